What follows belongs to an exercise in optimizing a design on an open flow for small area, a short achievable clock period and few clock cycles per item; a production flow would make more cautious choices.
Where RTL was checked, it was by simulation tests only, not by an equivalence proof against the original.
The runs stand in the order in which they began. Some may have run side by side, so a run need not build on the results above it, and the first need not be the original design.
Some runs may be left out. An edit can pass the tests and still lose a function that they never use.
No functional check of the RTL was part of runs 4 to 6, 14 and 15.
Power is estimated from default activity; no workload was simulated.

[flow/design.v]
`timescale 1ns/1ps
module action_config
#(parameter
    C_S_AXI_ADDR_WIDTH = 16,
    C_S_AXI_DATA_WIDTH = 32
)(
    (* X_INTERFACE_INFO = "xilinx.com:signal:clock:1.0 clk CLK" *)
    (* X_INTERFACE_PARAMETER = "ASSOCIATED_BUSIF s_axi, ASSOCIATED_RESET resetn" *)
    input                                   clk                   ,
    (* X_INTERFACE_INFO = "xilinx.com:signal:reset:1.0 resetn RST" *)
    (* X_INTERFACE_PARAMETER = "POLARITY ACTIVE_LOW" *)
    input                                   resetn                 ,
    input  wire [C_S_AXI_ADDR_WIDTH-1:0]   s_axi_AWADDR,
    input  wire                            s_axi_AWVALID,
    output wire                            s_axi_AWREADY,
    input  wire [C_S_AXI_DATA_WIDTH-1:0]   s_axi_WDATA,
    input  wire [C_S_AXI_DATA_WIDTH/8-1:0] s_axi_WSTRB,
    input  wire                            s_axi_WVALID,
    output wire                            s_axi_WREADY,
    output wire [1:0]                      s_axi_BRESP,
    output wire                            s_axi_BVALID,
    input  wire                            s_axi_BREADY,
    input  wire [C_S_AXI_ADDR_WIDTH-1:0]   s_axi_ARADDR,
    input  wire                            s_axi_ARVALID,
    output wire                            s_axi_ARREADY,
    output wire [C_S_AXI_DATA_WIDTH-1:0]   s_axi_RDATA,
    output wire [1:0]                      s_axi_RRESP,
    output wire                            s_axi_RVALID,
    input  wire                            s_axi_RREADY,
    output reg [31:0]                      data_collection_mode     ,
    output reg [47:0]                      fpga_mac_addr            ,
    output reg [31:0]                      fpga_ipv4_addr           ,
    output reg [31:0]                      one_over_energy          ,
    output reg [31:0]                      frames_per_trigger       ,
    output reg [7:0]                       nmodules                 ,
    output reg [3:0]                       nstorage_cells           ,
    output reg                             data_collection_start    ,
    output reg                             data_collection_cancel   ,
    input                                  data_collection_idle     ,
    input                                  qsfpdd_modprs            ,
    input [6:0]                            hbm_temperature          ,
    input                                  hbm_temp_trip            ,
    input                                  apb_complete_0           ,
    input                                  pede2gain_data_fifo_empty  ,
    input                                  pede2gain_data_fifo_full   ,
    input                                  pede2gain_addr_fifo_empty  ,
    input                                  pede2gain_addr_fifo_full   ,
    input                                  udp_fifo_empty             ,
    input                                  udp_fifo_full              ,
    input                                  host_mem_data_fifo_empty   ,
    input                                  host_mem_data_fifo_full    ,
    input                                  host_mem_cmd_fifo_empty    ,
    input                                  host_mem_cmd_fifo_full     ,
    input                                  work_req_fifo_empty        ,
    input                                  work_req_fifo_full         ,
    input                                  work_compl_fifo_empty      ,
    input                                  work_compl_fifo_full       ,
    input                                  last_data_fifo_empty       ,
    input                                  last_data_fifo_full        ,
    input                                  last_addr_fifo_empty       ,
    input                                  last_addr_fifo_full        ,
    input                                  mailbox_interrupt_0        ,
    input                                  mailbox_interrupt_1        ,
    input [63:0]                           stalls_hbm                 ,
    input [63:0]                           stalls_host                ,
    input                                  stalls_hbm_valid           ,
    input                                  stalls_host_valid          ,
    input [63:0]                           packets_processed          ,
    input                                  packets_processed_valid    ,
    input [63:0]                           packets_eth                ,
    input                                  packets_eth_valid          ,
    input [63:0]                           packets_icmp               ,
    input                                  packets_icmp_valid         ,
    input [63:0]                           packets_udp                ,
    input                                  packets_udp_valid          ,
    input [3:0]                            host_writer_err       ,
    input                                  host_writer_err_valid ,
    input                                  eth_stat_rx_status         ,
    input                                  eth_stat_rx_aligned        ,
    input                                  eth_busy                   ,
    input                                  eth_stat_rx_packet_bad_fcs ,
    input                                  mm2s_error                 ,
    input                                  s2mm_error                 ,
    output                                 qsfp_led_busy                ,
    output                                 qsfp_led_conn
);
localparam
    WRIDLE                 = 2'd0,
    WRDATA                 = 2'd1,
    WRRESP                 = 2'd2,
    WRRESET                = 2'd3,
    RDIDLE                 = 2'd0,
    RDDATA                 = 2'd1,
    RDRESET                = 2'd2,
    ADDR_BITS              = C_S_AXI_ADDR_WIDTH;
    reg  [1:0]                    wstate;
    reg  [1:0]                    wnext;
    reg  [ADDR_BITS-1:0]          waddr;
    wire [31:0]                   wmask;
    wire                          aw_hs;
    wire                          w_hs;
    reg  [1:0]                    rstate;
    reg  [1:0]                    rnext;
    reg  [31:0]                   rdata;
    wire                          ar_hs;
    wire [ADDR_BITS-1:0]          raddr;
    (* ASYNC_REG = "TRUE" *) reg reg_eth_busy_1;
    (* ASYNC_REG = "TRUE" *) reg reg_eth_busy_2;
    (* ASYNC_REG = "TRUE" *) reg reg_eth_stat_rx_status_1;
    (* ASYNC_REG = "TRUE" *) reg reg_eth_stat_rx_aligned_1;
    (* ASYNC_REG = "TRUE" *) reg reg_eth_stat_rx_status_2;
    (* ASYNC_REG = "TRUE" *) reg reg_eth_stat_rx_aligned_2;
    (* ASYNC_REG = "TRUE" *) reg reg_eth_stat_rx_packet_bad_fcs_1;
    (* ASYNC_REG = "TRUE" *) reg reg_eth_stat_rx_packet_bad_fcs_2;
    reg reg_eth_stat_rx_packet_bad_fcs_ever;
    reg [6:0]  reg_hbm_temperature;
    reg [6:0]  reg_hbm_max_temperature;
    reg        reg_hbm_temp_trip;
    reg        reg_hbm_temp_trip_ever;
    reg [63:0] reg_stalls_hbm;
    reg [63:0] reg_stalls_host;
    reg [63:0] reg_packets_processed;
    reg [63:0] reg_packets_eth;
    reg [63:0] reg_packets_icmp;
    reg [63:0] reg_packets_udp;
    reg [31:0] reg_fifo_status;
    reg [3:0]  reg_host_writer_err;
    reg        reg_qsfpdd_modprs;
    reg        reg_data_collection_idle;
assign s_axi_AWREADY = (wstate == WRIDLE);
assign s_axi_WREADY  = (wstate == WRDATA);
assign s_axi_BRESP   = 2'b00;   
assign s_axi_BVALID  = (wstate == WRRESP);
assign wmask   = { {8{s_axi_WSTRB[3]}}, {8{s_axi_WSTRB[2]}}, {8{s_axi_WSTRB[1]}}, {8{s_axi_WSTRB[0]}} };
assign aw_hs   = s_axi_AWVALID & s_axi_AWREADY;
assign w_hs    = s_axi_WVALID & s_axi_WREADY;
always @(posedge clk) begin
    if (!resetn)
        wstate <= WRRESET;
    else
        wstate <= wnext;
end
always @(*) begin
    case (wstate)
        WRIDLE:
            if (s_axi_AWVALID)
                wnext = WRDATA;
            else
                wnext = WRIDLE;
        WRDATA:
            if (s_axi_WVALID)
                wnext = WRRESP;
            else
                wnext = WRDATA;
        WRRESP:
            if (s_axi_BREADY)
                wnext = WRIDLE;
            else
                wnext = WRRESP;
        default:
            wnext = WRIDLE;
    endcase
end
always @(posedge clk) begin
    if (aw_hs)
        waddr <= s_axi_AWADDR[ADDR_BITS-1:0];
end
assign s_axi_ARREADY = (rstate == RDIDLE);
assign s_axi_RDATA   = rdata;
assign s_axi_RRESP   = 2'b00;   
assign s_axi_RVALID  = (rstate == RDDATA);
assign ar_hs   = s_axi_ARVALID & s_axi_ARREADY;
assign raddr   = s_axi_ARADDR[ADDR_BITS-1:0];
always @(posedge clk) begin
    if (!resetn)
        rstate <= RDRESET;
    else
        rstate <= rnext;
end
always @(*) begin
    case (rstate)
        RDIDLE:
            if (s_axi_ARVALID)
                rnext = RDDATA;
            else
                rnext = RDIDLE;
        RDDATA:
            if (s_axi_RREADY & s_axi_RVALID)
                rnext = RDIDLE;
            else
                rnext = RDDATA;
        default:
            rnext = RDIDLE;
    endcase
end
always @(posedge clk) begin
    if (ar_hs) begin
        rdata <= 1'b0;
        case (raddr)
            16'h0000: begin
                rdata[0] <= data_collection_start;
                rdata[1] <= reg_data_collection_idle;
                rdata[2] <= data_collection_cancel;
                rdata[8] <= reg_eth_stat_rx_status_2;
                rdata[9] <= reg_eth_stat_rx_aligned_2;
                if (mm2s_error)
                    rdata[10] <= 1;
                if (s2mm_error)
                    rdata[11] <= 1;
                rdata[12] <= reg_hbm_temp_trip;
                rdata[13] <= reg_hbm_temp_trip_ever;
                rdata[14] <= apb_complete_0;
                rdata[15] <= reg_eth_stat_rx_packet_bad_fcs_ever;
                rdata[16] <= mailbox_interrupt_0;
                rdata[17] <= mailbox_interrupt_1;
                rdata[18] <= !reg_qsfpdd_modprs;
                rdata[31:24] <= reg_host_writer_err;
            end
            16'h0064: begin
                rdata <= fpga_mac_addr[47:32];
            end
            16'h0060: begin
                rdata <= fpga_mac_addr[31:0];
            end
            16'h0068: begin
                rdata <= fpga_ipv4_addr;
            end
            16'h0070: begin
                rdata <= data_collection_mode;
            end
            16'h0074: begin
                rdata <= one_over_energy;
            end
            16'h0078: begin
                rdata <= frames_per_trigger;
            end
            16'h006C: begin
                rdata <= nmodules;
            end
            16'h007C: begin
                rdata <= nstorage_cells;
            end
            32'h0010: begin
                rdata <= 32'h52324158;
            end
            32'h0014: begin
                rdata <= 32'h00000000;
            end
            16'h000C: begin
                rdata <= 32'h00000000;
            end
            16'h0020: begin
                rdata <= 32'd8;
            end
            16'h0024: begin
                rdata <= 32'd1;
            end
            16'h0018: begin
                rdata <= reg_hbm_temperature;
            end
            16'h001C: begin
                rdata <= reg_hbm_max_temperature;
            end
            16'h0034: begin
                rdata <= reg_stalls_hbm[63:32];
            end
            16'h0030: begin
                rdata <= reg_stalls_hbm[31:0];
            end
            16'h002C: begin
                rdata <= reg_stalls_host[63:32];
            end
            16'h0028: begin
                rdata <= reg_stalls_host[31:0];
            end
            16'h004C: begin
                rdata <= reg_packets_eth[63:32];
            end
            16'h0048: begin
                rdata <= reg_packets_eth[31:0];
            end
            16'h005C: begin
                rdata <= reg_packets_udp[63:32];
            end
            16'h0058: begin
                rdata <= reg_packets_udp[31:0];
            end
            16'h0054: begin
                rdata <= reg_packets_icmp[63:32];
            end
            16'h0050: begin
                rdata <= reg_packets_icmp[31:0];
            end
            16'h0044: begin
                rdata <= reg_packets_processed[63:32];
            end
            16'h0040: begin
                rdata <= reg_packets_processed[31:0];
            end
            16'h0038: begin
                rdata <= reg_fifo_status;
            end
        endcase
    end
end
always @(posedge clk) begin
    if (!resetn)
        data_collection_start <= 1'b0;
    else if (!reg_data_collection_idle)
        data_collection_start <= 1'b0;
    else if (w_hs && waddr == 16'h0000 && s_axi_WSTRB[0] && s_axi_WDATA[0])
        data_collection_start <= 1'b1;
end
always @(posedge clk) begin
    if (!resetn)
        data_collection_cancel <= 1'b0;
    else if (w_hs && waddr == 16'h0000 && s_axi_WSTRB[0])
        data_collection_cancel <= s_axi_WDATA[2];
end
always @(posedge clk) begin
    if (!resetn)
        reg_data_collection_idle <= 1'b1;
    else begin
        reg_data_collection_idle <= data_collection_idle;
    end
end
always @(posedge clk) begin
    if (!resetn)
        data_collection_mode <= 0;
    else if (reg_data_collection_idle) begin
        if (w_hs && waddr == 16'h0070)
            data_collection_mode <= (s_axi_WDATA[31:0] & wmask) | (data_collection_mode & ~wmask);
    end
end
always @(posedge clk) begin
    if (!resetn)
        fpga_mac_addr[47:32] <= 0;
    else if (reg_data_collection_idle) begin
        if (w_hs && waddr == 16'h0064 )
            fpga_mac_addr[47:32] <= (s_axi_WDATA[31:0] & wmask) | (fpga_mac_addr[47:32] & ~wmask);
    end
end
always @(posedge clk) begin
    if (!resetn)
        fpga_mac_addr[31:0] <= 0;
    else if (reg_data_collection_idle) begin
        if (w_hs && waddr == 16'h0060 )
            fpga_mac_addr[31:0] <= (s_axi_WDATA[31:0] & wmask) | (fpga_mac_addr[31:0] & ~wmask);
    end
end
always @(posedge clk) begin
    if (!resetn)
        fpga_ipv4_addr <= 0;
    else if (reg_data_collection_idle) begin
        if (w_hs && waddr == 16'h0068 )
            fpga_ipv4_addr <= (s_axi_WDATA[31:0] & wmask) | (fpga_ipv4_addr & ~wmask);
    end
end
always @(posedge clk) begin
    if (!resetn)
        one_over_energy <= 0;
    else if (reg_data_collection_idle) begin
        if (w_hs && waddr == 16'h0074 )
            one_over_energy <= (s_axi_WDATA[31:0] & wmask) | (one_over_energy & ~wmask);
    end
end
always @(posedge clk) begin
    if (!resetn)
        frames_per_trigger <= 0;
    else if (reg_data_collection_idle) begin
        if (w_hs && waddr == 16'h0078 )
            frames_per_trigger <= (s_axi_WDATA[31:0] & wmask) | (frames_per_trigger & ~wmask);
    end
end
always @(posedge clk) begin
    if (!resetn)
        nmodules <= 0;
    else if (reg_data_collection_idle) begin
        if (w_hs && waddr == 16'h006C )
            nmodules <= (s_axi_WDATA[7:0] & wmask[7:0]) | (nmodules & ~wmask[7:0]);
    end
end
always @(posedge clk) begin
    if (!resetn)
        nstorage_cells <= 0;
    else if (reg_data_collection_idle) begin
        if (w_hs && waddr == 16'h007C)
            nstorage_cells <= (s_axi_WDATA[3:0] & wmask[3:0]) | (nstorage_cells & ~wmask[3:0]);
    end
end
always @ (posedge clk) begin
    reg_eth_stat_rx_status_1  <= eth_stat_rx_status;
    reg_eth_stat_rx_status_2  <= reg_eth_stat_rx_status_1;
    reg_eth_stat_rx_aligned_1 <= eth_stat_rx_aligned;
    reg_eth_stat_rx_aligned_2 <= reg_eth_stat_rx_aligned_1;
    reg_eth_stat_rx_packet_bad_fcs_1 <= eth_stat_rx_packet_bad_fcs;
    reg_eth_stat_rx_packet_bad_fcs_2 <= reg_eth_stat_rx_packet_bad_fcs_1;
    reg_eth_busy_1            <= eth_busy;
    reg_eth_busy_2            <= reg_eth_busy_1;
    reg_hbm_temperature       <= hbm_temperature;
    reg_hbm_temp_trip         <= hbm_temp_trip;
end
always @ (posedge clk) begin
    if (!resetn)
        begin
            reg_stalls_hbm        <= 0;
            reg_stalls_host       <= 0;
            reg_packets_processed <= 0;
            reg_packets_eth       <= 0;
            reg_packets_udp       <= 0;
            reg_packets_icmp      <= 0;
            reg_host_writer_err   <= 0;
        end
    else
        begin
            if (stalls_hbm_valid)
                reg_stalls_hbm <= stalls_hbm;
            if (stalls_host_valid)
                reg_stalls_host <= stalls_host;
            if (packets_processed_valid)
                reg_packets_processed <= packets_processed;
            if (packets_eth_valid)
                reg_packets_eth <= packets_eth;
            if (packets_udp_valid)
                reg_packets_udp <= packets_udp;
            if (packets_icmp_valid)
                reg_packets_icmp <= packets_icmp;
            if (host_writer_err_valid)
                reg_host_writer_err <= host_writer_err;
        end
end
always @ (posedge clk) begin
    if (!resetn)
        reg_hbm_temp_trip_ever <= 0;
    else if (hbm_temp_trip)
        reg_hbm_temp_trip_ever <= 1;
end
always @ (posedge clk) begin
    if (!resetn)
        reg_eth_stat_rx_packet_bad_fcs_ever <= 0;
    else if (reg_eth_stat_rx_packet_bad_fcs_2)
        reg_eth_stat_rx_packet_bad_fcs_ever <= 1;
end
always @ (posedge clk) begin
    if (!resetn)
        reg_qsfpdd_modprs <= 0;
    else
        reg_qsfpdd_modprs <= qsfpdd_modprs;
end
always @ (posedge clk) begin
    if (!resetn)
        reg_hbm_max_temperature <= 0;
    else if (reg_hbm_temperature > reg_hbm_max_temperature)
        reg_hbm_max_temperature <= reg_hbm_temperature;
end
always @(posedge clk) begin
    if (!resetn)
        reg_fifo_status <= 32'h0;
    else
        begin
        reg_fifo_status[0] <= pede2gain_data_fifo_empty;
        reg_fifo_status[1] <= pede2gain_data_fifo_full;
        reg_fifo_status[2] <= pede2gain_addr_fifo_empty;
        reg_fifo_status[3] <= pede2gain_addr_fifo_full;
        reg_fifo_status[6] <= udp_fifo_empty;
        reg_fifo_status[7] <= udp_fifo_full;
        reg_fifo_status[8] <= host_mem_data_fifo_empty;
        reg_fifo_status[9] <= host_mem_data_fifo_full;
        reg_fifo_status[10] <= host_mem_cmd_fifo_empty;
        reg_fifo_status[11] <= host_mem_cmd_fifo_full;
        reg_fifo_status[12] <= work_req_fifo_empty;
        reg_fifo_status[13] <= work_req_fifo_full;
        reg_fifo_status[14] <= work_compl_fifo_empty;
        reg_fifo_status[15] <= work_compl_fifo_full;
        reg_fifo_status[16] <= last_data_fifo_empty;
        reg_fifo_status[17] <= last_data_fifo_full;
        reg_fifo_status[18] <= last_addr_fifo_empty;
        reg_fifo_status[19] <= last_addr_fifo_full;
        end
end
assign qsfp_led_conn = !reg_eth_stat_rx_status_2;
assign qsfp_led_busy = !reg_eth_busy_2;
endmodule
[flow/config.mk]
export PLATFORM = sky130hd
export DESIGN_NAME = action_config
export DESIGN_NICKNAME = action_config
export VERILOG_FILES = /design/flow/design.v
export SDC_FILE = /design/flow/constraint.sdc
export NUM_CORES = 4
export LEC_CHECK = 0
export CAP_MARGIN = 20
export CORE_MARGIN = 2
export CORE_UTILIZATION = 40
export SLEW_MARGIN = 20
[flow/constraint.sdc]
create_clock -name core_clock -period 4.0 [get_ports {clk}]
set_input_delay 0.8000 -clock core_clock [delete_from_list [all_inputs] [get_ports {clk}]]
set_output_delay 0.8000 -clock core_clock [all_outputs]
set_load 0.01 [all_outputs]
[flow/run.sh]
#!/bin/bash
# synth_recipe.tcl (not shown) runs the flow's synth.tcl, then flattens the netlist and writes it again
# the make line also repeats each setting of config.mk as NAME=value (left out here)
make -C /OpenROAD-flow-scripts/flow DESIGN_CONFIG=/design/flow/config.mk WORK_HOME=/design/flow/orfs CLKGATE_MAP_FILE= SYNTH_SCRIPT=/design/flow/synth_recipe.tcl finish
==> impl_metrics.json, run 1 <==
{
  "max_freq_ghz": 0.3127,
  "gp_congestion": 0.9813,
  "min-delay-start": "reg_eth_busy_1",
  "grt_usage": 0.3822,
  "synthCells": 2832,
  "fin_crit_ns": 3.198,
  "numCtsBuffers": 75,
  "r2r_setup_slack_ns": 1.13,
  "dpl_worst_slack_ns": 0.2602,
  "setup_violations": 0,
  "dieArea_sq_um": 71370,
  "die_x_um": 267.2,
  "antenna_found_initial": 17,
  "synth_top_area_frac": 0.4531,
  "clock_skew_ns": 0.02236,
  "grt-ovfl-total": 0,
  "instances_no_fill": 4568,
  "synth_async_sr_flop_share": 0,
  "startpoint_type": "input pin",
  "ys_types": 63,
  "dp_cells": 4423,
  "clock-sinks": 675,
  "tightestPinTransition_ns": 1.118,
  "hold_viol_final": 0,
  "htree_levels": 3,
  "layout-drive-gt1-share": 0.08464,
  "path_class": "input pin to flip-flop",
  "ys_seq_elements": 675,
  "viasPerCell": 5.928,
  "worst_path_largest_cell_delay_ns": 0.68,
  "grt_setup_unrepaired": "no",
  "setup_slack_ns": 0.8017,
  "ys.warnings.count": 1,
  "status": "timing/DRC/antenna clean",
  "min_path_type": "flip-flop to flip-flop",
  "synth_area_per_cell_sq_um": 9.782,
  "first_pass_iters": 8,
  "power_density_nw_per_um2": 399.5,
  "antenna_left": 0,
  "leakagePower_nw": 15.54,
  "critPathBufInv": 4,
  "maxSlewHeadroom": 0.2488,
  "dr_total_vias": 27080,
  "ys_seq_area_frac": 0.5051,
  "tns_ns": 0,
  "yosys.area.top_type": "dfxtp_1",
  "clk_latency_ns": 0.62,
  "syn2layout_area_growth_pct": 41.42,
  "cts_resized": 0,
  "root_buffer": "clkbuf_16",
  "core_area_sq_um": 68590,
  "startpoint": "s_axi_ARADDR[5]",
  "arrival_ns": 3.67,
  "hold_buffers": 0,
  "crit_top_cell": "buf_4",
  "fin_crit_sh": 0.7996,
  "gr-usage-met2": 0.6244,
  "path_cells": "clkdlybuf4s50_1, buf_4, buf_4, nor4_1, nor4b_4, buf_4, a22o_1, a221oi_1, and3_1, nand4_1",
  "nNetsFinal": 4084,
  "drc": 0,
  "reg2reg_depth": 7,
  "max-vdd-ir-drop_mv": 0.2771,
  "postCtsSetupRepairBufs": 0,
  "rows": 96,
  "path_delay_family": "simple AND/OR/NAND/NOR gates",
  "whs_path_depth": 0,
  "busiest_layer": "met2",
  "grt_start_max_net_pins": 107,
  "die_y_um": 267.2,
  "endpoint_kind": "flip-flop",
  "synth_area_sq_um": 27700,
  "grt_pass1_wl_um": 193300,
  "worst_hold_path.endpoint": "reg_eth_busy_2",
  "clk_pin_slew_ns": 0.06,
  "grt_util_met3": 0.08165,
  "critPathSlowestCell": "nor4_1",
  "clockBufferDepth": 3,
  "ys.flop_type": "dfxtp_1",
  "worstPathMaxFanout": 10,
  "cts_tree": "yes",
  "drv_slew": 0,
  "wire_per_inst_um": 31.01,
  "maxCapViolCount": 0,
  "num-fill-cells": 5935,
  "dpl.hpwl_um": 107700,
  "grt_pass1_vias": 26060,
  "met1_usage": 0.4698,
  "synthTopCellsByArea": "dfxtp_1, mux2i_1, nor2_1",
  "initial_core_util": 0.4039,
  "r2r-start": "waddr[1]",
  "port_buffers": 735,
  "ios": 740,
  "synth_edf_count": 48,
  "drt-initial-drc-count": 3516,
  "worstPathRequired_ns": 4.47,
  "wl_um": 141700
}
==> layout by cell type, fill, tap and decap left out, types with 4 or more instances in the layout <==
master           synthesis  layout
clkinv_1                 0       6
nor3_1                   5       5
diode_2                  0      10
clkdlybuf4s50_1          0     728
nor2_1                 436     436
nand2_1                313     313
nor2b_1                  6       6
nor4_2                  21       9
clkbuf_16                0      78
and4_1                   5       5
a222oi_1                47      47
a21oi_1                171     171
clkbuf_1               127      20
conb_1                   1       4
nor4_4                  15      31
mux2i_1                428     428
a221oi_1                77      77
nand3_1                 75      75
clkbuf_8                 0      10
nor4b_4                  1       4
a22o_1                  70      70
inv_1                   21      21
nand4_1                 33      33
a31oi_1                  4       4
or4b_1                   4       4
clkinv_2                 0      11
o21ai_0                  5       5
buf_4                   16     123
buf_12                   0      23
nor4_1                  14      10
a22oi_1                 79      79
ha_1                     7       7
dfxtp_1                627     627
and3_1                  17      17
and2_1                  34      33
nand2b_1                 4       4
edfxtp_1                48      48
==> kinds of logic (layout without fill, tap and decap cells) <==
kind of cell | Yosys count | after routing | synth area share
buffers and inverters | 239 | 1031 | 0.03880
muxes | 428 | 428 | 0.1547
DFF | 675 | 675 | 0.5051
adders and majority gates | 7 | 7 | 0.003162
and+or+nand+nor | 1008 | 1008 | 0.1742
AOI/OAI and AO/OA | 473 | 473 | 0.1236
xor gates and xnor gates | 1 | 1 | 0.0003162
other | 1 | 14 | 0.0001354
==> worst register-to-register path, cell delays in order, from the launching register on <==
cell      delay, ns
edfxtp_1       0.38
nor4b_1        0.52
nand4_1        0.40
nor4_4         0.53
buf_4          0.31
nand2_1        0.30
nand2_1        0.21
a21oi_1        0.08
==> synth_stat cells (5+ instances only) <==
library cell	number
nor3_1	5
a22oi_1	79
clkbuf_1	127
nor2_1	436
nand2_1	313
and4_1	5
mux2i_1	428
and3_1	17
nor4_2	21
inv_1	21
buf_6	10
a222oi_1	47
nor4_4	15
o21ai_0	5
buf_4	16
nor2b_1	6
nor4_1	14
nand4_1	33
a21oi_1	171
a22o_1	70
edfxtp_1	48
buf_2	34
a221oi_1	77
nand3_1	75
dfxtp_1	627
and2_1	34
ha_1	7
buf_1	30
==> power breakdown <==
part           internal (mW)  total [mW]  switching (mW)
Sequential              7.08        7.32           0.245
Combinational          0.782        1.50           0.723
Clock                   3.96        6.82            2.86
==> per-layer routing <==
| layer | share of wire | vias up |
|---|---|---|
| met5 | 0.00092 | - |
| met4 | 0.061 | 18 |
| met3 | 0.090 | 410 |
| met2 | 0.46 | 1776 |
| met1 | 0.38 | 13180 |
| li1 | - | 11700 |
==> per-stage QoR <==
step	util	power (mW)	hold WS [ns]	instance area, sq um
after floorplan	-	7.971	0.3096	27710
after global placement	0.5360	8.928	0.3119	36760
after detailed placement	0.5360	8.936	0.3128	36760
after CTS	0.5707	15.66	0.3262	39140
after global routing	0.5711	16.05	0.3301	39170
final	0.5712	15.65	0.3254	39180
==> layout make-up <==
cell class	instances	area (sq um)	area share
diodes	10	25.02	0.0006388
clock inverters	25	209.0	0.005334
repair buffers	875	8676	0.2215
clock buffers	109	2172	0.05544
flip-flops and latches	675	13990	0.3572
well taps	931	1165	0.02973
inverters	22	90.09	0.002300
multi-input cells	1921	12850	0.3279
==> worst max-delay path by stage <==
stage,end,slack (ns),cells past startpoint
after floorplan,rdata[25],1.23,9
after global placement,rdata[12],0.32,9
after detailed placement,rdata[11],0.26,9
after CTS,rdata[7],0.91,9
after global routing,rdata[12],0.77,10
final,rdata[12],0.80,10
Testbench counts, summed over its fixed seeds: cycles 5,971, transactions 4,800.
==> run 2: changes to the inputs <==
==> flow/design.v (replaced) <==
`timescale 1ns/1ps
module action_config
#(parameter
    C_S_AXI_ADDR_WIDTH = 16,
    C_S_AXI_DATA_WIDTH = 32
)(
    input                                   clk                   ,
    input                                   resetn                 ,
    input  wire [C_S_AXI_ADDR_WIDTH-1:0]   s_axi_AWADDR,
    input  wire                            s_axi_AWVALID,
    output wire                            s_axi_AWREADY,
    input  wire [C_S_AXI_DATA_WIDTH-1:0]   s_axi_WDATA,
    input  wire [C_S_AXI_DATA_WIDTH/8-1:0] s_axi_WSTRB,
    input  wire                            s_axi_WVALID,
    output wire                            s_axi_WREADY,
    output wire [1:0]                      s_axi_BRESP,
    output wire                            s_axi_BVALID,
    input  wire                            s_axi_BREADY,
    input  wire [C_S_AXI_ADDR_WIDTH-1:0]   s_axi_ARADDR,
    input  wire                            s_axi_ARVALID,
    output wire                            s_axi_ARREADY,
    output wire [C_S_AXI_DATA_WIDTH-1:0]   s_axi_RDATA,
    output wire [1:0]                      s_axi_RRESP,
    output wire                            s_axi_RVALID,
    input  wire                            s_axi_RREADY,
    output reg [31:0]                      data_collection_mode     ,
    output reg [47:0]                      fpga_mac_addr            ,
    output reg [31:0]                      fpga_ipv4_addr           ,
    output reg [31:0]                      one_over_energy          ,
    output reg [31:0]                      frames_per_trigger       ,
    output reg [7:0]                       nmodules                 ,
    output reg [3:0]                       nstorage_cells           ,
    output reg                             data_collection_start    ,
    output reg                             data_collection_cancel   ,
    input                                  data_collection_idle     ,
    input                                  qsfpdd_modprs            ,
    input [6:0]                            hbm_temperature          ,
    input                                  hbm_temp_trip            ,
    input                                  apb_complete_0           ,
    input                                  pede2gain_data_fifo_empty  ,
    input                                  pede2gain_data_fifo_full   ,
    input                                  pede2gain_addr_fifo_empty  ,
    input                                  pede2gain_addr_fifo_full   ,
    input                                  udp_fifo_empty             ,
    input                                  udp_fifo_full              ,
    input                                  host_mem_data_fifo_empty   ,
    input                                  host_mem_data_fifo_full    ,
    input                                  host_mem_cmd_fifo_empty    ,
    input                                  host_mem_cmd_fifo_full     ,
    input                                  work_req_fifo_empty        ,
    input                                  work_req_fifo_full         ,
    input                                  work_compl_fifo_empty      ,
    input                                  work_compl_fifo_full       ,
    input                                  last_data_fifo_empty       ,
    input                                  last_data_fifo_full        ,
    input                                  last_addr_fifo_empty       ,
    input                                  last_addr_fifo_full        ,
    input                                  mailbox_interrupt_0        ,
    input                                  mailbox_interrupt_1        ,
    input [63:0]                           stalls_hbm                 ,
    input [63:0]                           stalls_host                ,
    input                                  stalls_hbm_valid           ,
    input                                  stalls_host_valid          ,
    input [63:0]                           packets_processed          ,
    input                                  packets_processed_valid    ,
    input [63:0]                           packets_eth                ,
    input                                  packets_eth_valid          ,
    input [63:0]                           packets_icmp               ,
    input                                  packets_icmp_valid         ,
    input [63:0]                           packets_udp                ,
    input                                  packets_udp_valid          ,
    input [3:0]                            host_writer_err       ,
    input                                  host_writer_err_valid ,
    input                                  eth_stat_rx_status         ,
    input                                  eth_stat_rx_aligned        ,
    input                                  eth_busy                   ,
    input                                  eth_stat_rx_packet_bad_fcs ,
    input                                  mm2s_error                 ,
    input                                  s2mm_error                 ,
    output                                 qsfp_led_busy                ,
    output                                 qsfp_led_conn
);
    reg        rvalid;
    reg [31:0] rdata;
    reg [1:0]  bcnt;           
    reg        idle_r;
    reg        rst_d;          
    reg        st1, st2, al1, al2, fcs1, fcs2, fcs_ever, busy1, busy2n;
    reg [6:0]  temp_r, maxtemp;
    reg        trip_r, trip_ever, modprs_r;
    reg [17:0] fifo_r;
    reg [3:0]  hwerr;
    reg [63:0] c_shost, c_shbm, c_pproc, c_peth, c_picmp, c_pudp;
    reg        v_shost, v_shbm, v_pproc, v_peth, v_picmp, v_pudp;
    wire wr_ok = (bcnt != 2'd3);
    assign s_axi_AWREADY = wr_ok & s_axi_WVALID;
    assign s_axi_WREADY  = wr_ok & s_axi_AWVALID;
    assign s_axi_BVALID  = (bcnt != 2'd0);
    assign s_axi_BRESP   = 2'b00;
    wire wr = s_axi_AWVALID & s_axi_WVALID & wr_ok;
    wire b_hs = s_axi_BVALID & s_axi_BREADY;
    always @(posedge clk) begin
        if (!resetn)
            bcnt <= 2'd0;
        else
            bcnt <= bcnt + {1'b0, wr} - {1'b0, b_hs};
    end
    wire aw_hi0 = (s_axi_AWADDR[15:7] == 9'd0) && (s_axi_AWADDR[1:0] == 2'd0);
    wire w_ap   = wr && aw_hi0 && (s_axi_AWADDR[6:2] == 5'd0);
    wire w_cfg  = wr && aw_hi0 && (s_axi_AWADDR[6:5] == 2'b11) && idle_r;
    wire [2:0] w_idx = s_axi_AWADDR[4:2];
    wire [31:0] wd = s_axi_WDATA & {32{resetn}};
    wire [7:0]  w_sel = {8{w_cfg}} & (8'd1 << w_idx);
    wire [3:0] be_maclo  = ({4{w_sel[0]}} & s_axi_WSTRB) | {4{~resetn}};
    wire [3:0] be_machi  = ({4{w_sel[1]}} & s_axi_WSTRB) | {4{~resetn}};
    wire [3:0] be_ipv4   = ({4{w_sel[2]}} & s_axi_WSTRB) | {4{~resetn}};
    wire [3:0] be_nmod   = ({4{w_sel[3]}} & s_axi_WSTRB) | {4{~resetn}};
    wire [3:0] be_mode   = ({4{w_sel[4]}} & s_axi_WSTRB) | {4{~resetn}};
    wire [3:0] be_energy = ({4{w_sel[5]}} & s_axi_WSTRB) | {4{~resetn}};
    wire [3:0] be_frames = ({4{w_sel[6]}} & s_axi_WSTRB) | {4{~resetn}};
    wire [3:0] be_nsc    = ({4{w_sel[7]}} & s_axi_WSTRB) | {4{~resetn}};
    integer i;
    always @(posedge clk) begin
        for (i = 0; i < 4; i = i + 1) begin
            if (be_maclo[i])  fpga_mac_addr[8*i +: 8]    <= wd[8*i +: 8];
            if (be_ipv4[i])   fpga_ipv4_addr[8*i +: 8]   <= wd[8*i +: 8];
            if (be_mode[i])   data_collection_mode[8*i +: 8] <= wd[8*i +: 8];
            if (be_energy[i]) one_over_energy[8*i +: 8]  <= wd[8*i +: 8];
            if (be_frames[i]) frames_per_trigger[8*i +: 8] <= wd[8*i +: 8];
        end
        for (i = 0; i < 2; i = i + 1)
            if (be_machi[i])  fpga_mac_addr[32+8*i +: 8] <= wd[8*i +: 8];
        if (be_nmod[0]) nmodules       <= wd[7:0];
        if (be_nsc[0])  nstorage_cells <= wd[3:0];
    end
    always @(posedge clk) begin
        if (!resetn)
            data_collection_start <= 1'b0;
        else if (!idle_r)
            data_collection_start <= 1'b0;
        else if (w_ap && s_axi_WSTRB[0] && s_axi_WDATA[0])
            data_collection_start <= 1'b1;
    end
    always @(posedge clk) begin
        if (!resetn)
            data_collection_cancel <= 1'b0;
        else if (w_ap && s_axi_WSTRB[0])
            data_collection_cancel <= s_axi_WDATA[2];
    end
    assign s_axi_ARREADY = ~rvalid | s_axi_RREADY;
    assign s_axi_RVALID  = rvalid;
    assign s_axi_RDATA   = rdata;
    assign s_axi_RRESP   = 2'b00;
    always @(posedge clk) begin
        if (!resetn)
            rvalid <= 1'b0;
        else if (s_axi_ARREADY)
            rvalid <= s_axi_ARVALID;
    end
    wire [31:0] ap_ctrl = {4'd0, hwerr, 5'd0,
                           ~(modprs_r & rst_d), mailbox_interrupt_1, mailbox_interrupt_0,
                           fcs_ever, apb_complete_0, trip_ever, trip_r,
                           s2mm_error, mm2s_error, al2, st2,
                           5'd0, data_collection_cancel, idle_r, data_collection_start};
    reg [31:0] rmux;
    always @(*) begin
        rmux = 32'd0;
        case (s_axi_ARADDR[6:2])
            5'd0:  rmux = ap_ctrl;
            5'd4:  rmux = 32'h52324158;
            5'd6:  rmux = {25'd0, temp_r};
            5'd7:  rmux = {25'd0, maxtemp};
            5'd8:  rmux = 32'd8;
            5'd9:  rmux = 32'd1;
            5'd10: rmux = c_shost[31:0]  & {32{v_shost}};
            5'd11: rmux = c_shost[63:32] & {32{v_shost}};
            5'd12: rmux = c_shbm[31:0]   & {32{v_shbm}};
            5'd13: rmux = c_shbm[63:32]  & {32{v_shbm}};
            5'd14: rmux = {12'd0, fifo_r[17:4], 2'd0, fifo_r[3:0]} & {32{rst_d}};
            5'd16: rmux = c_pproc[31:0]  & {32{v_pproc}};
            5'd17: rmux = c_pproc[63:32] & {32{v_pproc}};
            5'd18: rmux = c_peth[31:0]   & {32{v_peth}};
            5'd19: rmux = c_peth[63:32]  & {32{v_peth}};
            5'd20: rmux = c_picmp[31:0]  & {32{v_picmp}};
            5'd21: rmux = c_picmp[63:32] & {32{v_picmp}};
            5'd22: rmux = c_pudp[31:0]   & {32{v_pudp}};
            5'd23: rmux = c_pudp[63:32]  & {32{v_pudp}};
            5'd24: rmux = fpga_mac_addr[31:0];
            5'd25: rmux = {16'd0, fpga_mac_addr[47:32]};
            5'd26: rmux = fpga_ipv4_addr;
            5'd27: rmux = {24'd0, nmodules};
            5'd28: rmux = data_collection_mode;
            5'd29: rmux = one_over_energy;
            5'd30: rmux = frames_per_trigger;
            5'd31: rmux = {28'd0, nstorage_cells};
            default: rmux = 32'd0;
        endcase
        if (s_axi_ARADDR[15:7] != 9'd0 || s_axi_ARADDR[1:0] != 2'd0)
            rmux = 32'd0;
    end
    always @(posedge clk) begin
        if (s_axi_ARREADY)
            rdata <= rmux;
    end
    always @(posedge clk) begin
        st1    <= eth_stat_rx_status;
        st2    <= st1;
        al1    <= eth_stat_rx_aligned;
        al2    <= al1;
        fcs1   <= eth_stat_rx_packet_bad_fcs;
        fcs2   <= fcs1;
        busy1  <= eth_busy;
        busy2n <= ~busy1;
        temp_r <= hbm_temperature;
        trip_r <= hbm_temp_trip;
        rst_d  <= resetn;
        modprs_r <= qsfpdd_modprs;
        fifo_r <= {last_addr_fifo_full, last_addr_fifo_empty,
                   last_data_fifo_full, last_data_fifo_empty,
                   work_compl_fifo_full, work_compl_fifo_empty,
                   work_req_fifo_full, work_req_fifo_empty,
                   host_mem_cmd_fifo_full, host_mem_cmd_fifo_empty,
                   host_mem_data_fifo_full, host_mem_data_fifo_empty,
                   udp_fifo_full, udp_fifo_empty,
                   pede2gain_addr_fifo_full, pede2gain_addr_fifo_empty,
                   pede2gain_data_fifo_full, pede2gain_data_fifo_empty};
    end
    assign qsfp_led_conn = ~st2;
    assign qsfp_led_busy = busy2n;
    always @(posedge clk) begin
        if (!resetn) begin
            idle_r    <= 1'b1;
            trip_ever <= 1'b0;
            fcs_ever  <= 1'b0;
            maxtemp   <= 7'd0;
            hwerr     <= 4'd0;
        end else begin
            idle_r <= data_collection_idle;
            if (hbm_temp_trip) trip_ever <= 1'b1;
            if (fcs2) fcs_ever <= 1'b1;
            if (temp_r > maxtemp) maxtemp <= temp_r;
            if (host_writer_err_valid) hwerr <= host_writer_err;
        end
    end
    always @(posedge clk) begin
        if (stalls_host_valid)       c_shost <= stalls_host;
        if (stalls_hbm_valid)        c_shbm  <= stalls_hbm;
        if (packets_processed_valid) c_pproc <= packets_processed;
        if (packets_eth_valid)       c_peth  <= packets_eth;
        if (packets_icmp_valid)      c_picmp <= packets_icmp;
        if (packets_udp_valid)       c_pudp  <= packets_udp;
    end
    always @(posedge clk) begin
        if (!resetn) begin
            v_shost <= 1'b0; v_shbm <= 1'b0; v_pproc <= 1'b0;
            v_peth  <= 1'b0; v_picmp <= 1'b0; v_pudp <= 1'b0;
        end else begin
            if (stalls_host_valid)       v_shost <= 1'b1;
            if (stalls_hbm_valid)        v_shbm  <= 1'b1;
            if (packets_processed_valid) v_pproc <= 1'b1;
            if (packets_eth_valid)       v_peth  <= 1'b1;
            if (packets_icmp_valid)      v_picmp <= 1'b1;
            if (packets_udp_valid)       v_pudp  <= 1'b1;
        end
    end
endmodule
==> run 2 against run 1 <==
Effect of this change: still clean; wire length fell by 19%; first-iteration DRC count shrank 24%; critical path depth shrank 1; combinational power up 23%; critical path type unchanged; critical endpoint is now rdata[22]; largest power group unchanged; highest routed layer unchanged.
==> impl_metrics.json, run 2 <==
{
  "yosys.area.top_type": "edfxtp_1",
  "drc": 0,
  "place_area_sq_um": 34010,
  "ys_types": 68,
  "root_buffer": "clkbuf_16",
  "wl_um": 114700,
  "tns_ns": 0,
  "layout_commonest_cell": "clkdlybuf4s50_1",
  "clock_skew_ns": 0.02261,
  "crit_top_cell": "buf_4",
  "worstPathRequired_ns": 4.36,
  "port_buffers": 735,
  "hold_buffers": 0,
  "initial_core_util": 0.4031,
  "whs_path_depth": 0,
  "tightestPinTransition_ns": 1.166,
  "antenna_left": 0,
  "endpoint_kind": "flip-flop",
  "grt_pass1_vias": 19190,
  "rows": 92,
  "final_cell_mix": "clkdlybuf4s50_1, edfxtp_1, o221ai_1",
  "path_class": "input pin to flip-flop",
  "synthTopCellsByArea": "edfxtp_1, dfxtp_1, o221ai_1",
  "drt-initial-drc-count": 2681,
  "clk_pin_slew_ns": 0.06,
  "dr_total_vias": 19270,
  "ys_seq_elements": 665,
  "ys.warnings.count": 1,
  "r2r-start": "maxtemp[5]",
  "maxSlewHeadroom": 0.2224,
  "fin_area_sq_um": 36440,
  "postCtsSetupRepairBufs": 0,
  "min_path_type": "flip-flop to flip-flop",
  "fin_hold_ws_ns": 0.3320,
  "reg2reg_depth": 7,
  "die_y_um": 255.7,
  "synth_async_sr_flop_share": 0,
  "max-vdd-ir-drop_mv": 0.2758,
  "grt_pass1_wl_um": 155600,
  "grt_start_max_net_pins": 66,
  "synth_top_area_frac": 0.7159,
  "nNetsFinal": 2838,
  "path_delay_family": "buffers and inverters",
  "num-fill-cells": 5030,
  "dpl_worst_slack_ns": 0.04105,
  "dieArea_sq_um": 65360,
  "antenna_found_initial": 25,
  "ys_top_cells_by_count": "edfxtp_1, o221ai_1, dfxtp_1, clkbuf_1, a22oi_1",
  "synth_area_sq_um": 25330,
  "maxCapViolCount": 0,
  "viasPerCell": 5.949,
  "cts_resized": 0,
  "synth_most_common_cell": "edfxtp_1",
  "htree_levels": 3,
  "worstPathMaxFanout": 18,
  "cts_tree": "yes",
  "die_x_um": 255.7,
  "synth_edf_count": 604,
  "clk_latency_ns": 0.61,
  "fin_crit_sh": 0.8722,
  "core_area_sq_um": 62850,
  "syn2layout_area_growth_pct": 43.83,
  "first_pass_iters": 8,
  "dpl.hpwl_um": 88280,
  "total_power_mw": 17.22,
  "grt_usage": 0.3433,
  "layout-drive-gt1-share": 0.09891,
  "ys.flop_type": "edfxtp_1",
  "ys_seq_area_frac": 0.7641,
  "status": "timing/DRC/antenna clean",
  "min-delay-start": "al1",
  "leakagePower_nw": 12.87,
  "critPathSlowestCell": "a222oi_1",
  "final_core_util": 0.5798,
  "clock-sinks": 665,
  "path_cells": "clkdlybuf4s50_1, buf_4, and3b_1, and2_1, buf_4, buf_4, a222oi_1, nand3_1, o31a_1",
  "cp.depth": 9,
  "gp_congestion": 0.9670,
  "arrival_ns": 3.85,
  "setup_slack_ns": 0.5113,
  "wire_per_inst_um": 35.40,
  "hold_viol_final": 0,
  "setup_violations": 0,
  "dp_cells": 3093,
  "power_density_nw_per_um2": 472.6,
  "worst_path_largest_cell_delay_ns": 0.57,
  "grt_setup_unrepaired": "no",
  "startpoint_type": "input pin",
  "grt-ovfl-total": 0,
  "critPathBufInv": 4,
  "numCtsBuffers": 73,
  "synth_area_per_cell_sq_um": 16.59,
  "clockBufferDepth": 3,
  "drv_slew": 0,
  "ios": 740,
  "fin_crit_ns": 3.489,
  "instances_no_fill": 3239,
  "synthCells": 1527,
  "max_freq_ghz": 0.2866,
  "startpoint": "s_axi_ARADDR[3]"
}
[run 2: metal layers]
layer  GRT usage  vias up  share of wire
li1            -     7962              -
met1      0.4494     9771           0.38
met2      0.5617     1315           0.48
met3     0.08705      204           0.10
met4      0.1106       18          0.033
met5           0        -        0.00091
[run 2: final timing paths]
kind,slack (ns),to
worst max-delay path,0.51,rdata[22]
worst min-delay path,0.33,al2
worst max register to register,1.44,maxtemp[6]
worst min register to register,0.33,al2
[run 2: layout make-up]
| type | instances | area (sq um) | share of cell area |
|---|---|---|---|
| Multi-Input combinational cell | 739 | 5461 | 0.1499 |
| Sequential cell | 665 | 19360 | 0.5313 |
| Timing Repair Buffer | 825 | 8068 | 0.2214 |
| Clock inverter | 38 | 394.1 | 0.01082 |
| Inverter | 18 | 67.56 | 0.001854 |
| Clock buffer | 91 | 1988 | 0.05456 |
| Tap cell | 846 | 1059 | 0.02905 |
| Antenna cell | 17 | 42.54 | 0.001167 |
[run 2: report_power, final]
part           internal, mW  switching (mW)
Combinational         0.963           0.886
Clock                  3.99            2.80
Sequential             8.19           0.394
[run 2: cell families after synthesis]
logic type                 Yosys count  synth area share
and+or+nand+nor                    287           0.06519
AOI/OAI and AO/OA                  379            0.1202
adders and majority gates            9          0.004445
xor gates and xnor gates             3          0.001037
other                                1         0.0001480
muxes                               57           0.02297
buffers and inverters              126           0.02193
DFF                                665            0.7641
Testbench counts for the RTL of run 2, summed over its fixed seeds: cycles 2,995, transactions 4,800.
==> run 3: changes to the inputs <==
==> flow/flow/run.sh (new file) <==
#!/bin/bash
# Standard ORFS flow, with small port buffers and no CTS dummy loads.
set -e
cp standard.sh standard.sh.txt 2>/dev/null || true
export BUFFER_PORTS_ARGS="-buffer_cell sky130_fd_sc_hd__buf_1"
export CTS_ARGS="-sink_clustering_enable -repair_clock_nets -dont_use_dummy_load"
bash standard.sh > standard.log 2>&1
==> flow/standard.sh (new file) <==
#!/bin/bash
# synth_recipe.tcl (not shown) runs the flow's synth.tcl, then flattens the netlist and writes it again
# the make line also repeats each setting of config.mk as NAME=value (left out here)
make -C /OpenROAD-flow-scripts/flow DESIGN_CONFIG=/design/flow/config.mk WORK_HOME=/design/flow/orfs CLKGATE_MAP_FILE= SYNTH_SCRIPT=/design/flow/synth_recipe.tcl "${@:-finish}"
--- a/flow/config.mk
+++ b/flow/config.mk
@@ -8,4 +8,5 @@
 export CAP_MARGIN = 20
 export CORE_MARGIN = 2
 export CORE_UTILIZATION = 40
+export SETUP_SLACK_MARGIN = 1.5
 export SLEW_MARGIN = 20
removed: flow/run.sh
==> run 3 against run 2 <==
Effect of this change: core utilization shrank 7.0 points; clock power shrank 16%; first-iteration DRC count grew 11%; power shrank 9.1%; highest routed layer unchanged.
==> impl_metrics.json, run 3 <==
{
  "status": "timing/DRC/antenna clean",
  "whs_path_depth": 1,
  "synthTopCellsByArea": "edfxtp_1, dfxtp_1, o221ai_1",
  "clk_pin_slew_ns": 0.06,
  "rows": 92,
  "final_core_util": 0.5099,
  "dpl.hpwl_um": 85710,
  "met1_usage": 0.4562,
  "startpoint_type": "input pin",
  "synthCells": 1527,
  "clockBufferDepth": 3,
  "root_buffer": "clkbuf_16",
  "tightestPinTransition_ns": 1.264,
  "reg2reg_depth": 7,
  "cts_tree": "yes",
  "ios": 740,
  "ys_top_cells_by_count": "edfxtp_1, o221ai_1, dfxtp_1, clkbuf_1, a22oi_1",
  "grt_usage": 0.3369,
  "p_switching_mw": 3.830,
  "total_power_mw": 15.66,
  "min-delay-start": "last_addr_fifo_full",
  "min_path_type": "input pin to flip-flop",
  "layout-drive-gt1-share": 0.1121,
  "die_x_um": 255.7,
  "fin_crit_ns": 2.599,
  "place_area_sq_um": 29370,
  "worstPathRequired_ns": 4.30,
  "maxSlewHeadroom": 0.1574,
  "synth_area_sq_um": 25330,
  "seq_power_share": 0.547,
  "leakagePower_nw": 10.92,
  "fin_crit_sh": 0.6497,
  "die_y_um": 255.7,
  "wire_per_inst_um": 35.81,
  "setup_violations": 0,
  "dieArea_sq_um": 65360,
  "synth_top_area_frac": 0.7159,
  "power_density_nw_per_um2": 488.7,
  "synth_area_per_cell_sq_um": 16.59,
  "ys_seq_elements": 665,
  "viasPerCell": 6.159,
  "critPathSlowestCell": "a222oi_1",
  "antenna_left": 0,
  "pwr-share-clk": 0.362,
  "gr-usage-met2": 0.5429,
  "synth_async_sr_flop_share": 0,
  "gp_congestion": 0.9914,
  "initial_core_util": 0.4031,
  "drv_slew": 0,
  "numCtsBuffers": 72,
  "core_area_sq_um": 62850,
  "startpoint": "s_axi_ARADDR[5]",
  "dpl_worst_slack_ns": 0.2018,
  "hold_viol_final": 0,
  "tns_ns": 0,
  "ys_types": 68,
  "grt_setup_unrepaired": "yes",
  "swShare": 0.2446,
  "clk_latency_ns": 0.64,
  "first_pass_iters": 6,
  "r2r-start": "maxtemp[5]",
  "grt-ovfl-total": 0,
  "path_cells": "buf_12, buf_12, nor3b_4, buf_6, and2_4, buf_12, a222oi_1, a41oi_1",
  "busiest_layer": "met2",
  "worst_path_largest_cell_delay_ns": 1.06,
  "max_freq_ghz": 0.3848,
  "r2r_setup_slack_ns": 1.60,
  "wl_um": 114500,
  "maxCapViolCount": 0,
  "dr_total_vias": 19700,
  "power.internal_mw": 11.83,
  "instances_no_fill": 3198,
  "max-vdd-ir-drop_mv": 0.3323,
  "worstPathMaxFanout": 7,
  "ys.warnings.count": 1,
  "power_frac_comb": 0.090,
  "dp_cells": 3066,
  "ys.flop_type": "edfxtp_1",
  "synth_most_common_cell": "edfxtp_1",
  "crit_top_cell": "buf_12",
  "clock_skew_ns": 0.07367,
  "setup_slack_ns": 1.401,
  "drt-initial-drc-count": 2964,
  "antenna_found_initial": 22,
  "drc": 0,
  "layout_commonest_cell": "buf_1",
  "synth_edf_count": 604,
  "yosys.area.top_type": "edfxtp_1",
  "grt_pass1_vias": 19130,
  "path_class": "input pin to flip-flop",
  "syn2layout_area_growth_pct": 26.49,
  "nNetsFinal": 2855,
  "fin_hold_ws_ns": 0.2551,
  "endpoint_kind": "flip-flop",
  "grt_start_max_net_pins": 66,
  "grt_pass1_wl_um": 153300,
  "grt_util_met3": 0.08606,
  "fin_area_sq_um": 32040,
  "final_cell_mix": "buf_1, edfxtp_1, o221ai_1",
  "port_buffers": 735,
  "ys_seq_area_frac": 0.7641,
  "clock-sinks": 665,
  "htree_levels": 3,
  "arrival_ns": 2.90
}
[run 3: cell counts after synthesis]
No cell type changed its count.
[run 3: worst paths after layout]
check,end
max,rdata[19]
min,fifo_r[17]
max reg2reg,maxtemp[5]
min reg2reg,st2
[run 3: critical path, delay by kind of cell]
kind	cells	cell delay [ns]
AOI/OAI and AO/OA	2	1.28
and+or+nand+nor	2	0.30
buffers and inverters	4	0.50
[run 3: routing by layer]
metal	part of all wire	vias to the layer above	wire length, um
met1	0.39	10020	44380
li1	-	7946	-
met3	0.11	195	12450
met5	0.0012	-	133
met2	0.48	1514	54570
met4	0.026	20	3000
[run 3: power groups by stage]
stage / logic, mW / clock network (mW) / registers (mW)
3_5_place_dp: 1.32 / 0 / 8.68
6_report: 1.42 / 5.68 / 8.57
4_1_cts: 1.37 / 5.70 / 8.55
5_1_grt: 1.49 / 5.95 / 8.59
2_1_floorplan: 0.502 / 0 / 8.58
3_3_place_gp: 1.30 / 0 / 8.70
[run 3: cells by family (layout without fill, tap and decap cells)]
| kind of cell | after synthesis | after routing | synth area share |
|---|---|---|---|
| AOI/OAI and AO/OA | 379 | 379 | 0.1202 |
| xor gates and xnor gates | 3 | 3 | 0.001037 |
| adders and majority gates | 9 | 9 | 0.004445 |
| buffers and inverters | 126 | 932 | 0.02193 |
| DFF | 665 | 665 | 0.7641 |
| muxes | 57 | 57 | 0.02297 |
| other | 1 | 19 | 0.0001480 |
| and+or+nand+nor | 287 | 288 | 0.06519 |
[run 3: cell type report]
| cell class | instances | area, sq um |
|---|---|---|
| diodes | 15 | 37.54 |
| clock buffers | 72 | 1802 |
| fillers | 5430 | 30810 |
| inverters | 18 | 67.56 |
| multi-input cells | 740 | 5717 |
| flip-flops and latches | 665 | 19360 |
| well taps | 846 | 1059 |
| repair buffers | 842 | 4004 |
[run 3: timing repair]
item                       in CTS  in global routing
hold buffers                    0                  0
pin swaps                      15                 16
setup endpoints to repair      56                130
gates resized for setup        50                 32
setup buffers                  18                 15
cloned                          7                  5
==> run 4: changes to the inputs <==
--- a/flow/design.v
+++ b/flow/design.v
@@ -85,30 +85,54 @@
     reg [1:0]  bcnt;           
     reg        idle_r;
     reg        rst_d;          
-    reg        st1, st2, al1, al2, fcs1, fcs2, fcs_ever, busy1, busy2n;
+    reg        st1, st2n, al1, al2, fcs1, fcs2, fcs_ever, busy1, busy2n;
     reg [6:0]  temp_r, maxtemp;
     reg        trip_r, trip_ever, modprs_r;
     reg [17:0] fifo_r;
     reg [3:0]  hwerr;
     reg [63:0] c_shost, c_shbm, c_pproc, c_peth, c_picmp, c_pudp;
     reg        v_shost, v_shbm, v_pproc, v_peth, v_picmp, v_pudp;
-    wire wr_ok = (bcnt != 2'd3);
-    assign s_axi_AWREADY = wr_ok & s_axi_WVALID;
-    assign s_axi_WREADY  = wr_ok & s_axi_AWVALID;
+    reg        awready_r, wready_r;
+    reg        q0v, q1v;
+    reg [4:0]  q0c, q1c;
+    assign s_axi_AWREADY = awready_r;
+    assign s_axi_WREADY  = wready_r;
     assign s_axi_BVALID  = (bcnt != 2'd0);
     assign s_axi_BRESP   = 2'b00;
-    wire wr = s_axi_AWVALID & s_axi_WVALID & wr_ok;
-    wire b_hs = s_axi_BVALID & s_axi_BREADY;
-    always @(posedge clk) begin
-        if (!resetn)
+    wire aw_hs = s_axi_AWVALID & awready_r;
+    wire wr    = s_axi_WVALID & wready_r;
+    wire b_hs  = s_axi_BVALID & s_axi_BREADY;
+    wire aw_hi0 = (s_axi_AWADDR[15:7] == 9'd0) && (s_axi_AWADDR[1:0] == 2'd0);
+    wire [4:0] aw_code = {aw_hi0 && (s_axi_AWADDR[6:2] == 5'd0),
+                          aw_hi0 && (s_axi_AWADDR[6:5] == 2'b11),
+                          s_axi_AWADDR[4:2]};
+    wire       n_q0v = q1v | (q0v & ~wr) | (aw_hs & ~(q0v & ~wr));
+    wire       n_q1v = (q1v & ~wr) | (aw_hs & q0v & ~wr);
+    wire [1:0] n_bcnt = bcnt + {1'b0, wr} - {1'b0, b_hs};
+    always @(posedge clk) begin
+        if (!resetn) begin
+            q0v <= 1'b0;
+            q1v <= 1'b0;
             bcnt <= 2'd0;
-        else
-            bcnt <= bcnt + {1'b0, wr} - {1'b0, b_hs};
-    end
-    wire aw_hi0 = (s_axi_AWADDR[15:7] == 9'd0) && (s_axi_AWADDR[1:0] == 2'd0);
-    wire w_ap   = wr && aw_hi0 && (s_axi_AWADDR[6:2] == 5'd0);
-    wire w_cfg  = wr && aw_hi0 && (s_axi_AWADDR[6:5] == 2'b11) && idle_r;
-    wire [2:0] w_idx = s_axi_AWADDR[4:2];
+            awready_r <= 1'b1;
+            wready_r <= 1'b0;
+        end else begin
+            q0v <= n_q0v;
+            q1v <= n_q1v;
+            bcnt <= n_bcnt;
+            awready_r <= ~n_q1v;
+            wready_r <= n_q0v & (n_bcnt != 2'd3);
+        end
+    end
+    always @(posedge clk) begin
+        if (q1v ? wr : (~q0v | wr))
+            q0c <= q1v ? q1c : aw_code;
+        if (~q1v)
+            q1c <= aw_code;
+    end
+    wire w_ap  = wr && q0c[4];
+    wire w_cfg = wr && q0c[3] && idle_r;
+    wire [2:0] w_idx = q0c[2:0];
     wire [31:0] wd = s_axi_WDATA & {32{resetn}};
     wire [7:0]  w_sel = {8{w_cfg}} & (8'd1 << w_idx);
     wire [3:0] be_maclo  = ({4{w_sel[0]}} & s_axi_WSTRB) | {4{~resetn}};
@@ -147,20 +171,38 @@
         else if (w_ap && s_axi_WSTRB[0])
             data_collection_cancel <= s_axi_WDATA[2];
     end
-    assign s_axi_ARREADY = ~rvalid | s_axi_RREADY;
+    reg        arready_r, svalid;
+    reg [31:0] sdata;
+    assign s_axi_ARREADY = arready_r;
     assign s_axi_RVALID  = rvalid;
     assign s_axi_RDATA   = rdata;
     assign s_axi_RRESP   = 2'b00;
-    always @(posedge clk) begin
-        if (!resetn)
+    wire ar_hs     = s_axi_ARVALID & arready_r;
+    wire main_free = ~rvalid | s_axi_RREADY;
+    always @(posedge clk) begin
+        if (!resetn) begin
             rvalid <= 1'b0;
-        else if (s_axi_ARREADY)
-            rvalid <= s_axi_ARVALID;
+            svalid <= 1'b0;
+            arready_r <= 1'b1;
+        end else begin
+            if (main_free)
+                rvalid <= svalid | ar_hs;
+            if (svalid) begin
+                if (main_free) begin
+                    svalid <= 1'b0;
+                    arready_r <= 1'b1;
+                end
+            end else if (ar_hs && !main_free) begin
+                svalid <= 1'b1;
+                arready_r <= 1'b0;
+            end else
+                arready_r <= 1'b1;
+        end
     end
     wire [31:0] ap_ctrl = {4'd0, hwerr, 5'd0,
                            ~(modprs_r & rst_d), mailbox_interrupt_1, mailbox_interrupt_0,
                            fcs_ever, apb_complete_0, trip_ever, trip_r,
-                           s2mm_error, mm2s_error, al2, st2,
+                           s2mm_error, mm2s_error, al2, ~st2n,
                            5'd0, data_collection_cancel, idle_r, data_collection_start};
     reg [31:0] rmux;
     always @(*) begin
@@ -199,12 +241,14 @@
             rmux = 32'd0;
     end
     always @(posedge clk) begin
-        if (s_axi_ARREADY)
-            rdata <= rmux;
+        if (main_free)
+            rdata <= svalid ? sdata : rmux;
+        if (!svalid)
+            sdata <= rmux;
     end
     always @(posedge clk) begin
         st1    <= eth_stat_rx_status;
-        st2    <= st1;
+        st2n   <= ~st1;
         al1    <= eth_stat_rx_aligned;
         al2    <= al1;
         fcs1   <= eth_stat_rx_packet_bad_fcs;
@@ -225,7 +269,7 @@
                    pede2gain_addr_fifo_full, pede2gain_addr_fifo_empty,
                    pede2gain_data_fifo_full, pede2gain_data_fifo_empty};
     end
-    assign qsfp_led_conn = ~st2;
+    assign qsfp_led_conn = st2n;
     assign qsfp_led_busy = busy2n;
     always @(posedge clk) begin
         if (!resetn) begin
==> run 4 against run 3 <==
Effect of this change: critical path type unchanged; non-clock buffer count up 21; maximum frequency decreased by 3.4%; cell count is 7.2% higher; critical endpoint is now rdata[4]; first-iteration DRC count shrank 8.2%; still clean.
==> impl_metrics.json, run 4 <==
{
  "status": "timing/DRC/antenna clean",
  "fin_crit_ns": 2.689,
  "port_buffers": 735,
  "core_area_sq_um": 65860,
  "r2r-start": "svalid",
  "p_switching_mw": 3.794,
  "die_y_um": 262,
  "dpl_worst_slack_ns": -0.2810,
  "ios": 740,
  "tightestPinTransition_ns": 1.059,
  "path_cells": "buf_6, buf_8, and3_4, and3_4, a222oi_1, nand4_1, o21ai_4, nand3_1",
  "critPathSlowestCell": "nand4_1",
  "grt_usage": 0.3416,
  "startpoint": "s_axi_ARADDR[4]",
  "critPathBufInv": 2,
  "initial_core_util": 0.4043,
  "viasPerCell": 5.898,
  "antenna_left": 0,
  "endpoint_kind": "flip-flop",
  "cp.depth": 8,
  "dr_total_vias": 20220,
  "wl_um": 121000,
  "hold_viol_final": 0,
  "power.internal_mw": 12.37,
  "layout_commonest_cell": "buf_1",
  "setup_slack_ns": 1.311,
  "ys_top_cells_by_count": "edfxtp_1, nand2_1, dfxtp_1, mux2i_1, o221ai_1",
  "nNetsFinal": 3064,
  "max_freq_ghz": 0.3718,
  "reg2reg_depth": 6,
  "rows": 94,
  "min_path_type": "input pin to flip-flop",
  "drt-initial-drc-count": 2720,
  "startpoint_type": "input pin",
  "drc": 0,
  "swShare": 0.2348,
  "crit_top_cell": "and3_4",
  "root_buffer": "clkbuf_16",
  "hold_buffers": 0,
  "synthCells": 1706,
  "gp_congestion": 0.9944,
  "dieArea_sq_um": 68640,
  "leakagePower_nw": 11.39,
  "r2r-end": "rdata[3]",
  "ys.flop_type": "edfxtp_1",
  "maxCapViolCount": 0,
  "dp_cells": 3292,
  "clk_pin_slew_ns": 0.06,
  "clockBufferDepth": 3,
  "final_cell_mix": "buf_1, edfxtp_1, nand2_1",
  "path_class": "input pin to flip-flop",
  "max-vdd-ir-drop_mv": 0.2894,
  "synth_area_sq_um": 26630,
  "r2r_setup_slack_ns": 1.68,
  "dpl.hpwl_um": 92180,
  "power_density_nw_per_um2": 482.4,
  "power_frac_comb": 0.075,
  "clk_latency_ns": 0.62,
  "grt-ovfl-total": 0,
  "setup_violations": 0,
  "pwr-share-clk": 0.372,
  "first_pass_iters": 6,
  "numCtsBuffers": 76,
  "grt_pass1_wl_um": 158900,
  "instances_no_fill": 3428,
  "setup.worst_path.end": "rdata[4]",
  "ys_types": 72,
  "synthTopCellsByArea": "edfxtp_1, dfxtp_1, mux2i_1",
  "worstPathRequired_ns": 4.36,
  "cts_tree": "yes",
  "synth_edf_count": 609,
  "seq_power_share": 0.552,
  "clock_skew_ns": 0.04133,
  "maxSlewHeadroom": 0.2943,
  "htree_levels": 3,
  "fin_crit_sh": 0.6724,
  "ys.warnings.count": 1,
  "grt_start_max_net_pins": 66,
  "clock-sinks": 713,
  "ys_seq_area_frac": 0.7650,
  "total_power_mw": 16.16,
  "worst_path_largest_cell_delay_ns": 0.55,
  "yosys.area.top_type": "edfxtp_1",
  "synth_most_common_cell": "edfxtp_1",
  "synth_top_area_frac": 0.6868,
  "synth_area_per_cell_sq_um": 15.61,
  "die_x_um": 262,
  "drv_slew": 0,
  "wire_per_inst_um": 35.29,
  "path_delay_family": "simple AND/OR/NAND/NOR gates",
  "worstPathMaxFanout": 6,
  "antenna_found_initial": 21,
  "syn2layout_area_growth_pct": 25.83,
  "grt_pass1_vias": 19650,
  "ys_seq_elements": 713,
  "layout-drive-gt1-share": 0.1182,
  "synth_async_sr_flop_share": 0,
  "tns_ns": 0,
  "arrival_ns": 3.05,
  "grt_setup_unrepaired": "no"
}
run 4: cell types whose count changed in the layout (fill, tap and decap cells not counted), sizes merged, moves of 11 or more:
cell	delta
a21oi	+50
and3	-30
buf	+31
dfxtp	+43
mux2i	+25
nand2	+134
nand4	-11
nor2	-11
nor3	+14
nor4	+16
o21ai	+39
o221ai	-44
o22ai	-15
o31a	-20
run 4: what timing repair did:
action | in CTS | in global routing
setup endpoints to repair | 65 | 28
gates resized for setup | 79 | 35
setup buffers | 28 | 9
hold endpoints to repair | 0 | 0
cloned | 2 | 3
pin swaps | 26 | 25
run 4: worst register-to-register path, cell delays in order (launching register included):
cell,delay (ns)
dfxtp_4,0.47
buf_4,0.34
nand2_1,0.21
o21ai_0,0.12
a21oi_1,0.13
o311ai_0,0.30
o41a_1,0.48
run 4: routing by layer:
layer  vias up  share of wire  global-route usage
met5         -        0.00028                   0
met4         6          0.041              0.1224
met3       230           0.10             0.08777
met2      1324           0.48              0.5638
met1     10260           0.38              0.4370
li1       8405              -                   -
run 4: cell families (layout without fill, tap and decap cells):
logic type,Yosys count,after routing,synth area share
AOI/OAI and AO/OA,379,379,0.1025
xor gates and xnor gates,2,2,0.0006580
DFF,713,713,0.7650
muxes,87,87,0.03365
buffers and inverters,124,959,0.02105
other,1,22,0.0001408
and+or+nand+nor,391,393,0.07270
adders and majority gates,9,9,0.004229
run 4: worst min-delay path by stage:
stage | from | end | slack (ns) | depth (start not counted)
CTS | work_req_fifo_empty | fifo_r[10] | 0.25 | 1
floorplan | al1 | al2 | 0.31 | 0
finish | work_req_fifo_full | fifo_r[11] | 0.28 | 1
global route | work_req_fifo_empty | fifo_r[10] | 0.26 | 1
global placement | al1 | al2 | 0.32 | 0
detailed placement | al1 | al2 | 0.32 | 0
run 4: cell type report:
cell class | instances | area, sq um
multi-input cells | 874 | 6053
clock buffers | 76 | 1902
diodes | 18 | 45.04
repair buffers | 863 | 3974
well taps | 864 | 1081
fillers | 5758 | 32360
flip-flops and latches | 713 | 20370
inverters | 20 | 75.07
run 4: stage by stage:
stage                     utilization  instance area [sq um]  hold WS (ns)
after global routing           0.5085                  33490        0.2576
after global placement         0.4671                  30760        0.3209
after floorplan                     -                  26680        0.3096
final                          0.5087                  33500        0.2759
after detailed placement       0.4671                  30760        0.3179
after CTS                      0.5040                  33190        0.2481
run 4: power by group through the flow:
stage	sequential, mW	combinational, mW	clock (mW)
2_1_floorplan	8.98	0.384	0
3_3_place_gp	9.07	1.12	0
3_5_place_dp	9.07	1.14	0
4_1_cts	8.92	1.19	6.08
5_1_grt	8.96	1.29	6.33
6_report	8.93	1.22	6.02
==> run 5: changes to the inputs <==
--- a/flow/design.v
+++ b/flow/design.v
@@ -92,47 +92,23 @@
     reg [3:0]  hwerr;
     reg [63:0] c_shost, c_shbm, c_pproc, c_peth, c_picmp, c_pudp;
     reg        v_shost, v_shbm, v_pproc, v_peth, v_picmp, v_pudp;
-    reg        awready_r, wready_r;
-    reg        q0v, q1v;
-    reg [4:0]  q0c, q1c;
-    assign s_axi_AWREADY = awready_r;
-    assign s_axi_WREADY  = wready_r;
+    wire wr_ok = (bcnt != 2'd3);
+    assign s_axi_AWREADY = wr_ok & s_axi_WVALID;
+    assign s_axi_WREADY  = wr_ok & s_axi_AWVALID;
     assign s_axi_BVALID  = (bcnt != 2'd0);
     assign s_axi_BRESP   = 2'b00;
-    wire aw_hs = s_axi_AWVALID & awready_r;
-    wire wr    = s_axi_WVALID & wready_r;
-    wire b_hs  = s_axi_BVALID & s_axi_BREADY;
+    wire wr = s_axi_AWVALID & s_axi_WVALID & wr_ok;
+    wire b_hs = s_axi_BVALID & s_axi_BREADY;
+    always @(posedge clk) begin
+        if (!resetn)
+            bcnt <= 2'd0;
+        else
+            bcnt <= bcnt + {1'b0, wr} - {1'b0, b_hs};
+    end
     wire aw_hi0 = (s_axi_AWADDR[15:7] == 9'd0) && (s_axi_AWADDR[1:0] == 2'd0);
-    wire [4:0] aw_code = {aw_hi0 && (s_axi_AWADDR[6:2] == 5'd0),
-                          aw_hi0 && (s_axi_AWADDR[6:5] == 2'b11),
-                          s_axi_AWADDR[4:2]};
-    wire       n_q0v = q1v | (q0v & ~wr) | (aw_hs & ~(q0v & ~wr));
-    wire       n_q1v = (q1v & ~wr) | (aw_hs & q0v & ~wr);
-    wire [1:0] n_bcnt = bcnt + {1'b0, wr} - {1'b0, b_hs};
-    always @(posedge clk) begin
-        if (!resetn) begin
-            q0v <= 1'b0;
-            q1v <= 1'b0;
-            bcnt <= 2'd0;
-            awready_r <= 1'b1;
-            wready_r <= 1'b0;
-        end else begin
-            q0v <= n_q0v;
-            q1v <= n_q1v;
-            bcnt <= n_bcnt;
-            awready_r <= ~n_q1v;
-            wready_r <= n_q0v & (n_bcnt != 2'd3);
-        end
-    end
-    always @(posedge clk) begin
-        if (q1v ? wr : (~q0v | wr))
-            q0c <= q1v ? q1c : aw_code;
-        if (~q1v)
-            q1c <= aw_code;
-    end
-    wire w_ap  = wr && q0c[4];
-    wire w_cfg = wr && q0c[3] && idle_r;
-    wire [2:0] w_idx = q0c[2:0];
+    wire w_ap   = wr && aw_hi0 && (s_axi_AWADDR[6:2] == 5'd0);
+    wire w_cfg  = wr && aw_hi0 && (s_axi_AWADDR[6:5] == 2'b11) && idle_r;
+    wire [2:0] w_idx = s_axi_AWADDR[4:2];
     wire [31:0] wd = s_axi_WDATA & {32{resetn}};
     wire [7:0]  w_sel = {8{w_cfg}} & (8'd1 << w_idx);
     wire [3:0] be_maclo  = ({4{w_sel[0]}} & s_axi_WSTRB) | {4{~resetn}};
@@ -171,80 +147,54 @@
         else if (w_ap && s_axi_WSTRB[0])
             data_collection_cancel <= s_axi_WDATA[2];
     end
-    reg        arready_r, svalid;
-    reg [31:0] sdata;
-    assign s_axi_ARREADY = arready_r;
+    assign s_axi_ARREADY = ~rvalid | s_axi_RREADY;
     assign s_axi_RVALID  = rvalid;
     assign s_axi_RDATA   = rdata;
     assign s_axi_RRESP   = 2'b00;
-    wire ar_hs     = s_axi_ARVALID & arready_r;
-    wire main_free = ~rvalid | s_axi_RREADY;
-    always @(posedge clk) begin
-        if (!resetn) begin
+    always @(posedge clk) begin
+        if (!resetn)
             rvalid <= 1'b0;
-            svalid <= 1'b0;
-            arready_r <= 1'b1;
-        end else begin
-            if (main_free)
-                rvalid <= svalid | ar_hs;
-            if (svalid) begin
-                if (main_free) begin
-                    svalid <= 1'b0;
-                    arready_r <= 1'b1;
-                end
-            end else if (ar_hs && !main_free) begin
-                svalid <= 1'b1;
-                arready_r <= 1'b0;
-            end else
-                arready_r <= 1'b1;
-        end
+        else if (s_axi_ARREADY)
+            rvalid <= s_axi_ARVALID;
     end
     wire [31:0] ap_ctrl = {4'd0, hwerr, 5'd0,
                            ~(modprs_r & rst_d), mailbox_interrupt_1, mailbox_interrupt_0,
                            fcs_ever, apb_complete_0, trip_ever, trip_r,
                            s2mm_error, mm2s_error, al2, ~st2n,
                            5'd0, data_collection_cancel, idle_r, data_collection_start};
-    reg [31:0] rmux;
-    always @(*) begin
-        rmux = 32'd0;
-        case (s_axi_ARADDR[6:2])
-            5'd0:  rmux = ap_ctrl;
-            5'd4:  rmux = 32'h52324158;
-            5'd6:  rmux = {25'd0, temp_r};
-            5'd7:  rmux = {25'd0, maxtemp};
-            5'd8:  rmux = 32'd8;
-            5'd9:  rmux = 32'd1;
-            5'd10: rmux = c_shost[31:0]  & {32{v_shost}};
-            5'd11: rmux = c_shost[63:32] & {32{v_shost}};
-            5'd12: rmux = c_shbm[31:0]   & {32{v_shbm}};
-            5'd13: rmux = c_shbm[63:32]  & {32{v_shbm}};
-            5'd14: rmux = {12'd0, fifo_r[17:4], 2'd0, fifo_r[3:0]} & {32{rst_d}};
-            5'd16: rmux = c_pproc[31:0]  & {32{v_pproc}};
-            5'd17: rmux = c_pproc[63:32] & {32{v_pproc}};
-            5'd18: rmux = c_peth[31:0]   & {32{v_peth}};
-            5'd19: rmux = c_peth[63:32]  & {32{v_peth}};
-            5'd20: rmux = c_picmp[31:0]  & {32{v_picmp}};
-            5'd21: rmux = c_picmp[63:32] & {32{v_picmp}};
-            5'd22: rmux = c_pudp[31:0]   & {32{v_pudp}};
-            5'd23: rmux = c_pudp[63:32]  & {32{v_pudp}};
-            5'd24: rmux = fpga_mac_addr[31:0];
-            5'd25: rmux = {16'd0, fpga_mac_addr[47:32]};
-            5'd26: rmux = fpga_ipv4_addr;
-            5'd27: rmux = {24'd0, nmodules};
-            5'd28: rmux = data_collection_mode;
-            5'd29: rmux = one_over_energy;
-            5'd30: rmux = frames_per_trigger;
-            5'd31: rmux = {28'd0, nstorage_cells};
-            default: rmux = 32'd0;
-        endcase
-        if (s_axi_ARADDR[15:7] != 9'd0 || s_axi_ARADDR[1:0] != 2'd0)
-            rmux = 32'd0;
-    end
-    always @(posedge clk) begin
-        if (main_free)
-            rdata <= svalid ? sdata : rmux;
-        if (!svalid)
-            sdata <= rmux;
+    wire ar_in = (s_axi_ARADDR[15:7] == 9'd0) && (s_axi_ARADDR[1:0] == 2'd0);
+    wire [31:0] rsel = {31'd0, ar_in} << s_axi_ARADDR[6:2];
+    wire [31:0] rmux =
+          ({32{rsel[0]}}  & ap_ctrl)
+        | ({32{rsel[4]}}  & 32'h52324158)
+        | ({32{rsel[6]}}  & {25'd0, temp_r})
+        | ({32{rsel[7]}}  & {25'd0, maxtemp})
+        | ({32{rsel[8]}}  & 32'd8)
+        | ({32{rsel[9]}}  & 32'd1)
+        | ({32{rsel[10] & v_shost}} & c_shost[31:0])
+        | ({32{rsel[11] & v_shost}} & c_shost[63:32])
+        | ({32{rsel[12] & v_shbm}}  & c_shbm[31:0])
+        | ({32{rsel[13] & v_shbm}}  & c_shbm[63:32])
+        | ({32{rsel[14] & rst_d}}   & {12'd0, fifo_r[17:4], 2'd0, fifo_r[3:0]})
+        | ({32{rsel[16] & v_pproc}} & c_pproc[31:0])
+        | ({32{rsel[17] & v_pproc}} & c_pproc[63:32])
+        | ({32{rsel[18] & v_peth}}  & c_peth[31:0])
+        | ({32{rsel[19] & v_peth}}  & c_peth[63:32])
+        | ({32{rsel[20] & v_picmp}} & c_picmp[31:0])
+        | ({32{rsel[21] & v_picmp}} & c_picmp[63:32])
+        | ({32{rsel[22] & v_pudp}}  & c_pudp[31:0])
+        | ({32{rsel[23] & v_pudp}}  & c_pudp[63:32])
+        | ({32{rsel[24]}} & fpga_mac_addr[31:0])
+        | ({32{rsel[25]}} & {16'd0, fpga_mac_addr[47:32]})
+        | ({32{rsel[26]}} & fpga_ipv4_addr)
+        | ({32{rsel[27]}} & {24'd0, nmodules})
+        | ({32{rsel[28]}} & data_collection_mode)
+        | ({32{rsel[29]}} & one_over_energy)
+        | ({32{rsel[30]}} & frames_per_trigger)
+        | ({32{rsel[31]}} & {28'd0, nstorage_cells});
+    always @(posedge clk) begin
+        if (s_axi_ARREADY)
+            rdata <= rmux;
     end
     always @(posedge clk) begin
         st1    <= eth_stat_rx_status;
==> flow/flow/run.sh (replaced) <==
#!/bin/bash
# Standard ORFS flow, with small port buffers and no CTS dummy loads.
set -e
export BUFFER_PORTS_ARGS="-buffer_cell sky130_fd_sc_hd__buf_1"
export CTS_ARGS="-sink_clustering_enable -repair_clock_nets -dont_use_dummy_load"
bash standard.sh > standard.log 2>&1
--- a/flow/config.mk
+++ b/flow/config.mk
@@ -7,6 +7,6 @@
 export LEC_CHECK = 0
 export CAP_MARGIN = 20
 export CORE_MARGIN = 2
-export CORE_UTILIZATION = 40
-export SETUP_SLACK_MARGIN = 1.5
+export CORE_UTILIZATION = 55
+export SETUP_SLACK_MARGIN = 1.8
 export SLEW_MARGIN = 20
==> run 5 against run 4 <==
Effect of this change: sequential power decreased by 4.9%; core utilization increased by 22 points; still clean; maximum frequency shrank 10%; first-iteration DRC count up 25%; register-to-register slack got worse by 0.32 ns; critical path type unchanged; worst setup slack worse by 0.31 ns; non-clock buffer count up 34; count of clock-buffer cells in the layout fell by 8; clock power fell by 9.8%; clock skew down 0.018 ns.
==> impl_metrics.json, run 5 <==
{
  "grt_usage": 0.4363,
  "ys_seq_area_frac": 0.7865,
  "synthCells": 1398,
  "wl_um": 103600,
  "leakagePower_nw": 11.34,
  "highest_layer": "met5",
  "numCtsBuffers": 68,
  "root_buffer": "clkbuf_16",
  "max-vdd-ir-drop_mv": 0.3722,
  "nNetsFinal": 2802,
  "final_core_util": 0.7282,
  "grt_pass1_vias": 17930,
  "synth_top_area_frac": 0.7369,
  "dr_total_vias": 19060,
  "drt-met1-wl_um": 34630,
  "core_area_sq_um": 44220,
  "dpl.hpwl_um": 72860,
  "synth_async_sr_flop_share": 0,
  "p_switching_mw": 3.406,
  "status": "timing/DRC/antenna clean",
  "worst_path_largest_cell_delay_ns": 0.99,
  "grt-ovfl-total": 0,
  "clk_latency_ns": 0.60,
  "fin_hold_ws_ns": 0.2884,
  "ys.flop_type": "edfxtp_1",
  "dieArea_sq_um": 46460,
  "ys_seq_elements": 665,
  "path_delay_family": "simple AND/OR/NAND/NOR gates",
  "fin_area_sq_um": 32200,
  "startpoint_type": "input pin",
  "layout_commonest_cell": "buf_1",
  "dp_cells": 2686,
  "path_class": "input pin to flip-flop",
  "setup_violations": 0,
  "power.internal_mw": 11.50,
  "tightestPinTransition_ns": 1.180,
  "ys_types": 59,
  "endpoint_kind": "flip-flop",
  "antenna_found_initial": 36,
  "total_power_mw": 14.91,
  "dr_wl_met2_um": 48230,
  "rows": 77,
  "fin_crit_ns": 3.000,
  "synth_area_per_cell_sq_um": 17.61,
  "hold_viol_final": 0,
  "hold_buffers": 0,
  "path_cells": "buf_6, or4b_4, nor4_4, and2_4, buf_12, a222oi_1, inv_1, or4_1",
  "setup_slack_ns": 1.000,
  "fin_crit_sh": 0.7499,
  "final_cell_mix": "buf_1, edfxtp_1, a22oi_1",
  "critPathSlowestCell": "a222oi_1",
  "clock-sinks": 665,
  "die_y_um": 215.5,
  "clk_pin_slew_ns": 0.06,
  "antenna_left": 0,
  "ys.warnings.count": 1,
  "port_buffers": 735,
  "viasPerCell": 6.557,
  "worstPathRequired_ns": 4.32,
  "htree_levels": 3,
  "clock_skew_ns": 0.02294,
  "drt-initial-drc-count": 3393,
  "seq_power_share": 0.570,
  "arrival_ns": 3.32,
  "gp_congestion": 0.9756,
  "first_pass_iters": 6,
  "synthTopCellsByArea": "edfxtp_1, dfxtp_1, a22oi_1",
  "drv_slew": 0,
  "ios": 740,
  "tns_ns": 0,
  "wire_per_inst_um": 35.64,
  "die_x_um": 215.5,
  "clockBufferDepth": 3,
  "min_path_type": "input pin to flip-flop",
  "cts_tree": "yes",
  "dpl_worst_slack_ns": 0.1970,
  "syn2layout_area_growth_pct": 30.83,
  "place_area_sq_um": 28330,
  "pwr-share-clk": 0.364,
  "grt_setup_unrepaired": "yes",
  "critPathBufInv": 3,
  "power_frac_comb": 0.066,
  "maxSlewHeadroom": 0.2135,
  "synth_most_common_cell": "edfxtp_1",
  "yosys.area.top_type": "edfxtp_1",
  "max_freq_ghz": 0.3334,
  "synth_edf_count": 604,
  "initial_core_util": 0.5566,
  "maxCapViolCount": 0,
  "drc": 0,
  "ys_top_cells_by_count": "edfxtp_1, a22oi_1, dfxtp_1, and2_1, and3_1",
  "synth_area_sq_um": 24610,
  "worstPathMaxFanout": 7,
  "layout-drive-gt1-share": 0.1738,
  "power_density_nw_per_um2": 463.1,
  "instances_no_fill": 2907,
  "swShare": 0.2284,
  "wl_met3_um": 15250,
  "grt_start_max_net_pins": 66,
  "grt_pass1_wl_um": 138600
}
==> run 5: cell count changes in the layout (fill, tap and decap cells not counted), sizes merged, moves of 31 or more <==
cell	delta
o221ai	-73
a221oi	+31
nand2	-137
o21ai	-43
a22oi	+86
a21oi	-55
dfxtp	-43
and3	+48
mux2i	-57
==> run 5: final cells by class <==
cell class	instances	area (sq um)
Multi-Input combinational cell	635	5473
Inverter	19	71.32
Antenna cell	31	77.57
Fill cell	2943	12020
Clock buffer	68	1702
Timing Repair Buffer	897	4777
Sequential cell	665	19360
Tap cell	592	740.7
==> run 5: power by group through the flow <==
stage                     combinational [mW]  sequential (mW)  clock (mW)
after floorplan                        0.222             8.55           0
after global placement                 0.884             8.61           0
after detailed placement               0.893             8.60           0
after CTS                              0.941             8.47        5.41
after global routing                    1.03             8.52        5.65
final                                  0.985             8.49        5.43
==> run 5: logic make-up after synthesis <==
logic type               after synthesis  share of synthesized area
AO/OA/AOI/OAI                        314                     0.1028
XOR/XNOR                               2                  0.0007118
adder cells (fa/ha/maj)                9                   0.004575
buffers and inverters                105                    0.02511
flip-flops                           665                     0.7865
multiplexers                          17                   0.006964
other                                  1                  0.0001524
AND/OR/NAND/NOR                      285                    0.07315
==> run 5: worst paths after layout <==
path | from | endpoint | slack [ns] | depth (start not counted)
worst max-delay path | s_axi_ARADDR[4] | rdata[18] | 1.00 | 8
worst min register to register | fcs1 | fcs2 | 0.33 | 0
worst min-delay path | eth_busy | busy1 | 0.29 | 1
worst max register to register | one_over_energy[18] | rdata[18] | 1.36 | 3
==> run 5: layer usage <==
metal  up-vias  global-route usage
met5         -                   0
met4        18              0.2048
met3       311              0.1425
met2      1895              0.6777
met1      9289              0.5613
li1       7548                   -
==> run 5: what timing repair did <==
action,CTS,global route
gates resized for setup,132,63
endpoints found under the hold margin,0,0
setup buffers,90,19
setup endpoints to repair,182,201
pin swaps,57,63
cloned,12,1
==> run 5: worst reg2reg max path: stages, from the launching register on <==
cell	delay, ns
edfxtp_1	0.48
a222oi_1	1.05
inv_1	0.29
or4_1	0.55
==> run 6: changes to the inputs <==
==> flow/flow/run.sh (replaced) <==
#!/bin/bash
# Standard ORFS flow, with small port buffers, larger clock sink clusters and no CTS dummy loads.
set -e
export BUFFER_PORTS_ARGS="-buffer_cell sky130_fd_sc_hd__buf_1"
export CTS_ARGS="-sink_clustering_enable -repair_clock_nets -dont_use_dummy_load -sink_clustering_size 24 -sink_clustering_max_diameter 120"
bash standard.sh > standard.log 2>&1
==> run 6 against run 5 <==
Effect of this change: non-clock buffer count fell by 15; core utilization down 2.4 points; synthesized cell count is the same; clock power decreased by 36%; combinational power rose by 0.9%.
==> impl_metrics.json, run 6 <==
{
  "min-delay-start": "hbm_temperature[2]",
  "maxSlewHeadroom": 0.1844,
  "synth_area_per_cell_sq_um": 17.61,
  "setup_violations": 0,
  "tightestPinTransition_ns": 1.223,
  "setup.worst_path.end": "rdata[18]",
  "critPathBufInv": 3,
  "synth_area_sq_um": 24610,
  "ys_types": 59,
  "grt_usage": 0.4220,
  "worstPathRequired_ns": 4.37,
  "grt_pass1_vias": 17270,
  "first_pass_iters": 9,
  "status": "timing/DRC/antenna clean",
  "rows": 77,
  "dieArea_sq_um": 46460,
  "nNetsFinal": 2749,
  "min_path_type": "input pin to flip-flop",
  "hold_buffers": 0,
  "worst_path_largest_cell_delay_ns": 0.97,
  "tns_ns": 0,
  "num-fill-cells": 3098,
  "drc": 0,
  "grt_pass1_wl_um": 134900,
  "clockBufferDepth": 3,
  "synth_async_sr_flop_share": 0,
  "arrival_ns": 3.29,
  "clock_skew_ns": 0.03160,
  "cts_tree": "yes",
  "grt_setup_unrepaired": "yes",
  "final_cell_mix": "buf_1, edfxtp_1, a22oi_1",
  "cp.depth": 8,
  "ys_seq_elements": 665,
  "wl_um": 102400,
  "numCtsBuffers": 31,
  "instances_no_fill": 2851,
  "endpoint_kind": "flip-flop",
  "grt_start_max_net_pins": 66,
  "core_area_sq_um": 44220,
  "synth_edf_count": 604,
  "r2r-start": "one_over_energy[18]",
  "max_freq_ghz": 0.3420,
  "ys_top_cells_by_count": "edfxtp_1, a22oi_1, dfxtp_1, and2_1, and3_1",
  "drv_slew": 0,
  "critPathSlowestCell": "a222oi_1",
  "reg2reg_depth": 3,
  "fin_crit_sh": 0.7310,
  "drt-initial-drc-count": 3334,
  "port_buffers": 735,
  "dr_total_vias": 18640,
  "leakagePower_nw": 10.80,
  "synthTopCellsByArea": "edfxtp_1, dfxtp_1, a22oi_1",
  "antenna_left": 0,
  "clk_pin_slew_ns": 0.09,
  "clk_latency_ns": 0.64,
  "clock-sinks": 665,
  "ys.flop_type": "edfxtp_1",
  "path_cells": "buf_6, or4b_4, nor4_4, and2_4, buf_6, a222oi_1, inv_1, or4_1",
  "max-vdd-ir-drop_mv": 0.4581,
  "r2r-end": "rdata[18]",
  "gp_congestion": 0.9756,
  "antenna_found_initial": 30,
  "r2r_setup_slack_ns": 1.38,
  "syn2layout_area_growth_pct": 26.45,
  "synthCells": 1398,
  "path_class": "input pin to flip-flop",
  "die_y_um": 215.5,
  "startpoint": "s_axi_ARADDR[4]",
  "synth_most_common_cell": "edfxtp_1",
  "fin_crit_ns": 2.924,
  "layout-drive-gt1-share": 0.1569,
  "dp_cells": 2686,
  "htree_levels": 1,
  "ios": 740,
  "maxCapViolCount": 0,
  "crit_top_cell": "buf_6",
  "hold_viol_final": 0,
  "path_delay_family": "simple AND/OR/NAND/NOR gates",
  "power_density_nw_per_um2": 415.3,
  "die_x_um": 215.5,
  "worstPathMaxFanout": 3,
  "root_buffer": "clkbuf_16",
  "yosys.area.top_type": "edfxtp_1",
  "ys.warnings.count": 1,
  "startpoint_type": "input pin",
  "grt-ovfl-total": 0,
  "synth_top_area_frac": 0.7369,
  "initial_core_util": 0.5566,
  "viasPerCell": 6.538,
  "ys_seq_area_frac": 0.7865,
  "layout_commonest_cell": "buf_1",
  "wire_per_inst_um": 35.92,
  "dpl.hpwl_um": 72860
}
==> run 6: cell counts after synthesis <==
No cell type changed its count.
==> run 6: final cells by class <==
cell class / count / area [sq um] / share of cell area
antenna: 28 / 70.07 / 0.002251
clock buffer: 31 / 775.7 / 0.02492
inverter: 19 / 71.32 / 0.002291
multi-input combinational: 634 / 5391 / 0.1732
sequential: 665 / 19360 / 0.6220
tap: 592 / 740.7 / 0.02380
timing repair buffer: 882 / 4715 / 0.1515
==> run 6: power by group <==
group	internal [mW]	switching (mW)	total (mW)
registers	8.16	0.313	8.48
clock network	1.38	2.08	3.46
logic	0.347	0.647	0.994
total	9.89	3.04	12.9
==> run 6: worst min-delay path by stage <==
stage               depth (start not counted)   endpoint  slack (ns)
floorplan                                   0        al2        0.31
global placement                            0       fcs2        0.32
detailed placement                          0       fcs2        0.31
CTS                                         1  temp_r[2]        0.25
global route                                1      busy1        0.25
finish                                      1  temp_r[2]        0.25
==> run 6: stage by stage <==
step	total power, mW	setup slack (ns)	utilization	hold slack (ns)	cell area (sq um)
after floorplan	8.770	1.278	-	0.3096	24990
after detailed placement	9.491	0.1970	0.6406	0.3128	28330
after global routing	13.19	1.208	0.7029	0.2527	31080
final	12.93	1.076	0.7038	0.2524	31120
after global placement	9.494	0.2962	0.6406	0.3157	28330
after CTS	12.84	1.175	0.6815	0.2486	30140
==> run 6: layer usage <==
| layer | global-route usage | wire (um) | up-vias |
|---|---|---|---|
| met3 | 0.1205 | 14300 | 280 |
| met5 | 0 | 113 | - |
| met4 | 0.1618 | 4862 | 20 |
| met1 | 0.5494 | 34940 | 9204 |
| li1 | - | - | 7423 |
| met2 | 0.6786 | 48200 | 1712 |
==> run 6: logic make-up (layout without fill, tap and decap cells) <==
logic type,after synthesis,count (layout),share of synthesized area
other,1,32,0.0001524
muxes,17,17,0.006964
buffers and inverters,105,932,0.02511
xor gates and xnor gates,2,2,0.0007118
DFF,665,665,0.7865
AOI/OAI and AO/OA,314,314,0.1028
adders and majority gates,9,9,0.004575
and+or+nand+nor,285,288,0.07315
==> run 6: worst reg2reg max path, delay by kind of cell, from the launching register on <==
kind	cells	cell delay [ns]
compound gates	1	1.02
buf+inv	1	0.31
flops	1	0.48
simple gates	1	0.54
==> run 6: repair_timing <==
item / CTS / global route
endpoints found under the setup margin: 143 / 169
cloned: 7 / 3
buffers inserted: 54 / 41
pin swaps: 40 / 68
gates resized for setup: 94 / 102
==> run 7: changes to the inputs <==
--- a/flow/design.v
+++ b/flow/design.v
@@ -162,36 +162,42 @@
                            fcs_ever, apb_complete_0, trip_ever, trip_r,
                            s2mm_error, mm2s_error, al2, ~st2n,
                            5'd0, data_collection_cancel, idle_r, data_collection_start};
-    wire ar_in = (s_axi_ARADDR[15:7] == 9'd0) && (s_axi_ARADDR[1:0] == 2'd0);
-    wire [31:0] rsel = {31'd0, ar_in} << s_axi_ARADDR[6:2];
-    wire [31:0] rmux =
-          ({32{rsel[0]}}  & ap_ctrl)
-        | ({32{rsel[4]}}  & 32'h52324158)
-        | ({32{rsel[6]}}  & {25'd0, temp_r})
-        | ({32{rsel[7]}}  & {25'd0, maxtemp})
-        | ({32{rsel[8]}}  & 32'd8)
-        | ({32{rsel[9]}}  & 32'd1)
-        | ({32{rsel[10] & v_shost}} & c_shost[31:0])
-        | ({32{rsel[11] & v_shost}} & c_shost[63:32])
-        | ({32{rsel[12] & v_shbm}}  & c_shbm[31:0])
-        | ({32{rsel[13] & v_shbm}}  & c_shbm[63:32])
-        | ({32{rsel[14] & rst_d}}   & {12'd0, fifo_r[17:4], 2'd0, fifo_r[3:0]})
-        | ({32{rsel[16] & v_pproc}} & c_pproc[31:0])
-        | ({32{rsel[17] & v_pproc}} & c_pproc[63:32])
-        | ({32{rsel[18] & v_peth}}  & c_peth[31:0])
-        | ({32{rsel[19] & v_peth}}  & c_peth[63:32])
-        | ({32{rsel[20] & v_picmp}} & c_picmp[31:0])
-        | ({32{rsel[21] & v_picmp}} & c_picmp[63:32])
-        | ({32{rsel[22] & v_pudp}}  & c_pudp[31:0])
-        | ({32{rsel[23] & v_pudp}}  & c_pudp[63:32])
-        | ({32{rsel[24]}} & fpga_mac_addr[31:0])
-        | ({32{rsel[25]}} & {16'd0, fpga_mac_addr[47:32]})
-        | ({32{rsel[26]}} & fpga_ipv4_addr)
-        | ({32{rsel[27]}} & {24'd0, nmodules})
-        | ({32{rsel[28]}} & data_collection_mode)
-        | ({32{rsel[29]}} & one_over_energy)
-        | ({32{rsel[30]}} & frames_per_trigger)
-        | ({32{rsel[31]}} & {28'd0, nstorage_cells});
+    reg [31:0] rmux;
+    always @(*) begin
+        rmux = 32'd0;
+        case (s_axi_ARADDR[6:2])
+            5'd0:  rmux = ap_ctrl;
+            5'd4:  rmux = 32'h52324158;
+            5'd6:  rmux = {25'd0, temp_r};
+            5'd7:  rmux = {25'd0, maxtemp};
+            5'd8:  rmux = 32'd8;
+            5'd9:  rmux = 32'd1;
+            5'd10: rmux = c_shost[31:0]  & {32{v_shost}};
+            5'd11: rmux = c_shost[63:32] & {32{v_shost}};
+            5'd12: rmux = c_shbm[31:0]   & {32{v_shbm}};
+            5'd13: rmux = c_shbm[63:32]  & {32{v_shbm}};
+            5'd14: rmux = {12'd0, fifo_r[17:4], 2'd0, fifo_r[3:0]} & {32{rst_d}};
+            5'd16: rmux = c_pproc[31:0]  & {32{v_pproc}};
+            5'd17: rmux = c_pproc[63:32] & {32{v_pproc}};
+            5'd18: rmux = c_peth[31:0]   & {32{v_peth}};
+            5'd19: rmux = c_peth[63:32]  & {32{v_peth}};
+            5'd20: rmux = c_picmp[31:0]  & {32{v_picmp}};
+            5'd21: rmux = c_picmp[63:32] & {32{v_picmp}};
+            5'd22: rmux = c_pudp[31:0]   & {32{v_pudp}};
+            5'd23: rmux = c_pudp[63:32]  & {32{v_pudp}};
+            5'd24: rmux = fpga_mac_addr[31:0];
+            5'd25: rmux = {16'd0, fpga_mac_addr[47:32]};
+            5'd26: rmux = fpga_ipv4_addr;
+            5'd27: rmux = {24'd0, nmodules};
+            5'd28: rmux = data_collection_mode;
+            5'd29: rmux = one_over_energy;
+            5'd30: rmux = frames_per_trigger;
+            5'd31: rmux = {28'd0, nstorage_cells};
+            default: rmux = 32'd0;
+        endcase
+        if (s_axi_ARADDR[15:7] != 9'd0 || s_axi_ARADDR[1:0] != 2'd0)
+            rmux = 32'd0;
+    end
     always @(posedge clk) begin
         if (s_axi_ARREADY)
             rdata <= rmux;
==> flow/flow/run.sh (replaced) <==
#!/bin/bash
# Standard ORFS flow, with small port buffers, large clock sink clusters and no CTS dummy loads.
set -e
export BUFFER_PORTS_ARGS="-buffer_cell sky130_fd_sc_hd__buf_1"
export CTS_ARGS="-sink_clustering_enable -repair_clock_nets -dont_use_dummy_load -sink_clustering_size 25 -sink_clustering_max_diameter 80"
bash standard.sh > standard.log 2>&1
--- a/flow/config.mk
+++ b/flow/config.mk
@@ -8,5 +8,5 @@
 export CAP_MARGIN = 20
 export CORE_MARGIN = 2
 export CORE_UTILIZATION = 55
-export SETUP_SLACK_MARGIN = 1.8
-export SLEW_MARGIN = 20
+export SETUP_SLACK_MARGIN = 1.75
+export SLEW_MARGIN = 60
==> run 7 against run 6 <==
Effect of this change: cell area is 1.7% higher; synthesized area grew 4.1%; still clean; largest power group unchanged; power is 5.9% higher; critical endpoint is now rdata[5]; sequential share of layout area decreased by 1.0 points.
==> impl_metrics.json, run 7 <==
{
  "grt-ovfl-total": 0,
  "dr_total_vias": 19820,
  "hold_buffers": 0,
  "dieArea_sq_um": 48330,
  "wl_um": 106000,
  "grt_start_max_net_pins": 66,
  "drt-initial-drc-count": 2904,
  "ys_types": 77,
  "synth_edf_count": 604,
  "die_y_um": 219.8,
  "tightestPinTransition_ns": 0.6890,
  "syn2layout_area_growth_pct": 23.48,
  "grt_pass1_wl_um": 139600,
  "maxSlewHeadroom": 0.5407,
  "endpoint_kind": "flip-flop",
  "synth_async_sr_flop_share": 0,
  "instances_no_fill": 2948,
  "clock_skew_ns": 0.06207,
  "tns_ns": 0,
  "gr-usage-met2": 0.6873,
  "ios": 740,
  "first_pass_iters": 7,
  "synth_top_area_frac": 0.7079,
  "cts_tree": "yes",
  "synth_area_per_cell_sq_um": 16.57,
  "arrival_ns": 2.61,
  "antenna_left": 0,
  "status": "timing/DRC/antenna clean",
  "ys.warnings.count": 1,
  "ys_seq_area_frac": 0.7555,
  "port_buffers": 735,
  "drv_slew": 0,
  "grt_util_met3": 0.1119,
  "worstPathMaxFanout": 6,
  "clock-sinks": 665,
  "synthTopCellsByArea": "edfxtp_1, dfxtp_1, o221ai_1",
  "die_x_um": 219.8,
  "initial_core_util": 0.5539,
  "clk_pin_slew_ns": 0.10,
  "min_path_type": "input pin to flip-flop",
  "total_power_mw": 13.69,
  "numCtsBuffers": 35,
  "startpoint_type": "input pin",
  "fin_crit_ns": 2.312,
  "leakagePower_nw": 10.55,
  "num-fill-cells": 3372,
  "rows": 79,
  "dp_cells": 2824,
  "synth_area_sq_um": 25620,
  "core_area_sq_um": 46260,
  "wire_per_inst_um": 35.95,
  "synthCells": 1546,
  "worstPathRequired_ns": 4.30,
  "grt_setup_unrepaired": "yes",
  "drc": 0,
  "busiest_layer": "met2",
  "viasPerCell": 6.722,
  "nNetsFinal": 2832,
  "grt_pass1_vias": 18520,
  "hold_viol_final": 0,
  "max-vdd-ir-drop_mv": 0.3481,
  "ys_top_cells_by_count": "edfxtp_1, o221ai_1, mux2i_1, dfxtp_1, nand3_1",
  "ys_seq_elements": 665,
  "ys.flop_type": "edfxtp_1",
  "yosys.area.top_type": "edfxtp_1",
  "dpl.hpwl_um": 78560,
  "path_class": "input pin to flip-flop",
  "final_core_util": 0.6840,
  "power_density_nw_per_um2": 432.6,
  "grt_usage": 0.4241,
  "met1_usage": 0.5420,
  "max_freq_ghz": 0.4326,
  "htree_levels": 2,
  "layout_commonest_cell": "buf_1",
  "clockBufferDepth": 3,
  "fin_crit_sh": 0.5779,
  "antenna_found_initial": 22,
  "setup_violations": 0,
  "final_cell_mix": "buf_1, edfxtp_1, o221ai_1",
  "gp_congestion": 1.007,
  "layout-drive-gt1-share": 0.1296,
  "clk_latency_ns": 0.60,
  "root_buffer": "clkbuf_16",
  "maxCapViolCount": 0,
  "synth_most_common_cell": "edfxtp_1"
}
==> run 7: changes by cell type in the layout (fill, tap and decap cells not counted), moves of 20 or more <==
cell      change
o221ai_1    +109
a22oi_1      -86
mux2i_1      +44
nand3_1      +36
a222oi_1     -28
a221oi_1     -27
nor2_1       +25
a22o_1       -24
buf_6        -24
buf_1        +20
==> run 7: cell type report <==
type / count / area, sq um / share of cell area
antenna: 27 / 67.56 / 0.002135
multi-input combinational: 761 / 6440 / 0.2035
timing repair buffer: 834 / 4063 / 0.1284
clock buffer: 35 / 875.8 / 0.02768
inverter: 19 / 73.82 / 0.002333
tap: 607 / 759.5 / 0.02400
sequential: 665 / 19360 / 0.6119
==> run 7: path summary, 6_finish.rpt <==
path / from / to / slack (ns) / cells after the start
min: last_data_fifo_empty / fifo_r[14] / 0.29 / 1
min reg2reg: fcs1 / fcs2 / 0.33 / 0
max: s_axi_ARADDR[5] / rdata[5] / 1.69 / 7
max reg2reg: bcnt[1] / nmodules[5] / 1.87 / 4
==> run 7: per-stage QoR <==
step	cell area, sq um	hold slack (ns)	setup slack (ns)
floorplan	26290	0.3096	1.504
global placement	29320	0.3145	0.3873
detailed placement	29440	0.3121	0.5745
CTS	31010	0.2749	1.711
global route	31600	0.2814	1.671
finish	31640	0.2865	1.688
==> run 7: report_power, final <==
part | switching (mW) | internal [mW] | total, mW
sequential | 0.340 | 8.17 | 8.51
combinational | 0.968 | 0.526 | 1.49
clock | 2.10 | 1.57 | 3.68
==> run 7: critical path, cell delays in order <==
cell      delay [ns]
buf_6           0.12
buf_12          0.14
nor3b_4         0.24
nand2_2         0.13
mux2_4          0.33
a222oi_1        0.63
a41oi_1         0.21
==> run 7: repair_timing <==
item,CTS,global route
pin swaps,26,25
gates cloned,9,3
buffers inserted,26,19
gates resized for setup,64,45
endpoints found under the setup margin,176,116
==> run 7: kinds of logic after synthesis <==
logic type	count (synthesis)	synth area share
AO/OA/AOI/OAI	372	0.1166
XOR/XNOR	2	0.0006838
adder cells (fa/ha/maj)	9	0.004395
buffers and inverters	130	0.02603
flip-flops	665	0.7555
multiplexers	72	0.02876
other	1	0.0001464
AND/OR/NAND/NOR	295	0.06783
==> run 7: metal layers <==
metal,up-vias,share of wire
met1,9927,0.34
li1,7939,-
met3,272,0.13
met2,1669,0.48
met5,-,0.00058
met4,10,0.053
Testbench counts for the RTL of run 7, summed over its fixed seeds: cycles 2,995, transactions 4,800.
==> run 8: changes to the inputs <==
--- a/flow/config.mk
+++ b/flow/config.mk
@@ -7,6 +7,6 @@
 export LEC_CHECK = 0
 export CAP_MARGIN = 20
 export CORE_MARGIN = 2
-export CORE_UTILIZATION = 55
+export CORE_UTILIZATION = 65
 export SETUP_SLACK_MARGIN = 1.75
 export SLEW_MARGIN = 60
==> run 8 against run 7 <==
Effect of this change: the run now fails in I/O pin placement; synthesized cell count unchanged; synthesized area unchanged.
==> impl_metrics.json, run 8 <==
{
  "synth_area_per_cell_sq_um": 16.57,
  "synth_async_sr_flop_share": 0,
  "ys_top_cells_by_count": "edfxtp_1, o221ai_1, mux2i_1, dfxtp_1, nand3_1",
  "status": "stopped before the end",
  "ys_types": 77,
  "die_x_um": 202.5,
  "synth_edf_count": 604,
  "ys.warnings.count": 1,
  "ys_seq_elements": 665,
  "rows": 72,
  "ys.flop_type": "edfxtp_1",
  "synth_most_common_cell": "edfxtp_1",
  "yosys.area.top_type": "edfxtp_1",
  "ys_seq_area_frac": 0.7555,
  "error": "[ERROR PPL-0024] Number of IO pins (740) exceeds maximum number of available positions (726). Increase the die perimeter from 810.16um to 1006.40um.",
  "synthTopCellsByArea": "edfxtp_1, dfxtp_1, o221ai_1",
  "die_y_um": 202.5,
  "synth_top_area_frac": 0.7079,
  "lastStage": "I/O pin placement",
  "synth_area_sq_um": 25620,
  "synthCells": 1546,
  "initial_core_util": 0.6614
}
-- run 8: cells by family after synthesis --
family | after synthesis | synth area share
DFF | 665 | 0.7555
adders and majority gates | 9 | 0.004395
muxes | 72 | 0.02876
buffers and inverters | 130 | 0.02603
and+or+nand+nor | 295 | 0.06783
other | 1 | 0.0001464
xor gates and xnor gates | 2 | 0.0006838
AOI/OAI and AO/OA | 372 | 0.1166
==> run 9: changes to the inputs <==
--- a/flow/config.mk
+++ b/flow/config.mk
@@ -7,6 +7,7 @@
 export LEC_CHECK = 0
 export CAP_MARGIN = 20
 export CORE_MARGIN = 2
-export CORE_UTILIZATION = 65
-export SETUP_SLACK_MARGIN = 1.75
+export CORE_UTILIZATION = 55
+export SETUP_SLACK_MARGIN = 2.2
 export SLEW_MARGIN = 60
+export TNS_END_PERCENT = 0
==> run 9 against run 8 <==
Effect of this change: the run now finishes clean; synthesized area stayed put; synthesized cell count stayed put.
==> impl_metrics.json, run 9 <==
{
  "synth_compound_area_frac": 0.1166,
  "first_pass_iters": 6,
  "r2r-start": "temp_r[1]",
  "multi_input_area_sq_um": 6352,
  "fin_hold_ws_ns": 0.3055,
  "ios": 740,
  "ys_types": 77,
  "clk_latency_ns": 0.59,
  "tns_ns": 0,
  "arrival_ns": 2.65,
  "ys.warnings.count": 1,
  "startpoint_type": "input pin",
  "tightestPinTransition_ns": 0.6365,
  "synth_most_common_cell": "edfxtp_1",
  "syn2layout_area_growth_pct": 23.96,
  "gp_congestion": 0.9758,
  "wire_per_inst_um": 35.41,
  "clock-sinks": 665,
  "yosys.area_share.simple": 0.06783,
  "leakagePower_nw": 10.63,
  "max-vdd-ir-drop_mv": 0.3620,
  "synthAdderAreaFrac": 0.004395,
  "dpl.hpwl_um": 79050,
  "ys.flop_type": "edfxtp_1",
  "dr_total_vias": 19830,
  "synth_area_per_cell_sq_um": 16.57,
  "startpoint": "s_axi_ARADDR[6]",
  "clk_pin_slew_ns": 0.10,
  "fin_crit_sh": 0.5731,
  "synth_async_sr_flop_share": 0,
  "synth_mux_area_frac": 0.02876,
  "worstPathRequired_ns": 4.35,
  "drv_slew": 0,
  "core_area_sq_um": 46260,
  "antenna_left": 0,
  "grt_pass1_vias": 18580,
  "maxCapViolCount": 0,
  "grt_pass1_wl_um": 139700,
  "hold_buffers": 0,
  "critPathSlowestCell": "nand4_1",
  "antenna_found_initial": 28,
  "final_cell_mix": "buf_1, edfxtp_1, o221ai_1",
  "clock_skew_ns": 0.04312,
  "rows": 79,
  "min-delay-start": "eth_stat_rx_status",
  "yosys.area.top_type": "edfxtp_1",
  "grt_usage": 0.4231,
  "htree_levels": 2,
  "endpoint_kind": "flip-flop",
  "clockBufferDepth": 3,
  "grt_setup_unrepaired": "yes",
  "path_cells": "clkbuf_8, nor3b_4, and2_4, buf_12, buf_12, a22oi_1, nand4_1, o31a_1",
  "setup_violations": 0,
  "ys_top_cells_by_count": "edfxtp_1, o221ai_1, mux2i_1, dfxtp_1, nand3_1",
  "drc": 0,
  "seqCellArea_sq_um": 19360,
  "layout-drive-gt1-share": 0.1320,
  "synth_area_sq_um": 25620,
  "cts_tree": "yes",
  "viasPerCell": 6.674,
  "synthXorXnorAreaFrac": 0.0006837,
  "synth_edf_count": 604,
  "grt-ovfl-total": 0,
  "maxSlewHeadroom": 0.5724,
  "synth_top_family_by_area": "compound AO/OA/AOI/OAI gates",
  "die_y_um": 219.8,
  "ys_seq_area_frac": 0.7555,
  "status": "timing/DRC/antenna clean",
  "worstPathMaxFanout": 18,
  "root_buffer": "clkbuf_16",
  "nNetsFinal": 2844,
  "wl_um": 105200,
  "synthCells": 1546,
  "crit_top_cell": "buf_12",
  "num-fill-cells": 3308,
  "path_class": "input pin to flip-flop",
  "initial_core_util": 0.5539,
  "numCtsBuffers": 34,
  "min_path_type": "input pin to flip-flop",
  "hold_viol_final": 0,
  "worst_path_largest_cell_delay_ns": 0.38,
  "grt_start_max_net_pins": 66,
  "layout_commonest_cell": "buf_1",
  "die_x_um": 219.8,
  "ys_seq_elements": 665,
  "synth_top_area_frac": 0.7079,
  "dieArea_sq_um": 48330,
  "power_density_nw_per_um2": 429.9,
  "fin_crit_ns": 2.292,
  "drt-initial-drc-count": 2671,
  "synthTopCellsByArea": "edfxtp_1, dfxtp_1, o221ai_1",
  "port_buffers": 735,
  "max_freq_ghz": 0.4363
}
run 9: critical path: cells and delay by family:
kind | cells | cell delay (ns)
buf+inv | 3 | 0.44
simple gates | 3 | 0.76
compound gates | 2 | 0.62
run 9: kinds of logic (layout without fill, tap and decap cells):
logic type	count (synthesis)	count (layout)
XOR/XNOR	2	2
AND/OR/NAND/NOR	295	297
other	1	43
buffers and inverters	130	905
adder cells (fa/ha/maj)	9	9
AO/OA/AOI/OAI	372	372
multiplexers	72	72
flip-flops	665	665
run 9: worst paths after layout:
path | slack [ns] | cells after the start | endpoint
worst min register to register | 0.34 | 0 | fcs2
worst max-delay path | 1.71 | 8 | rdata[12]
worst min-delay path | 0.31 | 1 | st1
worst max register to register | 1.83 | 6 | maxtemp[4]
run 9: routing by layer:
metal	share of wire	global-route usage	vias up
met5	0.00078	0	-
met4	0.053	0.2013	14
met3	0.12	0.1176	260
met2	0.49	0.6942	1588
met1	0.34	0.5210	9999
li1	-	-	7973
run 9: final cells by class:
type / count / share of cell area
sequential: 665 / 0.6095
multi-input combinational: 756 / 0.2000
timing repair buffer: 852 / 0.1344
clock buffer: 34 / 0.02679
tap: 607 / 0.02391
antenna: 39 / 0.003073
inverter: 19 / 0.002245
run 9: where the power goes:
part / switching, mW / internal, mW / leakage [nW]
clock network: 2.11 / 1.53 / 0.419
registers: 0.320 / 8.18 / 6.45
logic: 0.976 / 0.539 / 3.76
total: 3.41 / 10.2 / 10.6
run 9: what timing repair did:
action,CTS,global route
setup buffers,42,9
pin swaps,38,21
gates resized for setup,149,36
setup endpoints to repair,458,458
cloned,6,4
run 9: stage by stage:
stage	instance area [sq um]	power, mW	setup WS [ns]	utilization	cells
after detailed placement	29260	9.946	0.3328	0.6324	2837
after global placement	29090	9.912	0.1686	0.6287	2831
after global routing	31710	13.97	1.770	0.6854	2950
final	31760	13.65	1.708	0.6866	2972
after CTS	31300	13.55	1.795	0.6766	2919
after floorplan	25730	9.090	1.495	-	1549
==> run 10: changes to the inputs <==
--- a/flow/config.mk
+++ b/flow/config.mk
@@ -8,6 +8,6 @@
 export CAP_MARGIN = 20
 export CORE_MARGIN = 2
 export CORE_UTILIZATION = 55
-export SETUP_SLACK_MARGIN = 2.2
+export SETUP_SLACK_MARGIN = 2.0
 export SLEW_MARGIN = 60
 export TNS_END_PERCENT = 0
==> run 10 against run 9 <==
Effect of this change: first-iteration DRC count did not move; register-to-register slack barely moved; count of clock-buffer cells in the layout did not move; critical path depth did not move; combinational power barely moved; worst setup slack did not move; die area did not move; wire length did not move; power did not move.
==> impl_metrics.json, run 10 <==
{
  "ys_types": 77,
  "r2r-end": "maxtemp[4]",
  "clk_latency_ns": 0.59,
  "arrival_ns": 2.65,
  "grt-ovfl-total": 0,
  "dr_total_vias": 19830,
  "root_buffer": "clkbuf_16",
  "max_freq_ghz": 0.4363,
  "startpoint_type": "input pin",
  "synth_area_per_cell_sq_um": 16.57,
  "fin_area_sq_um": 31760,
  "tns_ns": 0,
  "port_buffers": 735,
  "power_frac_comb": 0.111,
  "layout_commonest_cell": "buf_1",
  "synth_async_sr_flop_share": 0,
  "dieArea_sq_um": 48330,
  "seq_power_share": 0.622,
  "whs_path_depth": 1,
  "dpl.hpwl_um": 79050,
  "cts_tree": "yes",
  "status": "timing/DRC/antenna clean",
  "ys.flop_type": "edfxtp_1",
  "final_core_util": 0.6866,
  "clockBufferDepth": 3,
  "numCtsBuffers": 34,
  "grt_pass1_vias": 18580,
  "worstPathRequired_ns": 4.35,
  "r2r-start": "temp_r[1]",
  "drc": 0,
  "synth_area_sq_um": 25620,
  "reg2reg_depth": 6,
  "layout-drive-gt1-share": 0.1320,
  "synthCells": 1546,
  "num-fill-cells": 3308,
  "worstPathMaxFanout": 18,
  "grt_start_max_net_pins": 66,
  "synth_most_common_cell": "edfxtp_1",
  "path_delay_family": "simple AND/OR/NAND/NOR gates",
  "hold_viol_final": 0,
  "path_cells": "clkbuf_8, nor3b_4, and2_4, buf_12, buf_12, a22oi_1, nand4_1, o31a_1",
  "min-delay-start": "eth_stat_rx_status",
  "swShare": 0.2495,
  "ys_top_cells_by_count": "edfxtp_1, o221ai_1, mux2i_1, dfxtp_1, nand3_1",
  "htree_levels": 2,
  "crit_top_cell": "buf_12",
  "grt_pass1_wl_um": 139700,
  "ys.warnings.count": 1,
  "fin_crit_sh": 0.5731,
  "ys_seq_elements": 665,
  "antenna_left": 0,
  "nNetsFinal": 2844,
  "antenna_found_initial": 28,
  "final_cell_mix": "buf_1, edfxtp_1, o221ai_1",
  "clk_pin_slew_ns": 0.10,
  "drv_slew": 0,
  "rows": 79,
  "syn2layout_area_growth_pct": 23.96,
  "fin_crit_ns": 2.292,
  "critPathBufInv": 3,
  "maxCapViolCount": 0,
  "yosys.area.top_type": "edfxtp_1",
  "grt_usage": 0.4231,
  "maxSlewHeadroom": 0.5724,
  "gp_congestion": 0.9758,
  "ios": 740,
  "worst_hold_path.endpoint": "st1",
  "drt-initial-drc-count": 2671,
  "clock_skew_ns": 0.04312,
  "r2r_setup_slack_ns": 1.83,
  "worst_path_largest_cell_delay_ns": 0.38,
  "endpoint_kind": "flip-flop",
  "power_density_nw_per_um2": 429.9,
  "viasPerCell": 6.674,
  "clock-sinks": 665,
  "ys_seq_area_frac": 0.7555,
  "place_area_sq_um": 29260,
  "pwr-share-clk": 0.267,
  "path_class": "input pin to flip-flop",
  "die_y_um": 219.8,
  "critPathSlowestCell": "nand4_1",
  "first_pass_iters": 6,
  "tightestPinTransition_ns": 0.6365,
  "synth_top_area_frac": 0.7079,
  "hold_buffers": 0,
  "p_switching_mw": 3.407,
  "initial_core_util": 0.5539,
  "die_x_um": 219.8,
  "max-vdd-ir-drop_mv": 0.3620,
  "setup_violations": 0,
  "leakagePower_nw": 10.63,
  "synth_edf_count": 604,
  "synthTopCellsByArea": "edfxtp_1, dfxtp_1, o221ai_1",
  "grt_setup_unrepaired": "yes",
  "wire_per_inst_um": 35.41,
  "min_path_type": "input pin to flip-flop",
  "wl_um": 105200,
  "power.internal_mw": 10.25,
  "core_area_sq_um": 46260
}
run 10: per-stage QoR:
step | hold WS, ns | setup WS [ns] | instances | power [mW]
after global routing | 0.2894 | 1.770 | 2950 | 13.97
final | 0.3055 | 1.708 | 2972 | 13.65
after floorplan | 0.3096 | 1.495 | 1549 | 9.090
after detailed placement | 0.3185 | 0.3328 | 2837 | 9.946
after CTS | 0.2946 | 1.795 | 2919 | 13.55
after global placement | 0.3165 | 0.1686 | 2831 | 9.912
run 10: worst reg2reg max path, stage by stage, from the launching register on:
cell,delay [ns]
dfxtp_1,0.51
ha_1,0.30
nor2b_1,0.13
o21a_1,0.16
o21a_2,0.28
or4_1,0.51
a31oi_1,0.17
run 10: worst max-delay path by stage:
stage,startpoint,endpoint,cells after the start
floorplan,s_axi_AWADDR[8],fpga_ipv4_addr[0],5
global placement,s_axi_ARADDR[4],rdata[5],7
detailed placement,s_axi_ARADDR[4],rdata[5],8
CTS,s_axi_ARADDR[5],rdata[17],8
global route,s_axi_ARADDR[5],rdata[15],6
finish,s_axi_ARADDR[6],rdata[12],8
run 10: logic make-up (layout without fill, tap and decap cells):
family | after synthesis | after routing | synth area share
fa+ha+maj | 9 | 9 | 0.004395
xor+xnor | 2 | 2 | 0.0006838
flops | 665 | 665 | 0.7555
mux | 72 | 72 | 0.02876
compound gates | 372 | 372 | 0.1166
other cells | 1 | 43 | 0.0001464
buf+inv | 130 | 905 | 0.02603
simple gates | 295 | 297 | 0.06783
run 10: cell type report:
class | instances | area (sq um) | area share
sequential | 665 | 19360 | 0.6095
multi-input combinational | 756 | 6352 | 0.2000
timing repair buffer | 852 | 4270 | 0.1344
clock buffer | 34 | 850.8 | 0.02679
tap | 607 | 759.5 | 0.02391
antenna | 39 | 97.59 | 0.003073
inverter | 19 | 71.32 | 0.002245
run 10: repair_timing:
item,CTS,global route
gates cloned,6,4
setup buffers,42,9
resized for setup,149,36
setup endpoints to repair,308,355
pin swaps,38,21
run 10: power groups by stage:
| stage | clock network [mW] | logic, mW | registers [mW] |
|---|---|---|---|
| 2_1_floorplan | 0 | 0.512 | 8.58 |
| 3_3_place_gp | 0 | 1.29 | 8.63 |
| 3_5_place_dp | 0 | 1.32 | 8.63 |
| 4_1_cts | 3.63 | 1.44 | 8.48 |
| 5_1_grt | 3.84 | 1.60 | 8.53 |
| 6_report | 3.64 | 1.52 | 8.50 |
run 10: metal layers:
| metal | global-route usage | routed length (um) |
|---|---|---|
| met5 | 0 | 82 |
| met4 | 0.2013 | 5568 |
| met3 | 0.1176 | 12860 |
| met2 | 0.6942 | 51100 |
| met1 | 0.5210 | 35620 |
==> run 11: changes to the inputs <==
--- a/flow/design.v
+++ b/flow/design.v
@@ -162,42 +162,49 @@
                            fcs_ever, apb_complete_0, trip_ever, trip_r,
                            s2mm_error, mm2s_error, al2, ~st2n,
                            5'd0, data_collection_cancel, idle_r, data_collection_start};
-    reg [31:0] rmux;
-    always @(*) begin
-        rmux = 32'd0;
-        case (s_axi_ARADDR[6:2])
-            5'd0:  rmux = ap_ctrl;
-            5'd4:  rmux = 32'h52324158;
-            5'd6:  rmux = {25'd0, temp_r};
-            5'd7:  rmux = {25'd0, maxtemp};
-            5'd8:  rmux = 32'd8;
-            5'd9:  rmux = 32'd1;
-            5'd10: rmux = c_shost[31:0]  & {32{v_shost}};
-            5'd11: rmux = c_shost[63:32] & {32{v_shost}};
-            5'd12: rmux = c_shbm[31:0]   & {32{v_shbm}};
-            5'd13: rmux = c_shbm[63:32]  & {32{v_shbm}};
-            5'd14: rmux = {12'd0, fifo_r[17:4], 2'd0, fifo_r[3:0]} & {32{rst_d}};
-            5'd16: rmux = c_pproc[31:0]  & {32{v_pproc}};
-            5'd17: rmux = c_pproc[63:32] & {32{v_pproc}};
-            5'd18: rmux = c_peth[31:0]   & {32{v_peth}};
-            5'd19: rmux = c_peth[63:32]  & {32{v_peth}};
-            5'd20: rmux = c_picmp[31:0]  & {32{v_picmp}};
-            5'd21: rmux = c_picmp[63:32] & {32{v_picmp}};
-            5'd22: rmux = c_pudp[31:0]   & {32{v_pudp}};
-            5'd23: rmux = c_pudp[63:32]  & {32{v_pudp}};
-            5'd24: rmux = fpga_mac_addr[31:0];
-            5'd25: rmux = {16'd0, fpga_mac_addr[47:32]};
-            5'd26: rmux = fpga_ipv4_addr;
-            5'd27: rmux = {24'd0, nmodules};
-            5'd28: rmux = data_collection_mode;
-            5'd29: rmux = one_over_energy;
-            5'd30: rmux = frames_per_trigger;
-            5'd31: rmux = {28'd0, nstorage_cells};
-            default: rmux = 32'd0;
-        endcase
-        if (s_axi_ARADDR[15:7] != 9'd0 || s_axi_ARADDR[1:0] != 2'd0)
-            rmux = 32'd0;
-    end
+    wire [31:0] w [0:31];
+    assign w[0]  = ap_ctrl;
+    assign w[1]  = 32'd0;
+    assign w[2]  = 32'd0;
+    assign w[3]  = 32'd0;
+    assign w[4]  = 32'h52324158;
+    assign w[5]  = 32'd0;
+    assign w[6]  = {25'd0, temp_r};
+    assign w[7]  = {25'd0, maxtemp};
+    assign w[8]  = 32'd8;
+    assign w[9]  = 32'd1;
+    assign w[10] = c_shost[31:0]  & {32{v_shost}};
+    assign w[11] = c_shost[63:32] & {32{v_shost}};
+    assign w[12] = c_shbm[31:0]   & {32{v_shbm}};
+    assign w[13] = c_shbm[63:32]  & {32{v_shbm}};
+    assign w[14] = {12'd0, fifo_r[17:4], 2'd0, fifo_r[3:0]} & {32{rst_d}};
+    assign w[15] = 32'd0;
+    assign w[16] = c_pproc[31:0]  & {32{v_pproc}};
+    assign w[17] = c_pproc[63:32] & {32{v_pproc}};
+    assign w[18] = c_peth[31:0]   & {32{v_peth}};
+    assign w[19] = c_peth[63:32]  & {32{v_peth}};
+    assign w[20] = c_picmp[31:0]  & {32{v_picmp}};
+    assign w[21] = c_picmp[63:32] & {32{v_picmp}};
+    assign w[22] = c_pudp[31:0]   & {32{v_pudp}};
+    assign w[23] = c_pudp[63:32]  & {32{v_pudp}};
+    assign w[24] = fpga_mac_addr[31:0];
+    assign w[25] = {16'd0, fpga_mac_addr[47:32]};
+    assign w[26] = fpga_ipv4_addr;
+    assign w[27] = {24'd0, nmodules};
+    assign w[28] = data_collection_mode;
+    assign w[29] = one_over_energy;
+    assign w[30] = frames_per_trigger;
+    assign w[31] = {28'd0, nstorage_cells};
+    wire [1:0] alo = s_axi_ARADDR[3:2];
+    wire [2:0] ahi = s_axi_ARADDR[6:4];
+    wire [31:0] g [0:7];
+    genvar gi;
+    generate
+        for (gi = 0; gi < 8; gi = gi + 1) begin : grp
+            assign g[gi] = w[4*gi + alo];
+        end
+    endgenerate
+    wire [31:0] rmux = ((s_axi_ARADDR[15:7] == 9'd0) && (s_axi_ARADDR[1:0] == 2'd0)) ? g[ahi] : 32'd0;
     always @(posedge clk) begin
         if (s_axi_ARREADY)
             rdata <= rmux;
--- a/flow/config.mk
+++ b/flow/config.mk
@@ -7,7 +7,6 @@
 export LEC_CHECK = 0
 export CAP_MARGIN = 20
 export CORE_MARGIN = 2
-export CORE_UTILIZATION = 55
-export SETUP_SLACK_MARGIN = 2.0
+export CORE_UTILIZATION = 50
+export SETUP_SLACK_MARGIN = 1.75
 export SLEW_MARGIN = 60
-export TNS_END_PERCENT = 0
==> run 11 against run 10 <==
Effect of this change: cell count rose by 3.9%; combinational power rose by 4%; power rose by 0.69%; sequential share of layout area rose by 0.60 points; critical endpoint is now rdata[1]; highest routed layer unchanged; critical path depth did not move; worst setup slack improved by 0.060 ns; clock skew fell by 0.011 ns; largest power group unchanged; synthesized cell count rose by 6.1%; core utilization fell by 7.5 points.
==> impl_metrics.json, run 11 <==
{
  "status": "timing/DRC/antenna clean",
  "setup_slack_ns": 1.767,
  "first_pass_iters": 7,
  "multi_input_area_sq_um": 6504,
  "cts_tree": "yes",
  "dpl_worst_slack_ns": 0.7371,
  "max-vdd-ir-drop_mv": 0.4492,
  "max_freq_ghz": 0.4479,
  "grt_usage": 0.3420,
  "critPathSlowestCell": "a21oi_1",
  "tns_ns": 0,
  "die_y_um": 232.4,
  "grt_start_max_net_pins": 72,
  "htree_levels": 2,
  "hold_buffers": 0,
  "numCtsBuffers": 36,
  "layout_commonest_cell": "buf_1",
  "core_area_sq_um": 51410,
  "path_cells": "clkbuf_8, and2_4, buf_4, mux2i_1, o22ai_1, a21oi_1, a31oi_1, a21o_1",
  "whs_path_depth": 1,
  "synth_async_sr_flop_share": 0,
  "path_class": "input pin to flip-flop",
  "hold_viol_final": 0,
  "fin_crit_sh": 0.5582,
  "wire_per_inst_um": 30.97,
  "pwr-share-clk": 0.273,
  "clk_pin_slew_ns": 0.09,
  "synth_most_common_cell": "edfxtp_1",
  "swShare": 0.2466,
  "tightestPinTransition_ns": 0.6036,
  "viasPerCell": 5.864,
  "fin_crit_ns": 2.233,
  "clockBufferDepth": 3,
  "syn2layout_area_growth_pct": 20.61,
  "grt_pass1_vias": 17620,
  "setup_violations": 0,
  "grt_pass1_wl_um": 127900,
  "grt-ovfl-total": 0,
  "drv_slew": 0,
  "port_buffers": 735,
  "drt-initial-drc-count": 1736,
  "nNetsFinal": 2905,
  "gp_congestion": 0.9508,
  "min_path_type": "input pin to flip-flop",
  "power.internal_mw": 10.36,
  "p_switching_mw": 3.391,
  "clock_skew_ns": 0.03233,
  "yosys.area.top_type": "edfxtp_1",
  "wl_um": 95620,
  "ios": 740,
  "worst_path_largest_cell_delay_ns": 0.36,
  "layout-drive-gt1-share": 0.08630,
  "clk_latency_ns": 0.59,
  "final_core_util": 0.6118,
  "reg2reg_depth": 7,
  "num-fill-cells": 4154,
  "antenna_found_initial": 21,
  "seqCellArea_sq_um": 19360,
  "leakagePower_nw": 10.96,
  "ys_types": 57,
  "root_buffer": "clkbuf_16",
  "startpoint_type": "input pin",
  "arrival_ns": 2.58,
  "synthTopCellsByArea": "edfxtp_1, mux2i_1, dfxtp_1",
  "dpl.hpwl_um": 72950,
  "drc": 0,
  "synthCells": 1640,
  "power_frac_comb": 0.115,
  "initial_core_util": 0.5073,
  "ys_seq_elements": 665,
  "maxCapViolCount": 0,
  "worstPathRequired_ns": 4.35,
  "ys.flop_type": "edfxtp_1",
  "clock-sinks": 665,
  "synth_area_per_cell_sq_um": 15.90,
  "grt_setup_unrepaired": "yes",
  "worstPathMaxFanout": 16,
  "endpoint_kind": "flip-flop",
  "ys.warnings.count": 1,
  "final_cell_mix": "buf_1, edfxtp_1, mux2i_1",
  "dr_total_vias": 18100,
  "synth_edf_count": 604,
  "seq_power_share": 0.612,
  "antenna_left": 0,
  "ys_top_cells_by_count": "edfxtp_1, mux2i_1, nand2_1, o22ai_1, o21ai_0",
  "dieArea_sq_um": 54000,
  "die_x_um": 232.4,
  "maxSlewHeadroom": 0.5976,
  "ys_seq_area_frac": 0.7424,
  "power_density_nw_per_um2": 437.1,
  "synth_top_area_frac": 0.6956,
  "synth_area_sq_um": 26080,
  "rows": 83
}
## run 11: repair_timing
item | in CTS | in global routing
pin swaps | 7 | 12
buffers inserted | 20 | 7
endpoints found under the hold margin | 0 | 0
resized for setup | 28 | 41
cloned | 2 | 1
endpoints found under the setup margin | 85 | 150
## run 11: final timing paths
path | slack, ns | start | to
max | 1.77 | s_axi_ARADDR[2] | rdata[1]
min | 0.30 | host_mem_data_fifo_full | fifo_r[7]
min reg2reg | 0.34 | al1 | al2
max reg2reg | 1.83 | v_shost | rdata[14]
## run 11: power groups by stage
stage	Sequential, mW	Clock (mW)	Combinational [mW]
3_5_place_dp	8.57	0	1.50
3_3_place_gp	8.57	0	1.48
4_1_cts	8.42	3.78	1.55
2_1_floorplan	8.55	0	0.650
6_report	8.42	3.75	1.58
5_1_grt	8.46	3.98	1.68
## run 11: logic make-up after synthesis
family | after synthesis | share of synthesized area
mux | 245 | 0.09937
flops | 665 | 0.7424
compound gates | 325 | 0.07836
xor+xnor | 2 | 0.0006719
other cells | 1 | 0.0001438
buf+inv | 124 | 0.02509
fa+ha+maj | 9 | 0.004318
simple gates | 269 | 0.04966
## run 11: metrics by stage
stage                     area, sq um  instances  hold slack [ns]  total power, mW
final                           31450       3087           0.2970            13.75
after global routing            31430       3080           0.2844            14.12
after CTS                       31060       3058           0.2736            13.74
after detailed placement        29780       3000           0.3164            10.07
after global placement          29700       3000           0.3166            10.04
after floorplan                 26270       1643           0.3096            9.200
## run 11: critical path: cells and delay by family
kind                   cells  cell delay [ns]
AOI/OAI and AO/OA          4             0.83
buffers and inverters      2             0.39
muxes                      1             0.28
and+or+nand+nor            1             0.25
## run 11: final cells by class
cell class / count / area share
antenna: 20 / 0.001591
multi-input combinational: 855 / 0.2068
clock buffer: 36 / 0.02864
timing repair buffer: 809 / 0.1178
tap: 680 / 0.02705
sequential: 665 / 0.6155
inverter: 22 / 0.002626
## run 11: routing by layer
layer | routed length [um] | vias up | track usage
met5 | 75 | - | 0
met4 | 3243 | 12 | 0.1182
met3 | 9206 | 150 | 0.08615
met2 | 48420 | 978 | 0.5799
met1 | 34670 | 9127 | 0.4276
li1 | - | 7835 | -
Testbench counts for the RTL of run 11, summed over its fixed seeds: cycles 2,995, transactions 4,800.
==> run 12: changes to the inputs <==
--- a/flow/config.mk
+++ b/flow/config.mk
@@ -8,5 +8,6 @@
 export CAP_MARGIN = 20
 export CORE_MARGIN = 2
 export CORE_UTILIZATION = 50
-export SETUP_SLACK_MARGIN = 1.75
+export SETUP_SLACK_MARGIN = 2.0
 export SLEW_MARGIN = 60
+export TNS_END_PERCENT = 0
==> run 12 against run 11 <==
Effect of this change: core utilization increased by 0.63 points; sequential power barely moved; hold slack better by 0.0097 ns; register-to-register slack about the same; flip-flop and latch count is the same; largest power group unchanged.
==> impl_metrics.json, run 12 <==
{
  "ys_types": 57,
  "numCtsBuffers": 37,
  "root_buffer": "clkbuf_16",
  "dpl.hpwl_um": 72780,
  "syn2layout_area_growth_pct": 21.85,
  "synth_top_area_frac": 0.6956,
  "status": "timing/DRC/antenna clean",
  "grt-ovfl-total": 0,
  "drc": 0,
  "path_class": "input pin to flip-flop",
  "seqCellArea_sq_um": 19360,
  "drt-initial-drc-count": 1960,
  "synth_area_per_cell_sq_um": 15.90,
  "dieArea_sq_um": 54000,
  "gp_congestion": 0.9367,
  "ys_seq_area_frac": 0.7424,
  "synth_area_sq_um": 26080,
  "worst_path_largest_cell_delay_ns": 0.38,
  "yosys.area.top_type": "edfxtp_1",
  "worstPathMaxFanout": 32,
  "die_x_um": 232.4,
  "synthTopCellsByArea": "edfxtp_1, mux2i_1, dfxtp_1",
  "ios": 740,
  "hold_viol_final": 0,
  "endpoint_kind": "flip-flop",
  "worstPathRequired_ns": 4.29,
  "layout_commonest_cell": "buf_1",
  "max_freq_ghz": 0.4565,
  "multi_input_area_sq_um": 6575,
  "synth_async_sr_flop_share": 0,
  "cts_tree": "yes",
  "ys_seq_elements": 665,
  "synth_edf_count": 604,
  "clock_skew_ns": 0.04366,
  "clk_pin_slew_ns": 0.09,
  "ys.warnings.count": 1,
  "grt_setup_unrepaired": "yes",
  "setup_violations": 0,
  "grt_usage": 0.3472,
  "core_area_sq_um": 51410,
  "grt_start_max_net_pins": 90,
  "antenna_found_initial": 30,
  "clk_latency_ns": 0.58,
  "startpoint_type": "input pin",
  "fin_crit_sh": 0.5476,
  "first_pass_iters": 5,
  "tightestPinTransition_ns": 0.6059,
  "final_cell_mix": "buf_1, edfxtp_1, mux2i_1",
  "power_density_nw_per_um2": 435.0,
  "tns_ns": 0,
  "num-fill-cells": 4094,
  "htree_levels": 2,
  "place_area_sq_um": 29730,
  "viasPerCell": 5.893,
  "layout-drive-gt1-share": 0.09383,
  "antenna_left": 0,
  "grt_pass1_vias": 18140,
  "maxCapViolCount": 0,
  "wire_per_inst_um": 31.18,
  "leakagePower_nw": 11.10,
  "rows": 83,
  "path_delay_family": "buffers and inverters",
  "synthCells": 1640,
  "grt_pass1_wl_um": 130300,
  "die_y_um": 232.4,
  "critPathBufInv": 2,
  "synth_most_common_cell": "edfxtp_1",
  "hold_buffers": 0,
  "drv_slew": 0,
  "fin_crit_ns": 2.190,
  "max-vdd-ir-drop_mv": 0.4958,
  "arrival_ns": 2.48,
  "dr_total_vias": 18270,
  "nNetsFinal": 2916,
  "wl_um": 96650,
  "clock-sinks": 665,
  "initial_core_util": 0.5073,
  "min_path_type": "input pin to flip-flop",
  "critPathSlowestCell": "mux2i_1",
  "clockBufferDepth": 3,
  "ys_top_cells_by_count": "edfxtp_1, mux2i_1, nand2_1, o22ai_1, o21ai_0",
  "fin_area_sq_um": 31770,
  "port_buffers": 735,
  "path_cells": "clkbuf_16, and2_4, buf_4, mux2i_1, o22ai_2, nor3_1, nor2_1",
  "ys.flop_type": "edfxtp_1",
  "maxSlewHeadroom": 0.5918
}
==> run 12: power breakdown <==
part	switching, mW	total, mW	internal, mW	leakage [nW]
combinational	1.02	1.64	0.620	4.19
clock	2.12	3.78	1.66	0.456
sequential	0.241	8.40	8.16	6.45
total	3.39	13.8	10.4	11.1
==> run 12: what timing repair did <==
action	CTS	global route
pin swaps	12	18
setup buffers	21	7
resized for setup	85	24
gates cloned	5	3
setup endpoints to repair	238	277
==> run 12: worst paths after layout <==
check	start	slack (ns)	cells after the start	endpoint
hold reg to reg	al1	0.34	0	al2
setup reg to reg	idle_r	1.83	6	fpga_ipv4_addr[15]
setup / recovery	s_axi_ARADDR[2]	1.81	7	rdata[31]
hold / removal	eth_stat_rx_status	0.31	1	st1
==> run 12: cell type report <==
| type | instances | area share |
|---|---|---|
| flip-flops and latches | 665 | 0.6093 |
| clock buffers | 37 | 0.02914 |
| multi-input cells | 857 | 0.2069 |
| inverters | 22 | 0.002599 |
| diodes | 22 | 0.001733 |
| repair buffers | 817 | 0.1235 |
| well taps | 680 | 0.02678 |
==> run 12: worst reg2reg max path, stage by stage, from the launching register on <==
cell	delay, ns
dfxtp_1	0.50
nand3_1	0.25
nor4_4	0.45
nand3b_1	0.18
buf_6	0.18
o21ai_4	0.15
buf_12	0.15
==> run 12: metrics by stage <==
stage	worst slack (ns)	hold WS, ns	instances	power, mW	util
finish	1.810	0.3067	3100	13.82	0.6181
global route	1.744	0.2991	3094	14.23	0.6178
CTS	1.857	0.2831	3066	13.81	0.6101
detailed placement	0.6702	0.3168	3003	10.06	0.5784
global placement	0.5505	0.3140	3003	10.02	0.5763
floorplan	1.566	0.3096	1643	9.190	-
==> run 12: cells by family after synthesis <==
family,count (synthesis),synth area share
flops,665,0.7424
compound gates,325,0.07836
simple gates,269,0.04966
mux,245,0.09937
buf+inv,124,0.02509
fa+ha+maj,9,0.004318
xor+xnor,2,0.0006719
other cells,1,0.0001438
==> run 12: metal layers <==
| metal | up-vias | share of wire | track usage |
|---|---|---|---|
| met5 | - | 0.0013 | 0 |
| met4 | 20 | 0.035 | 0.1310 |
| met3 | 155 | 0.091 | 0.08591 |
| met2 | 946 | 0.51 | 0.5906 |
| met1 | 9290 | 0.37 | 0.4288 |
| li1 | 7857 | - | - |
==> run 13: changes to the inputs <==
--- a/flow/config.mk
+++ b/flow/config.mk
@@ -8,6 +8,7 @@
 export CAP_MARGIN = 20
 export CORE_MARGIN = 2
 export CORE_UTILIZATION = 50
+export PLACE_DENSITY = 0.75
 export SETUP_SLACK_MARGIN = 2.0
 export SLEW_MARGIN = 60
 export TNS_END_PERCENT = 0
==> run 13 against run 12 <==
Effect of this change: sequential share of layout area shrank 0.72 points; clock power rose by 2%; wire length is 1.3% lower; synthesized cell count stayed put; clock skew is 0.016 ns higher; synthesized area unchanged; critical path type is now flip-flop to flip-flop; largest power group unchanged.
==> impl_metrics.json, run 13 <==
{
  "power_density_nw_per_um2": 433.6,
  "dr_total_vias": 18780,
  "hold_viol_final": 0,
  "clk_pin_slew_ns": 0.09,
  "nNetsFinal": 2941,
  "fin_crit_sh": 0.5372,
  "reg2reg_depth": 8,
  "final_cell_mix": "buf_1, edfxtp_1, mux2i_1",
  "num-fill-cells": 3860,
  "r2r-start": "bcnt[1]",
  "synthCells": 1640,
  "grt_setup_unrepaired": "yes",
  "drv_slew": 0,
  "maxCapViolCount": 0,
  "synth_area_per_cell_sq_um": 15.90,
  "synth_area_sq_um": 26080,
  "synthTopCellsByArea": "edfxtp_1, mux2i_1, dfxtp_1",
  "die_y_um": 232.4,
  "die_x_um": 232.4,
  "ys_seq_elements": 665,
  "tightestPinTransition_ns": 0.6328,
  "total_power_mw": 13.94,
  "dieArea_sq_um": 54000,
  "htree_levels": 2,
  "ys.flop_type": "edfxtp_1",
  "ys_types": 57,
  "max-vdd-ir-drop_mv": 0.4581,
  "ios": 740,
  "grt-ovfl-total": 0,
  "yosys.area.top_type": "edfxtp_1",
  "leakagePower_nw": 11.29,
  "worstPathRequired_ns": 4.28,
  "initial_core_util": 0.5073,
  "arrival_ns": 2.43,
  "synth_most_common_cell": "edfxtp_1",
  "ys_top_cells_by_count": "edfxtp_1, mux2i_1, nand2_1, o22ai_1, o21ai_0",
  "worst_path_largest_cell_delay_ns": 0.40,
  "wire_per_inst_um": 30.55,
  "root_buffer": "clkbuf_16",
  "synth_edf_count": 604,
  "grt_start_max_net_pins": 68,
  "grt_usage": 0.3376,
  "ys.warnings.count": 1,
  "dpl.hpwl_um": 69500,
  "worstPathMaxFanout": 8,
  "drt-initial-drc-count": 2036,
  "syn2layout_area_growth_pct": 23.33,
  "startpoint_type": "flip-flop",
  "path_class": "flip-flop to flip-flop",
  "grt_pass1_vias": 18060,
  "core_area_sq_um": 51410,
  "setup.worst_path.end": "fpga_mac_addr[0]",
  "viasPerCell": 6.011,
  "synth_async_sr_flop_share": 0,
  "antenna_left": 0,
  "wl_um": 95430,
  "status": "timing/DRC/antenna clean",
  "endpoint_kind": "flip-flop",
  "r2r_setup_slack_ns": 1.85,
  "clock_skew_ns": 0.05940,
  "max_freq_ghz": 0.4654,
  "maxSlewHeadroom": 0.5737,
  "grt_pass1_wl_um": 127500,
  "port_buffers": 735,
  "critPathSlowestCell": "nor4_4",
  "numCtsBuffers": 38,
  "first_pass_iters": 6,
  "tns_ns": 0,
  "clockBufferDepth": 3,
  "layout-drive-gt1-share": 0.1106,
  "antenna_found_initial": 19,
  "clk_latency_ns": 0.59,
  "gp_congestion": 0.9711,
  "hold_buffers": 0,
  "path_cells": "nand2_1, and3_4, inv_1, nor4_4, buf_4, nand2_4, o21ai_4, buf_12",
  "ys_seq_area_frac": 0.7424,
  "cts_tree": "yes",
  "rows": 83,
  "min_path_type": "input pin to flip-flop",
  "clock-sinks": 665,
  "startpoint": "bcnt[1]",
  "drc": 0,
  "synth_top_area_frac": 0.6956,
  "setup_violations": 0,
  "fin_crit_ns": 2.149,
  "r2r-end": "fpga_mac_addr[0]",
  "layout_commonest_cell": "buf_1"
}
[run 13: logic make-up after synthesis]
logic type | after synthesis | share of synthesized area
adder cells (fa/ha/maj) | 9 | 0.004318
other | 1 | 0.0001438
AO/OA/AOI/OAI | 325 | 0.07836
multiplexers | 245 | 0.09937
buffers and inverters | 124 | 0.02509
flip-flops | 665 | 0.7424
XOR/XNOR | 2 | 0.0006719
AND/OR/NAND/NOR | 269 | 0.04966
[run 13: worst min path at each step]
stage	slack (ns)	endpoint	cells after the start	from
3_5_place_dp	0.32	al2	0	al1
2_1_floorplan	0.31	al2	0	al1
4_1_cts	0.26	st1	1	eth_stat_rx_status
6_report	0.29	st1	1	eth_stat_rx_status
5_1_grt	0.27	st1	1	eth_stat_rx_status
3_3_place_gp	0.31	al2	0	al1
[run 13: final cells by class]
class / count / area (sq um) / area share
sequential: 665 / 19360 / 0.6020
multi-input combinational: 855 / 6624 / 0.2060
timing repair buffer: 843 / 4238 / 0.1318
clock buffer: 38 / 950.9 / 0.02957
tap: 680 / 850.8 / 0.02646
inverter: 22 / 82.58 / 0.002568
antenna: 21 / 52.55 / 0.001634
[run 13: stage by stage]
step           hold WS [ns]  std cells  setup WS [ns]    util  cell area (sq um)
3_3_place_gp         0.3142       3003         0.4672  0.5764              29630
2_1_floorplan        0.3096       1643          1.566       -              26130
6_report             0.2919       3124          1.851  0.6256              32160
3_5_place_dp         0.3239       3003         0.6021  0.5779              29710
5_1_grt              0.2709       3117          1.766  0.6253              32140
4_1_cts              0.2638       3064          1.844  0.6116              31440
[run 13: report_power, final]
part	switching, mW	internal, mW
Sequential	0.245	8.16
Combinational	1.04	0.655
Clock	2.14	1.70
[run 13: routing by layer]
layer / wire length (um) / GRT usage / part of all wire / up-vias
met1: 34800 / 0.4344 / 0.36 / 9351
met5: 38 / 0 / 0.00040 / -
met2: 46980 / 0.5620 / 0.49 / 1297
li1: - / - / - / 7898
met3: 8953 / 0.05944 / 0.094 / 226
met4: 4656 / 0.1522 / 0.049 / 6
[run 13: timing repair]
action	in CTS	in global routing
resized for setup	86	48
setup endpoints to repair	253	289
pin swaps	10	17
cloned	6	4
buffers inserted	17	34
[run 13: critical path: cells and delay by family (launching register included)]
family | cells | cell delay, ns
buf+inv | 3 | 0.46
simple gates | 4 | 0.85
compound gates | 1 | 0.21
flops | 1 | 0.34
==> run 14: changes to the inputs <==
--- a/flow/design.v
+++ b/flow/design.v
@@ -92,22 +92,29 @@
     reg [3:0]  hwerr;
     reg [63:0] c_shost, c_shbm, c_pproc, c_peth, c_picmp, c_pudp;
     reg        v_shost, v_shbm, v_pproc, v_peth, v_picmp, v_pudp;
-    wire wr_ok = (bcnt != 2'd3);
+    reg  wok_r, cok_r;
+    wire wr_ok = wok_r;
     assign s_axi_AWREADY = wr_ok & s_axi_WVALID;
     assign s_axi_WREADY  = wr_ok & s_axi_AWVALID;
     assign s_axi_BVALID  = (bcnt != 2'd0);
     assign s_axi_BRESP   = 2'b00;
     wire wr = s_axi_AWVALID & s_axi_WVALID & wr_ok;
     wire b_hs = s_axi_BVALID & s_axi_BREADY;
-    always @(posedge clk) begin
-        if (!resetn)
-            bcnt <= 2'd0;
-        else
-            bcnt <= bcnt + {1'b0, wr} - {1'b0, b_hs};
+    wire [1:0] n_bcnt = bcnt + {1'b0, wr} - {1'b0, b_hs};
+    always @(posedge clk) begin
+        if (!resetn) begin
+            bcnt  <= 2'd0;
+            wok_r <= 1'b1;
+            cok_r <= 1'b1;
+        end else begin
+            bcnt  <= n_bcnt;
+            wok_r <= (n_bcnt != 2'd3);
+            cok_r <= (n_bcnt != 2'd3) & data_collection_idle;
+        end
     end
     wire aw_hi0 = (s_axi_AWADDR[15:7] == 9'd0) && (s_axi_AWADDR[1:0] == 2'd0);
     wire w_ap   = wr && aw_hi0 && (s_axi_AWADDR[6:2] == 5'd0);
-    wire w_cfg  = wr && aw_hi0 && (s_axi_AWADDR[6:5] == 2'b11) && idle_r;
+    wire w_cfg  = s_axi_AWVALID && s_axi_WVALID && cok_r && aw_hi0 && (s_axi_AWADDR[6:5] == 2'b11);
     wire [2:0] w_idx = s_axi_AWADDR[4:2];
     wire [31:0] wd = s_axi_WDATA & {32{resetn}};
     wire [7:0]  w_sel = {8{w_cfg}} & (8'd1 << w_idx);
@@ -162,49 +169,39 @@
                            fcs_ever, apb_complete_0, trip_ever, trip_r,
                            s2mm_error, mm2s_error, al2, ~st2n,
                            5'd0, data_collection_cancel, idle_r, data_collection_start};
-    wire [31:0] w [0:31];
-    assign w[0]  = ap_ctrl;
-    assign w[1]  = 32'd0;
-    assign w[2]  = 32'd0;
-    assign w[3]  = 32'd0;
-    assign w[4]  = 32'h52324158;
-    assign w[5]  = 32'd0;
-    assign w[6]  = {25'd0, temp_r};
-    assign w[7]  = {25'd0, maxtemp};
-    assign w[8]  = 32'd8;
-    assign w[9]  = 32'd1;
-    assign w[10] = c_shost[31:0]  & {32{v_shost}};
-    assign w[11] = c_shost[63:32] & {32{v_shost}};
-    assign w[12] = c_shbm[31:0]   & {32{v_shbm}};
-    assign w[13] = c_shbm[63:32]  & {32{v_shbm}};
-    assign w[14] = {12'd0, fifo_r[17:4], 2'd0, fifo_r[3:0]} & {32{rst_d}};
-    assign w[15] = 32'd0;
-    assign w[16] = c_pproc[31:0]  & {32{v_pproc}};
-    assign w[17] = c_pproc[63:32] & {32{v_pproc}};
-    assign w[18] = c_peth[31:0]   & {32{v_peth}};
-    assign w[19] = c_peth[63:32]  & {32{v_peth}};
-    assign w[20] = c_picmp[31:0]  & {32{v_picmp}};
-    assign w[21] = c_picmp[63:32] & {32{v_picmp}};
-    assign w[22] = c_pudp[31:0]   & {32{v_pudp}};
-    assign w[23] = c_pudp[63:32]  & {32{v_pudp}};
-    assign w[24] = fpga_mac_addr[31:0];
-    assign w[25] = {16'd0, fpga_mac_addr[47:32]};
-    assign w[26] = fpga_ipv4_addr;
-    assign w[27] = {24'd0, nmodules};
-    assign w[28] = data_collection_mode;
-    assign w[29] = one_over_energy;
-    assign w[30] = frames_per_trigger;
-    assign w[31] = {28'd0, nstorage_cells};
-    wire [1:0] alo = s_axi_ARADDR[3:2];
-    wire [2:0] ahi = s_axi_ARADDR[6:4];
-    wire [31:0] g [0:7];
-    genvar gi;
-    generate
-        for (gi = 0; gi < 8; gi = gi + 1) begin : grp
-            assign g[gi] = w[4*gi + alo];
-        end
-    endgenerate
-    wire [31:0] rmux = ((s_axi_ARADDR[15:7] == 9'd0) && (s_axi_ARADDR[1:0] == 2'd0)) ? g[ahi] : 32'd0;
+    wire [3:0] aq = s_axi_ARADDR[6:3];
+    wire cs_shost = (aq == 4'd5)  & v_shost;
+    wire cs_shbm  = (aq == 4'd6)  & v_shbm;
+    wire cs_pproc = (aq == 4'd8)  & v_pproc;
+    wire cs_peth  = (aq == 4'd9)  & v_peth;
+    wire cs_picmp = (aq == 4'd10) & v_picmp;
+    wire cs_pudp  = (aq == 4'd11) & v_pudp;
+    wire [63:0] cnt = ({64{cs_shost}} & c_shost) | ({64{cs_shbm}}  & c_shbm)
+                    | ({64{cs_pproc}} & c_pproc) | ({64{cs_peth}}  & c_peth)
+                    | ({64{cs_picmp}} & c_picmp) | ({64{cs_pudp}}  & c_pudp);
+    wire [31:0] cnt_w = s_axi_ARADDR[2] ? cnt[63:32] : cnt[31:0];
+    reg [31:0] oth;
+    always @(*) begin
+        case (s_axi_ARADDR[6:2])
+            5'd0:  oth = ap_ctrl;
+            5'd4:  oth = 32'h52324158;
+            5'd6:  oth = {25'd0, temp_r};
+            5'd7:  oth = {25'd0, maxtemp};
+            5'd8:  oth = 32'd8;
+            5'd9:  oth = 32'd1;
+            5'd14: oth = {12'd0, fifo_r[17:4], 2'd0, fifo_r[3:0]} & {32{rst_d}};
+            5'd24: oth = fpga_mac_addr[31:0];
+            5'd25: oth = {16'd0, fpga_mac_addr[47:32]};
+            5'd26: oth = fpga_ipv4_addr;
+            5'd27: oth = {24'd0, nmodules};
+            5'd28: oth = data_collection_mode;
+            5'd29: oth = one_over_energy;
+            5'd30: oth = frames_per_trigger;
+            5'd31: oth = {28'd0, nstorage_cells};
+            default: oth = 32'd0;
+        endcase
+    end
+    wire [31:0] rmux = ((s_axi_ARADDR[15:7] == 9'd0) && (s_axi_ARADDR[1:0] == 2'd0)) ? (cnt_w | oth) : 32'd0;
     always @(posedge clk) begin
         if (s_axi_ARREADY)
             rdata <= rmux;
--- a/flow/config.mk
+++ b/flow/config.mk
@@ -8,7 +8,6 @@
 export CAP_MARGIN = 20
 export CORE_MARGIN = 2
 export CORE_UTILIZATION = 50
-export PLACE_DENSITY = 0.75
 export SETUP_SLACK_MARGIN = 2.0
 export SLEW_MARGIN = 60
 export TNS_END_PERCENT = 0
==> run 14 against run 13 <==
Effect of this change: synthesized cell count fell by 6.5%; global-route usage up 4.1 points; flip-flop and latch count up 2; maximum frequency shrank 6.3%; sequential power is 0.6% higher; power fell by 3.3%; synthesized area fell by 5.6%; cell area decreased by 3.7%; register-to-register slack improved by 0.04 ns; highest routed layer unchanged; clock power is 2% lower; largest power group unchanged; first-iteration DRC count grew 6.7%.
==> impl_metrics.json, run 14 <==
{
  "ys_top_cells_by_count": "edfxtp_1, nand2_1, a22oi_1, dfxtp_1, nand3_1",
  "root_buffer": "clkbuf_16",
  "grt_usage": 0.3785,
  "numCtsBuffers": 36,
  "port_buffers": 735,
  "yosys.area_share.simple": 0.06888,
  "grt-ovfl-total": 0,
  "ys_seq_elements": 667,
  "maxSlewHeadroom": 0.5973,
  "first_pass_iters": 8,
  "synth_async_sr_flop_share": 0,
  "wl_um": 98730,
  "fin_crit_sh": 0.5730,
  "grt_start_max_net_pins": 66,
  "initial_core_util": 0.5049,
  "ios": 740,
  "min-delay-start": "work_req_fifo_full",
  "synth_most_common_cell": "edfxtp_1",
  "synth_compound_area_frac": 0.1127,
  "rows": 81,
  "r2r_setup_slack_ns": 1.89,
  "antenna_found_initial": 38,
  "synth_area_sq_um": 24610,
  "hold_buffers": 0,
  "final_core_util": 0.6355,
  "status": "timing/DRC/antenna clean",
  "total_power_mw": 13.49,
  "final_cell_mix": "buf_1, edfxtp_1, nand2_1",
  "worstPathRequired_ns": 4.31,
  "yosys.area.top_type": "edfxtp_1",
  "drt-initial-drc-count": 2172,
  "worst_hold_path.endpoint": "fifo_r[11]",
  "grt_pass1_wl_um": 133200,
  "synthCells": 1533,
  "synth_edf_count": 604,
  "clk_pin_slew_ns": 0.10,
  "worstPathMaxFanout": 9,
  "startpoint_type": "input pin",
  "drv_slew": 0,
  "dr_total_vias": 18560,
  "instances_no_fill": 3047,
  "tns_ns": 0,
  "drc": 0,
  "leakagePower_nw": 10.47,
  "clock-sinks": 667,
  "ys.flop_type": "edfxtp_1",
  "whs_path_depth": 1,
  "synthXorXnorAreaFrac": 0.0007117,
  "nNetsFinal": 2862,
  "max_freq_ghz": 0.4363,
  "synth_top_area_frac": 0.7369,
  "synthTopCellsByArea": "edfxtp_1, dfxtp_1, a22oi_1",
  "ys_types": 50,
  "arrival_ns": 2.60,
  "path_class": "input pin to flip-flop",
  "dpl.hpwl_um": 71110,
  "dp_cells": 2904,
  "grt_pass1_vias": 17720,
  "ys.warnings.count": 1,
  "synth_top_family_by_area": "compound AO/OA/AOI/OAI gates",
  "synthAdderAreaFrac": 0.004575,
  "r2r-start": "v_pproc",
  "cts_tree": "yes",
  "tightestPinTransition_ns": 0.6041,
  "core_area_sq_um": 48750,
  "layout_commonest_cell": "buf_1",
  "setup_violations": 0,
  "power_density_nw_per_um2": 435.4,
  "fin_crit_ns": 2.292,
  "clockBufferDepth": 3,
  "viasPerCell": 6.091,
  "grt_setup_unrepaired": "yes",
  "wire_per_inst_um": 32.40,
  "clock_skew_ns": 0.04886,
  "reg2reg_depth": 8,
  "r2r-end": "rdata[15]",
  "synth_mux_area_frac": 0.003253,
  "syn2layout_area_growth_pct": 25.86,
  "hold_viol_final": 0,
  "layout-drive-gt1-share": 0.1143,
  "num-fill-cells": 3690,
  "gp_congestion": 0.9644,
  "ys_seq_area_frac": 0.7881,
  "min_path_type": "input pin to flip-flop",
  "antenna_left": 0,
  "max-vdd-ir-drop_mv": 0.3856,
  "die_x_um": 225.9,
  "htree_levels": 2,
  "synth_area_per_cell_sq_um": 16.06,
  "clk_latency_ns": 0.59,
  "endpoint_kind": "flip-flop",
  "die_y_um": 225.9,
  "maxCapViolCount": 0,
  "dieArea_sq_um": 51020
}
-- run 14: cell types whose count changed in the layout (fill, tap and decap cells not counted), sizes merged, moves of 32 or more --
| cell | previous run | this run |
|---|---|---|
| o22ai | 83 | 14 |
| a221oi | 4 | 54 |
| nand2 | 101 | 171 |
| nand3 | 18 | 61 |
| mux2i | 233 | 8 |
| o21ai | 79 | 47 |
| a22oi | 35 | 122 |
-- run 14: area by class of cell --
type / count / area, sq um / area share
flip-flops and latches: 667 / 19400 / 0.6262
multi-input cells: 760 / 5436 / 0.1755
repair buffers: 862 / 4243 / 0.1370
clock buffers: 36 / 900.9 / 0.02908
well taps: 664 / 830.8 / 0.02682
diodes: 39 / 97.59 / 0.003150
inverters: 19 / 71.32 / 0.002302
-- run 14: timing repair --
item,CTS,global route
gates cloned,4,0
setup endpoints to repair,296,344
resized for setup,75,26
setup buffers,57,5
pin swaps,44,13
-- run 14: how the worst max path moves through the flow --
stage	from	slack, ns	endpoint
finish	s_axi_ARADDR[3]	1.71	rdata[3]
global route	s_axi_ARADDR[3]	1.69	rdata[16]
CTS	s_axi_ARADDR[3]	1.77	rdata[23]
detailed placement	s_axi_ARADDR[3]	0.68	rdata[23]
global placement	s_axi_ARADDR[3]	0.30	rdata[28]
floorplan	s_axi_AWADDR[13]	1.51	data_collection_mode[0]
-- run 14: cells by family after synthesis --
group / count (synthesis)
AO/OA/AOI/OAI: 382
AND/OR/NAND/NOR: 353
XOR/XNOR: 2
flip-flops: 667
multiplexers: 8
buffers and inverters: 111
adder cells (fa/ha/maj): 9
other: 1
-- run 14: power breakdown --
| group | internal [mW] | switching [mW] | leakage (nW) |
|---|---|---|---|
| Clock | 1.62 | 2.15 | 0.444 |
| Sequential | 8.19 | 0.268 | 6.47 |
| Combinational | 0.448 | 0.814 | 3.55 |
| Total | 10.3 | 3.24 | 10.5 |
-- run 14: layer usage --
| layer | vias to the layer above | part of all wire | wire length [um] | global-route usage |
|---|---|---|---|---|
| li1 | 7723 | - | - | - |
| met1 | 9380 | 0.36 | 35890 | 0.4911 |
| met2 | 1254 | 0.47 | 46800 | 0.6043 |
| met3 | 181 | 0.13 | 13050 | 0.1313 |
| met4 | 20 | 0.029 | 2850 | 0.1130 |
| met5 | - | 0.0014 | 135 | 0 |
-- run 14: critical path, stage by stage --
cell and delay [ns]:
buf_8 0.10, buf_6 0.12, and3b_2 0.21, and3b_2 0.29, buf_6 0.18, a222oi_1 0.41
nand3_1 0.18, o21ai_2 0.15, a41oi_1 0.14
-- run 14: stage by stage --
| stage | setup WS [ns] | instance area [sq um] | hold WS [ns] |
|---|---|---|---|
| 2_1_floorplan | 1.507 | 24900 | 0.3096 |
| 3_3_place_gp | 0.2965 | 28540 | 0.3176 |
| 3_5_place_dp | 0.6834 | 28740 | 0.3172 |
| 4_1_cts | 1.769 | 30690 | 0.2783 |
| 5_1_grt | 1.686 | 30920 | 0.2908 |
| 6_report | 1.708 | 30980 | 0.2989 |
==> run 15: changes to the inputs <==
--- a/flow/config.mk
+++ b/flow/config.mk
@@ -8,6 +8,7 @@
 export CAP_MARGIN = 20
 export CORE_MARGIN = 2
 export CORE_UTILIZATION = 50
+export PLACE_DENSITY = 0.75
 export SETUP_SLACK_MARGIN = 2.0
 export SLEW_MARGIN = 60
 export TNS_END_PERCENT = 0
==> run 15 against run 14 <==
Effect of this change: still clean on timing, DRC and antenna; maximum frequency up 0.78%; critical path depth unchanged; flip-flop and latch count unchanged; worst setup slack improved by 0.018 ns; first-iteration DRC count grew 27%; wire length shrank 1.7%; via count grew 2.7%.
==> impl_metrics.json, run 15 <==
{
  "tns_ns": 0,
  "layout-drive-gt1-share": 0.1196,
  "antenna_left": 0,
  "synth_edf_count": 604,
  "synth_area_per_cell_sq_um": 16.06,
  "synthAdderAreaFrac": 0.004575,
  "final_cell_mix": "buf_1, edfxtp_1, nand2_1",
  "yosys.area_share.simple": 0.06888,
  "num-fill-cells": 3504,
  "syn2layout_area_growth_pct": 26.41,
  "clk_pin_slew_ns": 0.09,
  "fin_area_sq_um": 31110,
  "viasPerCell": 6.272,
  "worstPathRequired_ns": 4.26,
  "endpoint_kind": "flip-flop",
  "status": "timing/DRC/antenna clean",
  "synthCells": 1533,
  "drv_slew": 0,
  "ys_seq_elements": 667,
  "grt_setup_unrepaired": "yes",
  "startpoint_type": "input pin",
  "crit_top_cell": "buf_6",
  "grt_pass1_vias": 18430,
  "clk_latency_ns": 0.59,
  "synthXorXnorAreaFrac": 0.0007117,
  "seqCellArea_sq_um": 19400,
  "multi_input_area_sq_um": 5524,
  "tightestPinTransition_ns": 0.5778,
  "grt_start_max_net_pins": 66,
  "synth_area_sq_um": 24610,
  "dieArea_sq_um": 51020,
  "synth_mux_area_frac": 0.003253,
  "synth_async_sr_flop_share": 0,
  "antenna_found_initial": 30,
  "hold_viol_final": 0,
  "final_core_util": 0.6383,
  "ys.warnings.count": 1,
  "min_path_type": "input pin to flip-flop",
  "port_buffers": 735,
  "grt_pass1_wl_um": 131200,
  "dr_total_vias": 19060,
  "wire_per_inst_um": 31.94,
  "power_density_nw_per_um2": 434.9,
  "layout_commonest_cell": "buf_1",
  "drt-initial-drc-count": 2756,
  "ys_seq_area_frac": 0.7881,
  "place_area_sq_um": 28740,
  "max_freq_ghz": 0.4397,
  "critPathSlowestCell": "a31o_1",
  "die_x_um": 225.9,
  "nNetsFinal": 2860,
  "hold_buffers": 0,
  "r2r-start": "bcnt[1]",
  "startpoint": "s_axi_ARADDR[6]",
  "min-delay-start": "host_mem_data_fifo_full",
  "path_class": "input pin to flip-flop",
  "root_buffer": "clkbuf_16",
  "synthTopCellsByArea": "edfxtp_1, dfxtp_1, a22oi_1",
  "wl_um": 97080,
  "htree_levels": 2,
  "yosys.area.top_type": "edfxtp_1",
  "synth_compound_area_frac": 0.1127,
  "drc": 0,
  "arrival_ns": 2.53,
  "maxCapViolCount": 0,
  "core_area_sq_um": 48750,
  "synth_most_common_cell": "edfxtp_1",
  "worstPathMaxFanout": 6,
  "ios": 740,
  "fin_crit_sh": 0.5686,
  "ys.flop_type": "edfxtp_1",
  "grt_usage": 0.3670,
  "path_cells": "buf_6, buf_6, and3b_2, and3b_4, buf_12, a22o_4, a211oi_2, a31o_1, a31oi_1",
  "grt-ovfl-total": 0,
  "fin_crit_ns": 2.274,
  "setup_violations": 0,
  "clockBufferDepth": 3,
  "initial_core_util": 0.5049,
  "maxSlewHeadroom": 0.6148,
  "gp_congestion": 1.008,
  "ys_types": 50,
  "clock-sinks": 667,
  "ys_top_cells_by_count": "edfxtp_1, nand2_1, a22oi_1, dfxtp_1, nand3_1",
  "rows": 81,
  "max-vdd-ir-drop_mv": 0.4734,
  "numCtsBuffers": 37,
  "die_y_um": 225.9,
  "clock_skew_ns": 0.06724,
  "synth_top_area_frac": 0.7369,
  "dpl.hpwl_um": 68790,
  "cts_tree": "yes",
  "synth_top_family_by_area": "compound AO/OA/AOI/OAI gates",
  "first_pass_iters": 9,
  "leakagePower_nw": 10.46,
  "total_power_mw": 13.53,
  "worst_path_largest_cell_delay_ns": 0.27
}
==> run 15: cell families (layout without fill, tap and decap cells) <==
| kind of cell | after synthesis | after routing |
|---|---|---|
| AO/OA/AOI/OAI | 382 | 382 |
| XOR/XNOR | 2 | 2 |
| adder cells (fa/ha/maj) | 9 | 9 |
| buffers and inverters | 111 | 915 |
| flip-flops | 667 | 667 |
| multiplexers | 8 | 8 |
| other | 1 | 37 |
| AND/OR/NAND/NOR | 353 | 355 |
==> run 15: where the power goes <==
group	total, mW	switching [mW]	internal (mW)
Combinational	1.27	0.822	0.444
Clock	3.79	2.13	1.66
Sequential	8.48	0.287	8.19
==> run 15: cell type report <==
type,count,share of cell area
antenna,33,0.002654
inverter,19,0.002292
tap,664,0.02670
multi-input combinational,760,0.1775
clock buffer,37,0.02976
timing repair buffer,859,0.1376
sequential,667,0.6235
==> run 15: final timing paths <==
check	end	slack [ns]	cells after the start
hold reg to reg	al2	0.34	0
setup / recovery	rdata[16]	1.73	9
hold / removal	fifo_r[7]	0.30	1
setup reg to reg	cok_r	1.91	10
==> run 15: repair_timing <==
item	4_1_cts	5_1_grt
setup endpoints to repair	285	315
resized for setup	93	19
cloned	6	1
setup buffers	48	12
pin swaps	52	15
==> run 15: metal layers <==
layer	GRT usage	vias up	part of all wire
met5	0	-	0.0012
met4	0.1647	18	0.044
met3	0.1184	271	0.15
met2	0.5794	1801	0.47
met1	0.4649	9273	0.34
li1	-	7698	-
==> run 15: through the flow <==
stage / worst slack (ns) / std cells / hold WS [ns]
after global routing: 1.682 / 3023 / 0.2770
after global placement: 0.4500 / 2889 / 0.3136
after CTS: 1.784 / 2991 / 0.2683
after floorplan: 1.507 / 1536 / 0.3096
final: 1.726 / 3039 / 0.2952
after detailed placement: 0.6579 / 2900 / 0.3179
==> run 15: critical path, delay by kind of cell <==
kind / cells / cell delay (ns)
compound gates: 4 / 0.84
buf+inv: 3 / 0.37
simple gates: 2 / 0.51
==> run 16: changes to the inputs <==
--- a/flow/design.v
+++ b/flow/design.v
@@ -169,39 +169,49 @@
                            fcs_ever, apb_complete_0, trip_ever, trip_r,
                            s2mm_error, mm2s_error, al2, ~st2n,
                            5'd0, data_collection_cancel, idle_r, data_collection_start};
-    wire [3:0] aq = s_axi_ARADDR[6:3];
-    wire cs_shost = (aq == 4'd5)  & v_shost;
-    wire cs_shbm  = (aq == 4'd6)  & v_shbm;
-    wire cs_pproc = (aq == 4'd8)  & v_pproc;
-    wire cs_peth  = (aq == 4'd9)  & v_peth;
-    wire cs_picmp = (aq == 4'd10) & v_picmp;
-    wire cs_pudp  = (aq == 4'd11) & v_pudp;
-    wire [63:0] cnt = ({64{cs_shost}} & c_shost) | ({64{cs_shbm}}  & c_shbm)
-                    | ({64{cs_pproc}} & c_pproc) | ({64{cs_peth}}  & c_peth)
-                    | ({64{cs_picmp}} & c_picmp) | ({64{cs_pudp}}  & c_pudp);
-    wire [31:0] cnt_w = s_axi_ARADDR[2] ? cnt[63:32] : cnt[31:0];
-    reg [31:0] oth;
-    always @(*) begin
-        case (s_axi_ARADDR[6:2])
-            5'd0:  oth = ap_ctrl;
-            5'd4:  oth = 32'h52324158;
-            5'd6:  oth = {25'd0, temp_r};
-            5'd7:  oth = {25'd0, maxtemp};
-            5'd8:  oth = 32'd8;
-            5'd9:  oth = 32'd1;
-            5'd14: oth = {12'd0, fifo_r[17:4], 2'd0, fifo_r[3:0]} & {32{rst_d}};
-            5'd24: oth = fpga_mac_addr[31:0];
-            5'd25: oth = {16'd0, fpga_mac_addr[47:32]};
-            5'd26: oth = fpga_ipv4_addr;
-            5'd27: oth = {24'd0, nmodules};
-            5'd28: oth = data_collection_mode;
-            5'd29: oth = one_over_energy;
-            5'd30: oth = frames_per_trigger;
-            5'd31: oth = {28'd0, nstorage_cells};
-            default: oth = 32'd0;
-        endcase
-    end
-    wire [31:0] rmux = ((s_axi_ARADDR[15:7] == 9'd0) && (s_axi_ARADDR[1:0] == 2'd0)) ? (cnt_w | oth) : 32'd0;
+    wire [31:0] w [0:31];
+    assign w[0]  = ap_ctrl;
+    assign w[1]  = 32'd0;
+    assign w[2]  = 32'd0;
+    assign w[3]  = 32'd0;
+    assign w[4]  = 32'h52324158;
+    assign w[5]  = 32'd0;
+    assign w[6]  = {25'd0, temp_r};
+    assign w[7]  = {25'd0, maxtemp};
+    assign w[8]  = 32'd8;
+    assign w[9]  = 32'd1;
+    assign w[10] = c_shost[31:0]  & {32{v_shost}};
+    assign w[11] = c_shost[63:32] & {32{v_shost}};
+    assign w[12] = c_shbm[31:0]   & {32{v_shbm}};
+    assign w[13] = c_shbm[63:32]  & {32{v_shbm}};
+    assign w[14] = {12'd0, fifo_r[17:4], 2'd0, fifo_r[3:0]} & {32{rst_d}};
+    assign w[15] = 32'd0;
+    assign w[16] = c_pproc[31:0]  & {32{v_pproc}};
+    assign w[17] = c_pproc[63:32] & {32{v_pproc}};
+    assign w[18] = c_peth[31:0]   & {32{v_peth}};
+    assign w[19] = c_peth[63:32]  & {32{v_peth}};
+    assign w[20] = c_picmp[31:0]  & {32{v_picmp}};
+    assign w[21] = c_picmp[63:32] & {32{v_picmp}};
+    assign w[22] = c_pudp[31:0]   & {32{v_pudp}};
+    assign w[23] = c_pudp[63:32]  & {32{v_pudp}};
+    assign w[24] = fpga_mac_addr[31:0];
+    assign w[25] = {16'd0, fpga_mac_addr[47:32]};
+    assign w[26] = fpga_ipv4_addr;
+    assign w[27] = {24'd0, nmodules};
+    assign w[28] = data_collection_mode;
+    assign w[29] = one_over_energy;
+    assign w[30] = frames_per_trigger;
+    assign w[31] = {28'd0, nstorage_cells};
+    wire [1:0] alo = s_axi_ARADDR[3:2];
+    wire [2:0] ahi = s_axi_ARADDR[6:4];
+    wire [31:0] g [0:7];
+    genvar gi;
+    generate
+        for (gi = 0; gi < 8; gi = gi + 1) begin : grp
+            assign g[gi] = w[4*gi + alo];
+        end
+    endgenerate
+    wire [31:0] rmux = ((s_axi_ARADDR[15:7] == 9'd0) && (s_axi_ARADDR[1:0] == 2'd0)) ? g[ahi] : 32'd0;
     always @(posedge clk) begin
         if (s_axi_ARREADY)
             rdata <= rmux;
==> run 16 against run 15 <==
Effect of this change: core utilization down 3.3 points; highest routed layer unchanged; critical path type unchanged; flip-flop and latch count unchanged; sequential share of layout area decreased by 1.1 points.
==> impl_metrics.json, run 16 <==
{
  "drv_slew": 0,
  "die_x_um": 233.6,
  "viasPerCell": 6.093,
  "path_cells": "clkbuf_16, bufbuf_16, mux2i_1, o22ai_1, a22oi_2, nand4_1, a22o_1",
  "grt_start_max_net_pins": 48,
  "gp_congestion": 0.9625,
  "initial_core_util": 0.5038,
  "htree_levels": 2,
  "startpoint_type": "input pin",
  "syn2layout_area_growth_pct": 20.08,
  "tns_ns": 0,
  "antenna_found_initial": 16,
  "final_core_util": 0.6050,
  "dpl_worst_slack_ns": 0.7014,
  "hold_viol_final": 0,
  "p_switching_mw": 3.523,
  "worst_path_largest_cell_delay_ns": 0.37,
  "clock_skew_ns": 0.05123,
  "setup_slack_ns": 1.858,
  "num-fill-cells": 4040,
  "grt_pass1_wl_um": 136800,
  "maxSlewHeadroom": 0.5963,
  "fin_hold_ws_ns": 0.3050,
  "path_delay_family": "compound AO/OA/AOI/OAI gates",
  "clk_pin_slew_ns": 0.09,
  "drt-met1-wl_um": 37610,
  "worst_hold_path.endpoint": "busy1",
  "max_freq_ghz": 0.4668,
  "first_pass_iters": 5,
  "r2r_setup_slack_ns": 1.97,
  "critPathBufInv": 2,
  "hold_buffers": 0,
  "clk_latency_ns": 0.59,
  "leakagePower_nw": 10.93,
  "status": "timing/DRC/antenna clean",
  "synth_area_sq_um": 26370,
  "layout-drive-gt1-share": 0.1012,
  "r2r-end": "maxtemp[6]",
  "instances_no_fill": 3063,
  "drt-initial-drc-count": 2284,
  "path_class": "input pin to flip-flop",
  "layout_commonest_cell": "buf_1",
  "pwr-share-clk": 0.271,
  "tightestPinTransition_ns": 0.5992,
  "synth_edf_count": 604,
  "synth_top_area_frac": 0.6878,
  "dr_wl_met2_um": 49980,
  "rows": 84,
  "drc": 0,
  "ios": 740,
  "ys.warnings.count": 1,
  "r2r-start": "maxtemp[1]",
  "worstPathMaxFanout": 19,
  "nNetsFinal": 2880,
  "final_cell_mix": "buf_1, edfxtp_1, mux2i_1",
  "seq_power_share": 0.608,
  "grt_usage": 0.3656,
  "grt-ovfl-total": 0,
  "wire_per_inst_um": 33.29,
  "numCtsBuffers": 36,
  "reg2reg_depth": 7,
  "grt_pass1_vias": 18130,
  "fin_area_sq_um": 31660,
  "dr_total_vias": 18660,
  "wl_um": 102000,
  "root_buffer": "clkbuf_16",
  "core_area_sq_um": 52340,
  "die_y_um": 233.6,
  "highest_layer": "met5",
  "swShare": 0.2529,
  "min_path_type": "input pin to flip-flop",
  "arrival_ns": 2.48,
  "endpoint_kind": "flip-flop",
  "min-delay-start": "eth_busy",
  "max-vdd-ir-drop_mv": 0.4539,
  "fin_crit_ns": 2.142,
  "critPathSlowestCell": "bufbuf_16",
  "ys_seq_elements": 667,
  "clockBufferDepth": 3,
  "power_density_nw_per_um2": 439.9,
  "synthTopCellsByArea": "edfxtp_1, mux2i_1, dfxtp_1",
  "dp_cells": 2985,
  "setup_violations": 0,
  "power.internal_mw": 10.41,
  "clock-sinks": 667,
  "total_power_mw": 13.93,
  "dpl.hpwl_um": 78210,
  "port_buffers": 735,
  "grt_setup_unrepaired": "yes",
  "ys_top_cells_by_count": "edfxtp_1, mux2i_1, nand2_1, o22ai_1, dfxtp_1",
  "ys_seq_area_frac": 0.7357,
  "dieArea_sq_um": 54590,
  "power_frac_comb": 0.121,
  "yosys.area.top_type": "edfxtp_1",
  "synth_async_sr_flop_share": 0,
  "ys.flop_type": "edfxtp_1",
  "worstPathRequired_ns": 4.34,
  "ys_types": 75,
  "place_area_sq_um": 29960,
  "wl_met3_um": 10540,
  "whs_path_depth": 1,
  "antenna_left": 0,
  "cts_tree": "yes",
  "synthCells": 1618,
  "maxCapViolCount": 0,
  "synth_most_common_cell": "edfxtp_1",
  "cp.depth": 7,
  "synth_area_per_cell_sq_um": 16.30,
  "fin_crit_sh": 0.5355
}
run 16: cell types whose count changed after synthesis, moves of 23 or more:
cell | before | now
mux2i_1 | 8 | 230
a221oi_1 | 54 | 4
nand2_1 | 171 | 143
a22oi_1 | 122 | 43
o22ai_1 | 14 | 77
nand3_1 | 61 | 14
o2bb2ai_1 | 0 | 32
o21ai_0 | 47 | 24
run 16: per-layer routing:
layer  vias to the layer above  global-route usage
met5                         -                   0
met3                       180             0.07690
met4                        12              0.1250
li1                       7799                   -
met2                      1298              0.6074
met1                      9373              0.4792
run 16: kinds of logic after synthesis:
logic type,synth area share
compound gates,0.07796
xor+xnor,0.0006644
fa+ha+maj,0.004271
buf+inv,0.02714
flops,0.7357
mux,0.09926
other cells,0.0001422
simple gates,0.05490
run 16: worst max-delay path by stage:
stage | from | endpoint | slack (ns)
finish | s_axi_ARADDR[2] | rdata[16] | 1.86
global route | s_axi_AWADDR[8] | fpga_ipv4_addr[31] | 1.85
CTS | s_axi_ARADDR[3] | rdata[26] | 1.87
detailed placement | s_axi_ARADDR[2] | rdata[18] | 0.70
global placement | s_axi_ARADDR[2] | rdata[30] | 0.57
floorplan | s_axi_AWADDR[8] | frames_per_trigger[24] | 1.75
run 16: power by group through the flow:
stage	clock network, mW	logic (mW)	registers, mW
6_report	3.77	1.69	8.47
5_1_grt	4.00	1.78	8.51
2_1_floorplan	0	0.676	8.58
3_3_place_gp	0	1.54	8.61
3_5_place_dp	0	1.58	8.61
4_1_cts	3.78	1.66	8.46
run 16: final cells by class:
cell class	instances	area, sq um	area share
clock buffers	36	900.9	0.02845
well taps	688	860.8	0.02719
inverters	15	56.30	0.001778
repair buffers	801	3646	0.1151
multi-input cells	843	6765	0.2137
diodes	13	32.53	0.001027
flip-flops and latches	667	19400	0.6128
run 16: repair_timing:
| action | CTS | global route |
|---|---|---|
| gates resized for setup | 52 | 31 |
| setup endpoints to repair | 312 | 340 |
| cloned | 8 | 1 |
| pin swaps | 5 | 3 |
| setup buffers | 17 | 3 |
Testbench counts for the RTL of run 16, summed over its fixed seeds: cycles 2,995, transactions 4,800.
==> run 17: changes to the inputs <==
--- a/flow/config.mk
+++ b/flow/config.mk
@@ -8,7 +8,7 @@
 export CAP_MARGIN = 20
 export CORE_MARGIN = 2
 export CORE_UTILIZATION = 50
-export PLACE_DENSITY = 0.75
+export PLACE_DENSITY = 0.85
 export SETUP_SLACK_MARGIN = 2.0
 export SLEW_MARGIN = 60
 export TNS_END_PERCENT = 0
==> run 17 against run 16 <==
Effect of this change: sequential power barely moved; count of clock-buffer cells in the layout rose by 2; largest cell class unchanged; register-to-register slack improved by 0.03 ns; worst setup slack got worse by 0.043 ns; global-route usage rose by 0.40 points; maximum frequency fell by 2.0%; cell count rose by 0.59%; cell area rose by 1.8%; hold slack improved by 0.0043 ns; first-iteration DRC count fell by 8.1%; synthesized cell count did not move; wire length rose by 1.8%.
==> impl_metrics.json, run 17 <==
{
  "htree_levels": 2,
  "yosys.area.top_type": "edfxtp_1",
  "endpoint_kind": "flip-flop",
  "leakagePower_nw": 11.20,
  "synth_area_per_cell_sq_um": 16.30,
  "rows": 84,
  "wire_per_inst_um": 33.70,
  "initial_core_util": 0.5038,
  "pwr-share-clk": 0.272,
  "gp_congestion": 0.9807,
  "hold_buffers": 0,
  "final_cell_mix": "buf_1, edfxtp_1, mux2i_1",
  "layout-drive-gt1-share": 0.1191,
  "r2r-end": "cok_r",
  "viasPerCell": 6.154,
  "max_freq_ghz": 0.4576,
  "r2r-start": "bcnt[1]",
  "antenna_left": 0,
  "grt-ovfl-total": 0,
  "ys_seq_elements": 667,
  "max-vdd-ir-drop_mv": 0.4518,
  "power.internal_mw": 10.54,
  "tns_ns": 0,
  "clk_latency_ns": 0.59,
  "antenna_found_initial": 10,
  "instances_no_fill": 3081,
  "dieArea_sq_um": 54590,
  "swShare": 0.2513,
  "tightestPinTransition_ns": 0.6190,
  "drt-initial-drc-count": 2100,
  "ys.warnings.count": 1,
  "synth_most_common_cell": "edfxtp_1",
  "power_density_nw_per_um2": 436.5,
  "power_frac_comb": 0.126,
  "dr_total_vias": 18960,
  "r2r_setup_slack_ns": 2.00,
  "startpoint_type": "input pin",
  "synth_async_sr_flop_share": 0,
  "grt_pass1_vias": 18540,
  "synthCells": 1618,
  "numCtsBuffers": 38,
  "ys.flop_type": "edfxtp_1",
  "clk_pin_slew_ns": 0.09,
  "root_buffer": "clkbuf_16",
  "ios": 740,
  "worstPathRequired_ns": 4.31,
  "fin_crit_ns": 2.186,
  "wl_um": 103800,
  "dpl_worst_slack_ns": 0.6075,
  "synth_edf_count": 604,
  "maxCapViolCount": 0,
  "ys_top_cells_by_count": "edfxtp_1, mux2i_1, nand2_1, o22ai_1, dfxtp_1",
  "clock_skew_ns": 0.07563,
  "first_pass_iters": 5,
  "die_y_um": 233.6,
  "ys_seq_area_frac": 0.7357,
  "arrival_ns": 2.50,
  "seq_power_share": 0.602,
  "path_class": "input pin to flip-flop",
  "layout_commonest_cell": "buf_1",
  "reg2reg_depth": 10,
  "grt_setup_unrepaired": "yes",
  "nNetsFinal": 2903,
  "grt_start_max_net_pins": 66,
  "cts_tree": "yes",
  "maxSlewHeadroom": 0.5830,
  "dpl.hpwl_um": 78080,
  "setup_violations": 0,
  "status": "timing/DRC/antenna clean",
  "ys_types": 75,
  "clockBufferDepth": 3,
  "clock-sinks": 667,
  "fin_crit_sh": 0.5464,
  "setup_slack_ns": 1.815,
  "min_path_type": "input pin to flip-flop",
  "worstPathMaxFanout": 12,
  "grt_usage": 0.3696,
  "p_switching_mw": 3.537,
  "drc": 0,
  "die_x_um": 233.6,
  "synth_area_sq_um": 26370,
  "startpoint": "s_axi_ARADDR[3]",
  "drv_slew": 0,
  "synthTopCellsByArea": "edfxtp_1, mux2i_1, dfxtp_1",
  "grt_pass1_wl_um": 138700,
  "core_area_sq_um": 52340,
  "syn2layout_area_growth_pct": 22.28,
  "synth_top_area_frac": 0.6878,
  "setup.worst_path.end": "rdata[1]",
  "dp_cells": 2981,
  "port_buffers": 735,
  "hold_viol_final": 0
}
-- run 17: cell types whose count changed in the layout (fill, tap and decap cells not counted), sizes merged --
| cell | change |
|---|---|
| buf | +17 |
| bufbuf | -1 |
| clkbuf | +7 |
| diode | -5 |
-- run 17: cell type report --
class | instances | area (sq um)
tap | 688 | 860.8
fill | 3932 | 20100
clock buffer | 38 | 950.9
multi-input combinational | 843 | 6943
antenna | 8 | 20.02
inverter | 15 | 56.30
timing repair buffer | 822 | 4009
sequential | 667 | 19400
-- run 17: power groups by stage --
stage / combinational [mW] / clock (mW) / sequential (mW)
3_3_place_gp: 1.52 / 0 / 8.59
6_report: 1.77 / 3.83 / 8.47
2_1_floorplan: 0.676 / 0 / 8.58
4_1_cts: 1.70 / 3.84 / 8.46
5_1_grt: 1.86 / 4.05 / 8.51
3_5_place_dp: 1.59 / 0 / 8.61
-- run 17: what timing repair did --
action,in CTS,in global routing
endpoints found under the setup margin,306,330
gates cloned,10,2
gates resized for setup,62,67
endpoints found under the hold margin,0,0
setup buffers,29,11
pin swaps,17,17
-- run 17: metal layers --
layer | wire (um) | GRT usage | vias up
li1 | - | - | 7847
met2 | 49170 | 0.5992 | 1493
met5 | 16 | 0 | -
met3 | 11040 | 0.08435 | 282
met4 | 6805 | 0.1990 | 2
met1 | 36800 | 0.4626 | 9336
-- run 17: cell families after synthesis --
logic type,count (synthesis),synth area share
fa+ha+maj,9,0.004271
xor+xnor,2,0.0006644
buf+inv,113,0.02714
compound gates,292,0.07796
flops,667,0.7357
other cells,1,0.0001422
simple gates,288,0.05490
mux,246,0.09926
-- run 17: per-stage QoR --
step	power (mW)	hold slack, ns	cell area (sq um)	util
2_1_floorplan	9.253	0.3096	26490	-
3_3_place_gp	10.11	0.3173	29740	0.5682
3_5_place_dp	10.19	0.3135	30020	0.5736
4_1_cts	14.00	0.2868	31750	0.6066
5_1_grt	14.42	0.3086	32240	0.6160
6_report	14.07	0.3093	32240	0.6160
-- run 17: worst min path at each step --
stage	from	endpoint	slack (ns)	cells after the start
floorplan	al1	al2	0.31	0
global placement	fcs1	fcs2	0.32	0
detailed placement	fcs1	fcs2	0.31	0
CTS	eth_busy	busy1	0.29	1
global route	work_compl_fifo_full	fifo_r[13]	0.31	1
finish	eth_busy	busy1	0.31	1
-- run 17: worst max-delay path, cell delays in order --
cell       delay (ns)
clkbuf_16        0.16
and2_4           0.24
buf_4            0.16
mux2i_1          0.53
o221a_1          0.31
nand3_1          0.08
a22o_1           0.20
==> run 18: changes to the inputs <==
--- a/flow/config.mk
+++ b/flow/config.mk
@@ -8,7 +8,8 @@
 export CAP_MARGIN = 20
 export CORE_MARGIN = 2
 export CORE_UTILIZATION = 50
-export PLACE_DENSITY = 0.85
+export GPL_ROUTABILITY_DRIVEN = 0
+export PLACE_DENSITY = 0.75
 export SETUP_SLACK_MARGIN = 2.0
 export SLEW_MARGIN = 60
 export TNS_END_PERCENT = 0
==> run 18 against run 17 <==
Effect of this change: still clean; sequential power barely moved; cell area fell by 1.4%; die area did not move; global-route usage fell by 0.69 points; hold slack got worse by 0.011 ns; count of clock-buffer cells in the layout fell by 1; register-to-register slack barely moved; worst setup slack improved by 0.052 ns; via count fell by 0.38%; sequential share of layout area rose by 0.85 points; critical path depth did not move; maximum frequency rose by 2.5%; largest power group unchanged.
==> impl_metrics.json, run 18 <==
{
  "critPathBufInv": 2,
  "port_buffers": 735,
  "min_path_type": "input pin to flip-flop",
  "yosys.area_share.simple": 0.05490,
  "final_cell_mix": "buf_1, edfxtp_1, mux2i_1",
  "setup_violations": 0,
  "grt_pass1_wl_um": 136400,
  "dpl.hpwl_um": 77600,
  "yosys.area.top_type": "edfxtp_1",
  "synth_edf_count": 604,
  "reg2reg_depth": 7,
  "initial_core_util": 0.5038,
  "clockBufferDepth": 3,
  "endpoint_kind": "flip-flop",
  "synthAdderAreaFrac": 0.004270,
  "synthTopCellsByArea": "edfxtp_1, mux2i_1, dfxtp_1",
  "max-vdd-ir-drop_mv": 0.4705,
  "path_class": "input pin to flip-flop",
  "power_density_nw_per_um2": 440.0,
  "grt_setup_unrepaired": "yes",
  "die_x_um": 233.6,
  "synth_area_per_cell_sq_um": 16.30,
  "grt_start_max_net_pins": 57,
  "maxSlewHeadroom": 0.5871,
  "fin_crit_ns": 2.133,
  "synth_most_common_cell": "edfxtp_1",
  "ios": 740,
  "synthXorXnorAreaFrac": 0.0006643,
  "root_buffer": "clkbuf_16",
  "synth_top_family_by_area": "multiplexers",
  "r2r-end": "maxtemp[0]",
  "wl_um": 101600,
  "ys.warnings.count": 1,
  "cp.depth": 7,
  "first_pass_iters": 5,
  "synth_compound_area_frac": 0.07796,
  "ys_types": 75,
  "antenna_left": 0,
  "startpoint": "s_axi_ARADDR[3]",
  "dr_total_vias": 18890,
  "numCtsBuffers": 37,
  "instances_no_fill": 3073,
  "grt_pass1_vias": 18540,
  "htree_levels": 2,
  "worstPathMaxFanout": 18,
  "worst_path_largest_cell_delay_ns": 0.38,
  "rows": 84,
  "antenna_found_initial": 13,
  "r2r_setup_slack_ns": 2.00,
  "tns_ns": 0,
  "worstPathRequired_ns": 4.27,
  "clock-sinks": 667,
  "leakagePower_nw": 11.03,
  "die_y_um": 233.6,
  "drt-initial-drc-count": 2208,
  "max_freq_ghz": 0.4688,
  "clk_latency_ns": 0.59,
  "grt-ovfl-total": 0,
  "viasPerCell": 6.146,
  "layout_commonest_cell": "buf_1",
  "synth_top_area_frac": 0.6878,
  "worst_hold_path.endpoint": "st1",
  "wire_per_inst_um": 33.05,
  "ys_top_cells_by_count": "edfxtp_1, mux2i_1, nand2_1, o22ai_1, dfxtp_1",
  "r2r-start": "temp_r[0]",
  "path_cells": "clkbuf_16, and2b_4, buf_4, mux2i_2, o22ai_1, nor2_2, a31oi_1",
  "drc": 0,
  "startpoint_type": "input pin",
  "path_delay_family": "simple AND/OR/NAND/NOR gates",
  "synth_area_sq_um": 26370,
  "core_area_sq_um": 52340,
  "synthCells": 1618,
  "ys_seq_area_frac": 0.7357,
  "nNetsFinal": 2887,
  "dp_cells": 2985,
  "dieArea_sq_um": 54590,
  "synth_mux_area_frac": 0.09926,
  "synth_async_sr_flop_share": 0,
  "status": "timing/DRC/antenna clean",
  "ys.flop_type": "edfxtp_1",
  "layout-drive-gt1-share": 0.1034,
  "ys_seq_elements": 667,
  "clock_skew_ns": 0.05441,
  "whs_path_depth": 1,
  "maxCapViolCount": 0,
  "fin_crit_sh": 0.5333,
  "arrival_ns": 2.41,
  "hold_viol_final": 0,
  "grt_usage": 0.3627,
  "tightestPinTransition_ns": 0.6194,
  "min-delay-start": "eth_stat_rx_status",
  "critPathSlowestCell": "and2b_4",
  "cts_tree": "yes",
  "clk_pin_slew_ns": 0.09,
  "syn2layout_area_growth_pct": 20.56,
  "drv_slew": 0
}
run 18: cell types whose count changed in the layout (fill, tap and decap cells not counted), moves of 4 or more:
cell	before	now
o22ai_1	65	72
buf_6	12	7
nand2_4	12	8
buf_4	52	47
buf_8	8	1
diode_2	8	16
nand2_2	12	16
o22ai_2	13	6
run 18: layer usage:
metal  vias to the layer above  routed length, um  track usage
li1                       7833                  -            -
met1                      9442              36050       0.4602
met2                      1385              48720       0.5884
met3                       222              11510      0.08984
met4                         6               5248       0.1687
met5                         -                 42            0
run 18: kinds of logic after synthesis:
| family | after synthesis |
|---|---|
| adders and majority gates | 9 |
| and+or+nand+nor | 288 |
| other | 1 |
| DFF | 667 |
| muxes | 246 |
| AOI/OAI and AO/OA | 292 |
| buffers and inverters | 113 |
| xor gates and xnor gates | 2 |
run 18: worst max-delay path by stage:
stage	endpoint
5_1_grt	fpga_ipv4_addr[20]
3_3_place_gp	rdata[30]
3_5_place_dp	rdata[30]
6_report	rdata[5]
4_1_cts	s_axi_BVALID
2_1_floorplan	frames_per_trigger[24]
run 18: stage by stage:
stage	hold WS, ns	util	cell area (sq um)	power (mW)	worst slack [ns]
4_1_cts	0.2746	0.6032	31570	13.94	1.879
5_1_grt	0.2866	0.6069	31760	14.32	1.851
3_3_place_gp	0.3159	0.5691	29790	10.12	0.5645
3_5_place_dp	0.3308	0.5723	29950	10.17	0.4845
2_1_floorplan	0.3096	-	26490	9.253	1.751
6_report	0.2981	0.6074	31790	13.99	1.867
run 18: worst reg2reg max path: stages (launching register included):
cell and delay (ns):
dfxtp_1 0.44, inv_1 0.08, ha_1 0.19, nand2b_1 0.17, a21oi_4 0.26, o21bai_1 0.13
and3_1 0.28, a221o_1 0.31
run 18: final cells by class:
class / count / area [sq um]
diodes: 16 / 40.04
clock buffers: 37 / 925.9
fillers: 3988 / 20550
inverters: 15 / 56.30
multi-input cells: 842 / 6731
flip-flops and latches: 667 / 19400
well taps: 688 / 860.8
repair buffers: 808 / 3776
run 18: timing repair:
action	in CTS	in global routing
hold buffers	0	0
buffers inserted	24	1
gates cloned	8	0
gates resized for setup	59	35
setup endpoints to repair	300	320
pin swaps	12	7
run 18: where the power goes:
| part | internal [mW] | switching (mW) |
|---|---|---|
| Sequential | 8.19 | 0.287 |
| Clock | 1.66 | 2.16 |
| Combinational | 0.622 | 1.08 |
| Total | 10.5 | 3.52 |
==> run 19: changes to the inputs <==
--- a/flow/config.mk
+++ b/flow/config.mk
@@ -8,8 +8,7 @@
 export CAP_MARGIN = 20
 export CORE_MARGIN = 2
 export CORE_UTILIZATION = 50
-export GPL_ROUTABILITY_DRIVEN = 0
 export PLACE_DENSITY = 0.75
 export SETUP_SLACK_MARGIN = 2.0
-export SLEW_MARGIN = 60
+export SLEW_MARGIN = 40
 export TNS_END_PERCENT = 0
==> run 19 against run 18 <==
Effect of this change: still clean on timing, DRC and antenna; core utilization down 0.28 points; wire length up 0.83%; sequential share of layout area up 0.29 points; via count is 0.26% lower; critical path type unchanged; critical endpoint is now rdata[15]; largest power group unchanged.
==> impl_metrics.json, run 19 <==
{
  "status": "timing/DRC/antenna clean",
  "swShare": 0.2525,
  "r2r-end": "maxtemp[3]",
  "path_class": "input pin to flip-flop",
  "worstPathRequired_ns": 4.31,
  "multi_input_area_sq_um": 6782,
  "leakagePower_nw": 10.91,
  "power.internal_mw": 10.41,
  "clockBufferDepth": 3,
  "worstPathMaxFanout": 24,
  "final_cell_mix": "buf_1, edfxtp_1, mux2i_1",
  "ys_top_cells_by_count": "edfxtp_1, mux2i_1, nand2_1, o22ai_1, dfxtp_1",
  "antenna_found_initial": 16,
  "antenna_left": 0,
  "p_switching_mw": 3.518,
  "maxSlewHeadroom": 0.4219,
  "htree_levels": 2,
  "total_power_mw": 13.93,
  "synth_async_sr_flop_share": 0,
  "dr_total_vias": 18840,
  "ios": 740,
  "yosys.area.top_type": "edfxtp_1",
  "clk_latency_ns": 0.60,
  "reg2reg_depth": 7,
  "synth_area_sq_um": 26370,
  "grt_setup_unrepaired": "yes",
  "power_frac_comb": 0.122,
  "fin_crit_sh": 0.5397,
  "die_y_um": 233.6,
  "endpoint_kind": "flip-flop",
  "fin_area_sq_um": 31650,
  "grt_pass1_vias": 18200,
  "core_area_sq_um": 52340,
  "rows": 84,
  "max_freq_ghz": 0.4632,
  "maxCapViolCount": 0,
  "dieArea_sq_um": 54590,
  "dp_cells": 2983,
  "nNetsFinal": 2876,
  "min_path_type": "input pin to flip-flop",
  "r2r_setup_slack_ns": 2.00,
  "synth_edf_count": 604,
  "ys_types": 75,
  "clk_pin_slew_ns": 0.09,
  "synthCells": 1618,
  "seqCellArea_sq_um": 19400,
  "grt-ovfl-total": 0,
  "min-delay-start": "eth_stat_rx_status",
  "tightestPinTransition_ns": 0.8671,
  "place_area_sq_um": 29820,
  "layout_commonest_cell": "buf_1",
  "grt_start_max_net_pins": 48,
  "syn2layout_area_growth_pct": 20.01,
  "grt_usage": 0.3645,
  "arrival_ns": 2.47,
  "grt_pass1_wl_um": 136700,
  "power_density_nw_per_um2": 440.3,
  "root_buffer": "clkbuf_16",
  "tns_ns": 0,
  "die_x_um": 233.6,
  "clock_skew_ns": 0.06874,
  "hold_viol_final": 0,
  "max-vdd-ir-drop_mv": 0.3603,
  "synthTopCellsByArea": "edfxtp_1, mux2i_1, dfxtp_1",
  "setup_slack_ns": 1.841,
  "dpl.hpwl_um": 78250,
  "num-fill-cells": 4020,
  "ys.flop_type": "edfxtp_1",
  "fin_hold_ws_ns": 0.3104,
  "wire_per_inst_um": 33.48,
  "ys.warnings.count": 1,
  "seq_power_share": 0.608,
  "port_buffers": 735,
  "setup_violations": 0,
  "drv_slew": 0,
  "clock-sinks": 667,
  "numCtsBuffers": 36,
  "gp_congestion": 0.9625,
  "drc": 0,
  "layout-drive-gt1-share": 0.09754,
  "synth_most_common_cell": "edfxtp_1",
  "dpl_worst_slack_ns": 0.5258,
  "ys_seq_area_frac": 0.7357,
  "startpoint_type": "input pin",
  "cts_tree": "yes",
  "ys_seq_elements": 667,
  "initial_core_util": 0.5038,
  "fin_crit_ns": 2.159,
  "worst_hold_path.endpoint": "st1",
  "final_core_util": 0.6046,
  "pwr-share-clk": 0.270,
  "instances_no_fill": 3059,
  "r2r-start": "temp_r[0]",
  "first_pass_iters": 6,
  "wl_um": 102400,
  "whs_path_depth": 1,
  "viasPerCell": 6.159,
  "drt-initial-drc-count": 2286,
  "synth_top_area_frac": 0.6878,
  "synth_area_per_cell_sq_um": 16.30
}
## run 19: logic make-up (layout without fill, tap and decap cells)
logic type | count (synthesis) | after routing | synth area share
flip-flops | 667 | 667 | 0.7357
AO/OA/AOI/OAI | 292 | 292 | 0.07796
AND/OR/NAND/NOR | 288 | 290 | 0.05490
multiplexers | 246 | 246 | 0.09926
buffers and inverters | 113 | 848 | 0.02714
adder cells (fa/ha/maj) | 9 | 9 | 0.004271
XOR/XNOR | 2 | 2 | 0.0006644
other | 1 | 17 | 0.0001422
## run 19: area by class of cell
cell class,instances,share of cell area
diodes,13,0.001028
clock buffers,36,0.02847
inverters,15,0.001779
multi-input cells,843,0.2143
flip-flops and latches,667,0.6131
well taps,688,0.02720
repair buffers,797,0.1141
## run 19: worst max path at each step
stage                               start                endpoint  slack (ns)  cells after the start
after floorplan           s_axi_AWADDR[8]  frames_per_trigger[24]        1.75                      5
after global placement    s_axi_ARADDR[2]               rdata[30]        0.57                      7
after detailed placement  s_axi_ARADDR[2]               rdata[30]        0.53                      7
after CTS                 s_axi_ARADDR[3]               rdata[16]        1.88                      7
after global routing      s_axi_AWADDR[8]     one_over_energy[31]        1.87                      7
final                     s_axi_ARADDR[2]               rdata[15]        1.84                      7
## run 19: routing by layer
layer | track usage | share of wire | vias up
li1 | - | - | 7809
met1 | 0.4785 | 0.36 | 9509
met2 | 0.6072 | 0.49 | 1315
met3 | 0.06836 | 0.11 | 194
met4 | 0.1329 | 0.041 | 12
met5 | 0 | 0.00079 | -
## run 19: timing repair
action,CTS,global route
endpoints found under the setup margin,298,320
hold buffers,0,0
buffers inserted,14,3
pin swaps,5,6
gates resized for setup,67,45
gates cloned,8,2
## run 19: power by group through the flow
stage | Clock (mW) | Combinational (mW) | Sequential (mW)
2_1_floorplan | 0 | 0.676 | 8.58
3_3_place_gp | 0 | 1.54 | 8.61
3_5_place_dp | 0 | 1.56 | 8.61
4_1_cts | 3.76 | 1.64 | 8.46
5_1_grt | 3.98 | 1.78 | 8.52
6_report | 3.76 | 1.70 | 8.48
## run 19: worst max-delay path, stage by stage
cell	delay, ns
clkbuf_16	0.17
bufbuf_16	0.38
mux2i_1	0.52
o2bb2ai_1	0.17
nand2_1	0.10
o2111ai_1	0.10
a22o_1	0.20
==> run 20: changes to the inputs <==
--- a/flow/config.mk
+++ b/flow/config.mk
@@ -7,8 +7,8 @@
 export LEC_CHECK = 0
 export CAP_MARGIN = 20
 export CORE_MARGIN = 2
-export CORE_UTILIZATION = 50
+export CORE_UTILIZATION = 55
 export PLACE_DENSITY = 0.75
 export SETUP_SLACK_MARGIN = 2.0
-export SLEW_MARGIN = 40
+export SLEW_MARGIN = 60
 export TNS_END_PERCENT = 0
==> run 20 against run 19 <==
Effect of this change: largest cell class unchanged; largest power group unchanged; global-route usage rose by 2.6 points; first-iteration DRC count up 3.8%; critical path depth fell by 6; core utilization rose by 5.5 points; synthesized cell count did not move.
==> impl_metrics.json, run 20 <==
{
  "status": "timing/DRC/antenna clean",
  "ys_top_cells_by_count": "edfxtp_1, mux2i_1, nand2_1, o22ai_1, dfxtp_1",
  "place_area_sq_um": 29870,
  "clk_latency_ns": 0.60,
  "synth_edf_count": 604,
  "final_cell_mix": "buf_1, edfxtp_1, mux2i_1",
  "synth_most_common_cell": "edfxtp_1",
  "path_cells": "buf_1",
  "initial_core_util": 0.5546,
  "dieArea_sq_um": 49710,
  "worstPathRequired_ns": 3.20,
  "path_class": "flip-flop to output pin",
  "hold_buffers": 0,
  "setup_slack_ns": 1.846,
  "clockBufferDepth": 3,
  "grt_start_max_net_pins": 66,
  "synth_top_area_frac": 0.6878,
  "synthTopCellsByArea": "edfxtp_1, mux2i_1, dfxtp_1",
  "hold_viol_final": 0,
  "htree_levels": 2,
  "nNetsFinal": 2871,
  "seqCellArea_sq_um": 19400,
  "total_power_mw": 13.91,
  "wl_um": 99300,
  "drv_slew": 0,
  "layout_commonest_cell": "buf_1",
  "ys_types": 75,
  "max-vdd-ir-drop_mv": 0.4448,
  "tightestPinTransition_ns": 0.5667,
  "num-fill-cells": 3411,
  "fin_crit_ns": 2.154,
  "antenna_left": 0,
  "grt-ovfl-total": 0,
  "ys_seq_area_frac": 0.7357,
  "layout-drive-gt1-share": 0.09052,
  "fin_area_sq_um": 31370,
  "cts_tree": "yes",
  "viasPerCell": 6.298,
  "numCtsBuffers": 36,
  "yosys.area.top_type": "edfxtp_1",
  "drc": 0,
  "leakagePower_nw": 10.87,
  "first_pass_iters": 6,
  "max_freq_ghz": 0.4642,
  "core_area_sq_um": 47550,
  "wire_per_inst_um": 33.31,
  "clk_pin_slew_ns": 0.09,
  "path_delay_family": "flip-flops",
  "synthCells": 1618,
  "fin_hold_ws_ns": 0.2904,
  "ys.warnings.count": 1,
  "worstPathMaxFanout": 3,
  "root_buffer": "clkbuf_16",
  "clock-sinks": 667,
  "dpl_worst_slack_ns": 0.7505,
  "dpl.hpwl_um": 75510,
  "grt_pass1_vias": 18330,
  "gp_congestion": 0.9947,
  "die_x_um": 223.0,
  "synth_area_per_cell_sq_um": 16.30,
  "setup_violations": 0,
  "critPathSlowestCell": "dfxtp_1",
  "syn2layout_area_growth_pct": 18.96,
  "grt_setup_unrepaired": "yes",
  "port_buffers": 735,
  "worst_path_largest_cell_delay_ns": 0.58,
  "startpoint_type": "flip-flop",
  "clock_skew_ns": 0.06890,
  "synth_async_sr_flop_share": 0,
  "power_density_nw_per_um2": 443.4,
  "r2r_setup_slack_ns": 1.92,
  "ys.flop_type": "edfxtp_1",
  "maxSlewHeadroom": 0.6114,
  "rows": 80,
  "arrival_ns": 1.35,
  "tns_ns": 0,
  "antenna_found_initial": 13,
  "min_path_type": "input pin to flip-flop",
  "multi_input_area_sq_um": 6640,
  "min-delay-start": "pede2gain_addr_fifo_full",
  "r2r-start": "maxtemp[1]",
  "maxCapViolCount": 0,
  "startpoint": "data_collection_cancel",
  "ys_seq_elements": 667,
  "grt_pass1_wl_um": 134900,
  "fin_crit_sh": 0.5386,
  "drt-initial-drc-count": 2372,
  "dr_total_vias": 18780,
  "synth_area_sq_um": 26370,
  "critPathBufInv": 1,
  "die_y_um": 223.0,
  "grt_usage": 0.3902,
  "endpoint_kind": "output pin",
  "ios": 740
}
run 20: cell families (layout without fill, tap and decap cells):
family / Yosys count / after routing / share of synthesized area
compound gates: 292 / 292 / 0.07796
xor+xnor: 2 / 2 / 0.0006644
fa+ha+maj: 9 / 9 / 0.004271
buf+inv: 113 / 844 / 0.02714
flops: 667 / 667 / 0.7357
mux: 246 / 246 / 0.09926
other cells: 1 / 17 / 0.0001422
simple gates: 288 / 289 / 0.05490
run 20: repair_timing:
action	CTS	global route
gates cloned	5	1
pin swaps	6	6
setup buffers	7	2
setup endpoints to repair	301	345
resized for setup	43	22
run 20: worst paths after layout:
path	cells after the start	end
worst max register to register	7	maxtemp[6]
worst min register to register	0	fcs2
worst min-delay path	1	fifo_r[3]
worst max-delay path	1	data_collection_cancel
run 20: metrics by stage:
stage,utilization,instances
after floorplan,-,1621
after global placement,0.6250,2913
after detailed placement,0.6282,2915
after CTS,0.6549,2963
after global routing,0.6596,2977
final,0.6598,2981
run 20: final cells by class:
type,instances,share of cell area
Tap cell,615,0.02453
Clock buffer,36,0.02872
Multi-Input combinational cell,842,0.2117
Inverter,15,0.001795
Timing Repair Buffer,793,0.1137
Antenna cell,13,0.001037
Sequential cell,667,0.6185
run 20: layer usage:
layer | GRT usage | wire length, um | vias up
li1 | - | - | 7794
met1 | 0.5040 | 36020 | 9369
met2 | 0.6348 | 48110 | 1391
met3 | 0.1015 | 10820 | 215
met4 | 0.1576 | 4308 | 6
met5 | 0 | 40 | -
run 20: power by group:
group / internal, mW / switching, mW / total, mW
combinational: 0.599 / 1.08 / 1.68
sequential: 8.19 / 0.273 / 8.46
clock: 1.62 / 2.15 / 3.76
==> run 21: changes to the inputs <==
==> flow/flow/run.sh (replaced) <==
#!/bin/bash
# Standard ORFS flow, with small port buffers, large clock sink clusters and no CTS dummy loads.
set -e
export BUFFER_PORTS_ARGS="-buffer_cell sky130_fd_sc_hd__buf_1"
export CTS_ARGS="-sink_clustering_enable -repair_clock_nets -dont_use_dummy_load -sink_clustering_size 20 -sink_clustering_max_diameter 60 -root_buf sky130_fd_sc_hd__clkbuf_16 -buf_list sky130_fd_sc_hd__clkbuf_8"
bash standard.sh > standard.log 2>&1
--- a/flow/config.mk
+++ b/flow/config.mk
@@ -7,7 +7,7 @@
 export LEC_CHECK = 0
 export CAP_MARGIN = 20
 export CORE_MARGIN = 2
-export CORE_UTILIZATION = 55
+export CORE_UTILIZATION = 50
 export PLACE_DENSITY = 0.75
 export SETUP_SLACK_MARGIN = 2.0
 export SLEW_MARGIN = 60
==> run 21 against run 20 <==
Effect of this change: still clean on timing, DRC and antenna; flip-flop and latch count is the same; core utilization shrank 5.8 points; die area rose by 9.8%; synthesized area is the same; sequential power about the same; sequential share of layout area fell by 0.24 points; cell area up 0.39%; hold slack improved by 0.0064 ns; critical path type unchanged; largest cell class unchanged; highest routed layer unchanged.
==> impl_metrics.json, run 21 <==
{
  "power_frac_comb": 0.127,
  "fin_crit_ns": 2.086,
  "reg2reg_depth": 7,
  "endpoint_kind": "output pin",
  "setup.worst_path.end": "s_axi_RDATA[5]",
  "ys.flop_type": "edfxtp_1",
  "path_class": "flip-flop to output pin",
  "power.internal_mw": 9.986,
  "num-fill-cells": 4064,
  "whs_path_depth": 1,
  "pwr-share-clk": 0.244,
  "startpoint": "rdata[5]",
  "worst_path_largest_cell_delay_ns": 0.51,
  "clk_latency_ns": 0.60,
  "synth_area_sq_um": 26370,
  "synth_most_common_cell": "edfxtp_1",
  "critPathBufInv": 1,
  "max_freq_ghz": 0.4795,
  "gp_congestion": 0.9625,
  "path_cells": "buf_1",
  "clk_pin_slew_ns": 0.12,
  "first_pass_iters": 5,
  "hold_buffers": 0,
  "grt_pass1_vias": 18270,
  "hold_viol_final": 0,
  "synthAdderAreaFrac": 0.004270,
  "seq_power_share": 0.628,
  "arrival_ns": 1.29,
  "synthTopCellsByArea": "edfxtp_1, mux2i_1, dfxtp_1",
  "drc": 0,
  "path_delay_family": "flip-flops",
  "initial_core_util": 0.5038,
  "numCtsBuffers": 47,
  "synth_compound_area_frac": 0.07796,
  "leakagePower_nw": 10.87,
  "p_switching_mw": 3.496,
  "drv_slew": 0,
  "viasPerCell": 6.121,
  "yosys.area_share.simple": 0.05490,
  "dr_total_vias": 18830,
  "core_area_sq_um": 52340,
  "synth_top_family_by_area": "multiplexers",
  "die_x_um": 233.6,
  "dpl.hpwl_um": 78210,
  "synth_top_area_frac": 0.6878,
  "synth_edf_count": 604,
  "final_cell_mix": "buf_1, edfxtp_1, mux2i_1",
  "die_y_um": 233.6,
  "maxCapViolCount": 0,
  "startpoint_type": "flip-flop",
  "max-vdd-ir-drop_mv": 0.3311,
  "yosys.area.top_type": "edfxtp_1",
  "ys_types": 75,
  "status": "timing/DRC/antenna clean",
  "ios": 740,
  "maxSlewHeadroom": 0.6060,
  "r2r-end": "maxtemp[6]",
  "min_path_type": "input pin to flip-flop",
  "min-delay-start": "eth_stat_rx_status",
  "clock_skew_ns": 0.06117,
  "r2r-start": "maxtemp[1]",
  "layout_commonest_cell": "buf_1",
  "swShare": 0.2593,
  "instances_no_fill": 3077,
  "grt-ovfl-total": 0,
  "layout-drive-gt1-share": 0.1082,
  "ys_seq_area_frac": 0.7357,
  "nNetsFinal": 2894,
  "synth_async_sr_flop_share": 0,
  "wl_um": 102700,
  "fin_crit_sh": 0.5214,
  "clock-sinks": 667,
  "power_density_nw_per_um2": 428.1,
  "grt_setup_unrepaired": "yes",
  "grt_start_max_net_pins": 48,
  "dieArea_sq_um": 54590,
  "final_core_util": 0.6017,
  "htree_levels": 2,
  "wire_per_inst_um": 33.38,
  "critPathSlowestCell": "edfxtp_1",
  "dp_cells": 2985,
  "setup_violations": 0,
  "synthXorXnorAreaFrac": 0.0006643,
  "antenna_found_initial": 15,
  "r2r_setup_slack_ns": 1.97,
  "tns_ns": 0,
  "worstPathRequired_ns": 3.20,
  "cts_tree": "yes",
  "ys_seq_elements": 667,
  "synthCells": 1618,
  "grt_pass1_wl_um": 137000,
  "worstPathMaxFanout": 1,
  "rows": 84,
  "tightestPinTransition_ns": 0.5745,
  "cp.depth": 1,
  "drt-initial-drc-count": 2139,
  "ys_top_cells_by_count": "edfxtp_1, mux2i_1, nand2_1, o22ai_1, dfxtp_1",
  "antenna_left": 0,
  "synth_area_per_cell_sq_um": 16.30,
  "grt_usage": 0.3662,
  "ys.warnings.count": 1,
  "port_buffers": 735,
  "synth_mux_area_frac": 0.09926,
  "root_buffer": "clkbuf_16",
  "clockBufferDepth": 3,
  "syn2layout_area_growth_pct": 19.43
}
==> run 21: kinds of logic after synthesis <==
group | after synthesis
buffers and inverters | 113
muxes | 246
xor gates and xnor gates | 2
AOI/OAI and AO/OA | 292
DFF | 667
other | 1
and+or+nand+nor | 288
adders and majority gates | 9
==> run 21: per-stage QoR <==
| step | hold slack, ns | power [mW] | cell area (sq um) | worst slack, ns |
|---|---|---|---|---|
| after global placement | 0.3402 | 10.15 | 29810 | 0.5697 |
| after global routing | 0.2884 | 13.83 | 31480 | 1.842 |
| after detailed placement | 0.3306 | 10.19 | 29960 | 0.7014 |
| after floorplan | 0.3096 | 9.253 | 26490 | 1.751 |
| final | 0.2968 | 13.48 | 31490 | 1.914 |
| after CTS | 0.2738 | 13.42 | 31260 | 1.880 |
==> run 21: worst min-delay path by stage <==
stage	to	slack, ns
detailed placement	fcs2	0.33
global placement	busy2n	0.34
global route	temp_r[6]	0.29
floorplan	al2	0.31
finish	st1	0.30
CTS	st1	0.27
==> run 21: layout make-up <==
cell class / instances / area [sq um] / share of cell area
Antenna cell: 13 / 32.53 / 0.001033
Clock buffer: 47 / 703.2 / 0.02233
Inverter: 15 / 56.30 / 0.001788
Multi-Input combinational cell: 843 / 6778 / 0.2152
Sequential cell: 667 / 19400 / 0.6161
Tap cell: 688 / 860.8 / 0.02733
Timing Repair Buffer: 804 / 3660 / 0.1162
==> run 21: power by group through the flow <==
stage	clock network (mW)	registers [mW]	logic [mW]
floorplan	0	8.58	0.676
global placement	0	8.61	1.54
detailed placement	0	8.61	1.58
CTS	3.30	8.46	1.67
global route	3.52	8.51	1.80
finish	3.30	8.47	1.72
==> run 21: repair_timing <==
action                     CTS  global route
pin swaps                    5             3
buffers inserted            19             3
gates resized for setup     62            29
gates cloned                 7             3
setup endpoints to repair  313           345
==> run 21: routing by layer <==
metal	GRT usage	part of all wire	vias up
met5	0	0.00074	-
met4	0.1210	0.037	12
met3	0.08167	0.10	192
met2	0.6116	0.49	1335
met1	0.4756	0.37	9465
li1	-	-	7829
==> run 22: changes to the inputs <==
==> flow/flow/run.sh (replaced) <==
#!/bin/bash
# Standard ORFS flow, with small port buffers, large clock sink clusters and no CTS dummy loads.
set -e
export BUFFER_PORTS_ARGS="-buffer_cell sky130_fd_sc_hd__buf_1"
export CTS_ARGS="-sink_clustering_enable -repair_clock_nets -dont_use_dummy_load -sink_clustering_size 16 -sink_clustering_max_diameter 60 -root_buf sky130_fd_sc_hd__clkbuf_16 -buf_list sky130_fd_sc_hd__clkbuf_8"
bash standard.sh > standard.log 2>&1
--- a/flow/config.mk
+++ b/flow/config.mk
@@ -7,7 +7,7 @@
 export LEC_CHECK = 0
 export CAP_MARGIN = 20
 export CORE_MARGIN = 2
-export CORE_UTILIZATION = 50
+export CORE_UTILIZATION = 55
 export PLACE_DENSITY = 0.75
 export SETUP_SLACK_MARGIN = 2.0
 export SLEW_MARGIN = 60
==> run 22 against run 21 <==
Effect of this change: still clean on timing, DRC and antenna; clock skew decreased by 0.0054 ns; worst setup slack worse by 0.039 ns; synthesized area unchanged; global-route usage up 2.5 points; core utilization grew 5.8 points; wire length is 2.9% lower; synthesized cell count did not move; critical path type is now input pin to flip-flop; critical endpoint is now rdata[28].
==> impl_metrics.json, run 22 <==
{
  "wl_um": 99710,
  "r2r-start": "temp_r[0]",
  "arrival_ns": 2.44,
  "fin_crit_sh": 0.5312,
  "r2r_setup_slack_ns": 1.89,
  "ios": 740,
  "worstPathMaxFanout": 14,
  "max-vdd-ir-drop_mv": 0.3677,
  "grt_setup_unrepaired": "yes",
  "layout-drive-gt1-share": 0.09966,
  "wire_per_inst_um": 33.17,
  "grt_usage": 0.3915,
  "htree_levels": 2,
  "synth_area_sq_um": 26370,
  "min_path_type": "input pin to flip-flop",
  "clock_skew_ns": 0.05581,
  "startpoint": "s_axi_ARADDR[4]",
  "ys_top_cells_by_count": "edfxtp_1, mux2i_1, nand2_1, o22ai_1, dfxtp_1",
  "maxSlewHeadroom": 0.6031,
  "startpoint_type": "input pin",
  "first_pass_iters": 6,
  "dpl.hpwl_um": 75510,
  "die_y_um": 223.0,
  "synth_area_per_cell_sq_um": 16.30,
  "cts_tree": "yes",
  "worst_path_largest_cell_delay_ns": 0.32,
  "grt_pass1_vias": 18450,
  "dr_total_vias": 18900,
  "ys_seq_area_frac": 0.7357,
  "antenna_found_initial": 13,
  "power_density_nw_per_um2": 433.1,
  "ys.warnings.count": 1,
  "grt-ovfl-total": 0,
  "rows": 80,
  "fin_crit_ns": 2.125,
  "synth_top_area_frac": 0.6878,
  "nNetsFinal": 2896,
  "antenna_left": 0,
  "root_buffer": "clkbuf_16",
  "endpoint_kind": "flip-flop",
  "path_class": "input pin to flip-flop",
  "final_core_util": 0.6594,
  "synth_most_common_cell": "edfxtp_1",
  "grt_start_max_net_pins": 66,
  "die_x_um": 223.0,
  "layout_commonest_cell": "buf_1",
  "hold_viol_final": 0,
  "clk_pin_slew_ns": 0.09,
  "worstPathRequired_ns": 4.31,
  "total_power_mw": 13.58,
  "yosys.area.top_type": "edfxtp_1",
  "clock-sinks": 667,
  "min-delay-start": "pede2gain_addr_fifo_full",
  "setup_violations": 0,
  "clockBufferDepth": 3,
  "status": "timing/DRC/antenna clean",
  "critPathBufInv": 2,
  "initial_core_util": 0.5546,
  "critPathSlowestCell": "buf_4",
  "dieArea_sq_um": 49710,
  "tns_ns": 0,
  "synth_edf_count": 604,
  "port_buffers": 735,
  "path_delay_family": "simple AND/OR/NAND/NOR gates",
  "tightestPinTransition_ns": 0.5788,
  "synthCells": 1618,
  "clk_latency_ns": 0.59,
  "synthTopCellsByArea": "edfxtp_1, mux2i_1, dfxtp_1",
  "path_cells": "buf_2, and4bb_2, nand2_4, buf_4, o22ai_1, nor3_4, a31oi_1",
  "final_cell_mix": "buf_1, edfxtp_1, mux2i_1",
  "drc": 0,
  "leakagePower_nw": 10.88,
  "drt-initial-drc-count": 2427,
  "ys_seq_elements": 667,
  "ys_types": 75,
  "grt_pass1_wl_um": 135400,
  "max_freq_ghz": 0.4706,
  "numCtsBuffers": 52,
  "gp_congestion": 0.9947,
  "ys.flop_type": "edfxtp_1",
  "synth_async_sr_flop_share": 0,
  "viasPerCell": 6.288,
  "syn2layout_area_growth_pct": 18.89,
  "drv_slew": 0,
  "core_area_sq_um": 47550,
  "maxCapViolCount": 0
}
## run 22: cell count changes in the layout (fill, tap and decap cells not counted), moves of 5 or more
cell	previous run	this run
buf_12	3	13
buf_4	47	39
clkbuf_8	45	50
mux2i_1	219	227
mux2i_2	11	3
nand2_4	8	2
## run 22: final cells by class
class	instances	area [sq um]
flip-flops and latches	667	19400
fillers	3409	16190
multi-input cells	842	6651
repair buffers	802	3669
clock buffers	52	772.0
well taps	615	769.5
inverters	15	56.30
diodes	13	32.53
## run 22: per-layer routing
layer  global-route usage  vias up  wire (um)
met2               0.6349     1350      47940
met5                    0        -         13
met4               0.1630        2       4624
li1                     -     7826          -
met3              0.08784      212      10370
met1               0.5152     9511      36760
## run 22: report_power, final
part	total [mW]	internal, mW	leakage, nW	switching, mW
Combinational	1.70	0.614	4.02	1.09
Sequential	8.46	8.19	6.47	0.273
Clock	3.41	1.29	0.400	2.13
Total	13.6	10.1	10.9	3.49
## run 22: per-stage QoR
step	cell area, sq um	hold WS (ns)	setup WS, ns	instances
floorplan	26490	0.3096	1.751	1621
global placement	29720	0.3123	0.4996	2913
CTS	31040	0.2772	1.864	2981
finish	31350	0.2977	1.875	3006
detailed placement	29870	0.3198	0.7505	2915
global route	31350	0.2909	1.844	3004
## run 22: kinds of logic after synthesis
family                   after synthesis  share of synthesized area
AO/OA/AOI/OAI                        292                    0.07796
XOR/XNOR                               2                  0.0006644
adder cells (fa/ha/maj)                9                   0.004271
buffers and inverters                113                    0.02714
flip-flops                           667                     0.7357
multiplexers                         246                    0.09926
other                                  1                  0.0001422
AND/OR/NAND/NOR                      288                    0.05490
## run 22: worst paths after layout
check / cells past startpoint / endpoint
setup reg to reg: 6 / maxtemp[6]
hold reg to reg: 0 / fcs2
hold / removal: 1 / fifo_r[3]
setup / recovery: 7 / rdata[28]
## run 22: worst reg2reg max path, delay by kind of cell (launching register included)
| family | cells | cell delay [ns] |
|---|---|---|
| AOI/OAI and AO/OA | 1 | 0.37 |
| DFF | 1 | 0.48 |
| adders and majority gates | 1 | 0.30 |
| and+or+nand+nor | 3 | 0.73 |
| buffers and inverters | 1 | 0.08 |
## run 22: timing repair
action,in CTS,in global routing
endpoints found under the setup margin,291,326
buffers inserted,9,8
hold buffers,0,0
pin swaps,5,9
resized for setup,43,30
gates cloned,5,2
==> run 23: changes to the inputs <==
--- a/flow/config.mk
+++ b/flow/config.mk
@@ -7,7 +7,7 @@
 export LEC_CHECK = 0
 export CAP_MARGIN = 20
 export CORE_MARGIN = 2
-export CORE_UTILIZATION = 55
+export CORE_UTILIZATION = 50
 export PLACE_DENSITY = 0.75
 export SETUP_SLACK_MARGIN = 2.0
 export SLEW_MARGIN = 60
==> run 23 against run 22 <==
Effect of this change: maximum frequency up 1.6%; clock skew down 0.00083 ns; still clean on timing, DRC and antenna; critical path depth down 6; die area up 9.8%; wire length up 3.1%; critical path type is now flip-flop to output pin; count of clock-buffer cells in the layout down 1; highest routed layer unchanged; sequential power about the same.
==> impl_metrics.json, run 23 <==
{
  "synth_most_common_cell": "edfxtp_1",
  "antenna_found_initial": 18,
  "ys.flop_type": "edfxtp_1",
  "r2r-start": "maxtemp[1]",
  "instances_no_fill": 3089,
  "cp.depth": 1,
  "path_delay_family": "flip-flops",
  "grt_setup_unrepaired": "yes",
  "clock_skew_ns": 0.05497,
  "seqCellArea_sq_um": 19400,
  "dpl.hpwl_um": 78210,
  "swShare": 0.2588,
  "clk_latency_ns": 0.59,
  "ys_seq_area_frac": 0.7357,
  "worst_path_largest_cell_delay_ns": 0.48,
  "place_area_sq_um": 29960,
  "fin_area_sq_um": 31640,
  "synth_top_area_frac": 0.6878,
  "fin_crit_ns": 2.092,
  "total_power_mw": 13.60,
  "arrival_ns": 1.29,
  "antenna_left": 0,
  "htree_levels": 2,
  "grt_pass1_wl_um": 137000,
  "grt_usage": 0.3654,
  "wl_um": 102800,
  "synth_area_per_cell_sq_um": 16.30,
  "ys_seq_elements": 667,
  "drc": 0,
  "gp_congestion": 0.9625,
  "endpoint_kind": "output pin",
  "dieArea_sq_um": 54590,
  "clk_pin_slew_ns": 0.10,
  "synth_edf_count": 604,
  "root_buffer": "clkbuf_16",
  "wire_per_inst_um": 33.28,
  "tightestPinTransition_ns": 0.6045,
  "path_class": "flip-flop to output pin",
  "maxCapViolCount": 0,
  "worstPathRequired_ns": 3.20,
  "maxSlewHeadroom": 0.5970,
  "hold_buffers": 0,
  "leakagePower_nw": 10.94,
  "fin_crit_sh": 0.5229,
  "grt-ovfl-total": 0,
  "critPathSlowestCell": "edfxtp_1",
  "multi_input_area_sq_um": 6802,
  "synth_async_sr_flop_share": 0,
  "path_cells": "buf_1",
  "pwr-share-clk": 0.250,
  "numCtsBuffers": 51,
  "hold_viol_final": 0,
  "worstPathMaxFanout": 2,
  "syn2layout_area_growth_pct": 20.00,
  "core_area_sq_um": 52340,
  "max_freq_ghz": 0.4781,
  "max-vdd-ir-drop_mv": 0.3070,
  "first_pass_iters": 5,
  "drt-initial-drc-count": 2193,
  "synthCells": 1618,
  "reg2reg_depth": 7,
  "setup_violations": 0,
  "ys.warnings.count": 1,
  "setup_slack_ns": 1.908,
  "yosys.area.top_type": "edfxtp_1",
  "power.internal_mw": 10.08,
  "layout-drive-gt1-share": 0.1120,
  "seq_power_share": 0.623,
  "r2r-end": "maxtemp[6]",
  "p_switching_mw": 3.518,
  "power_frac_comb": 0.127,
  "power_density_nw_per_um2": 429.7,
  "dpl_worst_slack_ns": 0.7014,
  "status": "timing/DRC/antenna clean",
  "ys_top_cells_by_count": "edfxtp_1, mux2i_1, nand2_1, o22ai_1, dfxtp_1",
  "critPathBufInv": 1,
  "final_cell_mix": "buf_1, edfxtp_1, mux2i_1",
  "clockBufferDepth": 3,
  "tns_ns": 0,
  "rows": 84,
  "dp_cells": 2985,
  "grt_pass1_vias": 18390,
  "ios": 740,
  "startpoint_type": "flip-flop",
  "drv_slew": 0,
  "viasPerCell": 6.132,
  "initial_core_util": 0.5038,
  "die_x_um": 233.6,
  "setup.worst_path.end": "fpga_ipv4_addr[2]",
  "min_path_type": "input pin to flip-flop",
  "synth_area_sq_um": 26370,
  "dr_total_vias": 18940,
  "grt_start_max_net_pins": 48,
  "layout_commonest_cell": "buf_1",
  "port_buffers": 735,
  "num-fill-cells": 4043,
  "startpoint": "fpga_ipv4_addr[2]",
  "nNetsFinal": 2902,
  "clock-sinks": 667,
  "synthTopCellsByArea": "edfxtp_1, mux2i_1, dfxtp_1",
  "die_y_um": 233.6,
  "ys_types": 75,
  "cts_tree": "yes",
  "r2r_setup_slack_ns": 1.98
}
## run 23: per-stage QoR
step | util | hold slack [ns]
floorplan | - | 0.3096
global placement | 0.5696 | 0.3402
detailed placement | 0.5724 | 0.3306
CTS | 0.5973 | 0.2815
global route | 0.6041 | 0.2928
finish | 0.6046 | 0.3033
## run 23: worst min-delay path by stage
stage                     startpoint  cells after the start  slack [ns]      to
after floorplan                  al1                      0        0.31     al2
after global placement         busy1                      1        0.34  busy2n
after detailed placement        fcs1                      0        0.33    fcs2
after CTS                   eth_busy                      1        0.28   busy1
after global routing        eth_busy                      1        0.29   busy1
final                       eth_busy                      1        0.30   busy1
## run 23: timing repair
item | 4_1_cts | 5_1_grt
gates resized for setup | 55 | 43
gates cloned | 6 | 4
pin swaps | 5 | 3
setup buffers | 17 | 9
hold endpoints to repair | 0 | 0
endpoints found under the setup margin | 304 | 324
## run 23: kinds of logic (layout without fill, tap and decap cells)
logic type | after synthesis | after routing | synth area share
other cells | 1 | 21 | 0.0001422
compound gates | 292 | 292 | 0.07796
xor+xnor | 2 | 2 | 0.0006644
simple gates | 288 | 290 | 0.05490
fa+ha+maj | 9 | 9 | 0.004271
flops | 667 | 667 | 0.7357
mux | 246 | 246 | 0.09926
buf+inv | 113 | 874 | 0.02714
## run 23: worst register-to-register path, stage by stage (launching register included)
cell and delay, ns:
dfxtp_1 0.40, inv_1 0.06, ha_1 0.32, nand2b_1 0.11
a21oi_4 0.26, o21bai_1 0.13, and3_1 0.28, a221o_1 0.32
## run 23: cell type report
class                           instances  share of cell area
Sequential cell                       667              0.6132
Multi-Input combinational cell        843              0.2149
Timing Repair Buffer                  808              0.1176
Tap cell                              688             0.02720
Clock buffer                           51             0.02396
Inverter                               15            0.001779
Antenna cell                           17            0.001344
## run 23: power groups by stage
stage	clock (mW)	combinational (mW)	sequential (mW)
2_1_floorplan	0	0.676	8.58
3_3_place_gp	0	1.54	8.61
3_5_place_dp	0	1.58	8.61
4_1_cts	3.41	1.66	8.46
5_1_grt	3.62	1.81	8.51
6_report	3.40	1.73	8.47
## run 23: layer usage
layer	global-route usage	up-vias	part of all wire
met2	0.6049	1309	0.49
li1	-	7848	-
met3	0.08386	219	0.11
met1	0.4721	9553	0.37
met5	0	-	0.00074
met4	0.1341	12	0.039
==> run 24: changes to the inputs <==
==> flow/flow/run.sh (replaced) <==
#!/bin/bash
# Standard ORFS flow, with small port buffers, large clock sink clusters and no CTS dummy loads.
set -e
export BUFFER_PORTS_ARGS="-buffer_cell sky130_fd_sc_hd__buf_1"
export CTS_ARGS="-sink_clustering_enable -repair_clock_nets -dont_use_dummy_load -sink_clustering_size 12 -sink_clustering_max_diameter 50 -root_buf sky130_fd_sc_hd__clkbuf_16 -buf_list sky130_fd_sc_hd__clkbuf_8"
bash standard.sh > standard.log 2>&1
==> run 24 against run 23 <==
Effect of this change: first-iteration DRC count up 7.3%; worst setup slack worse by 0.020 ns; hold slack hardly changed; power grew 4.8%; synthesized area is the same; maximum frequency is 0.96% lower; cell area increased by 1.1%; combinational power about the same; non-clock buffer count grew 2; critical path depth is 5 higher; clock power is 19% higher; critical path type is now input pin to flip-flop.
==> impl_metrics.json, run 24 <==
{
  "ys_seq_elements": 667,
  "nNetsFinal": 2924,
  "core_area_sq_um": 52340,
  "place_area_sq_um": 29960,
  "r2r_setup_slack_ns": 2.02,
  "r2r-start": "maxtemp[1]",
  "r2r-end": "maxtemp[6]",
  "clock_skew_ns": 0.04853,
  "maxCapViolCount": 0,
  "power_density_nw_per_um2": 445.3,
  "dr_total_vias": 19060,
  "power.internal_mw": 10.61,
  "drt-initial-drc-count": 2354,
  "first_pass_iters": 6,
  "grt-ovfl-total": 0,
  "synth_edf_count": 604,
  "worstPathMaxFanout": 27,
  "syn2layout_area_growth_pct": 21.30,
  "max_freq_ghz": 0.4735,
  "startpoint_type": "input pin",
  "min-delay-start": "hbm_temperature[6]",
  "dp_cells": 2985,
  "fin_crit_ns": 2.112,
  "pwr-share-clk": 0.284,
  "arrival_ns": 2.42,
  "fin_crit_sh": 0.5280,
  "maxSlewHeadroom": 0.5938,
  "yosys.area.top_type": "edfxtp_1",
  "tns_ns": 0,
  "dpl.hpwl_um": 78210,
  "path_cells": "buf_6, bufbuf_16, mux2i_1, o22ai_1, a22oi_1, a31oi_1",
  "rows": 84,
  "clk_pin_slew_ns": 0.08,
  "instances_no_fill": 3108,
  "fin_hold_ws_ns": 0.3030,
  "num-fill-cells": 4010,
  "grt_setup_unrepaired": "yes",
  "min_path_type": "input pin to flip-flop",
  "root_buffer": "clkbuf_16",
  "critPathSlowestCell": "a22oi_1",
  "reg2reg_depth": 7,
  "leakagePower_nw": 11.12,
  "ys_top_cells_by_count": "edfxtp_1, mux2i_1, nand2_1, o22ai_1, dfxtp_1",
  "synthCells": 1618,
  "ys_types": 75,
  "layout_commonest_cell": "buf_1",
  "clk_latency_ns": 0.60,
  "synth_area_per_cell_sq_um": 16.30,
  "tightestPinTransition_ns": 0.6093,
  "synth_area_sq_um": 26370,
  "max-vdd-ir-drop_mv": 0.3310,
  "initial_core_util": 0.5038,
  "p_switching_mw": 3.638,
  "ys_seq_area_frac": 0.7357,
  "swShare": 0.2554,
  "grt_pass1_wl_um": 137800,
  "fin_area_sq_um": 31990,
  "synthTopCellsByArea": "edfxtp_1, mux2i_1, dfxtp_1",
  "antenna_left": 0,
  "synth_top_area_frac": 0.6878,
  "synth_most_common_cell": "edfxtp_1",
  "grt_pass1_vias": 18550,
  "final_cell_mix": "buf_1, edfxtp_1, mux2i_1",
  "port_buffers": 735,
  "seq_power_share": 0.595,
  "dieArea_sq_um": 54590,
  "htree_levels": 3,
  "hold_buffers": 0,
  "worst_hold_path.endpoint": "temp_r[6]",
  "ios": 740,
  "gp_congestion": 0.9625,
  "die_x_um": 233.6,
  "path_class": "input pin to flip-flop",
  "viasPerCell": 6.132,
  "endpoint_kind": "flip-flop",
  "drv_slew": 0,
  "layout-drive-gt1-share": 0.1205,
  "status": "timing/DRC/antenna clean",
  "drc": 0,
  "setup_violations": 0,
  "ys.warnings.count": 1,
  "antenna_found_initial": 16,
  "die_y_um": 233.6,
  "ys.flop_type": "edfxtp_1",
  "wl_um": 103100,
  "synth_async_sr_flop_share": 0,
  "clockBufferDepth": 3,
  "clock-sinks": 667,
  "wire_per_inst_um": 33.19,
  "power_frac_comb": 0.121,
  "numCtsBuffers": 71,
  "grt_usage": 0.3688,
  "worstPathRequired_ns": 4.31,
  "worst_path_largest_cell_delay_ns": 0.43,
  "cts_tree": "yes",
  "hold_viol_final": 0,
  "whs_path_depth": 1,
  "grt_start_max_net_pins": 48
}
==> run 24: worst max-delay path, delay by kind of cell <==
kind,cells,cell delay (ns)
multiplexers,1,0.23
AO/OA/AOI/OAI,3,0.73
buffers and inverters,2,0.64
==> run 24: what timing repair did <==
item                                   4_1_cts  5_1_grt
setup endpoints to repair                  297      302
buffers inserted                            15       12
pin swaps                                    6        5
gates resized for setup                     54       44
gates cloned                                 7        4
endpoints found under the hold margin        0        0
==> run 24: worst max path at each step <==
stage                                        from                 endpoint  depth (start not counted)
after floorplan                   s_axi_AWADDR[8]   frames_per_trigger[24]                          5
after global placement            s_axi_ARADDR[2]                rdata[30]                          7
after CTS                               rdata[15]          s_axi_RDATA[15]                          1
after global routing      data_collection_mode[6]  data_collection_mode[6]                          1
final                             s_axi_ARADDR[2]                 rdata[6]                          6
after detailed placement          s_axi_ARADDR[2]                rdata[18]                          6
==> run 24: cell type report <==
| class | instances | area, sq um | area share |
|---|---|---|---|
| flip-flops and latches | 667 | 19400 | 0.6066 |
| multi-input cells | 843 | 6800 | 0.2126 |
| repair buffers | 810 | 3752 | 0.1173 |
| clock buffers | 71 | 1079 | 0.03372 |
| well taps | 688 | 860.8 | 0.02691 |
| inverters | 15 | 56.30 | 0.001760 |
| diodes | 14 | 35.03 | 0.001095 |
==> run 24: stage by stage <==
step | power (mW) | util | setup slack (ns)
2_1_floorplan | 9.253 | - | 1.751
3_3_place_gp | 10.15 | 0.5696 | 0.5697
3_5_place_dp | 10.19 | 0.5724 | 0.7014
4_1_cts | 14.21 | 0.6034 | 1.877
5_1_grt | 14.62 | 0.6108 | 1.905
6_report | 14.24 | 0.6111 | 1.888
==> run 24: kinds of logic after synthesis <==
logic type                 count (synthesis)  synth area share
and+or+nand+nor                          288           0.05490
adders and majority gates                  9          0.004271
DFF                                      667            0.7357
xor gates and xnor gates                   2         0.0006644
other                                      1         0.0001422
buffers and inverters                    113           0.02714
AOI/OAI and AO/OA                        292           0.07796
muxes                                    246           0.09926
==> run 24: power groups by stage <==
stage	clock, mW	sequential (mW)	combinational, mW
3_3_place_gp	0	8.61	1.54
5_1_grt	4.30	8.51	1.81
2_1_floorplan	0	8.58	0.676
3_5_place_dp	0	8.61	1.58
4_1_cts	4.08	8.47	1.66
6_report	4.05	8.47	1.73
==> run 24: per-layer routing <==
| layer | wire length, um | GRT usage | share of wire | vias up |
|---|---|---|---|---|
| met4 | 4061 | 0.1422 | 0.039 | 12 |
| met2 | 50230 | 0.6062 | 0.49 | 1386 |
| met3 | 10770 | 0.08447 | 0.10 | 200 |
| met1 | 38010 | 0.4775 | 0.37 | 9566 |
| met5 | 78 | 0 | 0.00076 | - |
| li1 | - | - | - | 7894 |
==> run 25: changes to the inputs <==
==> flow/flow/run.sh (replaced) <==
#!/bin/bash
# Standard ORFS flow, with small port buffers, large clock sink clusters and no CTS dummy loads.
set -e
export BUFFER_PORTS_ARGS="-buffer_cell sky130_fd_sc_hd__buf_1"
export CTS_ARGS="-sink_clustering_enable -repair_clock_nets -dont_use_dummy_load -sink_clustering_size 16 -sink_clustering_max_diameter 60 -root_buf sky130_fd_sc_hd__clkbuf_16 -buf_list sky130_fd_sc_hd__clkbuf_8"
bash standard.sh > standard.log 2>&1
--- a/flow/config.mk
+++ b/flow/config.mk
@@ -7,7 +7,7 @@
 export LEC_CHECK = 0
 export CAP_MARGIN = 20
 export CORE_MARGIN = 2
-export CORE_UTILIZATION = 50
+export CORE_UTILIZATION = 45
 export PLACE_DENSITY = 0.75
 export SETUP_SLACK_MARGIN = 2.0
 export SLEW_MARGIN = 60
==> run 25 against run 24 <==
Effect of this change: still clean; power is 3.8% lower; register-to-register slack worse by 0.09 ns; core utilization is 5.6 points lower; via count is 1.4% lower; sequential power hardly changed; cell area is 0.26% higher; critical path depth is 5 lower; sequential share of layout area is 0.16 points lower; count of clock-buffer cells in the layout is 18 lower; synthesized cell count stayed put; non-clock buffer count is 18 higher; largest power group unchanged.
==> impl_metrics.json, run 25 <==
{
  "status": "timing/DRC/antenna clean",
  "synth_area_sq_um": 26370,
  "maxCapViolCount": 0,
  "drc": 0,
  "dieArea_sq_um": 60550,
  "worstPathRequired_ns": 3.20,
  "syn2layout_area_growth_pct": 21.62,
  "ys_seq_elements": 667,
  "grt_start_max_net_pins": 66,
  "grt_pass1_wl_um": 139800,
  "r2r-start": "temp_r[0]",
  "wl_um": 106300,
  "ys.warnings.count": 1,
  "viasPerCell": 5.909,
  "hold_viol_final": 0,
  "antenna_left": 0,
  "layout-drive-gt1-share": 0.1247,
  "dr_total_vias": 18790,
  "path_cells": "buf_1",
  "drt-initial-drc-count": 1932,
  "antenna_found_initial": 4,
  "port_buffers": 735,
  "min-delay-start": "eth_busy",
  "clk_latency_ns": 0.58,
  "cts_tree": "yes",
  "final_core_util": 0.5548,
  "nNetsFinal": 2923,
  "pwr-share-clk": 0.252,
  "power.internal_mw": 10.14,
  "power_frac_comb": 0.129,
  "rows": 88,
  "startpoint_type": "flip-flop",
  "synth_async_sr_flop_share": 0,
  "ios": 740,
  "critPathBufInv": 1,
  "maxSlewHeadroom": 0.5367,
  "seq_power_share": 0.620,
  "grt_setup_unrepaired": "yes",
  "die_x_um": 246.1,
  "synthCells": 1618,
  "grt_usage": 0.3355,
  "layout_commonest_cell": "buf_1",
  "max-vdd-ir-drop_mv": 0.3418,
  "fin_crit_ns": 2.138,
  "path_class": "flip-flop to output pin",
  "synth_area_per_cell_sq_um": 16.30,
  "synth_most_common_cell": "edfxtp_1",
  "clk_pin_slew_ns": 0.10,
  "core_area_sq_um": 57810,
  "die_y_um": 246.1,
  "root_buffer": "clkbuf_16",
  "r2r_setup_slack_ns": 1.93,
  "fin_crit_sh": 0.5345,
  "final_cell_mix": "buf_1, edfxtp_1, mux2i_1",
  "arrival_ns": 1.34,
  "ys_seq_area_frac": 0.7357,
  "setup_violations": 0,
  "num-fill-cells": 4739,
  "path_delay_family": "flip-flops",
  "whs_path_depth": 1,
  "synth_top_area_frac": 0.6878,
  "swShare": 0.2599,
  "clock_skew_ns": 0.07203,
  "wire_per_inst_um": 33.44,
  "initial_core_util": 0.4562,
  "dpl.hpwl_um": 81730,
  "fin_area_sq_um": 32070,
  "worst_path_largest_cell_delay_ns": 0.54,
  "dp_cells": 3076,
  "htree_levels": 2,
  "critPathSlowestCell": "edfxtp_1",
  "grt-ovfl-total": 0,
  "endpoint_kind": "output pin",
  "ys_top_cells_by_count": "edfxtp_1, mux2i_1, nand2_1, o22ai_1, dfxtp_1",
  "r2r-end": "maxtemp[6]",
  "synthTopCellsByArea": "edfxtp_1, mux2i_1, dfxtp_1",
  "worst_hold_path.endpoint": "busy1",
  "multi_input_area_sq_um": 6855,
  "gp_congestion": 0.9596,
  "tns_ns": 0,
  "place_area_sq_um": 30280,
  "ys.flop_type": "edfxtp_1",
  "power_density_nw_per_um2": 427.3,
  "ys_types": 75,
  "min_path_type": "input pin to flip-flop",
  "instances_no_fill": 3179,
  "drv_slew": 0,
  "numCtsBuffers": 53,
  "leakagePower_nw": 11.10,
  "synth_edf_count": 604,
  "clockBufferDepth": 3,
  "reg2reg_depth": 6,
  "first_pass_iters": 6,
  "max_freq_ghz": 0.4677,
  "grt_pass1_vias": 18660,
  "seqCellArea_sq_um": 19400,
  "tightestPinTransition_ns": 0.6902,
  "yosys.area.top_type": "edfxtp_1",
  "worstPathMaxFanout": 1,
  "clock-sinks": 667,
  "p_switching_mw": 3.561
}
==> run 25: cell counts after synthesis <==
Identical to the previous run, type by type.
==> run 25: final cells by class <==
class	instances	share of cell area
tap	765	0.02985
sequential	667	0.6050
timing repair buffer	828	0.1245
antenna	9	0.0007022
inverter	15	0.001756
clock buffer	53	0.02450
multi-input combinational	842	0.2138
==> run 25: per-layer routing <==
metal	vias up	global-route usage	wire length, um
met4	6	0.1134	4290
met1	9417	0.4140	38400
met3	203	0.07603	10480
met5	-	0	32
li1	7886	-	-
met2	1273	0.5811	53110
==> run 25: cells by family (layout without fill, tap and decap cells) <==
| family | after synthesis | count (layout) | synth area share |
|---|---|---|---|
| adders and majority gates | 9 | 9 | 0.004271 |
| AOI/OAI and AO/OA | 292 | 292 | 0.07796 |
| and+or+nand+nor | 288 | 289 | 0.05490 |
| buffers and inverters | 113 | 896 | 0.02714 |
| DFF | 667 | 667 | 0.7357 |
| muxes | 246 | 246 | 0.09926 |
| xor gates and xnor gates | 2 | 2 | 0.0006644 |
| other | 1 | 13 | 0.0001422 |
==> run 25: stage by stage <==
| stage | setup slack, ns | hold slack (ns) | power (mW) |
|---|---|---|---|
| after global routing | 1.836 | 0.2952 | 14.06 |
| after CTS | 1.845 | 0.2777 | 13.62 |
| after global placement | 0.3611 | 0.3214 | 10.18 |
| after floorplan | 1.751 | 0.3096 | 9.253 |
| final | 1.862 | 0.2995 | 13.70 |
| after detailed placement | 0.6298 | 0.3153 | 10.25 |
==> run 25: worst max path at each step <==
| stage | from | to | slack (ns) | cells after the start |
|---|---|---|---|---|
| 3_5_place_dp | s_axi_ARADDR[2] | rdata[6] | 0.63 | 6 |
| 5_1_grt | s_axi_AWADDR[13] | data_collection_mode[1] | 1.84 | 8 |
| 4_1_cts | rdata[31] | s_axi_RDATA[31] | 1.85 | 1 |
| 2_1_floorplan | s_axi_AWADDR[8] | frames_per_trigger[24] | 1.75 | 5 |
| 3_3_place_gp | s_axi_ARADDR[4] | rdata[31] | 0.36 | 6 |
| 6_report | rdata[21] | s_axi_RDATA[21] | 1.86 | 1 |
==> run 25: timing repair <==
action	CTS	global route
gates cloned	5	5
hold buffers	0	0
setup endpoints to repair	320	339
resized for setup	60	49
buffers inserted	12	18
pin swaps	11	21
==> run 25: power groups by stage <==
stage	sequential (mW)	clock (mW)	combinational, mW
after detailed placement	8.63	0	1.62
final	8.49	3.45	1.76
after global placement	8.62	0	1.56
after CTS	8.48	3.46	1.68
after floorplan	8.58	0	0.676
after global routing	8.53	3.68	1.85
==> run 26: changes to the inputs <==
--- a/flow/config.mk
+++ b/flow/config.mk
@@ -7,8 +7,8 @@
 export LEC_CHECK = 0
 export CAP_MARGIN = 20
 export CORE_MARGIN = 2
-export CORE_UTILIZATION = 45
-export PLACE_DENSITY = 0.75
+export CORE_UTILIZATION = 50
+export PLACE_DENSITY = 0.7
 export SETUP_SLACK_MARGIN = 2.0
 export SLEW_MARGIN = 60
 export TNS_END_PERCENT = 0
==> run 26 against run 25 <==
Effect of this change: via count about the same; critical path depth up 6; first-iteration DRC count rose by 5.7%; power fell by 0.43%; flip-flop and latch count stayed put.
==> impl_metrics.json, run 26 <==
{
  "grt_start_max_net_pins": 66,
  "dpl_worst_slack_ns": 0.7830,
  "cp.depth": 7,
  "worst_hold_path.endpoint": "temp_r[6]",
  "wire_per_inst_um": 33.41,
  "final_cell_mix": "buf_1, edfxtp_1, mux2i_1",
  "r2r_setup_slack_ns": 1.92,
  "path_cells": "clkbuf_16, buf_16, bufbuf_16, mux2i_1, o22ai_1, a22oi_1, a31oi_1",
  "fin_crit_sh": 0.5408,
  "drv_slew": 0,
  "p_switching_mw": 3.544,
  "port_buffers": 735,
  "antenna_left": 0,
  "drt-initial-drc-count": 2042,
  "clk_pin_slew_ns": 0.10,
  "synth_top_area_frac": 0.6878,
  "whs_path_depth": 1,
  "max-vdd-ir-drop_mv": 0.3008,
  "power.internal_mw": 10.10,
  "root_buffer": "clkbuf_16",
  "synth_area_per_cell_sq_um": 16.30,
  "first_pass_iters": 5,
  "ys_seq_elements": 667,
  "die_y_um": 233.6,
  "clock_skew_ns": 0.04450,
  "synth_most_common_cell": "edfxtp_1",
  "grt_usage": 0.3641,
  "gp_congestion": 0.9503,
  "drc": 0,
  "worst_path_largest_cell_delay_ns": 0.37,
  "power_density_nw_per_um2": 430.8,
  "power_frac_comb": 0.126,
  "dieArea_sq_um": 54590,
  "initial_core_util": 0.5038,
  "pwr-share-clk": 0.254,
  "setup_violations": 0,
  "viasPerCell": 6.089,
  "core_area_sq_um": 52340,
  "leakagePower_nw": 10.96,
  "cts_tree": "yes",
  "syn2layout_area_growth_pct": 20.10,
  "dpl.hpwl_um": 77490,
  "ios": 740,
  "maxCapViolCount": 0,
  "numCtsBuffers": 52,
  "dr_total_vias": 18780,
  "yosys.area.top_type": "edfxtp_1",
  "endpoint_kind": "flip-flop",
  "tns_ns": 0,
  "path_class": "input pin to flip-flop",
  "grt_pass1_wl_um": 135900,
  "grt-ovfl-total": 0,
  "setup_slack_ns": 1.837,
  "startpoint_type": "input pin",
  "synth_async_sr_flop_share": 0,
  "grt_setup_unrepaired": "yes",
  "total_power_mw": 13.64,
  "min-delay-start": "hbm_temperature[6]",
  "status": "timing/DRC/antenna clean",
  "critPathBufInv": 3,
  "ys.warnings.count": 1,
  "worstPathMaxFanout": 13,
  "min_path_type": "input pin to flip-flop",
  "critPathSlowestCell": "mux2i_1",
  "synth_area_sq_um": 26370,
  "synthCells": 1618,
  "hold_buffers": 0,
  "nNetsFinal": 2895,
  "tightestPinTransition_ns": 0.6166,
  "clock-sinks": 667,
  "ys_top_cells_by_count": "edfxtp_1, mux2i_1, nand2_1, o22ai_1, dfxtp_1",
  "antenna_found_initial": 16,
  "wl_um": 103100,
  "fin_crit_ns": 2.163,
  "synth_edf_count": 604,
  "reg2reg_depth": 7,
  "fin_hold_ws_ns": 0.3084,
  "grt_pass1_vias": 17960,
  "hold_viol_final": 0,
  "path_delay_family": "buffers and inverters",
  "r2r-start": "maxtemp[1]",
  "layout_commonest_cell": "buf_1",
  "worstPathRequired_ns": 4.32,
  "htree_levels": 2,
  "clockBufferDepth": 3,
  "ys.flop_type": "edfxtp_1",
  "num-fill-cells": 4115,
  "rows": 84,
  "die_x_um": 233.6,
  "layout-drive-gt1-share": 0.1060,
  "max_freq_ghz": 0.4622,
  "clk_latency_ns": 0.59,
  "synthTopCellsByArea": "edfxtp_1, mux2i_1, dfxtp_1",
  "maxSlewHeadroom": 0.5846,
  "ys_types": 75,
  "r2r-end": "maxtemp[4]",
  "swShare": 0.2597,
  "ys_seq_area_frac": 0.7357,
  "arrival_ns": 2.48,
  "seq_power_share": 0.621
}
-- run 26: cell counts after synthesis --
Identical to the previous run, type by type.
-- run 26: metrics by stage --
stage	area, sq um	utilization	instances
after floorplan	26490	-	1621
after global placement	29750	0.5684	2978
after CTS	31430	0.6004	3060
final	31670	0.6051	3084
after detailed placement	29920	0.5716	2983
after global routing	31650	0.6046	3075
-- run 26: layer usage --
metal	track usage	part of all wire
met5	0	0.00026
met4	0.1331	0.040
met3	0.08081	0.10
met2	0.6079	0.49
met1	0.4678	0.37
-- run 26: worst max path at each step --
| stage | from | endpoint | slack (ns) |
|---|---|---|---|
| 2_1_floorplan | s_axi_AWADDR[8] | frames_per_trigger[24] | 1.75 |
| 3_3_place_gp | s_axi_ARADDR[3] | rdata[30] | 0.52 |
| 3_5_place_dp | s_axi_ARADDR[3] | rdata[20] | 0.78 |
| 4_1_cts | rdata[28] | s_axi_RDATA[28] | 1.91 |
| 5_1_grt | s_axi_ARADDR[2] | rdata[22] | 1.77 |
| 6_report | s_axi_ARADDR[2] | rdata[22] | 1.84 |
-- run 26: final cells by class --
| type | instances | area [sq um] | area share |
|---|---|---|---|
| Antenna cell | 19 | 47.55 | 0.001501 |
| Clock buffer | 52 | 772.0 | 0.02438 |
| Inverter | 15 | 56.30 | 0.001778 |
| Multi-Input combinational cell | 843 | 6721 | 0.2122 |
| Sequential cell | 667 | 19400 | 0.6126 |
| Tap cell | 688 | 860.8 | 0.02718 |
| Timing Repair Buffer | 800 | 3810 | 0.1203 |
-- run 26: power groups by stage --
stage | Clock, mW | Combinational (mW) | Sequential (mW)
after floorplan | 0 | 0.676 | 8.58
after global placement | 0 | 1.53 | 8.61
after detailed placement | 0 | 1.57 | 8.62
after CTS | 3.47 | 1.67 | 8.46
after global routing | 3.69 | 1.80 | 8.51
final | 3.46 | 1.71 | 8.47
-- run 26: what timing repair did --
item,4_1_cts,5_1_grt
buffers inserted,17,0
cloned,8,3
gates resized for setup,74,19
setup endpoints to repair,306,331
pin swaps,10,2
-- run 26: worst register-to-register path, delay by kind of cell, from the launching register on --
family / cells / cell delay [ns]
buffers and inverters: 1 / 0.06
adders and majority gates: 1 / 0.32
and+or+nand+nor: 2 / 0.37
AOI/OAI and AO/OA: 3 / 0.79
DFF: 1 / 0.39
-- run 26: cell families after synthesis --
kind of cell,Yosys count,share of synthesized area
flops,667,0.7357
compound gates,292,0.07796
simple gates,288,0.05490
mux,246,0.09926
buf+inv,113,0.02714
fa+ha+maj,9,0.004271
xor+xnor,2,0.0006644
other cells,1,0.0001422
==> run 27: changes to the inputs <==
--- a/flow/design.v
+++ b/flow/design.v
@@ -92,29 +92,22 @@
     reg [3:0]  hwerr;
     reg [63:0] c_shost, c_shbm, c_pproc, c_peth, c_picmp, c_pudp;
     reg        v_shost, v_shbm, v_pproc, v_peth, v_picmp, v_pudp;
-    reg  wok_r, cok_r;
-    wire wr_ok = wok_r;
+    wire wr_ok = (bcnt != 2'd3);
     assign s_axi_AWREADY = wr_ok & s_axi_WVALID;
     assign s_axi_WREADY  = wr_ok & s_axi_AWVALID;
     assign s_axi_BVALID  = (bcnt != 2'd0);
     assign s_axi_BRESP   = 2'b00;
     wire wr = s_axi_AWVALID & s_axi_WVALID & wr_ok;
     wire b_hs = s_axi_BVALID & s_axi_BREADY;
-    wire [1:0] n_bcnt = bcnt + {1'b0, wr} - {1'b0, b_hs};
-    always @(posedge clk) begin
-        if (!resetn) begin
-            bcnt  <= 2'd0;
-            wok_r <= 1'b1;
-            cok_r <= 1'b1;
-        end else begin
-            bcnt  <= n_bcnt;
-            wok_r <= (n_bcnt != 2'd3);
-            cok_r <= (n_bcnt != 2'd3) & data_collection_idle;
-        end
+    always @(posedge clk) begin
+        if (!resetn)
+            bcnt <= 2'd0;
+        else
+            bcnt <= bcnt + {1'b0, wr} - {1'b0, b_hs};
     end
     wire aw_hi0 = (s_axi_AWADDR[15:7] == 9'd0) && (s_axi_AWADDR[1:0] == 2'd0);
     wire w_ap   = wr && aw_hi0 && (s_axi_AWADDR[6:2] == 5'd0);
-    wire w_cfg  = s_axi_AWVALID && s_axi_WVALID && cok_r && aw_hi0 && (s_axi_AWADDR[6:5] == 2'b11);
+    wire w_cfg  = wr && aw_hi0 && (s_axi_AWADDR[6:5] == 2'b11) && idle_r;
     wire [2:0] w_idx = s_axi_AWADDR[4:2];
     wire [31:0] wd = s_axi_WDATA & {32{resetn}};
     wire [7:0]  w_sel = {8{w_cfg}} & (8'd1 << w_idx);
--- a/flow/config.mk
+++ b/flow/config.mk
@@ -8,7 +8,7 @@
 export CAP_MARGIN = 20
 export CORE_MARGIN = 2
 export CORE_UTILIZATION = 50
-export PLACE_DENSITY = 0.7
+export PLACE_DENSITY = 0.75
 export SETUP_SLACK_MARGIN = 2.0
 export SLEW_MARGIN = 60
 export TNS_END_PERCENT = 0
==> run 27 against run 26 <==
Effect of this change: first-iteration DRC count decreased by 8.4%; critical path type is now flip-flop to flip-flop; largest cell class unchanged; combinational power hardly changed; clock power about the same; synthesized cell count up 1.4%; still clean; flip-flop and latch count shrank 2; via count grew 1.2%; largest power group unchanged; synthesized area down 1.1%.
==> impl_metrics.json, run 27 <==
{
  "drt-initial-drc-count": 1871,
  "clk_latency_ns": 0.60,
  "final_cell_mix": "buf_1, edfxtp_1, mux2i_1",
  "fin_crit_ns": 2.159,
  "fin_area_sq_um": 32220,
  "die_x_um": 232.4,
  "synth_most_common_cell": "edfxtp_1",
  "clockBufferDepth": 3,
  "synth_area_sq_um": 26080,
  "setup_violations": 0,
  "htree_levels": 2,
  "path_cells": "nand3_1, nor4_4, buf_4, nand3b_1, buf_4, o21ai_4, buf_12",
  "synth_async_sr_flop_share": 0,
  "ys.warnings.count": 1,
  "synth_top_area_frac": 0.6956,
  "dp_cells": 3003,
  "drc": 0,
  "synth_edf_count": 604,
  "ys_seq_area_frac": 0.7424,
  "antenna_found_initial": 18,
  "place_area_sq_um": 29710,
  "dpl.hpwl_um": 69500,
  "status": "timing/DRC/antenna clean",
  "crit_top_cell": "buf_4",
  "die_y_um": 232.4,
  "dieArea_sq_um": 54000,
  "wire_per_inst_um": 30.51,
  "synth_area_per_cell_sq_um": 15.90,
  "grt_usage": 0.3380,
  "initial_core_util": 0.5073,
  "syn2layout_area_growth_pct": 23.56,
  "worst_path_largest_cell_delay_ns": 0.49,
  "ys.flop_type": "edfxtp_1",
  "hold_viol_final": 0,
  "path_class": "flip-flop to flip-flop",
  "antenna_left": 0,
  "port_buffers": 735,
  "startpoint_type": "flip-flop",
  "wl_um": 96260,
  "numCtsBuffers": 54,
  "max_freq_ghz": 0.4631,
  "max-vdd-ir-drop_mv": 0.3165,
  "seqCellArea_sq_um": 19360,
  "clock_skew_ns": 0.07679,
  "leakagePower_nw": 11.34,
  "layout_commonest_cell": "buf_1",
  "rows": 83,
  "gp_congestion": 0.9711,
  "multi_input_area_sq_um": 6688,
  "grt_pass1_vias": 18220,
  "cts_tree": "yes",
  "nNetsFinal": 2975,
  "core_area_sq_um": 51410,
  "arrival_ns": 2.48,
  "min_path_type": "input pin to flip-flop",
  "first_pass_iters": 6,
  "ios": 740,
  "drv_slew": 0,
  "endpoint_kind": "flip-flop",
  "fin_crit_sh": 0.5398,
  "num-fill-cells": 3842,
  "worstPathMaxFanout": 8,
  "viasPerCell": 6.021,
  "worstPathRequired_ns": 4.32,
  "ys_seq_elements": 665,
  "yosys.area.top_type": "edfxtp_1",
  "grt-ovfl-total": 0,
  "hold_buffers": 0,
  "ys_top_cells_by_count": "edfxtp_1, mux2i_1, nand2_1, o22ai_1, o21ai_0",
  "clock-sinks": 665,
  "tightestPinTransition_ns": 0.5834,
  "root_buffer": "clkbuf_16",
  "layout-drive-gt1-share": 0.1266,
  "instances_no_fill": 3155,
  "tns_ns": 0,
  "grt_pass1_wl_um": 127500,
  "critPathSlowestCell": "dfxtp_1",
  "power_density_nw_per_um2": 422.5,
  "maxCapViolCount": 0,
  "grt_start_max_net_pins": 68,
  "ys_types": 57,
  "synthCells": 1640,
  "synthTopCellsByArea": "edfxtp_1, mux2i_1, dfxtp_1",
  "dr_total_vias": 19000,
  "clk_pin_slew_ns": 0.11,
  "maxSlewHeadroom": 0.6069,
  "grt_setup_unrepaired": "yes"
}
## run 27: cell count changes after synthesis, moves of 11 or more
| cell | delta |
|---|---|
| buf_6 | -11 |
| o2bb2ai_1 | -24 |
| clkbuf_1 | +15 |
| a21oi_1 | +22 |
| nor2_1 | +27 |
| a22o_1 | -15 |
| o21ai_0 | +43 |
| nand2_1 | -42 |
## run 27: logic make-up after synthesis
| family | synth area share |
|---|---|
| xor+xnor | 0.0006719 |
| other cells | 0.0001438 |
| mux | 0.09937 |
| fa+ha+maj | 0.004318 |
| compound gates | 0.07836 |
| flops | 0.7424 |
| simple gates | 0.04966 |
| buf+inv | 0.02509 |
## run 27: power breakdown
group          internal (mW)  leakage, nW  switching [mW]  total [mW]
Combinational          0.674         4.47            1.05        1.72
Sequential              8.16         6.45           0.249        8.41
Clock                   1.33        0.414            2.15        3.48
## run 27: layout make-up
| cell class | count | share of cell area |
|---|---|---|
| well taps | 680 | 0.02641 |
| clock buffers | 54 | 0.02481 |
| inverters | 22 | 0.002641 |
| flip-flops and latches | 665 | 0.6010 |
| repair buffers | 860 | 0.1362 |
| multi-input cells | 856 | 0.2076 |
| diodes | 18 | 0.001398 |
## run 27: worst paths after layout
| path | start | to | slack [ns] | cells after the start |
|---|---|---|---|---|
| setup / recovery | idle_r | fpga_mac_addr[43] | 1.84 | 7 |
| setup reg to reg | idle_r | fpga_mac_addr[43] | 1.84 | 7 |
| hold reg to reg | fcs1 | fcs2 | 0.34 | 0 |
| hold / removal | work_compl_fifo_empty | fifo_r[12] | 0.29 | 1 |
## run 27: what timing repair did
action | 4_1_cts | 5_1_grt
pin swaps | 7 | 25
setup endpoints to repair | 256 | 303
gates resized for setup | 85 | 69
cloned | 7 | 5
setup buffers | 15 | 51
## run 27: critical path: cells and delay by family, from the launching register on
kind / cells / cell delay, ns
flip-flops: 1 / 0.49
buffers and inverters: 3 / 0.51
AND/OR/NAND/NOR: 3 / 0.72
AO/OA/AOI/OAI: 1 / 0.17
## run 27: through the flow
stage	hold slack, ns	total power [mW]	util	setup WS, ns
floorplan	0.3096	9.190	-	1.566
global placement	0.3142	9.987	0.5764	0.4672
detailed placement	0.3239	10.04	0.5779	0.6021
CTS	0.2608	13.49	0.6074	1.835
global route	0.2641	13.99	0.6266	1.801
finish	0.2857	13.61	0.6268	1.841
## run 27: metal layers
| metal | wire, um | part of all wire | global-route usage | up-vias |
|---|---|---|---|---|
| met5 | 34 | 0.00035 | 0 | - |
| li1 | - | - | - | 7955 |
| met3 | 9532 | 0.099 | 0.07083 | 248 |
| met1 | 34820 | 0.36 | 0.4290 | 9457 |
| met4 | 5067 | 0.053 | 0.1611 | 6 |
| met2 | 46810 | 0.49 | 0.5565 | 1329 |
Testbench counts for the RTL of run 27, summed over its fixed seeds: cycles 2,995, transactions 4,800.

[re-timing with driven ports]
The flow's constraints put no driver on any port. The routed layouts listed below were extracted and timed again, unchanged, in two steps. Step 1: set_driving_cell puts a clkbuf_16 on clk and a buf_2 on each other input, an assumption about the parent block. Step 2, shift: input delay + t, output delay - t, t = (earliest + latest rising clock arrival at the registers) / 2. This alone moves slack from input paths to output paths. Slacks: ideal / step 1 / step 2; pairs: ideal / step 1.
run | t (ns) | slack for setup (ns) | latest minus earliest clock arrival (ns)
run 1 | 0.680 | 0.802 / 0.796 / 0.116 | 0.023 / 0.023
run 2 | 0.654 | 0.511 / 0.532 / -0.122 | 0.024 / 0.024
run 3 | 0.656 | 1.401 / 1.359 / 0.702 | 0.077 / 0.077
run 4 | 0.668 | 1.311 / 1.329 / 0.661 | 0.042 / 0.042
run 5 | 0.647 | 1.000 / 1.020 / 0.374 | 0.028 / 0.027
run 6 | 0.680 | 1.076 / 1.097 / 0.417 | 0.033 / 0.033
run 7 | 0.625 | 1.688 / 1.665 / 1.040 | 0.063 / 0.063
run 9 | 0.633 | 1.708 / 1.584 / 0.951 | 0.053 / 0.053
run 10 | 0.633 | 1.708 / 1.584 / 0.951 | 0.053 / 0.053
run 11 | 0.639 | 1.767 / 1.759 / 1.120 | 0.038 / 0.038
run 12 | 0.625 | 1.810 / 1.786 / 1.161 | 0.045 / 0.045
run 13 | 0.625 | 1.851 / 1.785 / 1.160 | 0.061 / 0.061
run 14 | 0.623 | 1.708 / 1.697 / 1.073 | 0.055 / 0.055
run 15 | 0.619 | 1.726 / 1.718 / 1.099 | 0.067 / 0.067
run 16 | 0.622 | 1.858 / 1.756 / 1.134 | 0.064 / 0.064
run 17 | 0.619 | 1.815 / 1.618 / 0.999 | 0.077 / 0.077
run 18 | 0.621 | 1.867 / 1.815 / 1.194 | 0.059 / 0.058
run 19 | 0.615 | 1.841 / 1.661 / 1.045 | 0.069 / 0.069
run 20 | 0.627 | 1.846 / 1.709 / 1.082 | 0.070 / 0.070
run 21 | 0.620 | 1.914 / 1.782 / 1.162 | 0.066 / 0.066
run 22 | 0.625 | 1.875 / 1.694 / 1.069 | 0.059 / 0.060
run 23 | 0.623 | 1.908 / 1.788 / 1.165 | 0.063 / 0.063
run 24 | 0.623 | 1.888 / 1.707 / 1.084 | 0.069 / 0.069
run 25 | 0.618 | 1.862 / 1.762 / 1.144 | 0.090 / 0.090
run 26 | 0.629 | 1.837 / 1.783 / 1.153 | 0.045 / 0.045
run 27 | 0.619 | 1.841 / 1.752 / 1.132 | 0.080 / 0.079
With both steps, setup timing fails in run 2, where it was met with ideal ports. The setup slack of run 17, which loses most, moves by -0.197 ns with the drivers and by -0.816 ns with both steps.
